Background: an optimization exercise with open tools, aiming at small area, a short achievable clock period and few clock cycles per item. Do not read the settings as production practice. RTL that was checked went through simulation tests only; none was proved equivalent to the original. Order is by start time. A run may have started before the one above it ended, and the first run may already hold edits. The series may have gaps, and a smaller design here may also do less where the tests do not look. For run 2, only the layout was checked, not whether the RTL still works. No activity file was given, so power comes from the tool's default toggle rates.

## flow/run.sh

```bash
#!/bin/bash
# synth_recipe.tcl (not shown) runs the flow's synth.tcl, then flattens the netlist and writes it again
# the make line also repeats each setting of config.mk as NAME=value (left out here)
make -C /OpenROAD-flow-scripts/flow DESIGN_CONFIG=/design/flow/config.mk WORK_HOME=/design/flow/orfs CLKGATE_MAP_FILE= SYNTH_SCRIPT=/design/flow/synth_recipe.tcl finish
```

## flow/config.mk

```make
export PLATFORM = sky130hd
export DESIGN_NAME = net_64_33_9_10_16_3
export DESIGN_NICKNAME = net_64_33_9_10_16_3
export VERILOG_FILES = /design/flow/design.v
export SDC_FILE = /design/flow/constraint.sdc
export NUM_CORES = 4
export LEC_CHECK = 0
export CAP_MARGIN = 20
export CORE_MARGIN = 2
export CORE_UTILIZATION = 40
export PLACE_DENSITY = 0.6
export SLEW_MARGIN = 20
```

## flow/constraint.sdc

```tcl
create_clock -name core_clock -period 9.0 [get_ports {clk}]
set_input_delay 1.8000 -clock core_clock [delete_from_list [all_inputs] [get_ports {clk}]]
set_output_delay 1.8000 -clock core_clock [all_outputs]
set_load 0.01 [all_outputs]
```

## flow/design.v

```verilog
module layer1_64_33_16_1_f_rom(clk, addr, z);
   input clk;
   input [5:0] addr;
   output logic signed [15:0] z;
   always_ff @(posedge clk) begin
      case(addr)
        0: z <= -16'd1;
        1: z <= 16'd5;
        2: z <= 16'd2;
        3: z <= -16'd4;
        4: z <= 16'd0;
        5: z <= 16'd4;
        6: z <= -16'd5;
        7: z <= 16'd0;
        8: z <= -16'd5;
        9: z <= -16'd5;
        10: z <= 16'd1;
        11: z <= -16'd8;
        12: z <= -16'd4;
        13: z <= 16'd7;
        14: z <= 16'd6;
        15: z <= 16'd0;
        16: z <= 16'd5;
        17: z <= -16'd3;
        18: z <= -16'd6;
        19: z <= -16'd2;
        20: z <= 16'd2;
        21: z <= 16'd1;
        22: z <= 16'd5;
        23: z <= 16'd2;
        24: z <= -16'd7;
        25: z <= 16'd3;
        26: z <= -16'd7;
        27: z <= -16'd2;
        28: z <= 16'd5;
        29: z <= 16'd2;
        30: z <= 16'd7;
        31: z <= -16'd3;
        32: z <= -16'd1;
      endcase
   end
endmodule
module layer1_64_33_16_1(clk, reset, x_data, x_valid, x_ready, y_data, y_valid, y_ready);
   parameter N = 64, M = 33, T = 16, P = 1;
   localparam LOGSIZE_N=$clog2(N);
   localparam LOGSIZE_M=$clog2(M); 
   input clk, reset, x_valid, y_ready;
   input signed [T-1:0] x_data;
   output x_ready, y_valid;
   output signed [T-1:0] y_data;
   topctrl_layer1_64_33_16_1 #(N, M, T, P) topc(.clk(clk),.reset(reset), .x_data(x_data), .x_valid(x_valid), .y_valid(y_valid), .x_ready(x_ready),.y_ready(y_ready), .y_data(y_data));
endmodule
module topctrl_layer1_64_33_16_1 (clk, reset, x_data, x_valid, y_valid, x_ready, y_ready, y_data);
   parameter N = 112, M = 49, T = 10, P = 1;
   localparam L = N-M+1;
   localparam LOGSIZE_N=$clog2(N);
   localparam LOGSIZE_M=$clog2(M); 
   localparam LOGSIZE_L=$clog2(L);    
   localparam LOGSIZE_P=(P > 1) ? $clog2(P) : 1;
   input clk, reset, x_valid, y_ready;
   output logic 		x_ready, y_valid;
   input signed [T-1:0] x_data;
   output signed [T-1:0]y_data;
   logic [LOGSIZE_N:0] 		load_x_counter;
   logic [LOGSIZE_P-1:0]        p_counter;
   logic done_x, done_load, done_conv, clear_counters, clear_p, inc_p;
   logic 		wr_en_x;
   logic [LOGSIZE_N-1:0] addr_x [P-1:0];
   logic [LOGSIZE_M-1:0] addr_f [P-1:0];
   logic [P-1:0]        clear_acc, en_acc;
   logic signed [T-1:0] y_data_p [P-1:0];
   logic [P-1:0] y_ready_p, y_valid_p, done_p;
   always_comb begin
      integer j;
      for (j = 0; j < P; j= j+1) begin
          y_ready_p[j] = 0;
      end 
      y_ready_p[p_counter] = y_ready;
   end 
   assign y_data = y_data_p[p_counter];
   assign y_valid = y_valid_p[p_counter];
   genvar i;
   generate 
       for (i = 0; i < P; i = i + 1) begin 
           datapath_i_layer1_64_33_16_1 #(N, M, T) d(.clk(clk),.reset(reset),.x_data(x_data),.y_data(y_data_p[i]),.addr_x(addr_x[i]),.addr_f(addr_f[i]),.wr_en_x(wr_en_x),.en_acc(en_acc[i]),.clear_acc(clear_acc[i]));
           ctrlpath_i #(i, N, M, T, P) c(.clk(clk), .reset(reset), .load_x_counter(load_x_counter), .y_valid(y_valid_p[i]), .y_ready(y_ready_p[i]), .addr_x(addr_x[i]), .addr_f(addr_f[i]), .clear_acc(clear_acc[i]), .en_acc(en_acc[i]), .done_p(done_p[i]), .done_load(done_load));
       end 
   endgenerate 
   always_ff @(posedge clk) begin
      if (clear_counters == 1)
        load_x_counter <= 0;
      else if (x_valid == 1 && x_ready == 1)
        load_x_counter <= load_x_counter+1;
   end
   always_ff @(posedge clk) begin
      if (clear_counters == 1 || clear_p)
        p_counter <= 0;
      else if (inc_p)
        p_counter <= p_counter + 1;
   end
   enum {INIT, LOAD, PROCESS, IDLE} state, next_state;
   assign clear_counters = reset || done_conv;
   assign inc_p = y_valid_p[p_counter] == 1 && y_ready_p[p_counter] == 1;
   assign clear_p = p_counter == P-1 && inc_p;
   assign done_x = (load_x_counter == N) || (load_x_counter == N-1 && x_valid == 1);
   assign done_load = done_x && state == LOAD;
   assign done_conv = (p_counter == P-1 && done_p[p_counter]);
   always_comb begin
      if (state == INIT)
	next_state = LOAD;
      else if (state == LOAD) begin
	 if (done_x == 1)
	   next_state = PROCESS;    
         else
	   next_state = LOAD;    
      end
      else if (state == PROCESS) begin
	 if (done_conv == 1)
	 	next_state = LOAD;
	 else
	   next_state = PROCESS;
      end
      else 
        next_state = IDLE;
   end
   always_ff @(posedge clk) begin
      if (reset == 1)
        state <= INIT;
      else
        state <= next_state;      
   end
   assign x_ready = (state == LOAD && load_x_counter < N);
   assign wr_en_x = (state == LOAD && load_x_counter < N);
endmodule
module datapath_i_layer1_64_33_16_1(clk, reset, x_data, y_data, addr_x, addr_f, wr_en_x, en_acc, clear_acc);
   parameter N = 112, M = 49, T = 10;
   localparam LOGSIZE_N=$clog2(N);
   localparam LOGSIZE_M=$clog2(M);   
   localparam signed [T-1:0] max = 2**(T-1)-1;
   localparam signed [T-1:0] min = -1*(2**(T-1));
   input clk, reset;
   input signed [T-1:0] x_data;
   output logic signed [T-1:0] y_data;
   input [LOGSIZE_N-1:0]      addr_x;
   input [LOGSIZE_M-1:0]      addr_f;
   input 		      wr_en_x, en_acc, clear_acc;
   logic signed [T-1:0] 	      x_out;
   logic signed [T-1:0] 	      f_out;
   logic signed [2*T-1:0] product;
   logic signed [T-1:0] product_reg;
   logic signed [T:0] sum;
   logic signed [T-1:0] accum;
   memory #(T, N) myMemInst_x(clk, x_data, x_out, addr_x, wr_en_x);
   layer1_64_33_16_1_f_rom myMemInst_f(clk, addr_f, f_out);
   assign product = x_out * f_out;
   always_ff @(posedge clk) begin
	  if (product > max) 
	     product_reg <= max;
	  else if (product < min)
	     product_reg <= min;
          else 
             product_reg <= product[T-1:0];
   end
      assign sum = accum + product_reg;
   always_ff @(posedge clk) begin
      if (reset == 1 || clear_acc == 1) 
   accum <= 0; 
      else if(en_acc == 1)
          if (sum > max) 
	     accum <= max;
	  else if (sum < min)
	     accum <= min;
          else 
             accum <= sum[T-1:0];
   end
   always_comb begin
       if (accum < 0)
            y_data = 0;
       else 
            y_data = accum;
   end
endmodule
module layer2_32_9_16_1_f_rom(clk, addr, z);
   input clk;
   input [3:0] addr;
   output logic signed [15:0] z;
   always_ff @(posedge clk) begin
      case(addr)
        0: z <= 16'd1;
        1: z <= 16'd1;
        2: z <= 16'd7;
        3: z <= -16'd2;
        4: z <= 16'd4;
        5: z <= -16'd1;
        6: z <= 16'd1;
        7: z <= 16'd7;
        8: z <= -16'd7;
      endcase
   end
endmodule
module layer2_32_9_16_1(clk, reset, x_data, x_valid, x_ready, y_data, y_valid, y_ready);
   parameter N = 32, M = 9, T = 16, P = 1;
   localparam LOGSIZE_N=$clog2(N);
   localparam LOGSIZE_M=$clog2(M); 
   input clk, reset, x_valid, y_ready;
   input signed [T-1:0] x_data;
   output x_ready, y_valid;
   output signed [T-1:0] y_data;
   topctrl_layer2_32_9_16_1 #(N, M, T, P) topc(.clk(clk),.reset(reset), .x_data(x_data), .x_valid(x_valid), .y_valid(y_valid), .x_ready(x_ready),.y_ready(y_ready), .y_data(y_data));
endmodule
module topctrl_layer2_32_9_16_1 (clk, reset, x_data, x_valid, y_valid, x_ready, y_ready, y_data);
   parameter N = 112, M = 49, T = 10, P = 1;
   localparam L = N-M+1;
   localparam LOGSIZE_N=$clog2(N);
   localparam LOGSIZE_M=$clog2(M); 
   localparam LOGSIZE_L=$clog2(L);    
   localparam LOGSIZE_P=(P > 1) ? $clog2(P) : 1;
   input clk, reset, x_valid, y_ready;
   output logic 		x_ready, y_valid;
   input signed [T-1:0] x_data;
   output signed [T-1:0]y_data;
   logic [LOGSIZE_N:0] 		load_x_counter;
   logic [LOGSIZE_P-1:0]        p_counter;
   logic done_x, done_load, done_conv, clear_counters, clear_p, inc_p;
   logic 		wr_en_x;
   logic [LOGSIZE_N-1:0] addr_x [P-1:0];
   logic [LOGSIZE_M-1:0] addr_f [P-1:0];
   logic [P-1:0]        clear_acc, en_acc;
   logic signed [T-1:0] y_data_p [P-1:0];
   logic [P-1:0] y_ready_p, y_valid_p, done_p;
   always_comb begin
      integer j;
      for (j = 0; j < P; j= j+1) begin
          y_ready_p[j] = 0;
      end 
      y_ready_p[p_counter] = y_ready;
   end 
   assign y_data = y_data_p[p_counter];
   assign y_valid = y_valid_p[p_counter];
   genvar i;
   generate 
       for (i = 0; i < P; i = i + 1) begin 
           datapath_i_layer2_32_9_16_1 #(N, M, T) d(.clk(clk),.reset(reset),.x_data(x_data),.y_data(y_data_p[i]),.addr_x(addr_x[i]),.addr_f(addr_f[i]),.wr_en_x(wr_en_x),.en_acc(en_acc[i]),.clear_acc(clear_acc[i]));
           ctrlpath_i #(i, N, M, T, P) c(.clk(clk), .reset(reset), .load_x_counter(load_x_counter), .y_valid(y_valid_p[i]), .y_ready(y_ready_p[i]), .addr_x(addr_x[i]), .addr_f(addr_f[i]), .clear_acc(clear_acc[i]), .en_acc(en_acc[i]), .done_p(done_p[i]), .done_load(done_load));
       end 
   endgenerate 
   always_ff @(posedge clk) begin
      if (clear_counters == 1)
        load_x_counter <= 0;
      else if (x_valid == 1 && x_ready == 1)
        load_x_counter <= load_x_counter+1;
   end
   always_ff @(posedge clk) begin
      if (clear_counters == 1 || clear_p)
        p_counter <= 0;
      else if (inc_p)
        p_counter <= p_counter + 1;
   end
   enum {INIT, LOAD, PROCESS, IDLE} state, next_state;
   assign clear_counters = reset || done_conv;
   assign inc_p = y_valid_p[p_counter] == 1 && y_ready_p[p_counter] == 1;
   assign clear_p = p_counter == P-1 && inc_p;
   assign done_x = (load_x_counter == N) || (load_x_counter == N-1 && x_valid == 1);
   assign done_load = done_x && state == LOAD;
   assign done_conv = (p_counter == P-1 && done_p[p_counter]);
   always_comb begin
      if (state == INIT)
	next_state = LOAD;
      else if (state == LOAD) begin
	 if (done_x == 1)
	   next_state = PROCESS;    
         else
	   next_state = LOAD;    
      end
      else if (state == PROCESS) begin
	 if (done_conv == 1)
	 	next_state = LOAD;
	 else
	   next_state = PROCESS;
      end
      else 
        next_state = IDLE;
   end
   always_ff @(posedge clk) begin
      if (reset == 1)
        state <= INIT;
      else
        state <= next_state;      
   end
   assign x_ready = (state == LOAD && load_x_counter < N);
   assign wr_en_x = (state == LOAD && load_x_counter < N);
endmodule
module datapath_i_layer2_32_9_16_1(clk, reset, x_data, y_data, addr_x, addr_f, wr_en_x, en_acc, clear_acc);
   parameter N = 112, M = 49, T = 10;
   localparam LOGSIZE_N=$clog2(N);
   localparam LOGSIZE_M=$clog2(M);   
   localparam signed [T-1:0] max = 2**(T-1)-1;
   localparam signed [T-1:0] min = -1*(2**(T-1));
   input clk, reset;
   input signed [T-1:0] x_data;
   output logic signed [T-1:0] y_data;
   input [LOGSIZE_N-1:0]      addr_x;
   input [LOGSIZE_M-1:0]      addr_f;
   input 		      wr_en_x, en_acc, clear_acc;
   logic signed [T-1:0] 	      x_out;
   logic signed [T-1:0] 	      f_out;
   logic signed [2*T-1:0] product;
   logic signed [T-1:0] product_reg;
   logic signed [T:0] sum;
   logic signed [T-1:0] accum;
   memory #(T, N) myMemInst_x(clk, x_data, x_out, addr_x, wr_en_x);
   layer2_32_9_16_1_f_rom myMemInst_f(clk, addr_f, f_out);
   assign product = x_out * f_out;
   always_ff @(posedge clk) begin
	  if (product > max) 
	     product_reg <= max;
	  else if (product < min)
	     product_reg <= min;
          else 
             product_reg <= product[T-1:0];
   end
      assign sum = accum + product_reg;
   always_ff @(posedge clk) begin
      if (reset == 1 || clear_acc == 1) 
   accum <= 0; 
      else if(en_acc == 1)
          if (sum > max) 
	     accum <= max;
	  else if (sum < min)
	     accum <= min;
          else 
             accum <= sum[T-1:0];
   end
   always_comb begin
       if (accum < 0)
            y_data = 0;
       else 
            y_data = accum;
   end
endmodule
module layer3_24_10_16_1_f_rom(clk, addr, z);
   input clk;
   input [3:0] addr;
   output logic signed [15:0] z;
   always_ff @(posedge clk) begin
      case(addr)
        0: z <= 16'd1;
        1: z <= -16'd5;
        2: z <= -16'd8;
        3: z <= -16'd1;
        4: z <= 16'd3;
        5: z <= 16'd5;
        6: z <= 16'd4;
        7: z <= 16'd5;
        8: z <= -16'd5;
        9: z <= -16'd2;
      endcase
   end
endmodule
module layer3_24_10_16_1(clk, reset, x_data, x_valid, x_ready, y_data, y_valid, y_ready);
   parameter N = 24, M = 10, T = 16, P = 1;
   localparam LOGSIZE_N=$clog2(N);
   localparam LOGSIZE_M=$clog2(M); 
   input clk, reset, x_valid, y_ready;
   input signed [T-1:0] x_data;
   output x_ready, y_valid;
   output signed [T-1:0] y_data;
   topctrl_layer3_24_10_16_1 #(N, M, T, P) topc(.clk(clk),.reset(reset), .x_data(x_data), .x_valid(x_valid), .y_valid(y_valid), .x_ready(x_ready),.y_ready(y_ready), .y_data(y_data));
endmodule
module topctrl_layer3_24_10_16_1 (clk, reset, x_data, x_valid, y_valid, x_ready, y_ready, y_data);
   parameter N = 112, M = 49, T = 10, P = 1;
   localparam L = N-M+1;
   localparam LOGSIZE_N=$clog2(N);
   localparam LOGSIZE_M=$clog2(M); 
   localparam LOGSIZE_L=$clog2(L);    
   localparam LOGSIZE_P=(P > 1) ? $clog2(P) : 1;
   input clk, reset, x_valid, y_ready;
   output logic 		x_ready, y_valid;
   input signed [T-1:0] x_data;
   output signed [T-1:0]y_data;
   logic [LOGSIZE_N:0] 		load_x_counter;
   logic [LOGSIZE_P-1:0]        p_counter;
   logic done_x, done_load, done_conv, clear_counters, clear_p, inc_p;
   logic 		wr_en_x;
   logic [LOGSIZE_N-1:0] addr_x [P-1:0];
   logic [LOGSIZE_M-1:0] addr_f [P-1:0];
   logic [P-1:0]        clear_acc, en_acc;
   logic signed [T-1:0] y_data_p [P-1:0];
   logic [P-1:0] y_ready_p, y_valid_p, done_p;
   always_comb begin
      integer j;
      for (j = 0; j < P; j= j+1) begin
          y_ready_p[j] = 0;
      end 
      y_ready_p[p_counter] = y_ready;
   end 
   assign y_data = y_data_p[p_counter];
   assign y_valid = y_valid_p[p_counter];
   genvar i;
   generate 
       for (i = 0; i < P; i = i + 1) begin 
           datapath_i_layer3_24_10_16_1 #(N, M, T) d(.clk(clk),.reset(reset),.x_data(x_data),.y_data(y_data_p[i]),.addr_x(addr_x[i]),.addr_f(addr_f[i]),.wr_en_x(wr_en_x),.en_acc(en_acc[i]),.clear_acc(clear_acc[i]));
           ctrlpath_i #(i, N, M, T, P) c(.clk(clk), .reset(reset), .load_x_counter(load_x_counter), .y_valid(y_valid_p[i]), .y_ready(y_ready_p[i]), .addr_x(addr_x[i]), .addr_f(addr_f[i]), .clear_acc(clear_acc[i]), .en_acc(en_acc[i]), .done_p(done_p[i]), .done_load(done_load));
       end 
   endgenerate 
   always_ff @(posedge clk) begin
      if (clear_counters == 1)
        load_x_counter <= 0;
      else if (x_valid == 1 && x_ready == 1)
        load_x_counter <= load_x_counter+1;
   end
   always_ff @(posedge clk) begin
      if (clear_counters == 1 || clear_p)
        p_counter <= 0;
      else if (inc_p)
        p_counter <= p_counter + 1;
   end
   enum {INIT, LOAD, PROCESS, IDLE} state, next_state;
   assign clear_counters = reset || done_conv;
   assign inc_p = y_valid_p[p_counter] == 1 && y_ready_p[p_counter] == 1;
   assign clear_p = p_counter == P-1 && inc_p;
   assign done_x = (load_x_counter == N) || (load_x_counter == N-1 && x_valid == 1);
   assign done_load = done_x && state == LOAD;
   assign done_conv = (p_counter == P-1 && done_p[p_counter]);
   always_comb begin
      if (state == INIT)
	next_state = LOAD;
      else if (state == LOAD) begin
	 if (done_x == 1)
	   next_state = PROCESS;    
         else
	   next_state = LOAD;    
      end
      else if (state == PROCESS) begin
	 if (done_conv == 1)
	 	next_state = LOAD;
	 else
	   next_state = PROCESS;
      end
      else 
        next_state = IDLE;
   end
   always_ff @(posedge clk) begin
      if (reset == 1)
        state <= INIT;
      else
        state <= next_state;      
   end
   assign x_ready = (state == LOAD && load_x_counter < N);
   assign wr_en_x = (state == LOAD && load_x_counter < N);
endmodule
module datapath_i_layer3_24_10_16_1(clk, reset, x_data, y_data, addr_x, addr_f, wr_en_x, en_acc, clear_acc);
   parameter N = 112, M = 49, T = 10;
   localparam LOGSIZE_N=$clog2(N);
   localparam LOGSIZE_M=$clog2(M);   
   localparam signed [T-1:0] max = 2**(T-1)-1;
   localparam signed [T-1:0] min = -1*(2**(T-1));
   input clk, reset;
   input signed [T-1:0] x_data;
   output logic signed [T-1:0] y_data;
   input [LOGSIZE_N-1:0]      addr_x;
   input [LOGSIZE_M-1:0]      addr_f;
   input 		      wr_en_x, en_acc, clear_acc;
   logic signed [T-1:0] 	      x_out;
   logic signed [T-1:0] 	      f_out;
   logic signed [2*T-1:0] product;
   logic signed [T-1:0] product_reg;
   logic signed [T:0] sum;
   logic signed [T-1:0] accum;
   memory #(T, N) myMemInst_x(clk, x_data, x_out, addr_x, wr_en_x);
   layer3_24_10_16_1_f_rom myMemInst_f(clk, addr_f, f_out);
   assign product = x_out * f_out;
   always_ff @(posedge clk) begin
	  if (product > max) 
	     product_reg <= max;
	  else if (product < min)
	     product_reg <= min;
          else 
             product_reg <= product[T-1:0];
   end
      assign sum = accum + product_reg;
   always_ff @(posedge clk) begin
      if (reset == 1 || clear_acc == 1) 
   accum <= 0; 
      else if(en_acc == 1)
          if (sum > max) 
	     accum <= max;
	  else if (sum < min)
	     accum <= min;
          else 
             accum <= sum[T-1:0];
   end
   always_comb begin
       if (accum < 0)
            y_data = 0;
       else 
            y_data = accum;
   end
endmodule
module net_64_33_9_10_16_3(clk, reset, x_data, x_valid, x_ready, y_data, y_valid, y_ready);
   parameter N = 64, M1 = 33, M2 = 9, M3 = 10, T = 16, P1 = 1, P2 = 1, P3 = 1;
   localparam L1 = N-M1+1, L2 = L1-M2+1;
   input clk, reset, x_valid, y_ready;
   input signed [T-1:0] x_data;
   output x_ready, y_valid;
   output signed [T-1:0] y_data;
   logic signed [T-1:0] y_data1;
   logic y_valid1;
   logic x_ready2;
   logic signed [T-1:0] y_data2;
   logic y_valid2;
   logic x_ready3;
   layer1_64_33_16_1 #(N, M1, T, P1) layer1(.clk(clk),.reset(reset), .x_data(x_data), .x_valid(x_valid), .x_ready(x_ready), .y_data(y_data1), .y_valid(y_valid1), .y_ready(x_ready2));
   layer2_32_9_16_1 #(L1, M2, T, P2) layer2(.clk(clk),.reset(reset), .x_data(y_data1), .x_valid(y_valid1), .x_ready(x_ready2), .y_data(y_data2), .y_valid(y_valid2), .y_ready(x_ready3));
   layer3_24_10_16_1 #(L2, M3, T, P3) layer3(.clk(clk),.reset(reset), .x_data(y_data2), .x_valid(y_valid2), .x_ready(x_ready3), .y_data(y_data), .y_valid(y_valid), .y_ready(y_ready));
endmodule
module memory(clk, data_in, data_out, addr, wr_en);
   parameter                   WIDTH=16, SIZE=64;
   localparam                  LOGSIZE=$clog2(SIZE);
   input [WIDTH-1:0]           data_in;
   output logic [WIDTH-1:0]    data_out;
   input [LOGSIZE-1:0] 	       addr;
   input                       clk, wr_en;
   logic [SIZE-1:0][WIDTH-1:0] mem;
   always_ff @(posedge clk) begin
      data_out <= mem[addr];
      if (wr_en)
        mem[addr] <= data_in;
   end
endmodule
module ctrlpath_i(clk, reset, load_x_counter, y_valid, y_ready, addr_x, addr_f, clear_acc, en_acc, done_p, done_load);
   parameter index = 0, N = 112, M = 49, T = 10, P = 1;
   localparam L = N-M+1;
   localparam LOGSIZE_N=$clog2(N);
   localparam LOGSIZE_M=$clog2(M); 
   localparam LOGSIZE_L=$clog2(L);    
   input clk, reset, y_ready, done_load;
   input [LOGSIZE_N:0] 		load_x_counter;
   output y_valid, done_p;
   output logic [LOGSIZE_N-1:0] addr_x;
   output logic [LOGSIZE_M-1:0] addr_f;
   output logic 		clear_acc, en_acc;
   logic 			inc_inner, clear_counters, clear_inner, inc_outer, done_inner, done_outer;
   logic [LOGSIZE_M:0] 		inner_counter; 
   logic [LOGSIZE_L - 1:0] 	outer_counter;
   enum 			{INIT, LOAD, CLEAR_ACC, FIRST_PIPE, INC_INNER, WAIT_READY, IDLE} state, next_state;
   always_comb begin
      if (state == INIT)
	next_state = LOAD;
      else if (state == LOAD) begin
	 if (done_load == 1)
	   next_state = CLEAR_ACC;    
         else
	   next_state = LOAD;    
      end
      else if (state == CLEAR_ACC) 
        next_state = FIRST_PIPE;
      else if (state == FIRST_PIPE)
        next_state = INC_INNER;
      else if (state == INC_INNER) begin
	 if (done_inner == 1)
	   next_state = WAIT_READY;
         else
           next_state = INC_INNER;
      end
      else if (state == WAIT_READY) begin
	 if (y_ready == 1)
           if (done_outer == 1)
             next_state = LOAD;
           else 
	     next_state = CLEAR_ACC;
	 else
	   next_state = WAIT_READY;
      end
      else 
        next_state = IDLE;
   end
   always_ff @(posedge clk) begin
      if (reset == 1)
        state <= INIT;
      else
        state <= next_state;      
   end
   always_comb begin
      if ( state == CLEAR_ACC || state == INC_INNER || state == FIRST_PIPE) begin
         addr_x = inner_counter + outer_counter;  
         addr_f = inner_counter;
      end
      else if (state == LOAD) begin
         addr_x = load_x_counter;
         addr_f = 0;
      end 
      else begin
         addr_x = 0;
         addr_f = 0;
      end 
   end 
   always_ff @(posedge clk) begin
      if (clear_counters == 1 || clear_inner == 1) 
        inner_counter <= 0;
      else if (inc_inner == 1) 
	inner_counter <= inner_counter + 1;
   end	
   always_ff @(posedge clk) begin
      if (clear_counters == 1)
        outer_counter <= index;
      else if (inc_outer == 1)
        outer_counter <= outer_counter + P;
   end	
   assign clear_counters = (reset == 1 || (next_state == LOAD && state == WAIT_READY));
   assign done_p = clear_counters;
   assign done_inner = (inner_counter == M + 1);
   assign done_outer = (outer_counter >= L - P);
   assign inc_inner = (state == INC_INNER || state == CLEAR_ACC || state == FIRST_PIPE) && done_inner == 0;
   assign y_valid = (state == WAIT_READY);
   assign inc_outer = (state == WAIT_READY && y_ready == 1) && done_outer == 0;
   assign clear_acc = (state == CLEAR_ACC);
   assign clear_inner = (next_state == CLEAR_ACC);
   assign en_acc = (state == INC_INNER);
endmodule
```

==> results of run 1 <==
==> where the power goes <==
| group | internal (mW) | leakage [nW] | total [mW] | switching, mW |
|---|---|---|---|---|
| clock | 5.71 | 3.89 | 10.0 | 4.31 |
| combinational | 12.7 | 33.0 | 30.9 | 18.2 |
| sequential | 11.6 | 20.5 | 11.9 | 0.326 |
| total | 30.0 | 57.4 | 52.9 | 22.8 |
==> logic make-up (layout without fill, tap and decap cells) <==
kind of cell               after synthesis  count (layout)  share of synthesized area [%]
and+or+nand+nor                       4665            4665                           15.3
AOI/OAI and AO/OA                     2538            2538                           13.2
DFF                                   2144            2144                           46.9
buffers and inverters                 1878            1591                           5.55
adders and majority gates              951             951                           12.2
muxes                                  628             628                           5.32
xor gates and xnor gates               216             216                           1.43
other                                    1               5                        0.00283
==> Yosys cell counts, types with 11 or more instances <==
master / instances
maj3_1: 28
a31oi_1: 104
ha_1: 335
nor2_2: 24
or2_2: 11
mux2_2: 549
and2_1: 181
nand4_1: 39
o21ai_1: 35
o21a_1: 14
a21o_1: 78
a22o_1: 542
nand3_1: 582
a311oi_1: 397
inv_1: 909
o21ai_0: 839
dfxtp_1: 212
o211ai_1: 15
and3_1: 255
nor4_1: 14
a22oi_1: 13
nor3_1: 79
or3_1: 18
buf_2: 77
a211oi_1: 43
xnor2_1: 147
nand2_1: 2988
xor2_1: 69
nor2_1: 291
o21bai_1: 29
a21oi_1: 272
buf_1: 59
edfxtp_1: 1932
o31ai_1: 23
a32o_1: 45
buf_4: 41
nand2b_1: 60
nor2b_1: 65
mux2_1: 71
clkbuf_1: 774
fa_1: 588
==> layer usage <==
layer | GRT usage (%) | routed length, µm | part of all wire [%]
met4 | 8.13 | 14800 | 3.8
met2 | 36.4 | 183000 | 47
met3 | 2.65 | 26000 | 6.6
met1 | 31.2 | 167000 | 43
met5 | 0 | 27 | 0.0069
==> layout make-up <==
class                   count  area [µm²]
inverters                 920        3490
well taps                4366        5460
flip-flops and latches   2144       62300
fillers                 31400      186000
clock inverters           143        1270
diodes                      4        10.0
multi-input cells        8999       63500
repair buffers            222        1980
clock buffers             306        6640
==> what timing repair did <==
| item | in CTS | in global routing |
|---|---|---|
| endpoints found under the hold margin | 0 | 0 |
| buffers inserted | 0 | 1 |
| setup endpoints to repair | 0 | 10 |
==> worst reg2reg max path, stage by stage (launching register included) <==
cell and delay (ns):
edfxtp_1 0.59, clkinv_1 0.39, nor2_1 0.31, inv_1 0.18, fa_1 0.39, inv_1 0.19
fa_1 0.48, fa_1 0.58, fa_1 0.43, fa_1 0.49, inv_1 0.06, fa_1 0.49
inv_1 0.05, ha_1 0.40, a21oi_1 0.17, o21bai_1 0.07, a21oi_1 0.38, nor2b_1 0.13
a221oi_1 0.23, o311ai_0 0.17, nor4_1 0.23, or4b_1 0.48, o41ai_2 0.61, inv_2 0.25
o21ai_0 0.22
==> worst min-delay path by stage <==
stage	startpoint	endpoint	slack, ns	depth (start not counted)
2_1_floorplan	layer3.topc.load_x_counter[5]	layer3.topc.load_x_counter[5]	0.43	1
3_3_place_gp	layer3.topc.load_x_counter[5]	layer3.topc.load_x_counter[5]	0.45	1
3_5_place_dp	layer3.topc.load_x_counter[5]	layer3.topc.load_x_counter[5]	0.45	1
4_1_cts	layer3.topc.load_x_counter[5]	layer3.topc.load_x_counter[5]	0.47	1
5_1_grt	layer3.topc.load_x_counter[5]	layer3.topc.load_x_counter[5]	0.48	1
6_report	layer3.topc.load_x_counter[5]	layer3.topc.load_x_counter[5]	0.46	1
==> metrics by stage <==
step,TNS [ns],hold WS [ns]
final,0,0.462
after global routing,0,0.481
after CTS,0,0.466
after detailed placement,0,0.446
after global placement,0,0.445
after floorplan,-9755.29,0.431
==> results.py, run 1 <==
metrics = {
    "outcome": {
        "status": "no timing/DRC/antenna violations",
    },
    "setup_path": {
        "crit_start": "layer3.topc.genblk1[0].d.myMemInst_f.z[14]",
        "crit_buf_inv": 6,
        "cp_slowest_stage_delay_ns": 0.61,
        "r2r_cells": 24,
        "crit_chain": "clkinv_1 > nor2_1 > inv_1 > fa_1 > inv_1 > fa_1 > fa_1 > fa_1 > fa_1 > inv_1 > fa_1 > inv_1 > ha_1 > a21oi_1 > o21bai_1 > a21oi_1 > nor2b_1 > a221oi_1 > o311ai_0 > nor4_1 > or4b_1 > o41ai_2 > inv_2 > o21ai_0",
        "path_max_fanout": 12,
        "worstSetupPathDepth": 24,
        "reg2reg_from": "layer3.topc.genblk1[0].d.myMemInst_f.z[14]",
        "worst-r2r-setup-slack_ns": 0.97,
        "endpoint": "layer3.topc.genblk1[0].d.product_reg[5]",
        "critical_path_arrival_ns": 8.79,
        "required_ns": 9.77,
        "cpLargestDelayFamily": "adder cells",
        "worstSetupPathType": "reg -> reg",
        "start_kind": "register",
        "crit_top_cell": "fa_1",
        "rr_endpoint": "layer3.topc.genblk1[0].d.product_reg[5]",
        "endpoint_kind": "register",
        "slowest_stage": "o41ai_2",
    },
    "route": {
        "first_pass_iters": 6,
        "ant_nets": 0,
        "drt_iter0_drc": 10100,
        "vias": 98500,
        "finalWirelength_um": 391000,
        "avgViaCountPerCell": 5.76,
        "drc": 0,
        "wl_per_cell_um": 22.9,
    },
    "sta": {
        "fin_crit_sh_pct": 89.2,
        "clock.fmax_mhz": 125,
        "finClkSkew_ns": 0.134,
        "finalHoldViolCount": 0,
        "setup-violations-final": 0,
        "min_period_ns": 8.03,
        "slew_viol_final": 0,
        "rsz0062_at_grt": "false",
        "setup_slack_ns": 0.975,
        "tightest_slew_ns": 1.26,
        "slew_headroom_pct": 15.3,
    },
    "clocking": {
        "numCtsBuffers": 241,
        "path_clk_slew_ns": 0.06,
        "cts_htree_levels": 4,
        "clock-sinks": 2144,
        "root_buffer": "clkbuf_16",
        "hold_buffers": 0,
        "clock_latency_ns": 0.97,
        "cts_tree": "built",
        "clockBufferDepth": 4,
        "cts_resized": 0,
    },
    "final_layout": {
        "fin_area_um2": 145000,
        "area_growth_pct": 8.93,
        "final_util_pct": 43.8,
        "largestRegisters": "layer1.topc.genblk1.d.myMemInst_x.mem x1024, layer2.topc.genblk1.d.myMemInst_x.mem x512, layer3.topc.genblk1.d.myMemInst_x.mem x384",
        "final_cell_count_no_fill": 17100,
        "regMostFlops": "layer1.topc.genblk1.d.myMemInst_x.mem",
        "layout_commonest_cell": "nand2_1",
        "nets": 13500,
        "final_cell_mix": "nand2_1, edfxtp_1, inv_1",
        "layout-drive-gt1-share_pct": 9.93,
        "largest_reg_flops": 1024,
    },
    "synthesis": {
        "ys_warn_count": 24,
        "synth.distinct_cells": 100,
        "syn_avg_cell_area_um2": 10.2,
        "syn_inst": 13000,
        "synth.top_cell.area_share_pct": 43.7,
        "synth-seq-cells": 2144,
        "yosys.area.top_type": "edfxtp_1",
        "synth_edf_count": 1932,
        "synthArstFlopShare_pct": 0,
        "netlist_area_um2": 133000,
        "ys_seq_area_share_pct": 46.9,
        "yosys_most_used_dff": "edfxtp_1",
        "synthTopCellsByArea": "edfxtp_1, fa_1, nand2_1",
    },
    "grt": {
        "grt_max_degree": 178,
        "grt_pass1_vias": 95200,
        "grt_overflow_total": 0,
        "grt_pass1_wl_um": 598000,
        "antenna_found_initial": 6,
        "track_usage_pct": 22.5,
    },
    "placement": {
        "place_ws_ns": 0.744,
        "place_area_um2": 137000,
        "dp.cells": 16600,
        "place_congestion": 0.889,
        "portBuffers": 36,
        "dpl.hpwl_um": 248000,
    },
    "power_and_ir_drop": {
        "irDropWorstVdd_mv": 2.03,
        "total_power_mw": 52.9,
        "powerDensity_nw_per_um2": 366,
        "leakagePower_nw": 57.4,
    },
    "floorplan": {
        "dieWidth_um": 580,
        "row_count": 211,
        "start_util_pct": 40.2,
        "die_y_um": 580,
        "io_pins": 38,
        "dieArea_um2": 336000,
        "fp.coreArea_um2": 330000,
    },
    "worst_hold_path": {
        "hp-class": "reg -> reg",
    },
    "job": {
        "drv_cap": 0,
    },
}
Testbench counts, summed over its fixed seeds: cycles 92,272, vectors 64.
==> run 2: changes to the inputs <==
==> flow/design.v (replaced) <==
module net_64_33_9_10_16_3(clk, reset, x_data, x_valid, x_ready, y_data, y_valid, y_ready);
   input clk, reset, x_valid, y_ready;
   input signed [15:0] x_data;
   output x_ready, y_valid;
   output signed [15:0] y_data;
   function automatic integer f1(input integer k);
      case (k)
        0: f1 = -1;  1: f1 = 5;   2: f1 = 2;   3: f1 = -4;  4: f1 = 0;
        5: f1 = 4;   6: f1 = -5;  7: f1 = 0;   8: f1 = -5;  9: f1 = -5;
        10: f1 = 1;  11: f1 = -8; 12: f1 = -4; 13: f1 = 7;  14: f1 = 6;
        15: f1 = 0;  16: f1 = 5;  17: f1 = -3; 18: f1 = -6; 19: f1 = -2;
        20: f1 = 2;  21: f1 = 1;  22: f1 = 5;  23: f1 = 2;  24: f1 = -7;
        25: f1 = 3;  26: f1 = -7; 27: f1 = -2; 28: f1 = 5;  29: f1 = 2;
        30: f1 = 7;  31: f1 = -3; 32: f1 = -1;
        default: f1 = 0;
      endcase
   endfunction
   function automatic integer f2(input integer k);
      case (k)
        0: f2 = 1;  1: f2 = 1;  2: f2 = 7;  3: f2 = -2; 4: f2 = 4;
        5: f2 = -1; 6: f2 = 1;  7: f2 = 7;  8: f2 = -7;
        default: f2 = 0;
      endcase
   endfunction
   function automatic integer f3(input integer k);
      case (k)
        0: f3 = 1;  1: f3 = -5; 2: f3 = -8; 3: f3 = -1; 4: f3 = 3;
        5: f3 = 5;  6: f3 = 4;  7: f3 = 5;  8: f3 = -5; 9: f3 = -2;
        default: f3 = 0;
      endcase
   endfunction
   logic yv;
   logic signed [15:0] yr;
   wire adv = !(yv && !y_ready);
   assign x_ready = adv;
   assign y_valid = yv;
   assign y_data = yr;
   wire accept = x_valid && adv && !reset;
   logic [5:0] cnt;
   always_ff @(posedge clk) begin
      if (reset) cnt <= 6'd0;
      else if (accept) cnt <= cnt + 6'd1;
   end
   logic signed [15:0] xr;
   logic xv, x32, x40, x49;
   always_ff @(posedge clk) begin
      if (reset) begin
         xv <= 1'b0;
      end else if (adv) begin
         xv <= accept;
      end
   end
   always_ff @(posedge clk) begin
      if (adv) begin
         xr <= x_data;
         x32 <= cnt >= 6'd32;
         x40 <= cnt >= 6'd40;
         x49 <= cnt >= 6'd49;
      end
   end
   logic signed [15:0] a1 [0:31];
   logic [14:0] y1r;
   logic y1v, y1_40, y1_49;
   wire en1 = xv && adv;
   wire signed [15:0] t1_0;
   mulsat #(.F(f1(0))) m1_0(.x(xr), .p(t1_0));
   always_ff @(posedge clk) if (en1) a1[0] <= t1_0;
   genvar k;
   generate
      for (k = 1; k < 32; k = k + 1) begin : g1
         wire signed [15:0] s;
         macsat #(.F(f1(k))) u(.acc(a1[k-1]), .x(xr), .s(s));
         always_ff @(posedge clk) if (en1) a1[k] <= s;
      end
   endgenerate
   wire signed [15:0] s1o;
   macsat #(.F(f1(32))) m1o(.acc(a1[31]), .x(xr), .s(s1o));
   always_ff @(posedge clk) begin
      if (reset) y1v <= 1'b0;
      else if (adv) y1v <= xv && x32;
   end
   always_ff @(posedge clk) begin
      if (adv) begin
         y1r <= s1o[15] ? 15'd0 : s1o[14:0];
         y1_40 <= x40;
         y1_49 <= x49;
      end
   end
   wire signed [15:0] x2 = {1'b0, y1r};
   logic signed [15:0] a2 [0:7];
   logic [14:0] y2r;
   logic y2v, y2_49;
   wire en2 = y1v && adv;
   wire signed [15:0] t2_0;
   mulsat #(.F(f2(0))) m2_0(.x(x2), .p(t2_0));
   always_ff @(posedge clk) if (en2) a2[0] <= t2_0;
   generate
      for (k = 1; k < 8; k = k + 1) begin : g2
         wire signed [15:0] s;
         macsat #(.F(f2(k))) u(.acc(a2[k-1]), .x(x2), .s(s));
         always_ff @(posedge clk) if (en2) a2[k] <= s;
      end
   endgenerate
   wire signed [15:0] s2o;
   macsat #(.F(f2(8))) m2o(.acc(a2[7]), .x(x2), .s(s2o));
   always_ff @(posedge clk) begin
      if (reset) y2v <= 1'b0;
      else if (adv) y2v <= y1v && y1_40;
   end
   always_ff @(posedge clk) begin
      if (adv) begin
         y2r <= s2o[15] ? 15'd0 : s2o[14:0];
         y2_49 <= y1_49;
      end
   end
   wire signed [15:0] x3 = {1'b0, y2r};
   logic signed [15:0] a3 [0:8];
   wire en3 = y2v && adv;
   wire signed [15:0] t3_0;
   mulsat #(.F(f3(0))) m3_0(.x(x3), .p(t3_0));
   always_ff @(posedge clk) if (en3) a3[0] <= t3_0;
   generate
      for (k = 1; k < 9; k = k + 1) begin : g3
         wire signed [15:0] s;
         macsat #(.F(f3(k))) u(.acc(a3[k-1]), .x(x3), .s(s));
         always_ff @(posedge clk) if (en3) a3[k] <= s;
      end
   endgenerate
   wire signed [15:0] s3o;
   macsat #(.F(f3(9))) m3o(.acc(a3[8]), .x(x3), .s(s3o));
   always_ff @(posedge clk) begin
      if (reset) yv <= 1'b0;
      else if (adv) yv <= y2v && y2_49;
   end
   always_ff @(posedge clk) begin
      if (adv) yr <= s3o[15] ? 16'sd0 : s3o;
   end
endmodule
module mulsat #(parameter integer F = 1) (x, p);
   input signed [15:0] x;
   output signed [15:0] p;
   wire signed [20:0] m = x * F;
   assign p = (m > 21'sd32767) ? 16'sh7fff : (m < -21'sd32768) ? 16'sh8000 : m[15:0];
endmodule
module macsat #(parameter integer F = 1) (acc, x, s);
   input signed [15:0] acc;
   input signed [15:0] x;
   output signed [15:0] s;
   wire signed [15:0] p;
   mulsat #(.F(F)) m(.x(x), .p(p));
   wire signed [16:0] sum = acc + p;
   assign s = (sum > 17'sd32767) ? 16'sh7fff : (sum < -17'sd32768) ? 16'sh8000 : sum[15:0];
endmodule
==> results.py, run 2 <==
metrics = {
    "outcome": {
        "status": "no timing/DRC/antenna violations",
    },
    "synthesis": {
        "synth_most_common_cell": "ha_1",
        "synth.top_cell.area_share_pct": 32.8,
        "synth-seq-cells": 859,
        "synthTopCellsByCount": "ha_1, edfxtp_1, a21oi_1",
        "syn_inst": 8248,
        "synthArstFlopShare_pct": 0,
        "synthTopCellsByArea": "edfxtp_1, ha_1, a21oi_1",
        "synth.distinct_cells": 87,
        "syn_avg_cell_area_um2": 9.41,
        "synth_edf_count": 849,
        "yosys_most_used_dff": "edfxtp_1",
        "netlist_area_um2": 77600,
        "yosys.area.top_type": "edfxtp_1",
        "ys_warn_count": 7,
        "ys_seq_area_share_pct": 33.1,
    },
    "floorplan": {
        "fp.coreArea_um2": 193000,
        "dieWidth_um": 445,
        "dieArea_um2": 198000,
        "row_count": 161,
        "io_pins": 38,
        "die_y_um": 445,
        "start_util_pct": 40.3,
    },
    "final_layout": {
        "nFillCells": 18400,
        "largest_reg_flops": 512,
        "nets": 9521,
        "regMostFlops": "a1",
        "layout-drive-gt1-share_pct": 4.59,
        "final_cell_mix": "ha_1, edfxtp_1, a21oi_1",
        "area_growth_pct": 8.96,
        "largestRegisters": "a1 x512, a3 x143, a2 x127",
        "layout_commonest_cell": "ha_1",
    },
    "grt": {
        "grt_pass1_wl_um": 357000,
        "grt_overflow_total": 0,
        "grt_pass1_vias": 60100,
        "track_usage_pct": 23.3,
        "antenna_found_initial": 14,
        "grt_max_degree": 175,
    },
    "setup_path": {
        "r2r_cells": 29,
        "required_ns": 9.44,
        "path_max_fanout": 16,
        "worst-r2r-setup-slack_ns": 0.67,
        "slowest_stage": "edfxtp_1",
        "cp_slowest_stage_delay_ns": 0.54,
        "critical_path_arrival_ns": 8.77,
        "worstSetupPathType": "reg -> reg",
        "crit_top_cell": "inv_1",
        "endpoint_kind": "register",
        "reg2reg_from": "xr[0]",
        "rr_endpoint": "a1[8][5]",
        "start_kind": "register",
    },
    "sta": {
        "fin_crit_sh_pct": 92.5,
        "setup_tns_ns": 0,
        "finalHoldViolCount": 0,
        "rsz0062_at_grt": "false",
        "slew_headroom_pct": 14.4,
        "setup-violations-final": 0,
        "finClkSkew_ns": 0.0512,
        "slew_viol_final": 0,
        "tightest_slew_ns": 1.27,
        "clock.fmax_mhz": 120,
        "min_period_ns": 8.33,
    },
    "clocking": {
        "cts_tree": "built",
        "cts_setup_buffers": 0,
        "hold_buffers": 0,
        "cts_htree_levels": 3,
        "clock-sinks": 859,
        "path_clk_slew_ns": 0.06,
        "root_buffer": "clkbuf_16",
        "numCtsBuffers": 106,
        "clockBufferDepth": 3,
        "clock_latency_ns": 0.76,
        "cts_resized": 0,
    },
    "placement": {
        "place_congestion": 1.02,
        "dpl.hpwl_um": 187000,
        "portBuffers": 36,
    },
    "worst_hold_path": {
        "holdPathEnd": "a1[15][10]",
        "hp-class": "reg -> reg",
        "hold_path_startpoint": "a1[14][10]",
        "whs_path_depth": 0,
    },
    "route": {
        "avgViaCountPerCell": 5.76,
        "ant_nets": 0,
        "first_pass_iters": 8,
        "drc": 0,
        "finalWirelength_um": 236000,
        "wl_per_cell_um": 21.7,
        "drt_iter0_drc": 5327,
        "vias": 62600,
    },
    "job": {
        "drv_cap": 0,
    },
}
==> run 2: changes by cell type after synthesis, sizes merged, moves of 537 or more <==
| cell | before | now |
|---|---|---|
| nand2 | 2995 | 495 |
| edfxtp | 1932 | 849 |
| ha | 335 | 1130 |
| mux2 | 620 | 8 |
| clkbuf | 775 | 215 |
| a21oi | 275 | 831 |
| a22o | 542 | 5 |
==> run 2: how the worst max path moves through the flow <==
stage,startpoint,depth (start not counted),slack [ns],endpoint
after floorplan,xr[0],30,1.57,a1[30][10]
after CTS,xr[0],27,0.52,a1[8][5]
after detailed placement,xr[2],28,0.58,a1[8][5]
after global placement,xr[2],30,0.78,a1[9][13]
after global routing,xr[0],29,0.005,a1[8][7]
final,xr[0],29,0.67,a1[8][5]
==> run 2: cell families (layout without fill, tap and decap cells) <==
| kind of cell | after synthesis | after routing | share of synthesized area, % |
|---|---|---|---|
| other | 1 | 11 | 0.00483 |
| AND/OR/NAND/NOR | 1851 | 1851 | 11.4 |
| XOR/XNOR | 707 | 707 | 7.98 |
| buffers and inverters | 794 | 885 | 3.87 |
| AO/OA/AOI/OAI | 2715 | 2715 | 21.5 |
| flip-flops | 859 | 859 | 33.1 |
| multiplexers | 20 | 20 | 0.271 |
| adder cells (fa/ha/maj) | 1301 | 1301 | 21.8 |
==> run 2: per-layer routing <==
metal / wire [µm] / vias up / GRT usage, %
met2: 102000 / 1828 / 35.9
met1: 109000 / 30000 / 33.2
met5: 0 / - / 0
met4: 8930 / 0 / 8.67
li1: - / 30400 / -
met3: 15900 / 375 / 3.30
==> run 2: area by class of cell <==
type / instances / area (µm²) / share of cell area (%)
Sequential cell: 859 / 25700 / 30.4
Multi-Input combinational cell: 6601 / 49100 / 58.0
Tap cell: 2526 / 3160 / 3.74
Clock buffer: 124 / 2740 / 3.24
Timing Repair Buffer: 133 / 1130 / 1.33
Clock inverter: 69 / 698 / 0.825
Inverter: 559 / 2100 / 2.48
Antenna cell: 4 / 10.0 / 0.0118
==> run 2: worst max-delay path, delay by kind of cell (launching register included) <==
kind,cells,cell delay (ns)
AOI/OAI and AO/OA,12,3.53
xor gates and xnor gates,1,0.17
adders and majority gates,6,1.97
buffers and inverters,5,0.63
DFF,1,0.54
muxes,1,0.15
and+or+nand+nor,4,0.98
==> run 2: through the flow <==
| step | setup WS (ns) | area [µm²] | cells | hold WS, ns | util [%] |
|---|---|---|---|---|---|
| after floorplan | 1.57 | 77700 | 8254 | 0.400 | - |
| after global placement | 0.785 | 81000 | 10700 | 0.401 | 42.0 |
| after detailed placement | 0.584 | 81100 | 10700 | 0.405 | 42.1 |
| after CTS | 0.523 | 84500 | 10900 | 0.406 | 43.8 |
| after global routing | 0.00515 | 84600 | 10900 | 0.411 | 43.9 |
| final | 0.671 | 84600 | 10900 | 0.411 | 43.9 |
Power of run 2 is not shown: the default activity estimate is doubtful for this run.
==> run 3: changes to the inputs <==
==> flow/design.v (replaced) <==
module net_64_33_9_10_16_3(clk, reset, x_data, x_valid, x_ready, y_data, y_valid, y_ready);
   input clk, reset, x_valid, y_ready;
   input signed [15:0] x_data;
   output x_ready, y_valid;
   output signed [15:0] y_data;
   function automatic integer f1(input integer k);
      case (k)
        0: f1 = -1;  1: f1 = 5;   2: f1 = 2;   3: f1 = -4;  4: f1 = 0;
        5: f1 = 4;   6: f1 = -5;  7: f1 = 0;   8: f1 = -5;  9: f1 = -5;
        10: f1 = 1;  11: f1 = -8; 12: f1 = -4; 13: f1 = 7;  14: f1 = 6;
        15: f1 = 0;  16: f1 = 5;  17: f1 = -3; 18: f1 = -6; 19: f1 = -2;
        20: f1 = 2;  21: f1 = 1;  22: f1 = 5;  23: f1 = 2;  24: f1 = -7;
        25: f1 = 3;  26: f1 = -7; 27: f1 = -2; 28: f1 = 5;  29: f1 = 2;
        30: f1 = 7;  31: f1 = -3; 32: f1 = -1;
        default: f1 = 0;
      endcase
   endfunction
   function automatic integer f2(input integer k);
      case (k)
        0: f2 = 1;  1: f2 = 1;  2: f2 = 7;  3: f2 = -2; 4: f2 = 4;
        5: f2 = -1; 6: f2 = 1;  7: f2 = 7;  8: f2 = -7;
        default: f2 = 0;
      endcase
   endfunction
   function automatic integer f3(input integer k);
      case (k)
        0: f3 = 1;  1: f3 = -5; 2: f3 = -8; 3: f3 = -1; 4: f3 = 3;
        5: f3 = 5;  6: f3 = 4;  7: f3 = 5;  8: f3 = -5; 9: f3 = -2;
        default: f3 = 0;
      endcase
   endfunction
   function automatic integer iabs(input integer v);
      iabs = (v < 0) ? -v : v;
   endfunction
   logic [1:0] ocnt;                  
   logic signed [15:0] ob0, ob1;      
   wire adv = !ocnt[1];
   assign x_ready = adv;
   assign y_valid = ocnt[1] | ocnt[0];
   assign y_data = ob0;
   wire accept = x_valid && adv && !reset;
   logic [5:0] cnt;                   
   always_ff @(posedge clk) begin
      if (reset) cnt <= 6'd0;
      else if (accept) cnt <= cnt + 6'd1;
   end
   logic xv, pv1, y1v, pv2, y2v, pv3;
   logic x32, x40, x49, q32, q40, q49, y1_40, y1_49, r40, r49, y2_49, s49;
   always_ff @(posedge clk) begin
      if (reset) begin
         xv <= 1'b0; pv1 <= 1'b0; y1v <= 1'b0; pv2 <= 1'b0; y2v <= 1'b0; pv3 <= 1'b0;
      end else if (adv) begin
         xv <= accept;
         pv1 <= xv;
         y1v <= pv1 && q32;
         pv2 <= y1v;
         y2v <= pv2 && r40;
         pv3 <= y2v;
      end
   end
   always_ff @(posedge clk) begin
      if (adv) begin
         x32 <= cnt[5]; x40 <= cnt >= 6'd40; x49 <= cnt >= 6'd49;
         q32 <= x32; q40 <= x40; q49 <= x49;
         y1_40 <= q40; y1_49 <= q49;
         r40 <= y1_40; r49 <= y1_49;
         y2_49 <= r49;
         s49 <= y2_49;
      end
   end
   logic signed [15:0] xr;
   always_ff @(posedge clk) if (adv) xr <= x_data;
   logic signed [15:0] p1 [1:8];
   logic e1 [1:8];
   genvar m, k;
   generate
      for (m = 1; m <= 8; m = m + 1) begin : gp1
         wire signed [19:0] v = xr * m;
         wire hi = !v[19] && (|v[18:15]);
         wire lo = v[19] && !(&v[18:15]);
         always_ff @(posedge clk) if (adv) begin
            p1[m] <= hi ? 16'sh7fff : lo ? 16'sh8000 : v[15:0];
            e1[m] <= hi || lo || (v[19:15] == 5'b11111 && v[14:0] == 15'd0);
         end
      end
   endgenerate
   logic signed [15:0] a1 [0:31];
   logic [14:0] y1r;
   wire en1 = pv1 && adv;
   wire signed [15:0] s1 [0:32];
   generate
      for (k = 0; k <= 32; k = k + 1) begin : g1
         if (f1(k) == 0) begin : z
            assign s1[k] = a1[k-1];
         end else begin : nz
            tap_s #(.NEG(f1(k) < 0), .FIRST(k == 0)) u(
               .acc(k == 0 ? 16'sd0 : a1[k == 0 ? 0 : k-1]),
               .p(p1[iabs(f1(k))]), .e(e1[iabs(f1(k))]), .s(s1[k]));
         end
         if (k < 32) begin : r
            always_ff @(posedge clk) if (en1) a1[k] <= s1[k];
         end
      end
   endgenerate
   always_ff @(posedge clk) if (adv) y1r <= s1[32][15] ? 15'd0 : s1[32][14:0];
   logic [14:0] p2 [1:8];
   logic e2 [1:8];
   generate
      for (m = 1; m <= 8; m = m + 1) begin : gp2
         if (m == 1 || m == 2 || m == 4 || m == 7) begin : u
            wire [17:0] v = y1r * m;
            always_ff @(posedge clk) if (adv) begin
               p2[m] <= (|v[17:15]) ? 15'h7fff : v[14:0];
               e2[m] <= |v[17:15];
            end
         end
      end
   endgenerate
   logic signed [15:0] a2 [0:7];
   logic [14:0] y2r;
   wire en2 = pv2 && adv;
   wire signed [15:0] s2 [0:8];
   generate
      for (k = 0; k <= 8; k = k + 1) begin : g2
         tap_u #(.NEG(f2(k) < 0), .FIRST(k == 0)) u(
            .acc(k == 0 ? 16'sd0 : a2[k == 0 ? 0 : k-1]),
            .p(p2[iabs(f2(k))]), .e(e2[iabs(f2(k))]), .s(s2[k]));
         if (k < 8) begin : r
            always_ff @(posedge clk) if (en2) a2[k] <= s2[k];
         end
      end
   endgenerate
   always_ff @(posedge clk) if (adv) y2r <= s2[8][15] ? 15'd0 : s2[8][14:0];
   logic [14:0] p3 [1:8];
   logic e3 [1:8];
   generate
      for (m = 1; m <= 8; m = m + 1) begin : gp3
         if (m != 6 && m != 7) begin : u
            wire [17:0] v = y2r * m;
            always_ff @(posedge clk) if (adv) begin
               p3[m] <= (|v[17:15]) ? 15'h7fff : v[14:0];
               e3[m] <= |v[17:15];
            end
         end
      end
   endgenerate
   logic signed [15:0] a3 [0:8];
   wire en3 = pv3 && adv;
   wire signed [15:0] s3 [0:9];
   generate
      for (k = 0; k <= 9; k = k + 1) begin : g3
         tap_u #(.NEG(f3(k) < 0), .FIRST(k == 0)) u(
            .acc(k == 0 ? 16'sd0 : a3[k == 0 ? 0 : k-1]),
            .p(p3[iabs(f3(k))]), .e(e3[iabs(f3(k))]), .s(s3[k]));
         if (k < 9) begin : r
            always_ff @(posedge clk) if (en3) a3[k] <= s3[k];
         end
      end
   endgenerate
   wire signed [15:0] yo = s3[9][15] ? 16'sd0 : s3[9];
   wire push = adv && pv3 && s49;
   wire pop = (ocnt != 2'd0) && y_ready;
   always_ff @(posedge clk) begin
      if (reset) ocnt <= 2'd0;
      else ocnt <= ocnt + {1'b0, push} - {1'b0, pop};
   end
   always_ff @(posedge clk) begin
      if (ocnt == 2'd2) begin
         if (pop) ob0 <= ob1;
      end else if (push) begin
         if (ocnt == 2'd0 || pop) ob0 <= yo;
         else ob1 <= yo;
      end
   end
endmodule
module tap_s #(parameter NEG = 0, parameter FIRST = 0)
   (input signed [15:0] acc, input signed [15:0] p, input e, output signed [15:0] s);
   wire signed [15:0] w = NEG ? ~p : p;
   wire signed [1:0] ci = {1'b0, NEG ? !e : 1'b0};
   generate
      if (FIRST) begin : f
         wire signed [16:0] t = w + ci;
         assign s = t[15:0];       
      end else begin : a
         wire signed [16:0] t = acc + w + ci;
         assign s = (t[16] != t[15]) ? {t[16], {15{!t[16]}}} : t[15:0];
      end
   endgenerate
endmodule
module tap_u #(parameter NEG = 0, parameter FIRST = 0)
   (input signed [15:0] acc, input [14:0] p, input e, output signed [15:0] s);
   generate
      if (FIRST) begin : f
         if (NEG) begin : n
            assign s = ~{1'b0, p} + {15'd0, !e};
         end else begin : q
            assign s = {1'b0, p};
         end
      end else if (NEG) begin : n
         wire signed [16:0] np = {2'b11, ~p};
         wire signed [1:0] ce = {1'b0, !e};
         wire signed [16:0] t = acc + np + ce;
         assign s = (t[16] != t[15]) ? 16'sh8000 : t[15:0];
      end else begin : q
         wire signed [16:0] pp = {2'b00, p};
         wire signed [16:0] t = acc + pp;
         assign s = (t[16] != t[15]) ? 16'sh7fff : t[15:0];
      end
   endgenerate
endmodule
--- a/flow/config.mk
+++ b/flow/config.mk
@@ -9,4 +9,5 @@
 export CORE_MARGIN = 2
 export CORE_UTILIZATION = 40
 export PLACE_DENSITY = 0.6
+export SETUP_SLACK_MARGIN = 5
 export SLEW_MARGIN = 20
==> results.py, run 3 <==
metrics = {
    "sta": {
        "setup-violations-final": 0,
        "rsz0062_at_grt": "true",
        "slew_viol_final": 0,
        "clock.fmax_mhz": 255,
        "finClkSkew_ns": 0.0426,
        "finalHoldViolCount": 0,
        "setup_tns_ns": 0,
        "fin_crit_sh_pct": 43.6,
        "tightest_slew_ns": 1.10,
        "slew_headroom_pct": 26.2,
        "min_period_ns": 3.93,
    },
    "setup_path": {
        "endpoint_kind": "register",
        "worst-r2r-setup-slack_ns": 5.07,
        "rr_endpoint": "a1[31][1]",
        "worstSetupPathType": "reg -> reg",
        "r2r_cells": 10,
        "crit_top_cell": "a21oi_1",
        "crit_start": "p1[3][1]",
        "start_kind": "register",
        "crit_chain": "inv_1 > ha_1 > nor2b_1 > o31a_1 > o311ai_1 > a21oi_1 > a21o_1 > a21oi_1 > o311ai_4 > a31oi_1",
        "reg2reg_from": "p1[3][1]",
        "cp_slowest_stage_delay_ns": 0.67,
        "critical_path_arrival_ns": 4.47,
        "path_max_fanout": 15,
        "slowest_stage": "edfxtp_1",
        "required_ns": 9.55,
        "endpoint": "a1[31][1]",
    },
    "final_layout": {
        "fin_area_um2": 91700,
        "regMostFlops": "a1",
        "layout_commonest_cell": "edfxtp_1",
        "final_util_pct": 44.9,
        "layout-drive-gt1-share_pct": 8.34,
        "largestRegisters": "a1 x512, a3 x143, a2 x127",
        "nFillCells": 19200,
        "register_area_um2": 34800,
        "multi_input_area_um2": 45200,
        "nets": 8972,
        "final_cell_count_no_fill": 10800,
        "area_growth_pct": 11.7,
        "final_cell_mix": "edfxtp_1, ha_1, a21oi_1",
        "largest_reg_flops": 512,
    },
    "route": {
        "ant_nets": 0,
        "avgViaCountPerCell": 5.69,
        "drt_iter0_drc": 4967,
        "wl_per_cell_um": 21.5,
        "vias": 61400,
        "first_pass_iters": 6,
        "drc": 0,
        "finalWirelength_um": 232000,
    },
    "floorplan": {
        "io_pins": 38,
        "dieWidth_um": 457,
        "fp.coreArea_um2": 204000,
        "die_y_um": 457,
        "row_count": 166,
        "dieArea_um2": 209000,
        "start_util_pct": 40.2,
    },
    "grt": {
        "grt_max_degree": 165,
        "grt_pass1_vias": 59700,
        "grt_pass1_wl_um": 352000,
        "grt_overflow_total": 0,
        "track_usage_pct": 21.7,
        "antenna_found_initial": 9,
    },
    "synthesis": {
        "synth_most_common_cell": "edfxtp_1",
        "synth.distinct_cells": 118,
        "synth.top_cell.area_share_pct": 42.0,
        "ys_warn_count": 19,
        "synthArstFlopShare_pct": 0,
        "synth_edf_count": 1149,
        "synthTopCellsByArea": "edfxtp_1, ha_1, a21oi_1",
        "yosys_most_used_dff": "edfxtp_1",
        "netlist_area_um2": 82100,
        "yosys.area.top_type": "edfxtp_1",
        "syn_inst": 7810,
        "syn_avg_cell_area_um2": 10.5,
        "synthTopCellsByCount": "edfxtp_1, ha_1, a21oi_1",
        "ys_seq_area_share_pct": 42.4,
        "synth-seq-cells": 1163,
    },
    "placement": {
        "place_area_um2": 85500,
        "portBuffers": 36,
        "place_congestion": 0.929,
        "dpl.hpwl_um": 175000,
        "dp.cells": 10400,
    },
    "worst_hold_path": {
        "hp-class": "reg -> reg",
    },
    "clocking": {
        "path_clk_slew_ns": 0.06,
        "root_buffer": "clkbuf_16",
        "hold_buffers": 0,
        "cts_htree_levels": 4,
        "clock-sinks": 1163,
        "clockBufferDepth": 3,
        "numCtsBuffers": 140,
        "clock_latency_ns": 0.82,
        "cts_tree": "built",
    },
    "job": {
        "drv_cap": 0,
    },
    "outcome": {
        "status": "no timing/DRC/antenna violations",
    },
}
## run 3: repair_timing
item                                   in CTS  in global routing
gates cloned                                1                  2
setup endpoints to repair                 300                405
endpoints found under the hold margin       0                  0
buffers inserted                           42                 63
gates resized for setup                    58                 90
pin swaps                                   4                 27
## run 3: routing by layer
metal | vias to the layer above | global-route usage (%) | share of wire, %
li1 | 29800 | - | -
met1 | 29700 | 28.1 | 43
met3 | 399 | 2.95 | 5.1
met4 | 8 | 9.98 | 4.8
met2 | 1523 | 36.0 | 47
met5 | - | 0 | 0.025
## run 3: cell type report
cell class,instances,area share [%]
Timing Repair Buffer,190,1.82
Clock inverter,94,0.962
Inverter,572,2.36
Clock buffer,158,3.92
Antenna cell,1,0.00273
Tap cell,2688,3.67
Multi-Input combinational cell,5926,49.3
Sequential cell,1163,37.9
## run 3: kinds of logic after synthesis
family / count (synthesis) / share of synthesized area, %
AO/OA/AOI/OAI: 2334 / 19.3
AND/OR/NAND/NOR: 2019 / 12.6
flip-flops: 1163 / 42.4
adder cells (fa/ha/maj): 1002 / 16.0
buffers and inverters: 724 / 3.48
XOR/XNOR: 521 / 5.58
multiplexers: 46 / 0.590
other: 1 / 0.00457
## run 3: critical path: cells and delay by family, from the launching register on
family          cells  cell delay, ns
buf+inv             1            0.32
simple gates        1            0.14
flops               1            0.67
compound gates      7            2.20
fa+ha+maj           1            0.35
## run 3: stage by stage
stage | hold WS, ns | setup WS, ns
after global placement | 0.401 | 4.27
after CTS | 0.418 | 4.98
after floorplan | 0.400 | 0.515
final | 0.416 | 5.07
after detailed placement | 0.405 | 4.28
after global routing | 0.422 | 4.97
## run 3: worst min-delay path by stage
stage,depth (start not counted),from,to
final,0,a1[3][2],a1[4][2]
after detailed placement,0,a1[14][1],a1[15][1]
after CTS,0,a1[6][13],a1[7][13]
after floorplan,0,a1[14][0],a1[15][0]
after global placement,0,a1[14][12],a1[15][12]
after global routing,0,a1[3][2],a1[4][2]
Testbench counts for the RTL of run 3, summed over its fixed seeds: cycles 4,152, vectors 64.
Power of run 3 is not shown: the default activity estimate is doubtful for this run.
==> run 4: changes to the inputs <==
--- a/flow/design.v
+++ b/flow/design.v
@@ -32,12 +32,12 @@
    function automatic integer iabs(input integer v);
       iabs = (v < 0) ? -v : v;
    endfunction
-   logic [1:0] ocnt;                  
-   logic signed [15:0] ob0, ob1;      
-   wire adv = !ocnt[1];
-   assign x_ready = adv;
-   assign y_valid = ocnt[1] | ocnt[0];
-   assign y_data = ob0;
+   logic ne, fu, xrdy, yv;
+   logic [14:0] ob0, ob1;             
+   wire adv = !fu;
+   assign x_ready = xrdy;
+   assign y_valid = yv;
+   assign y_data = {1'b0, ob0};
    wire accept = x_valid && adv && !reset;
    logic [5:0] cnt;                   
    always_ff @(posedge clk) begin
@@ -75,7 +75,18 @@
    genvar m, k;
    generate
       for (m = 1; m <= 8; m = m + 1) begin : gp1
-         wire signed [19:0] v = xr * m;
+         wire signed [19:0] xe = xr;
+         wire signed [19:0] v;
+         if (m == 3 || m == 6) begin : a3
+            wire signed [19:0] t3 = xe + (xe <<< 1);
+            assign v = t3 <<< (m / 3 - 1);
+         end else if (m == 5) begin : a5
+            assign v = xe + (xe <<< 2);
+         end else if (m == 7) begin : a7
+            assign v = (xe <<< 3) - xe;
+         end else begin : sh
+            assign v = xe <<< $clog2(m);
+         end
          wire hi = !v[19] && (|v[18:15]);
          wire lo = v[19] && !(&v[18:15]);
          always_ff @(posedge clk) if (adv) begin
@@ -108,7 +119,17 @@
    generate
       for (m = 1; m <= 8; m = m + 1) begin : gp2
          if (m == 1 || m == 2 || m == 4 || m == 7) begin : u
-            wire [17:0] v = y1r * m;
+            wire [17:0] ye = y1r;
+            wire [17:0] v;
+            if (m == 3) begin : a3
+               assign v = ye + (ye << 1);
+            end else if (m == 5) begin : a5
+               assign v = ye + (ye << 2);
+            end else if (m == 7) begin : a7
+               assign v = (ye << 3) - ye;
+            end else begin : sh
+               assign v = ye << $clog2(m);
+            end
             always_ff @(posedge clk) if (adv) begin
                p2[m] <= (|v[17:15]) ? 15'h7fff : v[14:0];
                e2[m] <= |v[17:15];
@@ -136,7 +157,17 @@
    generate
       for (m = 1; m <= 8; m = m + 1) begin : gp3
          if (m != 6 && m != 7) begin : u
-            wire [17:0] v = y2r * m;
+            wire [17:0] ye = y2r;
+            wire [17:0] v;
+            if (m == 3) begin : a3
+               assign v = ye + (ye << 1);
+            end else if (m == 5) begin : a5
+               assign v = ye + (ye << 2);
+            end else if (m == 7) begin : a7
+               assign v = (ye << 3) - ye;
+            end else begin : sh
+               assign v = ye << $clog2(m);
+            end
             always_ff @(posedge clk) if (adv) begin
                p3[m] <= (|v[17:15]) ? 15'h7fff : v[14:0];
                e3[m] <= |v[17:15];
@@ -157,18 +188,23 @@
          end
       end
    endgenerate
-   wire signed [15:0] yo = s3[9][15] ? 16'sd0 : s3[9];
+   wire [14:0] yo = s3[9][15] ? 15'd0 : s3[9][14:0];
    wire push = adv && pv3 && s49;
-   wire pop = (ocnt != 2'd0) && y_ready;
-   always_ff @(posedge clk) begin
-      if (reset) ocnt <= 2'd0;
-      else ocnt <= ocnt + {1'b0, push} - {1'b0, pop};
-   end
-   always_ff @(posedge clk) begin
-      if (ocnt == 2'd2) begin
+   wire pop = ne && y_ready;
+   wire ne_n = fu || push || (ne && !pop);
+   wire fu_n = fu ? !pop : (ne && push && !pop);
+   always_ff @(posedge clk) begin
+      if (reset) begin
+         ne <= 1'b0; fu <= 1'b0; xrdy <= 1'b1; yv <= 1'b0;
+      end else begin
+         ne <= ne_n; fu <= fu_n; xrdy <= !fu_n; yv <= ne_n;
+      end
+   end
+   always_ff @(posedge clk) begin
+      if (fu) begin
          if (pop) ob0 <= ob1;
       end else if (push) begin
-         if (ocnt == 2'd0 || pop) ob0 <= yo;
+         if (!ne || pop) ob0 <= yo;
          else ob1 <= yo;
       end
    end
@@ -182,7 +218,10 @@
          wire signed [16:0] t = w + ci;
          assign s = t[15:0];       
       end else begin : a
-         wire signed [16:0] t = acc + w + ci;
+         wire signed [17:0] aa = {acc[15], acc, 1'b1};
+         wire signed [17:0] ww = {w[15], w, ci[0]};
+         wire signed [17:0] tt = aa + ww;
+         wire signed [16:0] t = tt[17:1];
          assign s = (t[16] != t[15]) ? {t[16], {15{!t[16]}}} : t[15:0];
       end
    endgenerate
@@ -197,9 +236,10 @@
             assign s = {1'b0, p};
          end
       end else if (NEG) begin : n
-         wire signed [16:0] np = {2'b11, ~p};
-         wire signed [1:0] ce = {1'b0, !e};
-         wire signed [16:0] t = acc + np + ce;
+         wire signed [17:0] aa = {acc[15], acc, 1'b1};
+         wire signed [17:0] np = {2'b11, ~p, !e};
+         wire signed [17:0] tt = aa + np;
+         wire signed [16:0] t = tt[17:1];
          assign s = (t[16] != t[15]) ? 16'sh8000 : t[15:0];
       end else begin : q
          wire signed [16:0] pp = {2'b00, p};
==> results.py, run 4 <==
metrics = {
    "placement": {
        "dp.cells": 10100,
        "dpl.hpwl_um": 174000,
        "place_congestion": 0.939,
        "place_area_um2": 82400,
        "portBuffers": 36,
    },
    "grt": {
        "busiest_layer": "met2",
        "grt_use_met3_pct": 3.03,
        "grt_pass1_vias": 56800,
        "grt_pass1_wl_um": 345000,
        "grt_overflow_total": 0,
        "antenna_found_initial": 9,
        "grt_max_degree": 169,
        "use_met2_pct": 37.5,
        "use_met1_pct": 29.8,
        "track_usage_pct": 22.6,
    },
    "route": {
        "wl_per_cell_um": 22.1,
        "drt_iter0_drc": 4965,
        "finalWirelength_um": 230000,
        "drc": 0,
        "vias": 58400,
        "avgViaCountPerCell": 5.60,
        "first_pass_iters": 7,
        "ant_nets": 0,
    },
    "floorplan": {
        "row_count": 163,
        "io_pins": 38,
        "dieArea_um2": 201000,
        "fp.coreArea_um2": 197000,
        "start_util_pct": 40.2,
        "die_y_um": 448,
        "dieWidth_um": 448,
    },
    "sta": {
        "fin_crit_sh_pct": 43.1,
        "slew_viol_final": 0,
        "clock.fmax_mhz": 258,
        "rsz0062_at_grt": "true",
        "slew_headroom_pct": 22.6,
        "min_period_ns": 3.88,
        "tightest_slew_ns": 1.16,
        "finClkSkew_ns": 0.0515,
        "finalHoldViolCount": 0,
        "setup-violations-final": 0,
        "setup_tns_ns": 0,
    },
    "final_layout": {
        "largest_reg_flops": 512,
        "nets": 8556,
        "final_cell_count_no_fill": 10400,
        "nFillCells": 18400,
        "final_cell_mix": "edfxtp_1, ha_1, a21oi_1",
        "layout-drive-gt1-share_pct": 6.46,
        "fin_area_um2": 87700,
        "largestRegisters": "a1 x512, a3 x143, a2 x127",
        "layout_commonest_cell": "edfxtp_1",
        "area_growth_pct": 11.0,
        "regMostFlops": "a1",
    },
    "synthesis": {
        "synth_edf_count": 1149,
        "synth-seq-cells": 1164,
        "syn_avg_cell_area_um2": 10.5,
        "synthArstFlopShare_pct": 0,
        "synthTopCellsByCount": "edfxtp_1, ha_1, a21oi_1",
        "synth_most_common_cell": "edfxtp_1",
        "synth.distinct_cells": 104,
        "synthTopCellsByArea": "edfxtp_1, ha_1, a21oi_1",
        "yosys_most_used_dff": "edfxtp_1",
        "netlist_area_um2": 79000,
        "ys_warn_count": 19,
        "syn_inst": 7537,
        "yosys.area.top_type": "edfxtp_1",
        "ys_seq_area_share_pct": 44.0,
        "synth.top_cell.area_share_pct": 43.7,
    },
    "power_and_ir_drop": {
        "netSwitchingPower_mw": 6.90,
        "power_frac_clock_pct": 29.9,
        "leakagePower_nw": 35.4,
        "combPwrFrac_pct": 33.2,
        "p_int_mw": 12.8,
        "swShare_pct": 35.1,
        "irDropWorstVdd_mv": 0.207,
        "powerDensity_nw_per_um2": 225,
        "pwr-share-seq_pct": 37.0,
    },
    "outcome": {
        "status": "no timing/DRC/antenna violations",
    },
    "clocking": {
        "root_buffer": "clkbuf_16",
        "clockBufferDepth": 3,
        "clock_latency_ns": 0.82,
        "path_clk_slew_ns": 0.06,
        "numCtsBuffers": 142,
        "cts_htree_levels": 4,
        "cts_tree": "built",
        "clock-sinks": 1164,
    },
    "setup_path": {
        "required_ns": 9.64,
        "worstSetupPathType": "reg -> reg",
        "path_max_fanout": 11,
        "endpoint_kind": "register",
        "start_kind": "register",
        "critical_path_arrival_ns": 4.52,
    },
    "worst_hold_path": {
        "hp-class": "reg -> reg",
    },
    "job": {
        "drv_cap": 0,
    },
}
==> run 4: layer usage <==
| metal | vias to the layer above | share of wire, % |
|---|---|---|
| met2 | 1613 | 47 |
| met3 | 387 | 5.2 |
| met5 | - | 0.0056 |
| met1 | 28300 | 44 |
| li1 | 28100 | - |
| met4 | 2 | 4.1 |
==> run 4: cell families (layout without fill, tap and decap cells) <==
| kind of cell | Yosys count | in the layout | synth area share [%] |
|---|---|---|---|
| simple gates | 1854 | 1854 | 11.5 |
| other cells | 1 | 6 | 0.00475 |
| compound gates | 2192 | 2192 | 18.0 |
| fa+ha+maj | 997 | 997 | 15.9 |
| xor+xnor | 609 | 609 | 6.76 |
| flops | 1164 | 1164 | 44.0 |
| mux | 27 | 27 | 0.363 |
| buf+inv | 693 | 928 | 3.48 |
==> run 4: final cells by class <==
class                      count  area, µm²  area share, %
multi-input combinational   5681      41700           47.6
sequential                  1164      34800           39.7
clock buffer                 169       3720           4.24
tap                         2640       3300           3.77
inverter                     560       2120           2.42
clock inverter                88       1010           1.16
timing repair buffer         110        991           1.13
antenna                        4       10.0         0.0114
timing repair inverter         1       5.00        0.00571
==> run 4: timing repair <==
action / in CTS / in global routing
pin swaps: 0 / 1
setup endpoints to repair: 83 / 253
buffers inserted: 11 / 26
hold buffers: 0 / 0
resized for setup: 8 / 38
endpoints found under the hold margin: 0 / 0
gates cloned: 0 / 1
==> run 4: per-stage QoR <==
stage / setup WS [ns] / hold WS [ns] / util (%) / power (mW)
2_1_floorplan: 0.554 / 0.400 / - / 11.9
6_report: 5.12 / 0.402 / 44.6 / 19.7
5_1_grt: 4.96 / 0.412 / 44.6 / 20.8
3_5_place_dp: 4.76 / 0.405 / 41.9 / 13.8
4_1_cts: 4.99 / 0.410 / 44.3 / 19.7
3_3_place_gp: 4.76 / 0.400 / 41.9 / 13.7
==> run 4: worst max-delay path, stage by stage, from the launching register on <==
cell      delay (ns)
edfxtp_1        0.83
ha_1            0.39
nor2b_1         0.16
a31oi_1         0.27
a21oi_1         0.17
a311o_1         0.46
a221oi_1        0.37
xnor2_1         0.38
nand2_1         0.40
a21oi_1         0.25
==> run 4: power groups by stage <==
stage	Sequential (mW)	Combinational (mW)	Clock, mW
after floorplan	7.02	4.92	0
after global placement	7.40	6.29	0
after detailed placement	7.40	6.37	0
after CTS	7.29	6.44	6.00
after global routing	7.29	7.25	6.21
final	7.28	6.53	5.88
==> run 4: final timing paths <==
check	from	endpoint	slack, ns	cells after the start
worst min-delay path	a1[3][4]	a1[4][4]	0.40	0
worst max register to register	p1[5][2]	a1[16][11]	5.12	9
worst max-delay path	p1[5][2]	a1[16][11]	5.12	9
worst min register to register	a1[3][4]	a1[4][4]	0.40	0
Testbench counts for the RTL of run 4, summed over its fixed seeds: cycles 4,152, vectors 64.
==> run 5: changes to the inputs <==
--- a/flow/design.v
+++ b/flow/design.v
@@ -211,40 +211,48 @@
 endmodule
 module tap_s #(parameter NEG = 0, parameter FIRST = 0)
    (input signed [15:0] acc, input signed [15:0] p, input e, output signed [15:0] s);
-   wire signed [15:0] w = NEG ? ~p : p;
-   wire signed [1:0] ci = {1'b0, NEG ? !e : 1'b0};
+   wire [15:0] b = NEG ? ~p : p;
+   wire ci = NEG ? !e : 1'b0;
    generate
       if (FIRST) begin : f
-         wire signed [16:0] t = w + ci;
-         assign s = t[15:0];       
+         assign s = b + {15'd0, ci};    
       end else begin : a
-         wire signed [17:0] aa = {acc[15], acc, 1'b1};
-         wire signed [17:0] ww = {w[15], w, ci[0]};
-         wire signed [17:0] tt = aa + ww;
-         wire signed [16:0] t = tt[17:1];
-         assign s = (t[16] != t[15]) ? {t[16], {15{!t[16]}}} : t[15:0];
+         satadd u(.a(acc), .b(b), .ci(ci), .s(s));
       end
    endgenerate
 endmodule
 module tap_u #(parameter NEG = 0, parameter FIRST = 0)
    (input signed [15:0] acc, input [14:0] p, input e, output signed [15:0] s);
+   wire [15:0] b = NEG ? {1'b1, ~p} : {1'b0, p};
+   wire ci = NEG ? !e : 1'b0;
    generate
       if (FIRST) begin : f
-         if (NEG) begin : n
-            assign s = ~{1'b0, p} + {15'd0, !e};
-         end else begin : q
-            assign s = {1'b0, p};
-         end
-      end else if (NEG) begin : n
-         wire signed [17:0] aa = {acc[15], acc, 1'b1};
-         wire signed [17:0] np = {2'b11, ~p, !e};
-         wire signed [17:0] tt = aa + np;
-         wire signed [16:0] t = tt[17:1];
-         assign s = (t[16] != t[15]) ? 16'sh8000 : t[15:0];
-      end else begin : q
-         wire signed [16:0] pp = {2'b00, p};
-         wire signed [16:0] t = acc + pp;
-         assign s = (t[16] != t[15]) ? 16'sh7fff : t[15:0];
-      end
-   endgenerate
-endmodule
+         assign s = b + {15'd0, ci};
+      end else begin : a
+         satadd u(.a(acc), .b(b), .ci(ci), .s(s));
+      end
+   endgenerate
+endmodule
+module satadd(input [15:0] a, input [15:0] b, input ci, output [15:0] s);
+   wire [15:0] g = a & b;
+   wire [15:0] q = a ^ b;
+   wire [16:0] c;
+   assign c[0] = ci;
+   genvar k;
+   generate
+      for (k = 0; k < 4; k = k + 1) begin : blk
+         wire [3:0] gg = g[4*k +: 4];
+         wire [3:0] pp = q[4*k +: 4];
+         wire cb = c[4*k];
+         assign c[4*k+1] = gg[0] | (pp[0] & cb);
+         assign c[4*k+2] = gg[1] | (pp[1] & gg[0]) | (pp[1] & pp[0] & cb);
+         assign c[4*k+3] = gg[2] | (pp[2] & gg[1]) | (pp[2] & pp[1] & gg[0])
+                           | (pp[2] & pp[1] & pp[0] & cb);
+         assign c[4*k+4] = gg[3] | (pp[3] & gg[2]) | (pp[3] & pp[2] & gg[1])
+                           | (pp[3] & pp[2] & pp[1] & gg[0]) | (&pp & cb);
+      end
+   endgenerate
+   wire [15:0] sum = q ^ c[15:0];
+   wire ovf = (a[15] == b[15]) && (sum[15] != a[15]);
+   assign s = ovf ? {a[15], {15{!a[15]}}} : sum;
+endmodule
==> results.py, run 5 <==
metrics = {
    "synthesis": {
        "yosys_most_used_dff": "edfxtp_1",
        "synth.top_cell.area_share_pct": 46.5,
        "netlist_area_um2": 74100,
        "ys_seq_area_share_pct": 46.9,
        "synth.distinct_cells": 100,
        "synth-seq-cells": 1162,
        "synth_most_common_cell": "edfxtp_1",
        "synthArstFlopShare_pct": 0,
        "syn_inst": 6537,
        "synthTopCellsByCount": "edfxtp_1, ha_1, inv_1",
        "ys_warn_count": 19,
        "synthTopCellsByArea": "edfxtp_1, ha_1, fa_1",
        "synth_edf_count": 1147,
        "yosys.area.top_type": "edfxtp_1",
        "syn_avg_cell_area_um2": 11.3,
    },
    "route": {
        "drt_iter0_drc": 4172,
        "finalWirelength_um": 198000,
        "drc": 0,
        "first_pass_iters": 5,
        "avgViaCountPerCell": 5.49,
        "wl_per_cell_um": 21.5,
        "ant_nets": 0,
        "vias": 50700,
    },
    "floorplan": {
        "die_y_um": 434,
        "dieWidth_um": 434,
        "fp.coreArea_um2": 183000,
        "row_count": 157,
        "start_util_pct": 40.4,
        "io_pins": 38,
        "dieArea_um2": 189000,
    },
    "clocking": {
        "root_buffer": "clkbuf_16",
        "clock-sinks": 1162,
        "clock_latency_ns": 0.77,
        "cts_tree": "built",
        "cts_htree_levels": 4,
        "clockBufferDepth": 3,
        "hold_buffers": 0,
        "numCtsBuffers": 134,
        "path_clk_slew_ns": 0.06,
    },
    "outcome": {
        "status": "no timing/DRC/antenna violations",
    },
    "grt": {
        "antenna_found_initial": 10,
        "grt_pass1_vias": 50100,
        "track_usage_pct": 20.9,
        "grt_pass1_wl_um": 300000,
        "grt_max_degree": 169,
        "grt_overflow_total": 0,
    },
    "worst_hold_path": {
        "hp-class": "reg -> reg",
    },
    "final_layout": {
        "largestRegisters": "a1 x512, a3 x143",
        "regMostFlops": "a1",
        "final_cell_count_no_fill": 9232,
        "final_cell_mix": "edfxtp_1, ha_1, inv_1",
        "final_util_pct": 44.8,
        "layout_commonest_cell": "edfxtp_1",
        "largest_reg_flops": 512,
        "fin_area_um2": 82100,
        "area_growth_pct": 10.8,
        "layout-drive-gt1-share_pct": 6.04,
        "nets": 7670,
        "nFillCells": 17000,
    },
    "sta": {
        "fin_crit_sh_pct": 43.0,
        "min_period_ns": 3.87,
        "setup-violations-final": 0,
        "setup_tns_ns": 0,
        "finClkSkew_ns": 0.0338,
        "rsz0062_at_grt": "true",
        "tightest_slew_ns": 1.14,
        "finalHoldViolCount": 0,
        "slew_headroom_pct": 23.9,
        "slew_viol_final": 0,
        "clock.fmax_mhz": 258,
    },
    "setup_path": {
        "worstSetupPathType": "reg -> reg",
        "endpoint": "a1[31][12]",
        "worst-r2r-setup-slack_ns": 5.13,
        "reg2reg_from": "p1[3][0]",
        "required_ns": 9.42,
        "rr_endpoint": "a1[31][12]",
        "critical_path_arrival_ns": 4.29,
        "start_kind": "register",
        "r2r_cells": 10,
        "path_max_fanout": 4,
        "crit_start": "p1[3][0]",
        "endpoint_kind": "register",
    },
    "power_and_ir_drop": {
        "pwr-share-seq_pct": 39.3,
        "netSwitchingPower_mw": 6.14,
        "power_frac_clock_pct": 30.1,
        "irDropWorstVdd_mv": 0.138,
        "swShare_pct": 33.2,
        "p_int_mw": 12.4,
        "powerDensity_nw_per_um2": 225,
        "leakagePower_nw": 33.8,
        "combPwrFrac_pct": 30.5,
    },
    "placement": {
        "dpl.hpwl_um": 149000,
        "dp.cells": 8953,
        "place_area_um2": 77400,
        "place_congestion": 0.913,
        "portBuffers": 36,
    },
    "job": {
        "drv_cap": 0,
    },
}
-- run 5: through the flow --
step	setup WS, ns	hold slack (ns)	total power, mW
6_report	5.13	0.403	18.5
5_1_grt	4.98	0.415	19.5
4_1_cts	5.02	0.407	18.6
3_5_place_dp	4.64	0.405	13.0
3_3_place_gp	4.60	0.401	12.8
2_1_floorplan	0.511	0.400	11.2
-- run 5: timing repair --
| action | in CTS | in global routing |
|---|---|---|
| setup endpoints to repair | 50 | 172 |
| resized for setup | 4 | 10 |
| pin swaps | 0 | 1 |
| setup buffers | 8 | 30 |
-- run 5: cells by family (layout without fill, tap and decap cells) --
| group | count (synthesis) | in the layout | synth area share, % |
|---|---|---|---|
| AOI/OAI and AO/OA | 1747 | 1747 | 15.3 |
| adders and majority gates | 1007 | 1007 | 18.8 |
| xor gates and xnor gates | 490 | 490 | 5.79 |
| buffers and inverters | 693 | 923 | 3.64 |
| and+or+nand+nor | 1430 | 1430 | 9.48 |
| other | 1 | 2 | 0.00506 |
| DFF | 1162 | 1162 | 46.9 |
| muxes | 7 | 7 | 0.0946 |
-- run 5: worst min-delay path by stage --
stage / startpoint / endpoint / slack (ns) / cells past startpoint
detailed placement: a1[14][7] / a1[15][7] / 0.40 / 0
CTS: a1[3][2] / a1[4][2] / 0.41 / 0
floorplan: a1[14][0] / a1[15][0] / 0.40 / 0
global placement: a1[3][1] / a1[4][1] / 0.40 / 0
global route: a1[14][7] / a1[15][7] / 0.41 / 0
finish: a1[3][2] / a1[4][2] / 0.40 / 0
-- run 5: layout make-up --
type                    count  area, µm²  area share (%)
multi-input cells        4682      36800            44.8
flip-flops and latches   1162      34700            42.3
clock buffers             170       3620            4.40
well taps                2464       3080            3.75
inverters                 569       2140            2.61
repair buffers            114        996            1.21
clock inverters            70        778           0.948
diodes                      1       2.50         0.00305
-- run 5: layer usage --
metal	track usage, %	wire length, µm
met1	27.6	86400
met2	34.8	94000
met3	2.80	9470
met4	8.66	8580
met5	0	13
-- run 5: worst max-delay path, stage by stage (launching register included) --
cell	delay (ns)
edfxtp_1	0.54
inv_1	0.13
ha_1	0.28
nor2b_1	0.14
o2111a_1	0.27
nor3_2	0.20
o21ai_1	0.18
a31oi_1	0.29
nor2b_1	0.22
fa_1	0.46
o21ai_0	0.82
-- run 5: power by group through the flow --
stage                     Clock (mW)  Combinational, mW  Sequential [mW]
after global placement             0               5.43             7.42
after CTS                       5.68               5.61             7.31
final                           5.58               5.65             7.28
after detailed placement           0               5.55             7.42
after floorplan                    0               4.09             7.13
after global routing            5.89               6.33             7.32
Testbench counts for the RTL of run 5, summed over its fixed seeds: cycles 4,152, vectors 64.
==> run 6: changes to the inputs <==
==> flow/design.v (replaced) <==
module net_64_33_9_10_16_3(clk, reset, x_data, x_valid, x_ready, y_data, y_valid, y_ready);
   input clk, reset, x_valid, y_ready;
   input signed [15:0] x_data;
   output x_ready, y_valid;
   output signed [15:0] y_data;
   function automatic integer f1(input integer k);
      case (k)
        0: f1 = -1;  1: f1 = 5;   2: f1 = 2;   3: f1 = -4;  4: f1 = 0;
        5: f1 = 4;   6: f1 = -5;  7: f1 = 0;   8: f1 = -5;  9: f1 = -5;
        10: f1 = 1;  11: f1 = -8; 12: f1 = -4; 13: f1 = 7;  14: f1 = 6;
        15: f1 = 0;  16: f1 = 5;  17: f1 = -3; 18: f1 = -6; 19: f1 = -2;
        20: f1 = 2;  21: f1 = 1;  22: f1 = 5;  23: f1 = 2;  24: f1 = -7;
        25: f1 = 3;  26: f1 = -7; 27: f1 = -2; 28: f1 = 5;  29: f1 = 2;
        30: f1 = 7;  31: f1 = -3; 32: f1 = -1;
        default: f1 = 0;
      endcase
   endfunction
   function automatic integer f2(input integer k);
      case (k)
        0: f2 = 1;  1: f2 = 1;  2: f2 = 7;  3: f2 = -2; 4: f2 = 4;
        5: f2 = -1; 6: f2 = 1;  7: f2 = 7;  8: f2 = -7;
        default: f2 = 0;
      endcase
   endfunction
   function automatic integer f3(input integer k);
      case (k)
        0: f3 = 1;  1: f3 = -5; 2: f3 = -8; 3: f3 = -1; 4: f3 = 3;
        5: f3 = 5;  6: f3 = 4;  7: f3 = 5;  8: f3 = -5; 9: f3 = -2;
        default: f3 = 0;
      endcase
   endfunction
   function automatic integer iabs(input integer v);
      iabs = (v < 0) ? -v : v;
   endfunction
   logic ne, fu, xrdy, yv;
   logic [14:0] ob0, ob1;             
   wire adv = !fu;
   assign x_ready = xrdy;
   assign y_valid = yv;
   assign y_data = {1'b0, ob0};
   wire accept = x_valid && adv && !reset;
   logic [5:0] cnt;                   
   always_ff @(posedge clk) begin
      if (reset) cnt <= 6'd0;
      else if (accept) cnt <= cnt + 6'd1;
   end
   logic vx, v1, vy1, v2, vy2, v3;
   logic [5:0] jx, j1, jy1, j2, jy2, j3;
   always_ff @(posedge clk) begin
      if (reset) begin
         vx <= 1'b0; v1 <= 1'b0; vy1 <= 1'b0; v2 <= 1'b0; vy2 <= 1'b0; v3 <= 1'b0;
      end else if (adv) begin
         vx <= accept; v1 <= vx; vy1 <= v1; v2 <= vy1; vy2 <= v2; v3 <= vy2;
      end
   end
   always_ff @(posedge clk) begin
      if (adv) begin
         jx <= cnt; j1 <= jx; jy1 <= j1; j2 <= jy1; jy2 <= j2; j3 <= jy2;
      end
   end
   logic signed [15:0] xr;
   always_ff @(posedge clk) if (adv) xr <= x_data;
   logic signed [15:0] pr1 [1:8];
   wire signed [15:0] p1 [1:8];
   logic e1 [1:8];
   genvar m, k;
   generate
      for (m = 1; m <= 8; m = m + 1) begin : gp1
         wire signed [19:0] xe = xr;
         wire signed [19:0] v;
         if (m == 3 || m == 6) begin : a3
            wire signed [19:0] t3 = xe + (xe <<< 1);
            assign v = t3 <<< (m / 3 - 1);
         end else if (m == 5) begin : a5
            assign v = xe + (xe <<< 2);
         end else if (m == 7) begin : a7
            assign v = (xe <<< 3) - xe;
         end else begin : sh
            assign v = xe <<< $clog2(m);
         end
         wire hi = !v[19] && (|v[18:15]);
         wire lo = v[19] && !(&v[18:15]);
         always_ff @(posedge clk) if (adv) e1[m] <= hi || lo || (v[19:15] == 5'b11111 && v[14:0] == 15'd0);
         if (m == 1 || m == 3 || m == 5 || m == 7) begin : r
            always_ff @(posedge clk) if (adv) pr1[m] <= hi ? 16'sh7fff : lo ? 16'sh8000 : v[15:0];
            assign p1[m] = pr1[m];
         end else begin : d
            localparam integer B = (m == 6) ? 3 : 1;
            localparam integer S = (m == 6) ? 1 : $clog2(m);
            wire signed [15:0] sv = {pr1[B][15], {15{!pr1[B][15]}}};
            assign p1[m] = e1[m] ? sv : (pr1[B] <<< S);
         end
      end
   endgenerate
   logic [14:0] y1r, y2r;
   logic [14:0] pr2 [1:8];
   wire [14:0] p2 [1:8];
   logic e2 [1:8];
   logic [14:0] pr3 [1:8];
   wire [14:0] p3 [1:8];
   logic e3 [1:8];
   generate
      for (m = 1; m <= 8; m = m + 1) begin : gp23
         wire [17:0] ya = y1r;
         wire [17:0] yb = y2r;
         wire [17:0] va, vb;
         if (m == 3) begin : a3
            assign va = ya + (ya << 1);
            assign vb = yb + (yb << 1);
         end else if (m == 5) begin : a5
            assign va = ya + (ya << 2);
            assign vb = yb + (yb << 2);
         end else if (m == 7) begin : a7
            assign va = (ya << 3) - ya;
            assign vb = (yb << 3) - yb;
         end else begin : sh
            assign va = ya << $clog2(m);
            assign vb = yb << $clog2(m);
         end
         if (m == 1 || m == 2 || m == 4 || m == 7) begin : u2
            always_ff @(posedge clk) if (adv) e2[m] <= |va[17:15];
            if (m == 1 || m == 7) begin : r
               always_ff @(posedge clk) if (adv) pr2[m] <= (|va[17:15]) ? 15'h7fff : va[14:0];
               assign p2[m] = pr2[m];
            end else begin : d
               assign p2[m] = e2[m] ? 15'h7fff : (pr2[1] << $clog2(m));
            end
         end
         if (m != 6 && m != 7) begin : u3
            always_ff @(posedge clk) if (adv) e3[m] <= |vb[17:15];
            if (m == 1 || m == 3 || m == 5) begin : r
               always_ff @(posedge clk) if (adv) pr3[m] <= (|vb[17:15]) ? 15'h7fff : vb[14:0];
               assign p3[m] = pr3[m];
            end else begin : d
               assign p3[m] = e3[m] ? 15'h7fff : (pr3[1] << $clog2(m));
            end
         end
      end
   endgenerate
   wire l2 = v2 && j2[5];                   
   wire l3 = v3 && (j3 >= 6'd40);           
   logic signed [15:0] R [0:31];
   wire signed [15:0] S [0:32];             
   generate
      for (k = 1; k <= 32; k = k + 1) begin : g
         localparam integer F1 = f1(k);
         wire [15:0] b1 = (F1 == 0) ? 16'd0 : (F1 < 0) ? ~p1[iabs(F1)] : p1[iabs(F1)];
         wire c1 = (F1 < 0) ? !e1[iabs(F1)] : 1'b0;
         wire [15:0] b;
         wire ci;
         if (k <= 8) begin : s2
            localparam integer F = f2(k);
            wire own = l2 && (j2 >= 6'd32 + k) && (j2 <= 6'd55 + k);
            wire [15:0] bo = (F < 0) ? {1'b1, ~p2[iabs(F)]} : {1'b0, p2[iabs(F)]};
            wire co = (F < 0) ? !e2[iabs(F)] : 1'b0;
            assign b = own ? bo : b1;
            assign ci = own ? co : c1;
         end else if (k <= 17) begin : s3
            localparam integer F = f3(k - 8);
            wire own = l3 && (j3 >= 6'd32 + k) && (j3 <= 6'd46 + k);
            wire [15:0] bo = (F < 0) ? {1'b1, ~p3[iabs(F)]} : {1'b0, p3[iabs(F)]};
            wire co = (F < 0) ? !e3[iabs(F)] : 1'b0;
            assign b = own ? bo : b1;
            assign ci = own ? co : c1;
         end else begin : s1
            assign b = b1;
            assign ci = c1;
         end
         satadd u(.a(R[k-1]), .b(b), .ci(ci), .s(S[k]));
      end
   endgenerate
   wire w1 = adv && v1;
   wire own2_0 = l2 && (j2 <= 6'd55);       
   wire own3_0 = l3 && (j3 <= 6'd54);       
   always_ff @(posedge clk) begin
      if ((w1 && !j1[5]) || (adv && own2_0))
         R[0] <= own2_0 ? {1'b0, p2[1]} : (~p1[1] + {15'd0, !e1[1]});
   end
   generate
      for (k = 1; k <= 31; k = k + 1) begin : wr
         if (k <= 7) begin : s2
            wire own = l2 && (j2 >= 6'd32 + k) && (j2 <= 6'd55 + k);
            always_ff @(posedge clk)
               if ((w1 && j1 >= k && j1 <= k + 31) || (adv && own)) R[k] <= S[k];
         end else if (k == 8) begin : s30
            always_ff @(posedge clk)
               if ((w1 && j1 >= 8 && j1 <= 39) || (adv && own3_0))
                  R[k] <= own3_0 ? {1'b0, p3[1]} : S[k];
         end else if (k <= 16) begin : s3
            wire own = l3 && (j3 >= 6'd32 + k) && (j3 <= 6'd46 + k);
            always_ff @(posedge clk)
               if ((w1 && j1 >= k && j1 <= k + 31) || (adv && own)) R[k] <= S[k];
         end else begin : s1
            always_ff @(posedge clk) if (w1) R[k] <= S[k];
         end
      end
   endgenerate
   always_ff @(posedge clk) begin
      if (adv) begin
         y1r <= S[32][15] ? 15'd0 : S[32][14:0];
         y2r <= S[8][15] ? 15'd0 : S[8][14:0];
      end
   end
   wire [14:0] yo = S[17][15] ? 15'd0 : S[17][14:0];
   wire push = adv && l3 && (j3 >= 6'd49);
   wire pop = ne && y_ready;
   wire ne_n = fu || push || (ne && !pop);
   wire fu_n = fu ? !pop : (ne && push && !pop);
   always_ff @(posedge clk) begin
      if (reset) begin
         ne <= 1'b0; fu <= 1'b0; xrdy <= 1'b1; yv <= 1'b0;
      end else begin
         ne <= ne_n; fu <= fu_n; xrdy <= !fu_n; yv <= ne_n;
      end
   end
   always_ff @(posedge clk) begin
      if (fu) begin
         if (pop) ob0 <= ob1;
      end else if (push) begin
         if (!ne || pop) ob0 <= yo;
         else ob1 <= yo;
      end
   end
endmodule
module satadd(input [15:0] a, input [15:0] b, input ci, output [15:0] s);
   wire [15:0] g = a & b;
   wire [15:0] q = a ^ b;
   wire [16:0] c;
   assign c[0] = ci;
   genvar k;
   generate
      for (k = 0; k < 4; k = k + 1) begin : blk
         wire [3:0] gg = g[4*k +: 4];
         wire [3:0] pp = q[4*k +: 4];
         wire cb = c[4*k];
         assign c[4*k+1] = gg[0] | (pp[0] & cb);
         assign c[4*k+2] = gg[1] | (pp[1] & gg[0]) | (pp[1] & pp[0] & cb);
         assign c[4*k+3] = gg[2] | (pp[2] & gg[1]) | (pp[2] & pp[1] & gg[0])
                           | (pp[2] & pp[1] & pp[0] & cb);
         assign c[4*k+4] = gg[3] | (pp[3] & gg[2]) | (pp[3] & pp[2] & gg[1])
                           | (pp[3] & pp[2] & pp[1] & gg[0]) | (&pp & cb);
      end
   endgenerate
   wire [15:0] sum = q ^ c[15:0];
   wire ovf = (a[15] == b[15]) && (sum[15] != a[15]);
   assign s = ovf ? {a[15], {15{!a[15]}}} : sum;
endmodule
--- a/flow/config.mk
+++ b/flow/config.mk
@@ -5,9 +5,12 @@
 export SDC_FILE = /design/flow/constraint.sdc
 export NUM_CORES = 4
 export LEC_CHECK = 0
+export ABC_AREA = 1
 export CAP_MARGIN = 20
 export CORE_MARGIN = 2
 export CORE_UTILIZATION = 40
+export CTS_CLUSTER_DIAMETER = 80
+export CTS_CLUSTER_SIZE = 30
 export PLACE_DENSITY = 0.6
 export SETUP_SLACK_MARGIN = 5
 export SLEW_MARGIN = 20
==> results.py, run 6 <==
metrics = {
    "outcome": {
        "status": "no timing/DRC/antenna violations",
    },
    "sta": {
        "min_period_ns": 3.92,
        "slew_viol_final": 0,
        "setup_tns_ns": 0,
        "finalHoldViolCount": 0,
        "slew_headroom_pct": 25.6,
        "rsz0062_at_grt": "true",
        "tightest_slew_ns": 1.12,
        "finClkSkew_ns": 0.0735,
        "fin_crit_sh_pct": 43.6,
        "setup-violations-final": 0,
        "clock.fmax_mhz": 255,
    },
    "floorplan": {
        "die_y_um": 384,
        "start_util_pct": 40.3,
        "dieArea_um2": 147000,
        "row_count": 139,
        "io_pins": 38,
        "fp.coreArea_um2": 143000,
        "dieWidth_um": 384,
    },
    "setup_path": {
        "required_ns": 9.53,
        "critical_path_arrival_ns": 4.46,
        "worstSetupPathType": "reg -> reg",
        "endpoint_kind": "register",
        "start_kind": "register",
        "path_max_fanout": 11,
    },
    "synthesis": {
        "yosys_most_used_dff": "edfxtp_1",
        "synth_edf_count": 776,
        "synthTopCellsByCount": "nand2_1, inv_1, edfxtp_1",
        "yosys.area.top_type": "edfxtp_1",
        "synth-seq-cells": 791,
        "ys_seq_area_share_pct": 40.9,
        "synth.top_cell.area_share_pct": 40.4,
        "synth.distinct_cells": 69,
        "synth_most_common_cell": "nand2_1",
        "synthArstFlopShare_pct": 0,
        "syn_inst": 6433,
        "netlist_area_um2": 57700,
        "synthTopCellsByArea": "edfxtp_1, ha_1, nand2_1",
        "ys_warn_count": 15,
        "syn_avg_cell_area_um2": 8.97,
    },
    "clocking": {
        "clockBufferDepth": 3,
        "root_buffer": "clkbuf_16",
        "path_clk_slew_ns": 0.11,
        "clock-sinks": 791,
        "clock_latency_ns": 0.74,
        "cts_tree": "built",
        "hold_buffers": 0,
        "cts_htree_levels": 2,
        "numCtsBuffers": 60,
    },
    "route": {
        "avgViaCountPerCell": 5.58,
        "drc": 0,
        "wl_met2_um": 89600,
        "routed.top_layer": "met4",
        "vias": 47600,
        "wl_met1_um": 83400,
        "finalWirelength_um": 200000,
        "first_pass_iters": 9,
        "dr_wl_met3_um": 14900,
        "ant_nets": 0,
        "drt_iter0_drc": 5210,
        "wl_per_cell_um": 23.4,
    },
    "grt": {
        "track_usage_pct": 26.0,
        "grt_max_degree": 139,
        "antenna_found_initial": 7,
        "grt_pass1_vias": 43800,
        "grt_pass1_wl_um": 283000,
        "grt_overflow_total": 0,
    },
    "placement": {
        "place_area_um2": 60300,
        "dpl.hpwl_um": 152000,
        "place_congestion": 0.978,
        "portBuffers": 36,
    },
    "final_layout": {
        "area_growth_pct": 11.8,
        "nets": 7304,
        "largestRegisters": "R x512, pr1 x64, pr3 x44",
        "regMostFlops": "R",
        "layout_commonest_cell": "nand2_1",
        "largest_reg_flops": 512,
        "layout-drive-gt1-share_pct": 8.03,
        "final_cell_mix": "nand2_1, inv_1, edfxtp_1",
        "fin_area_um2": 64500,
    },
    "worst_hold_path": {
        "hp-class": "reg -> reg",
    },
    "power_and_ir_drop": {
        "powerDensity_nw_per_um2": 203,
        "leakagePower_nw": 29.2,
        "irDropWorstVdd_mv": 0.160,
    },
    "job": {
        "drv_cap": 0,
    },
}
==> run 6: cell count changes after synthesis, moves of 126 or more <==
cell	delta
nand3_1	+223
nor2_1	-126
nand2_1	+954
edfxtp_1	-371
inv_1	+283
ha_1	-224
a21oi_1	+137
a21o_1	-178
==> run 6: cells by family (layout without fill, tap and decap cells) <==
logic type / count (synthesis) / in the layout / share of synthesized area [%]
flip-flops: 791 / 791 / 40.9
other: 1 / 5 / 0.00650
adder cells (fa/ha/maj): 713 / 713 / 17.2
AND/OR/NAND/NOR: 2159 / 2165 / 16.1
buffers and inverters: 1021 / 1203 / 6.86
AO/OA/AOI/OAI: 1391 / 1392 / 13.5
XOR/XNOR: 357 / 357 / 5.42
==> run 6: critical path: stages (launching register included) <==
cell	delay [ns]
edfxtp_1	0.40
buf_4	0.16
nand2_4	0.10
a21oi_4	0.19
buf_6	0.17
nand3_4	0.15
or2_4	0.35
o22ai_1	0.12
inv_1	0.06
ha_1	0.32
nand3_1	0.09
nand2_1	0.11
a21o_1	0.15
nand4_1	0.09
nand3_1	0.16
inv_1	0.09
o21ai_2	0.17
nand2_1	0.11
nand3b_1	0.21
buf_4	0.17
clkinvlp_4	0.14
o21ai_0	0.22
==> run 6: final timing paths <==
| path | startpoint | end | slack (ns) | depth (start not counted) |
|---|---|---|---|---|
| max | j3[5] | R[14][5] | 5.08 | 21 |
| min | jx[3] | j1[3] | 0.43 | 0 |
| max reg2reg | j3[5] | R[14][5] | 5.08 | 21 |
| min reg2reg | jx[3] | j1[3] | 0.43 | 0 |
==> run 6: what timing repair did <==
item	CTS	global route
buffers inserted	9	113
endpoints found under the setup margin	307	482
gates resized for setup	42	155
pin swaps	3	50
cloned	2	13
==> run 6: cell type report <==
cell class | count | area (µm²)
multi-input cells | 4628 | 30800
repair buffers | 223 | 1920
fillers | 13900 | 78800
clock inverters | 51 | 873
repair inverters | 4 | 27.5
flip-flops and latches | 791 | 23600
clock buffers | 62 | 1530
well taps | 1903 | 2380
inverters | 863 | 3300
diodes | 4 | 10.0
==> run 6: through the flow <==
step           std cells  setup slack, ns  hold slack [ns]  total power [mW]  util (%)
5_1_grt             8525             4.87            0.438              13.7      45.0
3_3_place_gp        8274             4.50            0.400              9.68      42.0
6_report            8529             5.08            0.430              13.1      45.0
4_1_cts             8398             4.86            0.432              13.0      43.9
3_5_place_dp        8274             4.44            0.405              9.72      42.0
2_1_floorplan       6433             5.31            0.400              8.01         -
==> run 6: metal layers <==
metal	vias to the layer above	track usage, %
li1	22400	-
met1	22800	35.4
met2	1902	41.3
met3	432	2.70
met4	0	13.0
met5	-	0
==> run 6: where the power goes <==
| group | total [mW] | switching [mW] | internal (mW) |
|---|---|---|---|
| Clock | 3.25 | 1.80 | 1.46 |
| Combinational | 4.70 | 3.07 | 1.63 |
| Sequential | 5.16 | 0.509 | 4.65 |
Testbench counts for the RTL of run 6, summed over its fixed seeds: cycles 4,152, vectors 64.
==> run 7: changes to the inputs <==
--- a/flow/design.v
+++ b/flow/design.v
@@ -44,18 +44,18 @@
       if (reset) cnt <= 6'd0;
       else if (accept) cnt <= cnt + 6'd1;
    end
-   logic vx, v1, vy1, v2, vy2, v3;
-   logic [5:0] jx, j1, jy1, j2, jy2, j3;
+   logic vx, v1, vy1, v2, vy2;
+   logic [5:0] jx, j1, jy1, j2, jy2;
    always_ff @(posedge clk) begin
       if (reset) begin
-         vx <= 1'b0; v1 <= 1'b0; vy1 <= 1'b0; v2 <= 1'b0; vy2 <= 1'b0; v3 <= 1'b0;
+         vx <= 1'b0; v1 <= 1'b0; vy1 <= 1'b0; v2 <= 1'b0; vy2 <= 1'b0;
       end else if (adv) begin
-         vx <= accept; v1 <= vx; vy1 <= v1; v2 <= vy1; vy2 <= v2; v3 <= vy2;
+         vx <= accept; v1 <= vx; vy1 <= v1; v2 <= vy1; vy2 <= v2;
       end
    end
    always_ff @(posedge clk) begin
       if (adv) begin
-         jx <= cnt; j1 <= jx; jy1 <= j1; j2 <= jy1; jy2 <= j2; j3 <= jy2;
+         jx <= cnt; j1 <= jx; jy1 <= j1; j2 <= jy1; jy2 <= j2;
       end
    end
    logic signed [15:0] xr;
@@ -63,7 +63,6 @@
    logic signed [15:0] pr1 [1:8];
    wire signed [15:0] p1 [1:8];
    logic e1 [1:8];
-   genvar m, k;
    generate
       for (m = 1; m <= 8; m = m + 1) begin : gp1
          wire signed [19:0] xe = xr;
@@ -137,8 +136,30 @@
          end
       end
    endgenerate
-   wire l2 = v2 && j2[5];                   
-   wire l3 = v3 && (j3 >= 6'd40);           
+   logic [16:0] u1;
+   logic [8:0] o2;
+   logic [9:0] o3;
+   genvar m, k;
+   generate
+      for (k = 0; k <= 16; k = k + 1) begin : gu1
+         always_ff @(posedge clk) begin
+            if (reset) u1[k] <= 1'b0;
+            else if (adv) u1[k] <= vx && (jx >= k) && (jx <= k + 31);
+         end
+      end
+      for (k = 0; k <= 8; k = k + 1) begin : go2
+         always_ff @(posedge clk) begin
+            if (reset) o2[k] <= 1'b0;
+            else if (adv) o2[k] <= vy1 && (jy1 >= 32 + k) && (jy1 <= 55 + k);
+         end
+      end
+      for (k = 0; k <= 9; k = k + 1) begin : go3
+         always_ff @(posedge clk) begin
+            if (reset) o3[k] <= 1'b0;
+            else if (adv) o3[k] <= vy2 && (jy2 >= 40 + k) && (jy2 <= 54 + k);
+         end
+      end
+   endgenerate
    logic signed [15:0] R [0:31];
    wire signed [15:0] S [0:32];             
    generate
@@ -150,14 +171,14 @@
          wire ci;
          if (k <= 8) begin : s2
             localparam integer F = f2(k);
-            wire own = l2 && (j2 >= 6'd32 + k) && (j2 <= 6'd55 + k);
+            wire own = o2[k];
             wire [15:0] bo = (F < 0) ? {1'b1, ~p2[iabs(F)]} : {1'b0, p2[iabs(F)]};
             wire co = (F < 0) ? !e2[iabs(F)] : 1'b0;
             assign b = own ? bo : b1;
             assign ci = own ? co : c1;
          end else if (k <= 17) begin : s3
             localparam integer F = f3(k - 8);
-            wire own = l3 && (j3 >= 6'd32 + k) && (j3 <= 6'd46 + k);
+            wire own = o3[k - 8];
             wire [15:0] bo = (F < 0) ? {1'b1, ~p3[iabs(F)]} : {1'b0, p3[iabs(F)]};
             wire co = (F < 0) ? !e3[iabs(F)] : 1'b0;
             assign b = own ? bo : b1;
@@ -170,26 +191,19 @@
       end
    endgenerate
    wire w1 = adv && v1;
-   wire own2_0 = l2 && (j2 <= 6'd55);       
-   wire own3_0 = l3 && (j3 <= 6'd54);       
-   always_ff @(posedge clk) begin
-      if ((w1 && !j1[5]) || (adv && own2_0))
-         R[0] <= own2_0 ? {1'b0, p2[1]} : (~p1[1] + {15'd0, !e1[1]});
+   always_ff @(posedge clk) begin
+      if (adv && (u1[0] || o2[0]))
+         R[0] <= o2[0] ? {1'b0, p2[1]} : (~p1[1] + {15'd0, !e1[1]});
    end
    generate
       for (k = 1; k <= 31; k = k + 1) begin : wr
          if (k <= 7) begin : s2
-            wire own = l2 && (j2 >= 6'd32 + k) && (j2 <= 6'd55 + k);
-            always_ff @(posedge clk)
-               if ((w1 && j1 >= k && j1 <= k + 31) || (adv && own)) R[k] <= S[k];
+            always_ff @(posedge clk) if (adv && (u1[k] || o2[k])) R[k] <= S[k];
          end else if (k == 8) begin : s30
             always_ff @(posedge clk)
-               if ((w1 && j1 >= 8 && j1 <= 39) || (adv && own3_0))
-                  R[k] <= own3_0 ? {1'b0, p3[1]} : S[k];
+               if (adv && (u1[8] || o3[0])) R[k] <= o3[0] ? {1'b0, p3[1]} : S[k];
          end else if (k <= 16) begin : s3
-            wire own = l3 && (j3 >= 6'd32 + k) && (j3 <= 6'd46 + k);
-            always_ff @(posedge clk)
-               if ((w1 && j1 >= k && j1 <= k + 31) || (adv && own)) R[k] <= S[k];
+            always_ff @(posedge clk) if (adv && (u1[k] || o3[k - 8])) R[k] <= S[k];
          end else begin : s1
             always_ff @(posedge clk) if (w1) R[k] <= S[k];
          end
@@ -202,7 +216,7 @@
       end
    end
    wire [14:0] yo = S[17][15] ? 15'd0 : S[17][14:0];
-   wire push = adv && l3 && (j3 >= 6'd49);
+   wire push = adv && o3[9];
    wire pop = ne && y_ready;
    wire ne_n = fu || push || (ne && !pop);
    wire fu_n = fu ? !pop : (ne && push && !pop);
==> results.py, run 7 <==
metrics = {
    "final_layout": {
        "largest_reg_flops": 512,
        "final_util_pct": 43.3,
        "nFillCells": 14400,
        "layout_commonest_cell": "nand2_1",
        "area_growth_pct": 7.75,
        "nets": 7452,
        "multi_input_area_um2": 31000,
        "register_area_um2": 24100,
        "layout-drive-gt1-share_pct": 5.10,
        "regMostFlops": "R",
        "largestRegisters": "R x512, pr1 x64, pr3 x45",
        "final_cell_mix": "nand2_1, inv_1, edfxtp_1",
    },
    "floorplan": {
        "dieArea_um2": 151000,
        "row_count": 141,
        "start_util_pct": 40.2,
        "die_y_um": 388,
        "dieWidth_um": 388,
        "fp.coreArea_um2": 147000,
        "io_pins": 38,
    },
    "route": {
        "first_pass_iters": 6,
        "finalWirelength_um": 187000,
        "vias": 47500,
        "drc": 0,
        "avgViaCountPerCell": 5.46,
        "wl_per_cell_um": 21.5,
        "ant_nets": 0,
        "drt_iter0_drc": 5034,
    },
    "synthesis": {
        "ys_seq_area_share_pct": 40.8,
        "syn_avg_cell_area_um2": 8.82,
        "synthTopCellsByArea": "edfxtp_1, ha_1, nand2_1",
        "synth_most_common_cell": "nand2_1",
        "synthArstFlopShare_pct": 0,
        "yosys.area.top_type": "edfxtp_1",
        "synth_edf_count": 770,
        "netlist_area_um2": 59100,
        "syn_inst": 6702,
        "synth.distinct_cells": 61,
        "synthTopCellsByCount": "nand2_1, inv_1, edfxtp_1",
        "synth.top_cell.area_share_pct": 39.1,
        "synth-seq-cells": 820,
        "yosys_most_used_dff": "edfxtp_1",
        "ys_warn_count": 15,
    },
    "power_and_ir_drop": {
        "powerDensity_nw_per_um2": 194,
        "irDropWorstVdd_mv": 0.149,
        "leakagePower_nw": 28.4,
    },
    "clocking": {
        "cts_tree": "built",
        "clock-sinks": 820,
        "root_buffer": "clkbuf_16",
        "cts_htree_levels": 2,
        "numCtsBuffers": 52,
        "clock_latency_ns": 0.72,
        "path_clk_slew_ns": 0.11,
        "clockBufferDepth": 3,
    },
    "grt": {
        "grt_pass1_vias": 44200,
        "grt_max_degree": 141,
        "grt_pass1_wl_um": 276000,
        "antenna_found_initial": 7,
        "grt_overflow_total": 0,
        "track_usage_pct": 24.3,
    },
    "worst_hold_path": {
        "hold_path_startpoint": "j1[1]",
        "hp-class": "reg -> reg",
    },
    "sta": {
        "hold-worst-slack_ns": 0.427,
        "finalHoldViolCount": 0,
        "setup_tns_ns": 0,
        "finClkSkew_ns": 0.0418,
        "fin_crit_sh_pct": 42.7,
        "min_period_ns": 3.84,
        "slew_headroom_pct": 32.5,
        "setup-violations-final": 0,
        "slew_viol_final": 0,
        "tightest_slew_ns": 1.00,
        "rsz0062_at_grt": "false",
        "clock.fmax_mhz": 260,
    },
    "setup_path": {
        "critical_path_arrival_ns": 4.14,
        "required_ns": 9.30,
        "crit_chain": "clkinv_8 > nand2_4 > clkinvlp_4 > buf_4 > buf_12",
        "worstSetupPathType": "reg -> reg",
        "endpoint_kind": "register",
        "cp_slowest_stage_delay_ns": 0.75,
        "path_max_fanout": 140,
        "reg2reg_from": "fu",
        "crit_start": "fu",
        "slowest_stage": "dfxtp_4",
        "start_kind": "register",
    },
    "outcome": {
        "status": "no timing/DRC/antenna violations",
    },
    "job": {
        "drv_cap": 0,
    },
    "placement": {
        "place_congestion": 0.973,
        "portBuffers": 36,
        "dpl.hpwl_um": 145000,
    },
}
run 7: logic make-up after synthesis:
| kind of cell | share of synthesized area [%] |
|---|---|
| XOR/XNOR | 5.08 |
| multiplexers | 0.474 |
| other | 0.00635 |
| buffers and inverters | 6.77 |
| AND/OR/NAND/NOR | 17.5 |
| AO/OA/AOI/OAI | 12.5 |
| flip-flops | 40.8 |
| adder cells (fa/ha/maj) | 16.8 |
run 7: stage by stage:
stage / instances / setup WS (ns) / area, µm² / power (mW)
floorplan: 6702 / 4.34 / 59100 / 7.96
global placement: 8576 / 4.90 / 61500 / 9.36
detailed placement: 8576 / 4.81 / 61500 / 9.41
CTS: 8674 / 5.00 / 63500 / 12.3
global route: 8690 / 4.97 / 63700 / 13.0
finish: 8691 / 5.16 / 63700 / 12.3
run 7: critical path: cells and delay by family (launching register included):
kind	cells	cell delay, ns
DFF	1	0.75
and+or+nand+nor	1	0.29
buffers and inverters	4	2.07
run 7: path summary, 6_finish.rpt:
kind | end | slack (ns) | depth (start not counted)
max | R[24][7] | 5.16 | 5
min | jy1[1] | 0.43 | 0
max reg2reg | R[24][7] | 5.16 | 5
min reg2reg | jy1[1] | 0.43 | 0
run 7: area by class of cell:
type,count,area share [%]
Clock inverter,40,0.969
Timing Repair Buffer,112,1.49
Clock buffer,55,2.13
Sequential cell,820,37.9
Tap cell,1930,3.79
Inverter,844,5.01
Multi-Input combinational cell,4888,48.7
Antenna cell,1,0.00393
Timing Repair inverter,1,0.00786
run 7: metal layers:
metal  share of wire (%)  vias to the layer above  global-route usage, %
li1                    -                    22900                      -
met1                  43                    22600                   33.7
met2                  43                     1722                   37.2
met3                 7.3                      353                   3.07
met4                 6.1                        2                   12.6
met5               0.010                        -                      0
run 7: where the power goes:
| part | total [mW] | switching (mW) | internal [mW] |
|---|---|---|---|
| Sequential | 5.17 | 0.430 | 4.74 |
| Combinational | 4.26 | 2.77 | 1.49 |
| Clock | 2.90 | 1.62 | 1.27 |
| Total | 12.3 | 4.82 | 7.50 |
run 7: what timing repair did:
action	CTS	global route
pin swaps	0	0
buffers inserted	3	14
gates cloned	0	1
endpoints found under the setup margin	71	206
hold endpoints to repair	0	0
gates resized for setup	2	20
hold buffers	0	0
Testbench counts for the RTL of run 7, summed over its fixed seeds: cycles 4,152, vectors 64.
==> run 8: changes to the inputs <==
--- a/flow/design.v
+++ b/flow/design.v
@@ -80,7 +80,7 @@
          wire hi = !v[19] && (|v[18:15]);
          wire lo = v[19] && !(&v[18:15]);
          always_ff @(posedge clk) if (adv) e1[m] <= hi || lo || (v[19:15] == 5'b11111 && v[14:0] == 15'd0);
-         if (m == 1 || m == 3 || m == 5 || m == 7) begin : r
+         if (m != 6 && m != 8) begin : r
             always_ff @(posedge clk) if (adv) pr1[m] <= hi ? 16'sh7fff : lo ? 16'sh8000 : v[15:0];
             assign p1[m] = pr1[m];
          end else begin : d
@@ -161,6 +161,7 @@
       end
    endgenerate
    logic signed [15:0] R [0:31];
+   logic r0c;
    wire signed [15:0] S [0:32];             
    generate
       for (k = 1; k <= 32; k = k + 1) begin : g
@@ -175,7 +176,11 @@
             wire [15:0] bo = (F < 0) ? {1'b1, ~p2[iabs(F)]} : {1'b0, p2[iabs(F)]};
             wire co = (F < 0) ? !e2[iabs(F)] : 1'b0;
             assign b = own ? bo : b1;
-            assign ci = own ? co : c1;
+            if (k == 1) begin : c0
+               assign ci = r0c;
+            end else begin : cn
+               assign ci = own ? co : c1;
+            end
          end else if (k <= 17) begin : s3
             localparam integer F = f3(k - 8);
             wire own = o3[k - 8];
@@ -192,8 +197,10 @@
    endgenerate
    wire w1 = adv && v1;
    always_ff @(posedge clk) begin
-      if (adv && (u1[0] || o2[0]))
-         R[0] <= o2[0] ? {1'b0, p2[1]} : (~p1[1] + {15'd0, !e1[1]});
+      if (adv && (u1[0] || o2[0])) begin
+         R[0] <= o2[0] ? {1'b0, p2[1]} : ~p1[1];
+         r0c <= o2[0] ? 1'b0 : !e1[1];
+      end
    end
    generate
       for (k = 1; k <= 31; k = k + 1) begin : wr
==> flow/flow/run.sh (new file) <==
#!/bin/bash
set -euo pipefail
MARGIN=6
export SETUP_SLACK_MARGIN=$MARGIN
bash standard.sh SETUP_SLACK_MARGIN=$MARGIN finish > standard_flow.log 2>&1
==> flow/standard.sh (new file) <==
#!/bin/bash
# synth_recipe.tcl (not shown) runs the flow's synth.tcl, then flattens the netlist and writes it again
# the make line also repeats each setting of config.mk as NAME=value (left out here)
make -C /OpenROAD-flow-scripts/flow DESIGN_CONFIG=/design/flow/config.mk WORK_HOME=/design/flow/orfs CLKGATE_MAP_FILE= SYNTH_SCRIPT=/design/flow/synth_recipe.tcl "${@:-finish}"
--- a/flow/config.mk
+++ b/flow/config.mk
@@ -8,9 +8,6 @@
 export ABC_AREA = 1
 export CAP_MARGIN = 20
 export CORE_MARGIN = 2
-export CORE_UTILIZATION = 40
-export CTS_CLUSTER_DIAMETER = 80
-export CTS_CLUSTER_SIZE = 30
-export PLACE_DENSITY = 0.6
-export SETUP_SLACK_MARGIN = 5
+export CORE_UTILIZATION = 60
+export PLACE_DENSITY = 0.75
 export SLEW_MARGIN = 20
removed: flow/run.sh
==> results.py, run 8 <==
metrics = {
    "outcome": {
        "status": "no timing/DRC/antenna violations",
    },
    "sta": {
        "tightest_slew_ns": 1.35,
        "rsz0062_at_grt": "true",
        "finClkSkew_ns": 0.0304,
        "fin_crit_sh_pct": 34.7,
        "min_period_ns": 3.13,
        "finalHoldViolCount": 0,
        "slew_headroom_pct": 9.52,
        "setup-violations-final": 0,
        "setup_tns_ns": 0,
        "clock.fmax_mhz": 320,
        "slew_viol_final": 0,
    },
    "power_and_ir_drop": {
        "pwr-share-seq_pct": 37.8,
        "irDropWorstVdd_mv": 0.192,
        "p_int_mw": 9.01,
        "netSwitchingPower_mw": 5.24,
        "powerDensity_nw_per_um2": 207,
        "swShare_pct": 36.8,
        "combPwrFrac_pct": 32.9,
        "leakagePower_nw": 31.2,
        "power_frac_clock_pct": 29.4,
    },
    "final_layout": {
        "regMostFlops": "R",
        "layout-drive-gt1-share_pct": 13.3,
        "final_cell_count_no_fill": 8448,
        "fin_area_um2": 68900,
        "final_cell_mix": "nand2_1, edfxtp_1, inv_1",
        "largest_reg_flops": 512,
        "nFillCells": 7485,
        "area_growth_pct": 15.1,
        "layout_commonest_cell": "nand2_1",
        "nets": 7810,
        "largestRegisters": "R x512, pr1 x95, pr3 x45",
    },
    "setup_path": {
        "required_ns": 7.20,
        "r2r_cells": 16,
        "path_max_fanout": 1,
        "endpoint_kind": "primary output",
        "start_kind": "register",
        "reg2reg_from": "pr1[3][15]",
        "crit_chain": "buf_2",
        "crit_buf_inv": 1,
        "worstSetupPathType": "reg -> out",
        "cpLargestDelayFamily": "flip-flops",
        "critical_path_arrival_ns": 1.33,
        "rr_endpoint": "R[14][12]",
        "slowest_stage": "edfxtp_1",
        "worst-r2r-setup-slack_ns": 5.96,
        "cp_slowest_stage_delay_ns": 0.45,
    },
    "synthesis": {
        "syn_inst": 6725,
        "synth.top_cell.area_share_pct": 40.2,
        "syn_avg_cell_area_um2": 8.90,
        "yosys.area.top_type": "edfxtp_1",
        "synth_most_common_cell": "nand2_1",
        "synthArstFlopShare_pct": 0,
        "ys_seq_area_share_pct": 41.9,
        "netlist_area_um2": 59900,
        "ys_warn_count": 15,
        "synth_edf_count": 802,
        "synth.distinct_cells": 64,
        "synthTopCellsByCount": "nand2_1, inv_1, edfxtp_1",
        "yosys_most_used_dff": "edfxtp_1",
        "synth-seq-cells": 852,
        "synthTopCellsByArea": "edfxtp_1, ha_1, nand2_1",
    },
    "placement": {
        "portBuffers": 36,
        "place_area_um2": 61400,
        "dpl.hpwl_um": 145000,
        "place_congestion": 1.05,
        "dp.cells": 7944,
    },
    "grt": {
        "grt_overflow_total": 0,
        "antenna_found_initial": 12,
        "grt_max_degree": 132,
        "grt_pass1_vias": 46800,
        "grt_pass1_wl_um": 284000,
        "track_usage_pct": 37.5,
    },
    "clocking": {
        "hold_buffers": 0,
        "root_buffer": "clkbuf_16",
        "clock-sinks": 852,
        "cts_htree_levels": 3,
        "clockBufferDepth": 3,
        "clock_latency_ns": 0.71,
        "cts_tree": "built",
        "numCtsBuffers": 93,
        "path_clk_slew_ns": 0.06,
    },
    "floorplan": {
        "io_pins": 38,
        "die_y_um": 320,
        "start_util_pct": 60.7,
        "dieWidth_um": 320,
        "fp.coreArea_um2": 98700,
        "dieArea_um2": 102000,
        "row_count": 115,
    },
    "route": {
        "wl_per_cell_um": 23.9,
        "vias": 52100,
        "avgViaCountPerCell": 6.17,
        "drc": 0,
        "ant_nets": 0,
        "first_pass_iters": 7,
        "drt_iter0_drc": 6888,
        "finalWirelength_um": 202000,
    },
    "worst_hold_path": {
        "hp-class": "reg -> reg",
        "holdPathEnd": "jy1[1]",
        "whs_path_depth": 0,
        "hold_path_startpoint": "j1[1]",
    },
    "job": {
        "drv_cap": 0,
    },
}
-- run 8: layout make-up --
class	count	area (µm²)	share of cell area [%]
timing repair buffer	392	3440	4.99
clock buffer	110	2470	3.59
timing repair inverter	11	67.6	0.0980
inverter	844	3330	4.82
clock inverter	65	797	1.16
multi-input combinational	4882	32100	46.5
sequential	852	25100	36.4
tap	1287	1610	2.34
antenna	5	12.5	0.0181
-- run 8: power by group through the flow --
stage                     sequential (mW)  clock, mW  combinational [mW]
final                                5.38       4.18                4.68
after global routing                 5.37       4.31                5.06
after CTS                            5.38       4.17                4.15
after detailed placement             5.51          0                3.93
after global placement               5.51          0                3.84
after floorplan                      5.16          0                2.84
-- run 8: worst max-delay path by stage --
stage | cells past startpoint | end | start | slack [ns]
final | 1 | y_data[12] | ob0[12] | 5.87
after global routing | 13 | R[1][13] | pr1[5][9] | 5.84
after CTS | 1 | y_data[12] | ob0[12] | 5.86
after detailed placement | 5 | R[17][12] | fu | 4.82
after global placement | 5 | R[17][6] | fu | 4.88
after floorplan | 4 | R[17][0] | fu | 4.45
-- run 8: kinds of logic after synthesis --
family	share of synthesized area, %
AO/OA/AOI/OAI	12.6
multiplexers	0.100
other	0.00626
adder cells (fa/ha/maj)	16.6
flip-flops	41.9
buffers and inverters	6.70
AND/OR/NAND/NOR	17.2
XOR/XNOR	4.94
-- run 8: what timing repair did --
item                       CTS  global route
buffers inserted           113           191
pin swaps                   19            79
cloned                       4            15
setup endpoints to repair  794           652
resized for setup          211           331
-- run 8: through the flow --
| stage | worst slack [ns] | util (%) | hold WS [ns] | total power [mW] |
|---|---|---|---|---|
| 2_1_floorplan | 4.45 | - | 0.400 | 8.00 |
| 3_3_place_gp | 4.88 | 62.2 | 0.400 | 9.35 |
| 3_5_place_dp | 4.82 | 62.2 | 0.405 | 9.44 |
| 4_1_cts | 5.86 | 66.9 | 0.417 | 13.7 |
| 5_1_grt | 5.84 | 69.8 | 0.420 | 14.7 |
| 6_report | 5.87 | 69.8 | 0.418 | 14.3 |
-- run 8: per-layer routing --
layer  track usage [%]  share of wire [%]
met2              56.0                 43
met1              49.1                 37
met4              22.7                7.5
met3              10.1                 13
met5                 0              0.029
Testbench counts for the RTL of run 8, summed over its fixed seeds: cycles 4,152, vectors 64.
==> run 9: changes to the inputs <==
--- a/flow/design.v
+++ b/flow/design.v
@@ -80,7 +80,7 @@
          wire hi = !v[19] && (|v[18:15]);
          wire lo = v[19] && !(&v[18:15]);
          always_ff @(posedge clk) if (adv) e1[m] <= hi || lo || (v[19:15] == 5'b11111 && v[14:0] == 15'd0);
-         if (m != 6 && m != 8) begin : r
+         if (m == 1 || m == 3 || m == 5 || m == 7) begin : r
             always_ff @(posedge clk) if (adv) pr1[m] <= hi ? 16'sh7fff : lo ? 16'sh8000 : v[15:0];
             assign p1[m] = pr1[m];
          end else begin : d
==> flow/flow/run.sh (replaced) <==
#!/bin/bash
set -euo pipefail
MARGIN=5.8
export SETUP_SLACK_MARGIN=$MARGIN
bash standard.sh SETUP_SLACK_MARGIN=$MARGIN finish > standard_flow.log 2>&1
==> results.py, run 9 <==
metrics = {
    "final_layout": {
        "final_cell_mix": "nand2_1, inv_1, edfxtp_1",
        "nets": 7583,
        "layout-drive-gt1-share_pct": 10.0,
        "final_cell_count_no_fill": 8211,
        "fin_area_um2": 65900,
        "layout_commonest_cell": "nand2_1",
        "regMostFlops": "R",
        "area_growth_pct": 11.9,
        "largestRegisters": "R x512, pr1 x64, pr3 x44",
        "largest_reg_flops": 512,
    },
    "synthesis": {
        "syn_avg_cell_area_um2": 8.84,
        "synth-seq-cells": 821,
        "syn_inst": 6666,
        "synth_most_common_cell": "nand2_1",
        "synthTopCellsByArea": "edfxtp_1, ha_1, nand2_1",
        "synth_edf_count": 771,
        "yosys.area.top_type": "edfxtp_1",
        "synthArstFlopShare_pct": 0,
        "ys_seq_area_share_pct": 41.0,
        "ys_warn_count": 15,
        "yosys_most_used_dff": "edfxtp_1",
        "synth.top_cell.area_share_pct": 39.3,
        "netlist_area_um2": 58900,
        "synth.distinct_cells": 59,
        "synthTopCellsByCount": "nand2_1, inv_1, edfxtp_1",
    },
    "grt": {
        "grt_max_degree": 173,
        "antenna_found_initial": 13,
        "busiest_layer": "met2",
        "use_met1_pct": 48.4,
        "grt_overflow_total": 0,
        "use_met2_pct": 53.4,
        "grt_use_met3_pct": 6.74,
        "track_usage_pct": 36.2,
        "grt_pass1_wl_um": 271000,
        "grt_pass1_vias": 45300,
    },
    "job": {
        "drv_cap": 0,
    },
    "sta": {
        "min_period_ns": 3.23,
        "rsz0062_at_grt": "true",
        "setup-violations-final": 0,
        "finClkSkew_ns": 0.0462,
        "fin_crit_sh_pct": 35.9,
        "slew_viol_final": 0,
        "tightest_slew_ns": 1.06,
        "finalHoldViolCount": 0,
        "clock.fmax_mhz": 310,
        "hold-worst-slack_ns": 0.420,
        "setup_tns_ns": 0,
        "slew_headroom_pct": 29.6,
    },
    "placement": {
        "dp.cells": 7881,
        "place_congestion": 1.05,
        "portBuffers": 36,
        "dpl.hpwl_um": 138000,
        "place_area_um2": 60500,
    },
    "setup_path": {
        "start_kind": "register",
        "slowest_stage": "edfxtp_1",
        "worst-r2r-setup-slack_ns": 5.77,
        "cp_slowest_stage_delay_ns": 0.50,
        "worstSetupPathType": "reg -> reg",
        "cpLargestDelayFamily": "compound AO/OA/AOI/OAI gates",
        "crit_buf_inv": 4,
        "rr_endpoint": "R[23][15]",
        "path_max_fanout": 5,
        "crit_chain": "buf_6 > buf_4 > nand2_4 > o21ai_1 > buf_4 > inv_1 > ha_1 > a21oi_1 > nor2_1 > nor2_1 > nand2_1 > o21ai_0",
        "endpoint_kind": "register",
        "r2r_cells": 12,
        "reg2reg_from": "e1[2]",
        "critical_path_arrival_ns": 3.69,
        "required_ns": 9.46,
    },
    "worst_hold_path": {
        "holdPathEnd": "jy1[0]",
        "hp-class": "reg -> reg",
        "whs_path_depth": 0,
        "hold_path_startpoint": "j1[0]",
    },
    "route": {
        "drt_iter0_drc": 6046,
        "drc": 0,
        "vias": 49400,
        "ant_nets": 0,
        "wl_per_cell_um": 22.7,
        "finalWirelength_um": 186000,
        "first_pass_iters": 7,
        "avgViaCountPerCell": 6.01,
    },
    "clocking": {
        "hold_buffers": 0,
        "path_clk_slew_ns": 0.06,
        "clock_latency_ns": 0.70,
        "clockBufferDepth": 3,
        "clock-sinks": 821,
        "cts_tree": "built",
        "numCtsBuffers": 91,
        "root_buffer": "clkbuf_16",
        "cts_htree_levels": 3,
    },
    "floorplan": {
        "dieWidth_um": 317,
        "dieArea_um2": 101000,
        "io_pins": 38,
        "row_count": 114,
        "die_y_um": 317,
        "fp.coreArea_um2": 97000,
        "start_util_pct": 60.7,
    },
    "power_and_ir_drop": {
        "powerDensity_nw_per_um2": 209,
        "irDropWorstVdd_mv": 0.177,
        "leakagePower_nw": 30.1,
    },
    "outcome": {
        "status": "no timing/DRC/antenna violations",
    },
}
-- run 9: worst max-delay path by stage --
stage | cells after the start | end | slack (ns) | start
floorplan | 5 | R[17][0] | 4.34 | fu
global placement | 18 | R[2][10] | 5.04 | e1[2]
detailed placement | 18 | R[2][2] | 4.89 | e1[2]
CTS | 14 | R[14][13] | 5.80 | o3[6]
global route | 17 | R[11][13] | 5.68 | pr1[1][15]
finish | 12 | R[23][15] | 5.77 | e1[2]
-- run 9: power breakdown --
| part | total (mW) | switching (mW) | internal [mW] |
|---|---|---|---|
| clock network | 3.87 | 1.69 | 2.17 |
| registers | 5.26 | 0.486 | 4.77 |
| logic | 4.64 | 2.96 | 1.68 |
| total | 13.8 | 5.14 | 8.62 |
-- run 9: timing repair --
action / in CTS / in global routing
pin swaps: 3 / 56
endpoints found under the setup margin: 546 / 646
gates resized for setup: 133 / 227
gates cloned: 0 / 8
setup buffers: 51 / 95
-- run 9: area by class of cell --
| class | instances | area, µm² |
|---|---|---|
| clock buffer | 98 | 2350 |
| inverter | 828 | 3170 |
| sequential | 821 | 24200 |
| fill | 7665 | 31100 |
| multi-input combinational | 4871 | 31800 |
| antenna | 5 | 12.5 |
| clock inverter | 73 | 696 |
| timing repair buffer | 239 | 2130 |
| tap | 1276 | 1600 |
-- run 9: per-stage QoR --
step / setup slack [ns] / util, % / power (mW)
6_report: 5.77 / 68.0 / 13.8
5_1_grt: 5.68 / 67.9 / 14.3
4_1_cts: 5.80 / 66.2 / 13.4
3_5_place_dp: 4.89 / 62.4 / 9.53
3_3_place_gp: 5.04 / 62.3 / 9.41
2_1_floorplan: 4.34 / - / 8.07
-- run 9: routing by layer --
layer	vias up	part of all wire (%)
met5	-	0.037
met4	10	8.2
met3	645	11
met2	2675	42
met1	23000	38
li1	23100	-
-- run 9: cells by family (layout without fill, tap and decap cells) --
kind of cell               Yosys count  after routing  share of synthesized area [%]
AOI/OAI and AO/OA                 1276           1276                           12.0
xor gates and xnor gates           338            338                           5.05
adders and majority gates          711            711                           16.8
buffers and inverters              981           1238                           6.74
DFF                                821            821                           41.0
muxes                               29             29                          0.493
other                                1              6                        0.00637
and+or+nand+nor                   2509           2516                           17.9
Testbench counts for the RTL of run 9, summed over its fixed seeds: cycles 4,152, vectors 64.
==> run 10: changes to the inputs <==
==> flow/flow/run.sh (replaced) <==
#!/bin/bash
set -euo pipefail
MARGIN=6
export SETUP_SLACK_MARGIN=$MARGIN
bash standard.sh SETUP_SLACK_MARGIN=$MARGIN finish > standard_flow.log 2>&1
==> results.py, run 10 <==
metrics = {
    "outcome": {
        "status": "no timing/DRC/antenna violations",
    },
    "setup_path": {
        "critical_path_arrival_ns": 3.78,
        "start_kind": "register",
        "endpoint_kind": "register",
        "path_max_fanout": 9,
        "worstSetupPathType": "reg -> reg",
        "required_ns": 9.40,
    },
    "floorplan": {
        "fp.coreArea_um2": 97000,
        "row_count": 114,
        "dieArea_um2": 101000,
        "die_y_um": 317,
        "dieWidth_um": 317,
        "io_pins": 38,
        "start_util_pct": 60.7,
    },
    "synthesis": {
        "synth-seq-cells": 821,
        "yosys.area.top_type": "edfxtp_1",
        "syn_inst": 6666,
        "synthArstFlopShare_pct": 0,
        "synthTopCellsByCount": "nand2_1, inv_1, edfxtp_1",
        "netlist_area_um2": 58900,
        "synthTopCellsByArea": "edfxtp_1, ha_1, nand2_1",
        "synth.top_cell.area_share_pct": 39.3,
        "synth.distinct_cells": 59,
        "ys_warn_count": 15,
        "yosys_most_used_dff": "edfxtp_1",
        "ys_seq_area_share_pct": 41.0,
        "synth_edf_count": 771,
        "synth_most_common_cell": "nand2_1",
        "syn_avg_cell_area_um2": 8.84,
    },
    "clocking": {
        "cts_htree_levels": 3,
        "root_buffer": "clkbuf_16",
        "clock-sinks": 821,
        "hold_buffers": 0,
        "numCtsBuffers": 91,
        "path_clk_slew_ns": 0.06,
        "clock_latency_ns": 0.69,
        "cts_tree": "built",
        "clockBufferDepth": 3,
    },
    "route": {
        "first_pass_iters": 8,
        "finalWirelength_um": 197000,
        "avgViaCountPerCell": 6.12,
        "drc": 0,
        "wl_per_cell_um": 23.4,
        "vias": 51500,
        "drt_iter0_drc": 5823,
        "ant_nets": 0,
    },
    "final_layout": {
        "largestRegisters": "R x512, pr1 x64, pr3 x44",
        "layout-drive-gt1-share_pct": 17.8,
        "largest_reg_flops": 512,
        "register_area_um2": 24200,
        "nets": 7786,
        "layout_commonest_cell": "nand2_1",
        "fin_area_um2": 70100,
        "regMostFlops": "R",
        "final_cell_count_no_fill": 8408,
        "area_growth_pct": 18.9,
        "final_cell_mix": "nand2_1, edfxtp_1, inv_1",
        "multi_input_area_um2": 34100,
        "nFillCells": 6943,
    },
    "sta": {
        "slew_headroom_pct": 31.5,
        "tightest_slew_ns": 1.03,
        "fin_crit_sh_pct": 37.6,
        "clock.fmax_mhz": 296,
        "setup_slack_ns": 5.62,
        "setup_tns_ns": 0,
        "min_period_ns": 3.38,
        "setup-violations-final": 0,
        "hold-worst-slack_ns": 0.417,
        "slew_viol_final": 0,
        "rsz0062_at_grt": "true",
        "finClkSkew_ns": 0.0311,
        "finalHoldViolCount": 0,
    },
    "power_and_ir_drop": {
        "netSwitchingPower_mw": 5.38,
        "leakagePower_nw": 31.5,
        "p_int_mw": 9.06,
        "swShare_pct": 37.2,
        "combPwrFrac_pct": 35.9,
        "pwr-share-seq_pct": 36.4,
        "irDropWorstVdd_mv": 0.180,
        "power_frac_clock_pct": 27.6,
        "powerDensity_nw_per_um2": 206,
    },
    "placement": {
        "place_congestion": 1.04,
        "place_ws_ns": 4.95,
        "dpl.hpwl_um": 137000,
        "dp.cells": 7883,
        "place_area_um2": 60500,
        "portBuffers": 36,
    },
    "grt": {
        "track_usage_pct": 36.5,
        "grt_pass1_vias": 45900,
        "antenna_found_initial": 11,
        "grt_pass1_wl_um": 273000,
        "grt_max_degree": 92,
        "grt_overflow_total": 0,
    },
    "worst_hold_path": {
        "hp-class": "reg -> reg",
    },
    "job": {
        "drv_cap": 0,
    },
}
-- run 10: cell families after synthesis --
group / count (synthesis) / synth area share, %
buffers and inverters: 981 / 6.74
adder cells (fa/ha/maj): 711 / 16.8
AO/OA/AOI/OAI: 1276 / 12.0
multiplexers: 29 / 0.493
flip-flops: 821 / 41.0
AND/OR/NAND/NOR: 2509 / 17.9
XOR/XNOR: 338 / 5.05
other: 1 / 0.00637
-- run 10: power by group through the flow --
stage | sequential (mW) | combinational [mW] | clock (mW)
floorplan | 5.03 | 3.05 | 0
global placement | 5.34 | 4.08 | 0
detailed placement | 5.34 | 4.18 | 0
CTS | 5.22 | 4.44 | 3.99
global route | 5.25 | 5.63 | 4.14
finish | 5.26 | 5.19 | 3.99
-- run 10: repair_timing --
action	4_1_cts	5_1_grt
endpoints found under the setup margin	771	672
gates cloned	6	24
pin swaps	45	219
resized for setup	324	672
buffers inserted	121	204
-- run 10: cell type report --
class,count,area share [%]
antenna,2,0.00714
sequential,821,34.5
inverter,828,4.58
clock buffer,104,3.38
tap,1276,2.28
timing repair inverter,3,0.0321
timing repair buffer,425,5.51
multi-input combinational,4885,48.6
clock inverter,64,1.08
-- run 10: metal layers --
metal	up-vias	part of all wire, %	global-route usage, %
met3	789	11	6.67
met5	-	0.034	0
met2	2896	42	53.4
met4	10	9.0	26.6
met1	24300	37	48.7
li1	23500	-	-
-- run 10: critical path, stage by stage (launching register included) --
cell	delay, ns
edfxtp_1	0.84
inv_1	0.38
o21ai_2	0.68
inv_1	0.33
nand2_1	0.22
nor2_4	0.09
o21ai_0	0.55
-- run 10: final timing paths --
check	slack, ns	cells past startpoint	to	startpoint
setup / recovery	5.62	6	R[19][2]	pr1[1][14]
hold / removal	0.42	0	jy1[1]	j1[1]
hold reg to reg	0.42	0	jy1[1]	j1[1]
setup reg to reg	5.62	6	R[19][2]	pr1[1][14]
-- run 10: per-stage QoR --
stage / util, % / power (mW)
finish: 72.2 / 14.4
global route: 72.2 / 15.0
CTS: 67.5 / 13.7
detailed placement: 62.4 / 9.52
global placement: 62.4 / 9.41
floorplan: - / 8.07
==> run 11: changes to the inputs <==
--- a/flow/design.v
+++ b/flow/design.v
@@ -37,7 +37,8 @@
    wire adv = !fu;
    assign x_ready = xrdy;
    assign y_valid = yv;
-   assign y_data = {1'b0, ob0};
+   logic [14:0] ydn;                  
+   assign y_data = {1'b0, ~ydn};
    wire accept = x_valid && adv && !reset;
    logic [5:0] cnt;                   
    always_ff @(posedge clk) begin
@@ -80,7 +81,7 @@
          wire hi = !v[19] && (|v[18:15]);
          wire lo = v[19] && !(&v[18:15]);
          always_ff @(posedge clk) if (adv) e1[m] <= hi || lo || (v[19:15] == 5'b11111 && v[14:0] == 15'd0);
-         if (m == 1 || m == 3 || m == 5 || m == 7) begin : r
+         if (m != 6 && m != 8) begin : r
             always_ff @(posedge clk) if (adv) pr1[m] <= hi ? 16'sh7fff : lo ? 16'sh8000 : v[15:0];
             assign p1[m] = pr1[m];
          end else begin : d
@@ -234,13 +235,11 @@
          ne <= ne_n; fu <= fu_n; xrdy <= !fu_n; yv <= ne_n;
       end
    end
-   always_ff @(posedge clk) begin
-      if (fu) begin
-         if (pop) ob0 <= ob1;
-      end else if (push) begin
-         if (!ne || pop) ob0 <= yo;
-         else ob1 <= yo;
-      end
+   wire [14:0] ob0_n = fu ? (pop ? ob1 : ob0) : (push && (!ne || pop)) ? yo : ob0;
+   always_ff @(posedge clk) begin
+      ob0 <= ob0_n;
+      ydn <= ~ob0_n;
+      if (!fu && push && ne && !pop) ob1 <= yo;
    end
 endmodule
 module satadd(input [15:0] a, input [15:0] b, input ci, output [15:0] s);
==> results.py, run 11 <==
metrics = {
    "placement": {
        "place_area_um2": 62100,
        "dp.cells": 8009,
        "place_congestion": 0.993,
        "place_ws_ns": 5.24,
        "portBuffers": 36,
        "dpl.hpwl_um": 144000,
    },
    "final_layout": {
        "final_util_pct": 69.7,
        "largestRegisters": "R x512, pr1 x95, pr3 x45",
        "fin_area_um2": 69800,
        "final_cell_count_no_fill": 8532,
        "nFillCells": 7567,
        "final_cell_mix": "nand2_1, inv_1, edfxtp_1",
        "layout-drive-gt1-share_pct": 13.8,
        "largest_reg_flops": 512,
        "area_growth_pct": 15.0,
        "nets": 7879,
        "layout_commonest_cell": "nand2_1",
        "regMostFlops": "R",
    },
    "floorplan": {
        "dieArea_um2": 104000,
        "die_y_um": 322,
        "row_count": 116,
        "fp.coreArea_um2": 100000,
        "start_util_pct": 60.6,
        "dieWidth_um": 322,
        "io_pins": 38,
    },
    "sta": {
        "slew_headroom_pct": 9.36,
        "fin_crit_sh_pct": 34.0,
        "setup_tns_ns": 0,
        "hold-worst-slack_ns": 0.417,
        "setup-violations-final": 0,
        "tightest_slew_ns": 1.35,
        "finalHoldViolCount": 0,
        "clock.fmax_mhz": 327,
        "rsz0062_at_grt": "true",
        "setup_slack_ns": 5.94,
        "finClkSkew_ns": 0.0246,
        "slew_viol_final": 0,
        "min_period_ns": 3.06,
    },
    "grt": {
        "grt_pass1_vias": 47000,
        "track_usage_pct": 36.8,
        "grt_overflow_total": 0,
        "antenna_found_initial": 11,
        "grt_pass1_wl_um": 283000,
        "grt_max_degree": 170,
    },
    "power_and_ir_drop": {
        "total_power_mw": 14.4,
        "irDropWorstVdd_mv": 0.169,
        "leakagePower_nw": 31.8,
        "powerDensity_nw_per_um2": 206,
    },
    "synthesis": {
        "synthArstFlopShare_pct": 0,
        "ys_seq_area_share_pct": 41.9,
        "synth_most_common_cell": "nand2_1",
        "synth.top_cell.area_share_pct": 39.7,
        "synth.distinct_cells": 59,
        "synth_edf_count": 802,
        "synthTopCellsByArea": "edfxtp_1, ha_1, nand2_1",
        "syn_avg_cell_area_um2": 8.91,
        "yosys.area.top_type": "edfxtp_1",
        "yosys_most_used_dff": "edfxtp_1",
        "syn_inst": 6809,
        "synthTopCellsByCount": "nand2_1, inv_1, edfxtp_1",
        "netlist_area_um2": 60700,
        "ys_warn_count": 15,
        "synth-seq-cells": 867,
    },
    "clocking": {
        "numCtsBuffers": 96,
        "path_clk_slew_ns": 0.06,
        "root_buffer": "clkbuf_16",
        "cts_htree_levels": 3,
        "cts_tree": "built",
        "clock_latency_ns": 0.70,
        "hold_buffers": 0,
        "clock-sinks": 867,
        "clockBufferDepth": 3,
    },
    "route": {
        "avgViaCountPerCell": 6.13,
        "vias": 52300,
        "ant_nets": 0,
        "drc": 0,
        "first_pass_iters": 7,
        "finalWirelength_um": 200000,
        "drt_iter0_drc": 7105,
        "wl_per_cell_um": 23.4,
    },
    "setup_path": {
        "worst-r2r-setup-slack_ns": 5.94,
        "worstSetupPathType": "reg -> reg",
        "start_kind": "register",
        "required_ns": 9.44,
        "reg2reg_from": "e3[4]",
        "crit_start": "e3[4]",
        "endpoint_kind": "register",
        "critical_path_arrival_ns": 3.50,
        "path_max_fanout": 7,
    },
    "outcome": {
        "status": "no timing/DRC/antenna violations",
    },
    "job": {
        "drv_cap": 0,
    },
    "worst_hold_path": {
        "hp-class": "reg -> reg",
        "hold_path_startpoint": "j2[5]",
    },
}
## run 11: cell count changes after synthesis, moves of 26 or more
| cell | previous run | this run |
|---|---|---|
| nor2_1 | 362 | 296 |
| nand2_2 | 51 | 25 |
| inv_1 | 809 | 881 |
| edfxtp_1 | 771 | 802 |
| a21oi_1 | 535 | 600 |
| mux2i_1 | 29 | 0 |
| a31oi_1 | 51 | 88 |
## run 11: repair_timing
item                                    in CTS  in global routing
buffers inserted                           102                211
cloned                                       5                 19
endpoints found under the setup margin     750                738
resized for setup                          224                403
pin swaps                                    8                129
## run 11: layer usage
layer  vias to the layer above  track usage, %  wire [µm]
li1                      24000               -          -
met1                     24600            48.2      73900
met2                      3149            55.0      85400
met3                       624            9.05      25400
met4                        12            22.7      14800
met5                         -               0         76
## run 11: layout make-up
type | count | area (µm²) | area share (%)
diodes | 8 | 20.0 | 0.0287
clock buffers | 129 | 2650 | 3.80
clock inverters | 49 | 474 | 0.680
inverters | 893 | 3470 | 4.97
multi-input cells | 4884 | 32600 | 46.8
flip-flops and latches | 867 | 25500 | 36.5
well taps | 1298 | 1620 | 2.33
repair buffers | 394 | 3400 | 4.87
repair inverters | 10 | 68.8 | 0.0986
## run 11: final timing paths
path | end | cells past startpoint
worst min register to register | jy2[5] | 0
worst min-delay path | jy2[5] | 0
worst max-delay path | R[14][0] | 14
worst max register to register | R[14][0] | 14
## run 11: where the power goes
part / internal, mW / leakage (nW) / total [mW] / switching [mW]
Combinational: 1.81 / 22.0 / 4.82 / 3.01
Sequential: 4.98 / 8.29 / 5.52 / 0.539
Clock: 2.30 / 1.53 / 4.01 / 1.71
## run 11: critical path, cell delays in order, from the launching register on
cell and delay (ns):
edfxtp_1 0.52, nor2_4 0.31, a22oi_2 0.15, ha_1 0.37, buf_4 0.16, a21oi_1 0.17, and3_1 0.18, nand2_1 0.07
nand4_1 0.09, nand3_2 0.11, buf_4 0.16, nand3_2 0.12, nand2_2 0.12, nand2_2 0.18, nand2_1 0.08
## run 11: cell families after synthesis
family	share of synthesized area [%]
compound gates	13.1
other cells	0.00618
xor+xnor	4.98
simple gates	16.7
flops	41.9
fa+ha+maj	16.3
buf+inv	7.03
Testbench counts for the RTL of run 11, summed over its fixed seeds: cycles 4,152, vectors 64.
==> run 12: changes to the inputs <==
==> flow/flow/run.sh (replaced) <==
#!/bin/bash
set -euo pipefail
MARGIN=6.2
export SETUP_SLACK_MARGIN=$MARGIN
bash standard.sh SETUP_SLACK_MARGIN=$MARGIN finish > standard_flow.log 2>&1
==> results.py, run 12 <==
metrics = {
    "placement": {
        "place_congestion": 1.00,
        "dp.cells": 8014,
        "portBuffers": 36,
        "place_area_um2": 62100,
        "place_ws_ns": 5.26,
        "dpl.hpwl_um": 145000,
    },
    "setup_path": {
        "crit_top_cell": "nand2_1",
        "worstSetupPathType": "reg -> reg",
        "rr_endpoint": "R[14][13]",
        "slowest_stage": "edfxtp_1",
        "critical_path_arrival_ns": 3.74,
        "r2r_cells": 17,
        "reg2reg_from": "pr1[3][3]",
        "path_max_fanout": 4,
        "required_ns": 9.44,
        "crit_chain": "inv_1 > a21oi_4 > buf_12 > o22ai_4 > inv_2 > ha_4 > nand2_4 > nor2_2 > nand2_1 > nand2_2 > nand4_1 > nand3_2 > inv_2 > fa_2 > xnor2_1 > nand2_1 > nand2_1",
        "worst-r2r-setup-slack_ns": 5.69,
        "endpoint_kind": "register",
        "cp_slowest_stage_delay_ns": 0.61,
        "start_kind": "register",
    },
    "synthesis": {
        "synth-seq-cells": 867,
        "synth_edf_count": 802,
        "synth_top_family_by_area": "simple AND/OR/NAND/NOR gates",
        "synthArstFlopShare_pct": 0,
        "ys_seq_area_share_pct": 41.9,
        "synth.top_cell.area_share_pct": 39.7,
        "synthTopCellsByArea": "edfxtp_1, ha_1, nand2_1",
        "syn_avg_cell_area_um2": 8.91,
        "synthTopCellsByCount": "nand2_1, inv_1, edfxtp_1",
        "synth_compound_area_share_pct": 13.1,
        "synth.distinct_cells": 59,
        "muxShareOfSynthArea_pct": 0,
        "synth_most_common_cell": "nand2_1",
        "syn_inst": 6809,
        "yosys.area_share.adder_pct": 16.3,
        "synthSimpleGateAreaFrac_pct": 16.7,
        "netlist_area_um2": 60700,
        "yosys_most_used_dff": "edfxtp_1",
        "synth_xor_area_share_pct": 4.98,
        "yosys.area.top_type": "edfxtp_1",
        "ys_warn_count": 15,
    },
    "power_and_ir_drop": {
        "leakagePower_nw": 33.7,
        "p_int_mw": 9.63,
        "power_frac_clock_pct": 26.8,
        "swShare_pct": 37.7,
        "combPwrFrac_pct": 37.6,
        "netSwitchingPower_mw": 5.82,
        "irDropWorstVdd_mv": 0.176,
        "pwr-share-seq_pct": 35.5,
        "powerDensity_nw_per_um2": 206,
    },
    "route": {
        "dr_wl_met3_um": 29200,
        "wl_met1_um": 77500,
        "vias": 55500,
        "finalWirelength_um": 219000,
        "drt_iter0_drc": 7820,
        "wl_met2_um": 92900,
        "routed.top_layer": "met5",
        "ant_nets": 0,
        "avgViaCountPerCell": 6.31,
        "first_pass_iters": 11,
        "wl_per_cell_um": 24.9,
        "drc": 0,
    },
    "final_layout": {
        "largest_reg_flops": 512,
        "largestRegisters": "R x512, pr1 x95, pr3 x45",
        "area_growth_pct": 24.0,
        "multi_input_area_um2": 35200,
        "final_cell_mix": "nand2_1, edfxtp_1, inv_1",
        "layout_commonest_cell": "nand2_1",
        "regMostFlops": "R",
        "register_area_um2": 25500,
        "layout-drive-gt1-share_pct": 23.3,
        "nets": 8142,
        "fin_area_um2": 75200,
        "nFillCells": 6538,
        "final_cell_count_no_fill": 8806,
    },
    "worst_hold_path": {
        "holdPathEnd": "jy2[4]",
        "hp-class": "reg -> reg",
        "hold_path_startpoint": "j2[4]",
        "whs_path_depth": 0,
    },
    "sta": {
        "slew_headroom_pct": 19.1,
        "setup-violations-final": 0,
        "min_period_ns": 3.31,
        "hold-worst-slack_ns": 0.418,
        "slew_viol_final": 0,
        "setup_tns_ns": 0,
        "fin_crit_sh_pct": 36.7,
        "setup_slack_ns": 5.69,
        "finalHoldViolCount": 0,
        "clock.fmax_mhz": 303,
        "finClkSkew_ns": 0.0220,
        "rsz0062_at_grt": "true",
        "tightest_slew_ns": 1.20,
    },
    "clocking": {
        "cts_tree": "built",
        "root_buffer": "clkbuf_16",
        "clockBufferDepth": 3,
        "clock-sinks": 867,
        "path_clk_slew_ns": 0.06,
        "cts_htree_levels": 3,
        "clock_latency_ns": 0.71,
        "numCtsBuffers": 98,
    },
    "floorplan": {
        "start_util_pct": 60.6,
        "dieWidth_um": 322,
        "die_y_um": 322,
        "fp.coreArea_um2": 100000,
        "row_count": 116,
        "dieArea_um2": 104000,
        "io_pins": 38,
    },
    "grt": {
        "grt_pass1_vias": 49200,
        "grt_overflow_total": 0,
        "antenna_found_initial": 17,
        "track_usage_pct": 38.7,
        "grt_pass1_wl_um": 297000,
        "grt_max_degree": 86,
    },
    "job": {
        "drv_cap": 0,
    },
    "outcome": {
        "status": "no timing/DRC/antenna violations",
    },
}
## run 12: cell counts after synthesis
Identical to the previous run, type by type.
## run 12: metrics by stage
step           utilization, %  power (mW)
3_3_place_gp             62.0        9.60
6_report                 75.1        15.5
4_1_cts                  69.3        14.3
5_1_grt                  75.1        16.0
3_5_place_dp             62.0        9.68
2_1_floorplan               -        8.20
## run 12: worst max path at each step
| stage | depth (start not counted) | start | to | slack, ns |
|---|---|---|---|---|
| global placement | 7 | y_ready | ydn[10] | 5.30 |
| finish | 17 | pr1[3][3] | R[14][13] | 5.69 |
| floorplan | 4 | fu | R[17][0] | 3.92 |
| global route | 17 | pr1[3][3] | R[14][13] | 5.66 |
| detailed placement | 14 | o2[8] | y2r[10] | 5.26 |
| CTS | 2 | ydn[3] | y_data[3] | 5.97 |
## run 12: cells by family after synthesis
group / after synthesis
other cells: 1
simple gates: 2398
xor+xnor: 344
buf+inv: 1068
compound gates: 1418
fa+ha+maj: 713
flops: 867
## run 12: power groups by stage
stage | registers, mW | logic (mW) | clock network (mW)
after floorplan | 5.25 | 2.96 | 0
after global placement | 5.65 | 3.95 | 0
after detailed placement | 5.64 | 4.03 | 0
after CTS | 5.45 | 4.69 | 4.11
after global routing | 5.47 | 6.20 | 4.28
final | 5.49 | 5.82 | 4.15
## run 12: timing repair
action | CTS | global route
endpoints found under the hold margin | 0 | 0
resized for setup | 535 | 857
setup endpoints to repair | 939 | 830
buffers inserted | 300 | 256
hold buffers | 0 | 0
cloned | 17 | 20
pin swaps | 132 | 282
## run 12: layout make-up
class                           count  area share [%]
Sequential cell                   867            33.8
Timing Repair Buffer              645            7.93
Antenna cell                       18          0.0599
Inverter                          893            4.76
Timing Repair inverter             16           0.155
Tap cell                         1298            2.16
Clock inverter                     52           0.649
Multi-Input combinational cell   4888            46.8
Clock buffer                      129            3.64
## run 12: worst max-delay path, delay by kind of cell, from the launching register on
kind                     cells  cell delay (ns)
buffers and inverters        4             0.56
XOR/XNOR                     1             0.17
flip-flops                   1             0.61
adder cells (fa/ha/maj)      2             0.63
AND/OR/NAND/NOR              8             0.78
AO/OA/AOI/OAI                2             0.27
## run 12: metal layers
metal | vias up | GRT usage (%)
met5 | - | 0
met4 | 26 | 26.5
met3 | 1016 | 9.92
met2 | 3981 | 56.6
met1 | 26000 | 50.4
li1 | 24500 | -

==> separate check: timing with driven ports <==
The flow's constraints put no driver on any port. The routed layouts listed below were extracted and timed again, unchanged, in two steps. Step 1 assumes that a clkbuf_16 drives the clock port and a buf_2 every other input. Step 2 adds t to the input delays and takes it off the output delays; t is the mean of the earliest and latest rising clock arrival at the registers after step 1. Input paths then give back, and output paths get back, about the clock's delay inside the block. Three values: ideal ports, drivers, drivers and shift; two values: the first two.
run	t (ns)	slack for setup (ns)	worst data-port slew with drivers (ns)
run 1	1.011	0.975 / 0.975 / 0.975	0.04
run 2	0.826	0.671 / 0.671 / 0.671	0.05
run 3	0.883	5.075 / 5.075 / 5.075	0.04
run 4	0.889	5.121 / 5.121 / 5.121	0.09
run 5	0.837	5.130 / 5.130 / 5.130	0.05
run 6	0.785	5.076 / 5.076 / 4.980	0.04
run 7	0.778	5.161 / 5.161 / 5.161	0.04
run 8	0.764	5.874 / 5.800 / 5.481	0.07
run 9	0.753	5.771 / 5.771 / 5.438	0.04
run 10	0.744	5.619 / 5.619 / 5.574	0.04
run 11	0.771	5.941 / 5.925 / 5.386	0.06
run 12	0.767	5.694 / 5.694 / 5.523	0.06
After both steps every run listed still meets setup and hold. The setup slack of run 11, which loses most, moves by -0.016 ns with the drivers and by -0.555 ns with both steps.
